Context: an optimization exercise on an open-source flow, tuned for small area, a short achievable clock period and few clock cycles. The choices shown serve that exercise and are no tape-out recipe. Function was checked by simulation only, so behaviour that the tests miss may differ from the original. Runs are listed by start time; runs that overlapped did not see each other's results, and the first one shown may already differ from the original design. Not every run is shown, and edits may drop behaviour that the tests do not exercise.

===== design/flow/config.mk =====
export PLATFORM = sky130hd
export DESIGN_NAME = gemm_accelerator_top
export DESIGN_NICKNAME = gemm_accelerator_top
export VERILOG_FILES = /design/flow/design.v
export SDC_FILE = /design/flow/constraint.sdc
export NUM_CORES = 4
export LEC_CHECK = 0
export CAP_MARGIN = 20
export CORE_MARGIN = 2
export CORE_UTILIZATION = 40
export SLEW_MARGIN = 20

===== design/flow/constraint.sdc =====
create_clock -name core_clock -period 7.0 [get_ports {clk}]
set_input_delay 1.4000 -clock core_clock [delete_from_list [all_inputs] [get_ports {clk}]]
set_output_delay 1.4000 -clock core_clock [all_outputs]
set_load 0.01 [all_outputs]

===== design/flow/design.v =====
`timescale 1ns / 1ps
module bram_buffer #(
    parameter WIDTH = 64,    
    parameter DEPTH = 256    
)(
    input                        clk,
    input                        we,     
    input  [$clog2(DEPTH)-1:0]   addr,   
    input  [WIDTH-1:0]           din,    
    output reg [WIDTH-1:0]       dout    
);
    reg [WIDTH-1:0] mem [0:DEPTH-1];
    always @(posedge clk) begin
        if (we) begin
            mem[addr] <= din;
        end
        dout <= mem[addr];
    end
endmodule
`timescale 1ns / 1ps
module pe #(
    parameter DW = 16,         
    parameter USE_RELU = 0     
)(
    input               clk,
    input               rst_n,
    input               load_w,     
    input      [DW-1:0] a_in,       
    input      [DW-1:0] sum_in,     
    input      [DW-1:0] w_in,       
    output reg [DW-1:0] a_out,      
    output reg [DW-1:0] sum_out,    
    output reg [DW-1:0] w_out       
);
    reg [DW-1:0] weight_reg;
    wire [DW-1:0] mac_result;
    always @(posedge clk or negedge rst_n) begin
        if (!rst_n) begin
            weight_reg <= 0;
            w_out      <= 0;
            a_out      <= 0;
            sum_out    <= 0;
        end else begin
            if (load_w) begin
                weight_reg <= w_in;
                w_out      <= w_in;        
            end
            a_out <= a_in;
            if (USE_RELU && (mac_result[DW-1] == 1'b1))  
                sum_out <= 0;
            else
                sum_out <= mac_result;
        end
    end
    assign mac_result = sum_in + (a_in * weight_reg);
endmodule
`timescale 1ns / 1ps
module systolic_array #(
    parameter N  = 4,   
    parameter DW = 16   
)(
    input                     clk,
    input                     rst_n,
    input                     load_weights,
    input      [N*DW-1:0]     A_flat,  
    input      [N*DW-1:0]     B_flat,  
    output     [N*DW-1:0]     C_flat   
);
    wire [DW-1:0] A_in [0:N-1];
    wire [DW-1:0] B_in [0:N-1];
    wire [DW-1:0] C_out [0:N-1];
    genvar k;
    generate
        for (k=0; k<N; k=k+1) begin : UNPACK
            assign A_in[k] = A_flat[k*DW +: DW];
            assign B_in[k] = B_flat[k*DW +: DW];
            assign C_flat[k*DW +: DW] = C_out[k];
        end
    endgenerate
    wire [DW-1:0] pe_a   [0:N-1][0:N];    
    wire [DW-1:0] pe_sum [0:N][0:N-1];    
    wire [DW-1:0] pe_w   [0:N][0:N-1];    
    reg [DW-1:0] a_skew_buf [0:N-1][0:N-1];  
    integer i_s, j_s;
    always @(posedge clk or negedge rst_n) begin
        if(!rst_n) begin
            for(i_s=0; i_s<N; i_s=i_s+1)
                for(j_s=0; j_s<N; j_s=j_s+1)
                    a_skew_buf[i_s][j_s] <= 0;
        end else begin
            for(i_s=0; i_s<N; i_s=i_s+1) begin
                a_skew_buf[i_s][0] <= A_in[i_s];
                for(j_s=1; j_s<N; j_s=j_s+1)
                    a_skew_buf[i_s][j_s] <= a_skew_buf[i_s][j_s-1];
            end
        end
    end
    genvar r, c;
    generate
        for (r=0; r<N; r=r+1) begin : ROW
            for (c=0; c<N; c=c+1) begin : COL
                assign pe_a[r][0] = (r==0) ? A_in[0] : a_skew_buf[r][r-1];
                if (r == 0) begin
                    assign pe_sum[0][c] = {DW{1'b0}};
                    assign pe_w[0][c]   = B_in[c];
                end
                pe #(.DW(DW)) pe_core (
                    .clk(clk), .rst_n(rst_n), .load_w(load_weights),
                    .a_in    (pe_a[r][c]),
                    .sum_in  (pe_sum[r][c]),
                    .w_in    (pe_w[r][c]),
                    .a_out   (pe_a[r][c+1]),
                    .sum_out (pe_sum[r+1][c]),
                    .w_out   (pe_w[r+1][c])
                );
            end
        end
    endgenerate
    reg [DW-1:0] c_deskew_buf [0:N-1][0:N-1];
    integer i_d, j_d;
    always @(posedge clk or negedge rst_n) begin
        if(!rst_n) begin
            for(i_d=0; i_d<N; i_d=i_d+1)
                for(j_d=0; j_d<N; j_d=j_d+1)
                    c_deskew_buf[i_d][j_d] <= 0;
        end else begin
            for(i_d=0; i_d<N; i_d=i_d+1) begin
                c_deskew_buf[i_d][0] <= pe_sum[N][i_d];
                for(j_d=1; j_d<N; j_d=j_d+1)
                    c_deskew_buf[i_d][j_d] <= c_deskew_buf[i_d][j_d-1];
            end
        end
    end
    genvar d;
    generate
        for (d=0; d<N; d=d+1) begin : DESKEW
            if (d == N-1) begin
                assign C_out[d] = pe_sum[N][d];
            end else begin
                assign C_out[d] = c_deskew_buf[d][N-2-d];
            end
        end
    endgenerate
endmodule
`timescale 1ns / 1ps
module gemm_controller #(
    parameter N = 4,
    parameter K = 16,
    parameter ADDR_WIDTH = 8
)(
    input                     clk,
    input                     rst_n,
    input                     start,
    output reg                load_weights,
    output reg                done,
    output                    busy,
    output reg [ADDR_WIDTH-1:0] addr_a,
    output reg [ADDR_WIDTH-1:0] addr_b,
    output reg [ADDR_WIDTH-1:0] addr_c,
    output reg                  we_c
);
    localparam IDLE   = 0;
    localparam LOAD_W = 1;
    localparam EXEC   = 2;
    reg [2:0] state;
    reg [15:0] counter;
    assign busy = (state != IDLE);
    always @(posedge clk or negedge rst_n) begin
        if (!rst_n) begin
            state <= IDLE;
            load_weights <= 0;
            done <= 0;
            addr_a <= 0;
            addr_b <= 0;
            addr_c <= 0;
            we_c <= 0;
            counter <= 0;
        end else begin
            we_c <= 0;
            done <= 0;
            case (state)
                IDLE: begin
                    if (start) begin
                        state <= LOAD_W;
                        counter <= 0;
                        addr_b <= N-1;       
                    end
                end
                LOAD_W: begin
                    load_weights <= (counter < N);
                    if (addr_b != 0) addr_b <= addr_b - 1;
                    if (counter == N) begin
                        state <= EXEC;
                        counter <= 0;
                        load_weights <= 0;
                        addr_a <= 0;
                    end else begin
                        counter <= counter + 1;
                    end
                end
                EXEC: begin
                    if (addr_a < K)
                        addr_a <= addr_a + 1;
                    counter <= counter + 1;
                    if (counter >= (2*N - 1) && counter < (2*N - 1 + K)) begin
                        we_c <= 1;
                        addr_c <= (counter - (2*N - 1));
                    end
                    if (counter == (2*N - 1 + K)) begin
                        state <= IDLE;
                        done <= 1;
                    end
                end
                default: state <= IDLE;
            endcase
        end
    end
endmodule
`timescale 1ns / 1ps
module gemm_accelerator_top #(
    parameter N  = 4,    
    parameter DW = 16,   
    parameter DEPTH = 16  
)(
    input         clk,
    input         rst_n,
    input         start_accel,
    output        done_accel,
    input         host_we_a,
    input  [7:0]  host_addr_a,
    input  [N*DW-1:0] host_wdata_a,
    input         host_we_b,
    input  [7:0]  host_addr_b,
    input  [N*DW-1:0] host_wdata_b,
    input  [7:0]  host_addr_c,
    output [N*DW-1:0] host_rdata_c
);
    localparam AW_AC = $clog2(DEPTH);
    localparam AW_B  = $clog2(N);
    wire load_weights;
    wire busy;
    wire [7:0] ctrl_addr_a, ctrl_addr_b, ctrl_addr_c;
    wire       ctrl_we_c;
    wire [N*DW-1:0] ram_a_out, ram_b_out, array_out;
    wire [7:0] mux_addr_a = (busy)      ? ctrl_addr_a : host_addr_a;
    wire [7:0] mux_addr_b = (busy)      ? ctrl_addr_b : host_addr_b;
    wire [7:0] mux_addr_c = (ctrl_we_c) ? ctrl_addr_c : host_addr_c;
    bram_buffer #(.WIDTH(N*DW), .DEPTH(DEPTH)) buff_A (
        .clk(clk), .we(host_we_a), .addr(mux_addr_a[AW_AC-1:0]), 
        .din(host_wdata_a), .dout(ram_a_out)
    );
    bram_buffer #(.WIDTH(N*DW), .DEPTH(N)) buff_B (
        .clk(clk), .we(host_we_b), .addr(mux_addr_b[AW_B-1:0]), 
        .din(host_wdata_b), .dout(ram_b_out)
    );
    bram_buffer #(.WIDTH(N*DW), .DEPTH(DEPTH)) buff_C (
        .clk(clk), .we(ctrl_we_c), .addr(mux_addr_c[AW_AC-1:0]), 
        .din(array_out), .dout(host_rdata_c)
    );
    systolic_array #(.N(N), .DW(DW)) array_core (
        .clk(clk), .rst_n(rst_n),
        .load_weights(load_weights),
        .A_flat(ram_a_out),
        .B_flat(ram_b_out),
        .C_flat(array_out)
    );
    gemm_controller #(.N(N), .K(DEPTH), .ADDR_WIDTH(8)) ctrl_unit (
        .clk(clk), .rst_n(rst_n),
        .start(start_accel),
        .done(done_accel),
        .busy(busy),
        .load_weights(load_weights),
        .addr_a(ctrl_addr_a),
        .addr_b(ctrl_addr_b),
        .addr_c(ctrl_addr_c),
        .we_c(ctrl_we_c)
    );
endmodule

===== design/flow/run.sh =====
#!/bin/bash
# synth_recipe.tcl (not shown) runs the flow's synth.tcl, then flattens the netlist and writes it again
# the make line also repeats each setting of config.mk as NAME=value (left out here)
make -C /OpenROAD-flow-scripts/flow DESIGN_CONFIG=/design/flow/config.mk WORK_HOME=/design/flow/orfs CLKGATE_MAP_FILE= SYNTH_SCRIPT=/design/flow/synth_recipe.tcl finish

==> results of run 1 <==
[worst max-delay path, delay by kind of cell (launching register included)]
family,cells,cell delay (ns)
simple gates,2,0.45
flops,1,0.80
buf+inv,2,0.09
xor+xnor,1,0.15
fa+ha+maj,7,2.94
compound gates,4,1.31
[worst max-delay path by stage]
stage	to	slack, ns
2_1_floorplan	buff_A.mem[10][0]	-0.32
3_3_place_gp	array_core.ROW[0].COL[1].pe_core.sum_out[13]	1.16
3_5_place_dp	array_core.ROW[0].COL[1].pe_core.sum_out[13]	1.14
4_1_cts	array_core.ROW[0].COL[1].pe_core.sum_out[13]	1.13
5_1_grt	array_core.ROW[0].COL[1].pe_core.sum_out[13]	0.93
6_report	array_core.ROW[0].COL[1].pe_core.sum_out[13]	1.16
[cells in the mapped netlist, types with 143 or more instances]
cell type  count  area (um^2)
a211oi_1     143         1070
and2_1      1000         6260
clkbuf_1     413         1550
dfrtp_1      937        23400
dfxtp_1      192         3840
edfxtp_1    2304        69200
fa_1        1448        29000
ha_1         830        10400
inv_1       2302         8640
mux2_2       262         2950
mux4_2       576        13000
nand2_1     1652         6200
xnor2_1      506         4430
[area by class of cell]
cell class / instances / area, um^2
sequential: 3433 / 96500
fill: 41900 / 258000
clock inverter: 184 / 2160
multi-input combinational: 7466 / 80600
timing repair buffer: 345 / 3670
inverter: 2302 / 8640
tap: 6198 / 7750
clock buffer: 495 / 10300
antenna: 12 / 30.0
[through the flow]
step	util	cell area (um^2)	TNS (ns)	std cells
finish	0.448	210000	0	20400
global route	0.448	210000	0	20400
global placement	0.422	197000	0	19700
CTS	0.448	209000	0	20400
detailed placement	0.422	197000	0	19700
floorplan	-	188000	-120.48	13700
[cells by family after synthesis]
| kind of cell | after synthesis | synth area share |
|---|---|---|
| DFF | 3433 | 0.514 |
| and+or+nand+nor | 3066 | 0.0780 |
| buffers and inverters | 2842 | 0.0585 |
| adders and majority gates | 2278 | 0.210 |
| muxes | 858 | 0.0860 |
| xor gates and xnor gates | 643 | 0.0312 |
| AOI/OAI and AO/OA | 621 | 0.0223 |
[layer usage]
metal / vias up / part of all wire / GRT usage
li1: 45800 / - / -
met1: 53900 / 0.44 / 0.249
met2: 2204 / 0.49 / 0.312
met3: 653 / 0.048 / 0.0238
met4: 24 / 0.023 / 0.0418
met5: - / 0.00038 / 0
==> out/results.md, run 1 <==
• no timing/DRC/antenna violations — status
• 0.114 ns — worst clock skew
• 0.283 — tightest slew margin relative to the limit
• fa_1 — Worst path most repeated cell
• 1.14 ns — worst-case setup slack after placement
• 1.07 ns — slew of the pin with the lowest slew margin
• and2_1 > fa_1 > fa_1 > ha_1 > inv_1 > fa_1 > fa_1 > fa_1 > inv_1 > ha_1 > and3_1 > a221o_1 > o41ai_1 > o21ai_0 > a21oi_1 > xnor2_1 — cells traversed along the worst timing path
• 6.70 ns — arrival time of the worst setup path
• flop — element type at the critical path start
• 6606 — violation count after the first detailed-route iteration
• 13.7k — synthesized netlist cell count
• 207 — count of input and output buffers
• 2304 — number of enable flip-flop cells after synthesis
• 103k — via count of the routed design
• 0.113 — share of post-route cells with drive strength above 1
• 1.16 ns — flop2flop setup slack
• 0.467 mm^2 — Floorplan Core Area
• 20.8 um — routed wire length per instance
• 70 — number of different library cells in the post-synthesis netlist
• 17 — largest fanout on the critical path
• array_core.ROW[0].COL[1].pe_core.w_out[1] — worst reg2reg startpoint
• 0.309 ns — worst hold slack
• array_core.ROW[0].COL[1].pe_core.sum_out[13] — Crit Reg-Reg Endpoint
• 16.3k — final net count
• 1.02 ns — clock insertion delay at the later pin of the skew report
• 13.7 um^2 — Mean Syn Cell Area
• 3433 — Synth Register Bits
• 0.188 mm^2 — Synth Cell Area
• array_core.ROW[0].COL[1].pe_core.w_out[1] — Setup crit start
• 16 — Worst Reg2Reg Path Length in Cells
• 110k — via count of the first global-routing pass
• 145 — maximum number of pins on one net before global-route repair
• 0 — # setup viols final
• 6 — 1st-pass router iterations
• 1.16 ns — Setup WS post-layout
• 171 MHz — highest clock rate
• 7.86 ns — Worst Path Required
• no — setup repair after global routing missed its margin
• 0 — final-report max-slew violation count
• 363 — number of buffers added by the clock tree synthesis step
• 0.273 — async set or reset register ratio after synthesis
• 222 — top-level I/O count
• clkbuf_16 — root buffer cell
• 0.514 — portion of the post-synthesis area used by sequential elements
• 251 — number of cell rows
• 0 — final-report hold violation count
• edfxtp_1 — dominant synthesized flop cell
• 42 — initial antenna violation count
• flop — element type at the critical path end
• 5.02 — average vias per placed instance
• 0.835 — share of the cycle needed by the critical path after routing
• 0.06 ns — post-CTS clock slew at the launch and capture registers of the worst setup and hold paths
• 689 um — Die W
• reg -> reg — kind of path behind the tightest hold check
• done — CTS tree
• array_core.a_skew_buf[12][2] — end point of the worst hold path
• 689 um — floorplan die height
• 11.7% — area added between synthesis and finish
• 0 — Antenna Nets Post-Route
• 5.84 ns — Min Clock Period, post-route
• 0.402 — starting utilization of the core area
• 668000 um — first-pass GRT wire length
• 0 — Remaining DRCs
• 0.475 mm^2 — die footprint
• dfrtp_1 — Slowest cell on crit path
• 278000 um — detailed placer's ending HPWL
• 4 — maximum clock insertion buffer count
• buff_A.mem: 1024 flops, buff_C.mem: 1024 flops — biggest registers after layout
• 16.2k — post-synth net total
• 0.829 — routability congestion estimate
• 0 — sum of overflow across all layers after global routing
• edfxtp_1 — most common cell after layout, fill and taps aside
• 0 — postcts setup bufs
• 9 — count of synthesis-stage warnings from yosys
• 0 — max-cap viol count
• 0 — post_cts resized
• 5 — number of H-tree levels
• buff_A.dout[50] — hold path start
• 0.183 — all-layer global routing usage
• reg -> reg — startpoint-to-endpoint class of the critical path
• 426000 um — total wire length
• edfxtp_1, inv_1, nand2_1, fa_1, and2_1 — commonest non-fill, non-tap cells in the layout
• 3433 — Sinks on Clock Net
• 0 — cts-stage hold buffer count
• 0 — depth of the worst hold-timing path
• 0.80 ns — Largest stage delay, worst path
Testbench counts, summed over its fixed seeds: cycles 7,944.
Power of run 1 is left out: the tool's default activity adds up to more than one toggle a clock period on the data nets, which glitch-free logic cannot reach.
==> run 2, diff against run 1 <==
==> design/flow/design.v (replaced) <==
`timescale 1ns / 1ps
module a_ring (
    input              clk,
    input      [63:0]  q,          
    input              we,
    input      [3:0]   waddr,
    input      [63:0]  din,
    output     [63:0]  row0,       
    output     [63:0]  row15       
);
    reg [63:0] mem [0:15];
    integer i;
    always @(posedge clk)
        for (i = 0; i < 16; i = i + 1)
            mem[i] <= (we && waddr == q[4*((i + 1) % 16) +: 4]) ? din : mem[(i + 1) % 16];
    assign row0  = mem[0];
    assign row15 = mem[15];
endmodule
module bram_buffer #(
    parameter WIDTH = 64,
    parameter DEPTH = 4
)(
    input                       clk,
    input                       we,
    input  [$clog2(DEPTH)-1:0]  waddr,
    input  [WIDTH-1:0]          din,
    output [WIDTH*DEPTH-1:0]    all       
);
    reg [WIDTH-1:0] mem [0:DEPTH-1];
    always @(posedge clk)
        if (we) mem[waddr] <= din;
    genvar r;
    generate
        for (r = 0; r < DEPTH; r = r + 1) begin : ALL
            assign all[WIDTH*r +: WIDTH] = mem[r];
        end
    endgenerate
endmodule
module c_ring #(
    parameter OFS = 0
)(
    input              clk,
    input      [63:0]  q,
    input              ins,        
    input      [63:0]  din,
    input      [3:0]   raddr,
    output reg [63:0]  dout
);
    reg [63:0] mem [0:15];
    reg [63:0] rd;
    integer i;
    always @(*) begin
        rd = 64'd0;
        for (i = 0; i < 16; i = i + 1)
            rd = rd | ({64{raddr == q[4*((i + 16 - OFS) % 16) +: 4]}} & mem[i]);
    end
    always @(posedge clk) begin
        for (i = 0; i < 15; i = i + 1)
            mem[i] <= mem[i + 1];
        mem[15] <= ins ? din : mem[0];
        dout <= rd;
    end
endmodule
`timescale 1ns / 1ps
module pe (
    input             clk,
    input      [63:0] a_in,    
    input      [63:0] t_in,    
    input     [103:0] b_in,    
    output     [15:0] c_out
);
    wire [15:0] a0 = a_in[15:0];
    wire [15:0] t0 = t_in[15:0];
    wire [25:0] b0 = b_in[25:0];
    wire [15:0] a1 = a_in[31:16];
    wire [15:0] t1 = t_in[31:16];
    wire [25:0] b1 = b_in[51:26];
    wire [15:0] a2 = a_in[47:32];
    wire [15:0] t2 = t_in[47:32];
    wire [25:0] b2 = b_in[77:52];
    wire [15:0] a3 = a_in[63:48];
    wire [15:0] t3 = t_in[63:48];
    wire [25:0] b3 = b_in[103:78];
    reg  [15:0] p0_x;
    reg  [15:0] p0_y;
    reg  [15:0] p1_x;
    reg  [15:0] p1_y;
    reg  [15:0] p2_x;
    reg  [15:0] p2_y;
    reg  [15:0] p3_x;
    reg  [15:0] p3_y;
    reg  [15:0] n_q;
    reg  [15:0] s_x;
    reg  [15:0] s_y;
    wire pp1;
    wire pp2;
    wire pp3;
    wire pp4;
    wire pp5;
    wire pp6;
    wire pp7;
    wire pp8;
    wire pp9;
    wire pp10;
    wire pp11;
    wire pp12;
    wire pp13;
    wire pp14;
    wire pp15;
    wire pp16;
    wire pp17;
    wire pp18;
    wire pp19;
    wire pp20;
    wire pp21;
    wire pp22;
    wire pp23;
    wire pp24;
    wire pp25;
    wire pp26;
    wire pp27;
    wire pp28;
    wire pp29;
    wire pp30;
    wire pp31;
    wire pp32;
    wire pp33;
    wire pp34;
    wire pp35;
    wire pp36;
    wire pp37;
    wire pp38;
    wire pp39;
    wire pp40;
    wire pp41;
    wire pp42;
    wire pp43;
    wire pp44;
    wire pp45;
    wire pp46;
    wire pp47;
    wire pp48;
    wire pp49;
    wire pp50;
    wire pp51;
    wire s52;
    wire c53;
    wire s54;
    wire c55;
    wire s56;
    wire c57;
    wire s58;
    wire c59;
    wire s60;
    wire c61;
    wire s62;
    wire c63;
    wire s64;
    wire c65;
    wire s66;
    wire c67;
    wire s68;
    wire c69;
    wire s70;
    wire c71;
    wire s72;
    wire c73;
    wire s74;
    wire c75;
    wire s76;
    wire c77;
    wire s78;
    wire c79;
    wire s80;
    wire c81;
    wire s82;
    wire c83;
    wire s84;
    wire c85;
    wire s86;
    wire c87;
    wire s88;
    wire c89;
    wire s90;
    wire c91;
    wire s92;
    wire c93;
    wire s94;
    wire c95;
    wire pp96;
    wire pp97;
    wire pp98;
    wire pp99;
    wire pp100;
    wire pp101;
    wire pp102;
    wire pp103;
    wire pp104;
    wire pp105;
    wire pp106;
    wire pp107;
    wire pp108;
    wire pp109;
    wire pp110;
    wire pp111;
    wire pp112;
    wire pp113;
    wire pp114;
    wire pp115;
    wire pp116;
    wire pp117;
    wire pp118;
    wire pp119;
    wire pp120;
    wire pp121;
    wire pp122;
    wire pp123;
    wire pp124;
    wire pp125;
    wire pp126;
    wire pp127;
    wire pp128;
    wire pp129;
    wire pp130;
    wire pp131;
    wire pp132;
    wire pp133;
    wire pp134;
    wire pp135;
    wire pp136;
    wire pp137;
    wire pp138;
    wire pp139;
    wire pp140;
    wire pp141;
    wire pp142;
    wire pp143;
    wire pp144;
    wire pp145;
    wire pp146;
    wire s147;
    wire c148;
    wire s149;
    wire c150;
    wire s151;
    wire c152;
    wire s153;
    wire c154;
    wire s155;
    wire c156;
    wire s157;
    wire c158;
    wire s159;
    wire c160;
    wire s161;
    wire c162;
    wire s163;
    wire c164;
    wire s165;
    wire c166;
    wire s167;
    wire c168;
    wire s169;
    wire c170;
    wire s171;
    wire c172;
    wire s173;
    wire c174;
    wire s175;
    wire c176;
    wire s177;
    wire c178;
    wire s179;
    wire c180;
    wire s181;
    wire c182;
    wire s183;
    wire c184;
    wire s185;
    wire c186;
    wire s187;
    wire c188;
    wire s189;
    wire c190;
    wire pp191;
    wire pp192;
    wire pp193;
    wire pp194;
    wire pp195;
    wire pp196;
    wire pp197;
    wire pp198;
    wire pp199;
    wire pp200;
    wire pp201;
    wire pp202;
    wire pp203;
    wire pp204;
    wire pp205;
    wire pp206;
    wire pp207;
    wire pp208;
    wire pp209;
    wire pp210;
    wire pp211;
    wire pp212;
    wire pp213;
    wire pp214;
    wire pp215;
    wire pp216;
    wire pp217;
    wire pp218;
    wire pp219;
    wire pp220;
    wire pp221;
    wire pp222;
    wire pp223;
    wire pp224;
    wire pp225;
    wire pp226;
    wire pp227;
    wire pp228;
    wire pp229;
    wire pp230;
    wire pp231;
    wire pp232;
    wire pp233;
    wire pp234;
    wire pp235;
    wire pp236;
    wire pp237;
    wire pp238;
    wire pp239;
    wire pp240;
    wire pp241;
    wire s242;
    wire c243;
    wire s244;
    wire c245;
    wire s246;
    wire c247;
    wire s248;
    wire c249;
    wire s250;
    wire c251;
    wire s252;
    wire c253;
    wire s254;
    wire c255;
    wire s256;
    wire c257;
    wire s258;
    wire c259;
    wire s260;
    wire c261;
    wire s262;
    wire c263;
    wire s264;
    wire c265;
    wire s266;
    wire c267;
    wire s268;
    wire c269;
    wire s270;
    wire c271;
    wire s272;
    wire c273;
    wire s274;
    wire c275;
    wire s276;
    wire c277;
    wire s278;
    wire c279;
    wire s280;
    wire c281;
    wire s282;
    wire c283;
    wire s284;
    wire c285;
    wire pp286;
    wire pp287;
    wire pp288;
    wire pp289;
    wire pp290;
    wire pp291;
    wire pp292;
    wire pp293;
    wire pp294;
    wire pp295;
    wire pp296;
    wire pp297;
    wire pp298;
    wire pp299;
    wire pp300;
    wire pp301;
    wire pp302;
    wire pp303;
    wire pp304;
    wire pp305;
    wire pp306;
    wire pp307;
    wire pp308;
    wire pp309;
    wire pp310;
    wire pp311;
    wire pp312;
    wire pp313;
    wire pp314;
    wire pp315;
    wire pp316;
    wire pp317;
    wire pp318;
    wire pp319;
    wire pp320;
    wire pp321;
    wire pp322;
    wire pp323;
    wire pp324;
    wire pp325;
    wire pp326;
    wire pp327;
    wire pp328;
    wire pp329;
    wire pp330;
    wire pp331;
    wire pp332;
    wire pp333;
    wire pp334;
    wire pp335;
    wire pp336;
    wire s337;
    wire c338;
    wire s339;
    wire c340;
    wire s341;
    wire c342;
    wire s343;
    wire c344;
    wire s345;
    wire c346;
    wire s347;
    wire c348;
    wire s349;
    wire c350;
    wire s351;
    wire c352;
    wire s353;
    wire c354;
    wire s355;
    wire c356;
    wire s357;
    wire c358;
    wire s359;
    wire c360;
    wire s361;
    wire c362;
    wire s363;
    wire c364;
    wire s365;
    wire c366;
    wire s367;
    wire c368;
    wire s369;
    wire c370;
    wire s371;
    wire c372;
    wire s373;
    wire c374;
    wire s375;
    wire c376;
    wire s377;
    wire c378;
    wire s379;
    wire c380;
    wire s381;
    wire c382;
    wire s383;
    wire c384;
    wire s385;
    wire c386;
    wire s387;
    wire c388;
    wire s389;
    wire c390;
    wire s391;
    wire c392;
    wire s393;
    wire c394;
    wire s395;
    wire c396;
    wire s397;
    wire c398;
    wire s399;
    wire c400;
    wire s401;
    wire c402;
    wire s403;
    wire c404;
    wire s405;
    wire c406;
    wire s407;
    wire c408;
    wire s409;
    wire c410;
    wire s411;
    wire c412;
    wire s413;
    wire c414;
    wire s415;
    wire c416;
    wire s417;
    wire c418;
    wire s419;
    wire c420;
    wire s421;
    wire c422;
    wire s423;
    wire c424;
    wire s425;
    wire c426;
    wire s427;
    wire c428;
    wire s429;
    wire c430;
    wire s431;
    wire c432;
    wire s433;
    wire c434;
    wire s435;
    wire c436;
    wire s437;
    wire c438;
    wire s439;
    wire c440;
    wire s441;
    wire c442;
    wire s443;
    wire c444;
    wire s445;
    wire c446;
    wire s447;
    wire c448;
    wire s449;
    wire c450;
    wire s451;
    wire c452;
    wire s453;
    wire c454;
    wire s455;
    wire c456;
    wire s457;
    wire c458;
    wire s459;
    wire c460;
    wire s461;
    wire c462;
    wire s463;
    wire c464;
    wire s465;
    wire c466;
    wire s467;
    wire c468;
    wire s469;
    wire c470;
    wire s471;
    wire c472;
    wire s473;
    wire c474;
    wire s475;
    wire c476;
    wire s477;
    wire c478;
    wire s479;
    wire c480;
    wire s481;
    wire c482;
    wire s483;
    wire c484;
    wire s485;
    wire c486;
    wire s487;
    wire c488;
    wire s489;
    wire c490;
    wire s491;
    wire c492;
    wire s493;
    wire c494;
    wire s495;
    wire c496;
    wire s497;
    wire c498;
    wire s499;
    wire c500;
    wire s501;
    wire c502;
    wire s503;
    wire c504;
    wire s505;
    wire c506;
    wire s507;
    wire c508;
    wire s509;
    wire c510;
    wire s511;
    wire c512;
    wire s513;
    wire c514;
    wire s515;
    wire c516;
    wire s517;
    wire c518;
    wire s519;
    wire c520;
    wire s521;
    wire c522;
    wire s523;
    wire c524;
    wire s525;
    wire c526;
    wire s527;
    wire c528;
    wire s529;
    wire c530;
    wire s531;
    wire c532;
    wire s533;
    wire c534;
    wire s535;
    wire c536;
    wire s537;
    wire c538;
    wire s539;
    wire c540;
    wire s541;
    wire c542;
    wire s543;
    wire c544;
    wire s545;
    wire c546;
    wire s547;
    wire c548;
    wire s549;
    wire c550;
    wire s551;
    wire c552;
    wire s553;
    wire c554;
    wire s555;
    wire c556;
    wire s557;
    wire c558;
    wire s559;
    wire c560;
    wire s561;
    wire c562;
    wire s563;
    wire c564;
    wire s565;
    wire c566;
    wire s567;
    wire c568;
    wire s569;
    wire c570;
    wire s571;
    wire c572;
    wire s573;
    wire c574;
    wire s575;
    wire c576;
    wire s577;
    wire c578;
    wire s579;
    wire c580;
    wire s581;
    wire c582;
    wire s583;
    wire c584;
    wire s585;
    wire c586;
    wire s587;
    wire c588;
    wire s589;
    wire c590;
    wire s591;
    wire c592;
    wire s593;
    wire c594;
    wire s595;
    wire c596;
    wire s597;
    wire c598;
    wire s599;
    wire c600;
    assign pp1 = ((b0[0] & a0[0]) | (b0[2] & t0[0])) ^ b0[4];
    assign pp2 = ((b0[0] & a0[1]) | (b0[2] & t0[1]) | (b0[1] & a0[0])) ^ b0[4];
    assign pp3 = ((b0[0] & a0[2]) | (b0[2] & t0[2]) | (b0[1] & a0[1]) | (b0[3] & a0[0])) ^ b0[4];
    assign pp4 = ((b0[0] & a0[3]) | (b0[2] & t0[3]) | (b0[1] & a0[2]) | (b0[3] & a0[1])) ^ b0[4];
    assign pp5 = ((b0[0] & a0[4]) | (b0[2] & t0[4]) | (b0[1] & a0[3]) | (b0[3] & a0[2])) ^ b0[4];
    assign pp6 = ((b0[0] & a0[5]) | (b0[2] & t0[5]) | (b0[1] & a0[4]) | (b0[3] & a0[3])) ^ b0[4];
    assign pp7 = ((b0[0] & a0[6]) | (b0[2] & t0[6]) | (b0[1] & a0[5]) | (b0[3] & a0[4])) ^ b0[4];
    assign pp8 = ((b0[0] & a0[7]) | (b0[2] & t0[7]) | (b0[1] & a0[6]) | (b0[3] & a0[5])) ^ b0[4];
    assign pp9 = ((b0[0] & a0[8]) | (b0[2] & t0[8]) | (b0[1] & a0[7]) | (b0[3] & a0[6])) ^ b0[4];
    assign pp10 = ((b0[0] & a0[9]) | (b0[2] & t0[9]) | (b0[1] & a0[8]) | (b0[3] & a0[7])) ^ b0[4];
    assign pp11 = ((b0[0] & a0[10]) | (b0[2] & t0[10]) | (b0[1] & a0[9]) | (b0[3] & a0[8])) ^ b0[4];
    assign pp12 = ((b0[0] & a0[11]) | (b0[2] & t0[11]) | (b0[1] & a0[10]) | (b0[3] & a0[9])) ^ b0[4];
    assign pp13 = ((b0[0] & a0[12]) | (b0[2] & t0[12]) | (b0[1] & a0[11]) | (b0[3] & a0[10])) ^ b0[4];
    assign pp14 = ((b0[0] & a0[13]) | (b0[2] & t0[13]) | (b0[1] & a0[12]) | (b0[3] & a0[11])) ^ b0[4];
    assign pp15 = ((b0[0] & a0[14]) | (b0[2] & t0[14]) | (b0[1] & a0[13]) | (b0[3] & a0[12])) ^ b0[4];
    assign pp16 = ((b0[0] & a0[15]) | (b0[2] & t0[15]) | (b0[1] & a0[14]) | (b0[3] & a0[13])) ^ b0[4];
    assign pp17 = ((b0[5] & a0[0]) | (b0[7] & t0[0])) ^ b0[9];
    assign pp18 = ((b0[5] & a0[1]) | (b0[7] & t0[1]) | (b0[6] & a0[0])) ^ b0[9];
    assign pp19 = ((b0[5] & a0[2]) | (b0[7] & t0[2]) | (b0[6] & a0[1]) | (b0[8] & a0[0])) ^ b0[9];
    assign pp20 = ((b0[5] & a0[3]) | (b0[7] & t0[3]) | (b0[6] & a0[2]) | (b0[8] & a0[1])) ^ b0[9];
    assign pp21 = ((b0[5] & a0[4]) | (b0[7] & t0[4]) | (b0[6] & a0[3]) | (b0[8] & a0[2])) ^ b0[9];
    assign pp22 = ((b0[5] & a0[5]) | (b0[7] & t0[5]) | (b0[6] & a0[4]) | (b0[8] & a0[3])) ^ b0[9];
    assign pp23 = ((b0[5] & a0[6]) | (b0[7] & t0[6]) | (b0[6] & a0[5]) | (b0[8] & a0[4])) ^ b0[9];
    assign pp24 = ((b0[5] & a0[7]) | (b0[7] & t0[7]) | (b0[6] & a0[6]) | (b0[8] & a0[5])) ^ b0[9];
    assign pp25 = ((b0[5] & a0[8]) | (b0[7] & t0[8]) | (b0[6] & a0[7]) | (b0[8] & a0[6])) ^ b0[9];
    assign pp26 = ((b0[5] & a0[9]) | (b0[7] & t0[9]) | (b0[6] & a0[8]) | (b0[8] & a0[7])) ^ b0[9];
    assign pp27 = ((b0[5] & a0[10]) | (b0[7] & t0[10]) | (b0[6] & a0[9]) | (b0[8] & a0[8])) ^ b0[9];
    assign pp28 = ((b0[5] & a0[11]) | (b0[7] & t0[11]) | (b0[6] & a0[10]) | (b0[8] & a0[9])) ^ b0[9];
    assign pp29 = ((b0[5] & a0[12]) | (b0[7] & t0[12]) | (b0[6] & a0[11]) | (b0[8] & a0[10])) ^ b0[9];
    assign pp30 = ((b0[10] & a0[0]) | (b0[12] & t0[0])) ^ b0[14];
    assign pp31 = ((b0[10] & a0[1]) | (b0[12] & t0[1]) | (b0[11] & a0[0])) ^ b0[14];
    assign pp32 = ((b0[10] & a0[2]) | (b0[12] & t0[2]) | (b0[11] & a0[1]) | (b0[13] & a0[0])) ^ b0[14];
    assign pp33 = ((b0[10] & a0[3]) | (b0[12] & t0[3]) | (b0[11] & a0[2]) | (b0[13] & a0[1])) ^ b0[14];
    assign pp34 = ((b0[10] & a0[4]) | (b0[12] & t0[4]) | (b0[11] & a0[3]) | (b0[13] & a0[2])) ^ b0[14];
    assign pp35 = ((b0[10] & a0[5]) | (b0[12] & t0[5]) | (b0[11] & a0[4]) | (b0[13] & a0[3])) ^ b0[14];
    assign pp36 = ((b0[10] & a0[6]) | (b0[12] & t0[6]) | (b0[11] & a0[5]) | (b0[13] & a0[4])) ^ b0[14];
    assign pp37 = ((b0[10] & a0[7]) | (b0[12] & t0[7]) | (b0[11] & a0[6]) | (b0[13] & a0[5])) ^ b0[14];
    assign pp38 = ((b0[10] & a0[8]) | (b0[12] & t0[8]) | (b0[11] & a0[7]) | (b0[13] & a0[6])) ^ b0[14];
    assign pp39 = ((b0[10] & a0[9]) | (b0[12] & t0[9]) | (b0[11] & a0[8]) | (b0[13] & a0[7])) ^ b0[14];
    assign pp40 = ((b0[15] & a0[0]) | (b0[17] & t0[0])) ^ b0[19];
    assign pp41 = ((b0[15] & a0[1]) | (b0[17] & t0[1]) | (b0[16] & a0[0])) ^ b0[19];
    assign pp42 = ((b0[15] & a0[2]) | (b0[17] & t0[2]) | (b0[16] & a0[1]) | (b0[18] & a0[0])) ^ b0[19];
    assign pp43 = ((b0[15] & a0[3]) | (b0[17] & t0[3]) | (b0[16] & a0[2]) | (b0[18] & a0[1])) ^ b0[19];
    assign pp44 = ((b0[15] & a0[4]) | (b0[17] & t0[4]) | (b0[16] & a0[3]) | (b0[18] & a0[2])) ^ b0[19];
    assign pp45 = ((b0[15] & a0[5]) | (b0[17] & t0[5]) | (b0[16] & a0[4]) | (b0[18] & a0[3])) ^ b0[19];
    assign pp46 = ((b0[15] & a0[6]) | (b0[17] & t0[6]) | (b0[16] & a0[5]) | (b0[18] & a0[4])) ^ b0[19];
    assign pp47 = ((b0[20] & a0[0]) | (b0[22] & t0[0])) ^ b0[24];
    assign pp48 = ((b0[20] & a0[1]) | (b0[22] & t0[1]) | (b0[21] & a0[0])) ^ b0[24];
    assign pp49 = ((b0[20] & a0[2]) | (b0[22] & t0[2]) | (b0[21] & a0[1]) | (b0[23] & a0[0])) ^ b0[24];
    assign pp50 = ((b0[20] & a0[3]) | (b0[22] & t0[3]) | (b0[21] & a0[2]) | (b0[23] & a0[1])) ^ b0[24];
    assign pp51 = b0[25] & a0[0];
    assign s52 = pp13 ^ pp26;
    assign c53 = pp13 & pp26;
    assign s54 = pp14 ^ pp27 ^ pp37;
    assign c55 = (pp14 & pp27) | (pp14 & pp37) | (pp27 & pp37);
    assign s56 = pp15 ^ pp28 ^ pp38;
    assign c57 = (pp15 & pp28) | (pp15 & pp38) | (pp28 & pp38);
    assign s58 = pp16 ^ pp29 ^ pp39;
    assign c59 = (pp16 & pp29) | (pp16 & pp39) | (pp29 & pp39);
    assign s60 = pp46 ^ pp50;
    assign c61 = pp46 & pp50;
    assign s62 = pp10 ^ pp23;
    assign c63 = pp10 & pp23;
    assign s64 = pp11 ^ pp24 ^ pp34;
    assign c65 = (pp11 & pp24) | (pp11 & pp34) | (pp24 & pp34);
    assign s66 = pp12 ^ pp25 ^ pp35;
    assign c67 = (pp12 & pp25) | (pp12 & pp35) | (pp25 & pp35);
    assign s68 = s52 ^ pp36 ^ pp43;
    assign c69 = (s52 & pp36) | (s52 & pp43) | (pp36 & pp43);
    assign s70 = s54 ^ pp44 ^ pp48;
    assign c71 = (s54 & pp44) | (s54 & pp48) | (pp44 & pp48);
    assign s72 = s56 ^ pp45 ^ pp49;
    assign c73 = (s56 & pp45) | (s56 & pp49) | (pp45 & pp49);
    assign s74 = s58 ^ s60 ^ pp51;
    assign c75 = (s58 & s60) | (s58 & pp51) | (s60 & pp51);
    assign s76 = pp7 ^ pp20;
    assign c77 = pp7 & pp20;
    assign s78 = pp8 ^ pp21 ^ pp31;
    assign c79 = (pp8 & pp21) | (pp8 & pp31) | (pp21 & pp31);
    assign s80 = pp9 ^ pp22 ^ pp32;
    assign c81 = (pp9 & pp22) | (pp9 & pp32) | (pp22 & pp32);
    assign s82 = s62 ^ pp33 ^ pp40;
    assign c83 = (s62 & pp33) | (s62 & pp40) | (pp33 & pp40);
    assign s84 = s64 ^ pp41 ^ c63;
    assign c85 = (s64 & pp41) | (s64 & c63) | (pp41 & c63);
    assign s86 = s66 ^ pp42 ^ c65;
    assign c87 = (s66 & pp42) | (s66 & c65) | (pp42 & c65);
    assign s88 = s68 ^ pp47 ^ c67;
    assign c89 = (s68 & pp47) | (s68 & c67) | (pp47 & c67);
    assign s90 = s70 ^ c53 ^ c69;
    assign c91 = (s70 & c53) | (s70 & c69) | (c53 & c69);
    assign s92 = s72 ^ c55 ^ c71;
    assign c93 = (s72 & c55) | (s72 & c71) | (c55 & c71);
    assign s94 = s74 ^ c57 ^ c73;
    assign c95 = (s74 & c57) | (s74 & c73) | (c57 & c73);
    assign pp96 = ((b1[0] & a1[0]) | (b1[2] & t1[0])) ^ b1[4];
    assign pp97 = ((b1[0] & a1[1]) | (b1[2] & t1[1]) | (b1[1] & a1[0])) ^ b1[4];
    assign pp98 = ((b1[0] & a1[2]) | (b1[2] & t1[2]) | (b1[1] & a1[1]) | (b1[3] & a1[0])) ^ b1[4];
    assign pp99 = ((b1[0] & a1[3]) | (b1[2] & t1[3]) | (b1[1] & a1[2]) | (b1[3] & a1[1])) ^ b1[4];
    assign pp100 = ((b1[0] & a1[4]) | (b1[2] & t1[4]) | (b1[1] & a1[3]) | (b1[3] & a1[2])) ^ b1[4];
    assign pp101 = ((b1[0] & a1[5]) | (b1[2] & t1[5]) | (b1[1] & a1[4]) | (b1[3] & a1[3])) ^ b1[4];
    assign pp102 = ((b1[0] & a1[6]) | (b1[2] & t1[6]) | (b1[1] & a1[5]) | (b1[3] & a1[4])) ^ b1[4];
    assign pp103 = ((b1[0] & a1[7]) | (b1[2] & t1[7]) | (b1[1] & a1[6]) | (b1[3] & a1[5])) ^ b1[4];
    assign pp104 = ((b1[0] & a1[8]) | (b1[2] & t1[8]) | (b1[1] & a1[7]) | (b1[3] & a1[6])) ^ b1[4];
    assign pp105 = ((b1[0] & a1[9]) | (b1[2] & t1[9]) | (b1[1] & a1[8]) | (b1[3] & a1[7])) ^ b1[4];
    assign pp106 = ((b1[0] & a1[10]) | (b1[2] & t1[10]) | (b1[1] & a1[9]) | (b1[3] & a1[8])) ^ b1[4];
    assign pp107 = ((b1[0] & a1[11]) | (b1[2] & t1[11]) | (b1[1] & a1[10]) | (b1[3] & a1[9])) ^ b1[4];
    assign pp108 = ((b1[0] & a1[12]) | (b1[2] & t1[12]) | (b1[1] & a1[11]) | (b1[3] & a1[10])) ^ b1[4];
    assign pp109 = ((b1[0] & a1[13]) | (b1[2] & t1[13]) | (b1[1] & a1[12]) | (b1[3] & a1[11])) ^ b1[4];
    assign pp110 = ((b1[0] & a1[14]) | (b1[2] & t1[14]) | (b1[1] & a1[13]) | (b1[3] & a1[12])) ^ b1[4];
    assign pp111 = ((b1[0] & a1[15]) | (b1[2] & t1[15]) | (b1[1] & a1[14]) | (b1[3] & a1[13])) ^ b1[4];
    assign pp112 = ((b1[5] & a1[0]) | (b1[7] & t1[0])) ^ b1[9];
    assign pp113 = ((b1[5] & a1[1]) | (b1[7] & t1[1]) | (b1[6] & a1[0])) ^ b1[9];
    assign pp114 = ((b1[5] & a1[2]) | (b1[7] & t1[2]) | (b1[6] & a1[1]) | (b1[8] & a1[0])) ^ b1[9];
    assign pp115 = ((b1[5] & a1[3]) | (b1[7] & t1[3]) | (b1[6] & a1[2]) | (b1[8] & a1[1])) ^ b1[9];
    assign pp116 = ((b1[5] & a1[4]) | (b1[7] & t1[4]) | (b1[6] & a1[3]) | (b1[8] & a1[2])) ^ b1[9];
    assign pp117 = ((b1[5] & a1[5]) | (b1[7] & t1[5]) | (b1[6] & a1[4]) | (b1[8] & a1[3])) ^ b1[9];
    assign pp118 = ((b1[5] & a1[6]) | (b1[7] & t1[6]) | (b1[6] & a1[5]) | (b1[8] & a1[4])) ^ b1[9];
    assign pp119 = ((b1[5] & a1[7]) | (b1[7] & t1[7]) | (b1[6] & a1[6]) | (b1[8] & a1[5])) ^ b1[9];
    assign pp120 = ((b1[5] & a1[8]) | (b1[7] & t1[8]) | (b1[6] & a1[7]) | (b1[8] & a1[6])) ^ b1[9];
    assign pp121 = ((b1[5] & a1[9]) | (b1[7] & t1[9]) | (b1[6] & a1[8]) | (b1[8] & a1[7])) ^ b1[9];
    assign pp122 = ((b1[5] & a1[10]) | (b1[7] & t1[10]) | (b1[6] & a1[9]) | (b1[8] & a1[8])) ^ b1[9];
    assign pp123 = ((b1[5] & a1[11]) | (b1[7] & t1[11]) | (b1[6] & a1[10]) | (b1[8] & a1[9])) ^ b1[9];
    assign pp124 = ((b1[5] & a1[12]) | (b1[7] & t1[12]) | (b1[6] & a1[11]) | (b1[8] & a1[10])) ^ b1[9];
    assign pp125 = ((b1[10] & a1[0]) | (b1[12] & t1[0])) ^ b1[14];
    assign pp126 = ((b1[10] & a1[1]) | (b1[12] & t1[1]) | (b1[11] & a1[0])) ^ b1[14];
    assign pp127 = ((b1[10] & a1[2]) | (b1[12] & t1[2]) | (b1[11] & a1[1]) | (b1[13] & a1[0])) ^ b1[14];
    assign pp128 = ((b1[10] & a1[3]) | (b1[12] & t1[3]) | (b1[11] & a1[2]) | (b1[13] & a1[1])) ^ b1[14];
    assign pp129 = ((b1[10] & a1[4]) | (b1[12] & t1[4]) | (b1[11] & a1[3]) | (b1[13] & a1[2])) ^ b1[14];
    assign pp130 = ((b1[10] & a1[5]) | (b1[12] & t1[5]) | (b1[11] & a1[4]) | (b1[13] & a1[3])) ^ b1[14];
    assign pp131 = ((b1[10] & a1[6]) | (b1[12] & t1[6]) | (b1[11] & a1[5]) | (b1[13] & a1[4])) ^ b1[14];
    assign pp132 = ((b1[10] & a1[7]) | (b1[12] & t1[7]) | (b1[11] & a1[6]) | (b1[13] & a1[5])) ^ b1[14];
    assign pp133 = ((b1[10] & a1[8]) | (b1[12] & t1[8]) | (b1[11] & a1[7]) | (b1[13] & a1[6])) ^ b1[14];
    assign pp134 = ((b1[10] & a1[9]) | (b1[12] & t1[9]) | (b1[11] & a1[8]) | (b1[13] & a1[7])) ^ b1[14];
    assign pp135 = ((b1[15] & a1[0]) | (b1[17] & t1[0])) ^ b1[19];
    assign pp136 = ((b1[15] & a1[1]) | (b1[17] & t1[1]) | (b1[16] & a1[0])) ^ b1[19];
    assign pp137 = ((b1[15] & a1[2]) | (b1[17] & t1[2]) | (b1[16] & a1[1]) | (b1[18] & a1[0])) ^ b1[19];
    assign pp138 = ((b1[15] & a1[3]) | (b1[17] & t1[3]) | (b1[16] & a1[2]) | (b1[18] & a1[1])) ^ b1[19];
    assign pp139 = ((b1[15] & a1[4]) | (b1[17] & t1[4]) | (b1[16] & a1[3]) | (b1[18] & a1[2])) ^ b1[19];
    assign pp140 = ((b1[15] & a1[5]) | (b1[17] & t1[5]) | (b1[16] & a1[4]) | (b1[18] & a1[3])) ^ b1[19];
    assign pp141 = ((b1[15] & a1[6]) | (b1[17] & t1[6]) | (b1[16] & a1[5]) | (b1[18] & a1[4])) ^ b1[19];
    assign pp142 = ((b1[20] & a1[0]) | (b1[22] & t1[0])) ^ b1[24];
    assign pp143 = ((b1[20] & a1[1]) | (b1[22] & t1[1]) | (b1[21] & a1[0])) ^ b1[24];
    assign pp144 = ((b1[20] & a1[2]) | (b1[22] & t1[2]) | (b1[21] & a1[1]) | (b1[23] & a1[0])) ^ b1[24];
    assign pp145 = ((b1[20] & a1[3]) | (b1[22] & t1[3]) | (b1[21] & a1[2]) | (b1[23] & a1[1])) ^ b1[24];
    assign pp146 = b1[25] & a1[0];
    assign s147 = pp108 ^ pp121;
    assign c148 = pp108 & pp121;
    assign s149 = pp109 ^ pp122 ^ pp132;
    assign c150 = (pp109 & pp122) | (pp109 & pp132) | (pp122 & pp132);
    assign s151 = pp110 ^ pp123 ^ pp133;
    assign c152 = (pp110 & pp123) | (pp110 & pp133) | (pp123 & pp133);
    assign s153 = pp111 ^ pp124 ^ pp134;
    assign c154 = (pp111 & pp124) | (pp111 & pp134) | (pp124 & pp134);
    assign s155 = pp141 ^ pp145;
    assign c156 = pp141 & pp145;
    assign s157 = pp105 ^ pp118;
    assign c158 = pp105 & pp118;
    assign s159 = pp106 ^ pp119 ^ pp129;
    assign c160 = (pp106 & pp119) | (pp106 & pp129) | (pp119 & pp129);
    assign s161 = pp107 ^ pp120 ^ pp130;
    assign c162 = (pp107 & pp120) | (pp107 & pp130) | (pp120 & pp130);
    assign s163 = s147 ^ pp131 ^ pp138;
    assign c164 = (s147 & pp131) | (s147 & pp138) | (pp131 & pp138);
    assign s165 = s149 ^ pp139 ^ pp143;
    assign c166 = (s149 & pp139) | (s149 & pp143) | (pp139 & pp143);
    assign s167 = s151 ^ pp140 ^ pp144;
    assign c168 = (s151 & pp140) | (s151 & pp144) | (pp140 & pp144);
    assign s169 = s153 ^ s155 ^ pp146;
    assign c170 = (s153 & s155) | (s153 & pp146) | (s155 & pp146);
    assign s171 = pp102 ^ pp115;
    assign c172 = pp102 & pp115;
    assign s173 = pp103 ^ pp116 ^ pp126;
    assign c174 = (pp103 & pp116) | (pp103 & pp126) | (pp116 & pp126);
    assign s175 = pp104 ^ pp117 ^ pp127;
    assign c176 = (pp104 & pp117) | (pp104 & pp127) | (pp117 & pp127);
    assign s177 = s157 ^ pp128 ^ pp135;
    assign c178 = (s157 & pp128) | (s157 & pp135) | (pp128 & pp135);
    assign s179 = s159 ^ pp136 ^ c158;
    assign c180 = (s159 & pp136) | (s159 & c158) | (pp136 & c158);
    assign s181 = s161 ^ pp137 ^ c160;
    assign c182 = (s161 & pp137) | (s161 & c160) | (pp137 & c160);
    assign s183 = s163 ^ pp142 ^ c162;
    assign c184 = (s163 & pp142) | (s163 & c162) | (pp142 & c162);
    assign s185 = s165 ^ c148 ^ c164;
    assign c186 = (s165 & c148) | (s165 & c164) | (c148 & c164);
    assign s187 = s167 ^ c150 ^ c166;
    assign c188 = (s167 & c150) | (s167 & c166) | (c150 & c166);
    assign s189 = s169 ^ c152 ^ c168;
    assign c190 = (s169 & c152) | (s169 & c168) | (c152 & c168);
    assign pp191 = ((b2[0] & a2[0]) | (b2[2] & t2[0])) ^ b2[4];
    assign pp192 = ((b2[0] & a2[1]) | (b2[2] & t2[1]) | (b2[1] & a2[0])) ^ b2[4];
    assign pp193 = ((b2[0] & a2[2]) | (b2[2] & t2[2]) | (b2[1] & a2[1]) | (b2[3] & a2[0])) ^ b2[4];
    assign pp194 = ((b2[0] & a2[3]) | (b2[2] & t2[3]) | (b2[1] & a2[2]) | (b2[3] & a2[1])) ^ b2[4];
    assign pp195 = ((b2[0] & a2[4]) | (b2[2] & t2[4]) | (b2[1] & a2[3]) | (b2[3] & a2[2])) ^ b2[4];
    assign pp196 = ((b2[0] & a2[5]) | (b2[2] & t2[5]) | (b2[1] & a2[4]) | (b2[3] & a2[3])) ^ b2[4];
    assign pp197 = ((b2[0] & a2[6]) | (b2[2] & t2[6]) | (b2[1] & a2[5]) | (b2[3] & a2[4])) ^ b2[4];
    assign pp198 = ((b2[0] & a2[7]) | (b2[2] & t2[7]) | (b2[1] & a2[6]) | (b2[3] & a2[5])) ^ b2[4];
    assign pp199 = ((b2[0] & a2[8]) | (b2[2] & t2[8]) | (b2[1] & a2[7]) | (b2[3] & a2[6])) ^ b2[4];
    assign pp200 = ((b2[0] & a2[9]) | (b2[2] & t2[9]) | (b2[1] & a2[8]) | (b2[3] & a2[7])) ^ b2[4];
    assign pp201 = ((b2[0] & a2[10]) | (b2[2] & t2[10]) | (b2[1] & a2[9]) | (b2[3] & a2[8])) ^ b2[4];
    assign pp202 = ((b2[0] & a2[11]) | (b2[2] & t2[11]) | (b2[1] & a2[10]) | (b2[3] & a2[9])) ^ b2[4];
    assign pp203 = ((b2[0] & a2[12]) | (b2[2] & t2[12]) | (b2[1] & a2[11]) | (b2[3] & a2[10])) ^ b2[4];
    assign pp204 = ((b2[0] & a2[13]) | (b2[2] & t2[13]) | (b2[1] & a2[12]) | (b2[3] & a2[11])) ^ b2[4];
    assign pp205 = ((b2[0] & a2[14]) | (b2[2] & t2[14]) | (b2[1] & a2[13]) | (b2[3] & a2[12])) ^ b2[4];
    assign pp206 = ((b2[0] & a2[15]) | (b2[2] & t2[15]) | (b2[1] & a2[14]) | (b2[3] & a2[13])) ^ b2[4];
    assign pp207 = ((b2[5] & a2[0]) | (b2[7] & t2[0])) ^ b2[9];
    assign pp208 = ((b2[5] & a2[1]) | (b2[7] & t2[1]) | (b2[6] & a2[0])) ^ b2[9];
    assign pp209 = ((b2[5] & a2[2]) | (b2[7] & t2[2]) | (b2[6] & a2[1]) | (b2[8] & a2[0])) ^ b2[9];
    assign pp210 = ((b2[5] & a2[3]) | (b2[7] & t2[3]) | (b2[6] & a2[2]) | (b2[8] & a2[1])) ^ b2[9];
    assign pp211 = ((b2[5] & a2[4]) | (b2[7] & t2[4]) | (b2[6] & a2[3]) | (b2[8] & a2[2])) ^ b2[9];
    assign pp212 = ((b2[5] & a2[5]) | (b2[7] & t2[5]) | (b2[6] & a2[4]) | (b2[8] & a2[3])) ^ b2[9];
    assign pp213 = ((b2[5] & a2[6]) | (b2[7] & t2[6]) | (b2[6] & a2[5]) | (b2[8] & a2[4])) ^ b2[9];
    assign pp214 = ((b2[5] & a2[7]) | (b2[7] & t2[7]) | (b2[6] & a2[6]) | (b2[8] & a2[5])) ^ b2[9];
    assign pp215 = ((b2[5] & a2[8]) | (b2[7] & t2[8]) | (b2[6] & a2[7]) | (b2[8] & a2[6])) ^ b2[9];
    assign pp216 = ((b2[5] & a2[9]) | (b2[7] & t2[9]) | (b2[6] & a2[8]) | (b2[8] & a2[7])) ^ b2[9];
    assign pp217 = ((b2[5] & a2[10]) | (b2[7] & t2[10]) | (b2[6] & a2[9]) | (b2[8] & a2[8])) ^ b2[9];
    assign pp218 = ((b2[5] & a2[11]) | (b2[7] & t2[11]) | (b2[6] & a2[10]) | (b2[8] & a2[9])) ^ b2[9];
    assign pp219 = ((b2[5] & a2[12]) | (b2[7] & t2[12]) | (b2[6] & a2[11]) | (b2[8] & a2[10])) ^ b2[9];
    assign pp220 = ((b2[10] & a2[0]) | (b2[12] & t2[0])) ^ b2[14];
    assign pp221 = ((b2[10] & a2[1]) | (b2[12] & t2[1]) | (b2[11] & a2[0])) ^ b2[14];
    assign pp222 = ((b2[10] & a2[2]) | (b2[12] & t2[2]) | (b2[11] & a2[1]) | (b2[13] & a2[0])) ^ b2[14];
    assign pp223 = ((b2[10] & a2[3]) | (b2[12] & t2[3]) | (b2[11] & a2[2]) | (b2[13] & a2[1])) ^ b2[14];
    assign pp224 = ((b2[10] & a2[4]) | (b2[12] & t2[4]) | (b2[11] & a2[3]) | (b2[13] & a2[2])) ^ b2[14];
    assign pp225 = ((b2[10] & a2[5]) | (b2[12] & t2[5]) | (b2[11] & a2[4]) | (b2[13] & a2[3])) ^ b2[14];
    assign pp226 = ((b2[10] & a2[6]) | (b2[12] & t2[6]) | (b2[11] & a2[5]) | (b2[13] & a2[4])) ^ b2[14];
    assign pp227 = ((b2[10] & a2[7]) | (b2[12] & t2[7]) | (b2[11] & a2[6]) | (b2[13] & a2[5])) ^ b2[14];
    assign pp228 = ((b2[10] & a2[8]) | (b2[12] & t2[8]) | (b2[11] & a2[7]) | (b2[13] & a2[6])) ^ b2[14];
    assign pp229 = ((b2[10] & a2[9]) | (b2[12] & t2[9]) | (b2[11] & a2[8]) | (b2[13] & a2[7])) ^ b2[14];
    assign pp230 = ((b2[15] & a2[0]) | (b2[17] & t2[0])) ^ b2[19];
    assign pp231 = ((b2[15] & a2[1]) | (b2[17] & t2[1]) | (b2[16] & a2[0])) ^ b2[19];
    assign pp232 = ((b2[15] & a2[2]) | (b2[17] & t2[2]) | (b2[16] & a2[1]) | (b2[18] & a2[0])) ^ b2[19];
    assign pp233 = ((b2[15] & a2[3]) | (b2[17] & t2[3]) | (b2[16] & a2[2]) | (b2[18] & a2[1])) ^ b2[19];
    assign pp234 = ((b2[15] & a2[4]) | (b2[17] & t2[4]) | (b2[16] & a2[3]) | (b2[18] & a2[2])) ^ b2[19];
    assign pp235 = ((b2[15] & a2[5]) | (b2[17] & t2[5]) | (b2[16] & a2[4]) | (b2[18] & a2[3])) ^ b2[19];
    assign pp236 = ((b2[15] & a2[6]) | (b2[17] & t2[6]) | (b2[16] & a2[5]) | (b2[18] & a2[4])) ^ b2[19];
    assign pp237 = ((b2[20] & a2[0]) | (b2[22] & t2[0])) ^ b2[24];
    assign pp238 = ((b2[20] & a2[1]) | (b2[22] & t2[1]) | (b2[21] & a2[0])) ^ b2[24];
    assign pp239 = ((b2[20] & a2[2]) | (b2[22] & t2[2]) | (b2[21] & a2[1]) | (b2[23] & a2[0])) ^ b2[24];
    assign pp240 = ((b2[20] & a2[3]) | (b2[22] & t2[3]) | (b2[21] & a2[2]) | (b2[23] & a2[1])) ^ b2[24];
    assign pp241 = b2[25] & a2[0];
    assign s242 = pp203 ^ pp216;
    assign c243 = pp203 & pp216;
    assign s244 = pp204 ^ pp217 ^ pp227;
    assign c245 = (pp204 & pp217) | (pp204 & pp227) | (pp217 & pp227);
    assign s246 = pp205 ^ pp218 ^ pp228;
    assign c247 = (pp205 & pp218) | (pp205 & pp228) | (pp218 & pp228);
    assign s248 = pp206 ^ pp219 ^ pp229;
    assign c249 = (pp206 & pp219) | (pp206 & pp229) | (pp219 & pp229);
    assign s250 = pp236 ^ pp240;
    assign c251 = pp236 & pp240;
    assign s252 = pp200 ^ pp213;
    assign c253 = pp200 & pp213;
    assign s254 = pp201 ^ pp214 ^ pp224;
    assign c255 = (pp201 & pp214) | (pp201 & pp224) | (pp214 & pp224);
    assign s256 = pp202 ^ pp215 ^ pp225;
    assign c257 = (pp202 & pp215) | (pp202 & pp225) | (pp215 & pp225);
    assign s258 = s242 ^ pp226 ^ pp233;
    assign c259 = (s242 & pp226) | (s242 & pp233) | (pp226 & pp233);
    assign s260 = s244 ^ pp234 ^ pp238;
    assign c261 = (s244 & pp234) | (s244 & pp238) | (pp234 & pp238);
    assign s262 = s246 ^ pp235 ^ pp239;
    assign c263 = (s246 & pp235) | (s246 & pp239) | (pp235 & pp239);
    assign s264 = s248 ^ s250 ^ pp241;
    assign c265 = (s248 & s250) | (s248 & pp241) | (s250 & pp241);
    assign s266 = pp197 ^ pp210;
    assign c267 = pp197 & pp210;
    assign s268 = pp198 ^ pp211 ^ pp221;
    assign c269 = (pp198 & pp211) | (pp198 & pp221) | (pp211 & pp221);
    assign s270 = pp199 ^ pp212 ^ pp222;
    assign c271 = (pp199 & pp212) | (pp199 & pp222) | (pp212 & pp222);
    assign s272 = s252 ^ pp223 ^ pp230;
    assign c273 = (s252 & pp223) | (s252 & pp230) | (pp223 & pp230);
    assign s274 = s254 ^ pp231 ^ c253;
    assign c275 = (s254 & pp231) | (s254 & c253) | (pp231 & c253);
    assign s276 = s256 ^ pp232 ^ c255;
    assign c277 = (s256 & pp232) | (s256 & c255) | (pp232 & c255);
    assign s278 = s258 ^ pp237 ^ c257;
    assign c279 = (s258 & pp237) | (s258 & c257) | (pp237 & c257);
    assign s280 = s260 ^ c243 ^ c259;
    assign c281 = (s260 & c243) | (s260 & c259) | (c243 & c259);
    assign s282 = s262 ^ c245 ^ c261;
    assign c283 = (s262 & c245) | (s262 & c261) | (c245 & c261);
    assign s284 = s264 ^ c247 ^ c263;
    assign c285 = (s264 & c247) | (s264 & c263) | (c247 & c263);
    assign pp286 = ((b3[0] & a3[0]) | (b3[2] & t3[0])) ^ b3[4];
    assign pp287 = ((b3[0] & a3[1]) | (b3[2] & t3[1]) | (b3[1] & a3[0])) ^ b3[4];
    assign pp288 = ((b3[0] & a3[2]) | (b3[2] & t3[2]) | (b3[1] & a3[1]) | (b3[3] & a3[0])) ^ b3[4];
    assign pp289 = ((b3[0] & a3[3]) | (b3[2] & t3[3]) | (b3[1] & a3[2]) | (b3[3] & a3[1])) ^ b3[4];
    assign pp290 = ((b3[0] & a3[4]) | (b3[2] & t3[4]) | (b3[1] & a3[3]) | (b3[3] & a3[2])) ^ b3[4];
    assign pp291 = ((b3[0] & a3[5]) | (b3[2] & t3[5]) | (b3[1] & a3[4]) | (b3[3] & a3[3])) ^ b3[4];
    assign pp292 = ((b3[0] & a3[6]) | (b3[2] & t3[6]) | (b3[1] & a3[5]) | (b3[3] & a3[4])) ^ b3[4];
    assign pp293 = ((b3[0] & a3[7]) | (b3[2] & t3[7]) | (b3[1] & a3[6]) | (b3[3] & a3[5])) ^ b3[4];
    assign pp294 = ((b3[0] & a3[8]) | (b3[2] & t3[8]) | (b3[1] & a3[7]) | (b3[3] & a3[6])) ^ b3[4];
    assign pp295 = ((b3[0] & a3[9]) | (b3[2] & t3[9]) | (b3[1] & a3[8]) | (b3[3] & a3[7])) ^ b3[4];
    assign pp296 = ((b3[0] & a3[10]) | (b3[2] & t3[10]) | (b3[1] & a3[9]) | (b3[3] & a3[8])) ^ b3[4];
    assign pp297 = ((b3[0] & a3[11]) | (b3[2] & t3[11]) | (b3[1] & a3[10]) | (b3[3] & a3[9])) ^ b3[4];
    assign pp298 = ((b3[0] & a3[12]) | (b3[2] & t3[12]) | (b3[1] & a3[11]) | (b3[3] & a3[10])) ^ b3[4];
    assign pp299 = ((b3[0] & a3[13]) | (b3[2] & t3[13]) | (b3[1] & a3[12]) | (b3[3] & a3[11])) ^ b3[4];
    assign pp300 = ((b3[0] & a3[14]) | (b3[2] & t3[14]) | (b3[1] & a3[13]) | (b3[3] & a3[12])) ^ b3[4];
    assign pp301 = ((b3[0] & a3[15]) | (b3[2] & t3[15]) | (b3[1] & a3[14]) | (b3[3] & a3[13])) ^ b3[4];
    assign pp302 = ((b3[5] & a3[0]) | (b3[7] & t3[0])) ^ b3[9];
    assign pp303 = ((b3[5] & a3[1]) | (b3[7] & t3[1]) | (b3[6] & a3[0])) ^ b3[9];
    assign pp304 = ((b3[5] & a3[2]) | (b3[7] & t3[2]) | (b3[6] & a3[1]) | (b3[8] & a3[0])) ^ b3[9];
    assign pp305 = ((b3[5] & a3[3]) | (b3[7] & t3[3]) | (b3[6] & a3[2]) | (b3[8] & a3[1])) ^ b3[9];
    assign pp306 = ((b3[5] & a3[4]) | (b3[7] & t3[4]) | (b3[6] & a3[3]) | (b3[8] & a3[2])) ^ b3[9];
    assign pp307 = ((b3[5] & a3[5]) | (b3[7] & t3[5]) | (b3[6] & a3[4]) | (b3[8] & a3[3])) ^ b3[9];
    assign pp308 = ((b3[5] & a3[6]) | (b3[7] & t3[6]) | (b3[6] & a3[5]) | (b3[8] & a3[4])) ^ b3[9];
    assign pp309 = ((b3[5] & a3[7]) | (b3[7] & t3[7]) | (b3[6] & a3[6]) | (b3[8] & a3[5])) ^ b3[9];
    assign pp310 = ((b3[5] & a3[8]) | (b3[7] & t3[8]) | (b3[6] & a3[7]) | (b3[8] & a3[6])) ^ b3[9];
    assign pp311 = ((b3[5] & a3[9]) | (b3[7] & t3[9]) | (b3[6] & a3[8]) | (b3[8] & a3[7])) ^ b3[9];
    assign pp312 = ((b3[5] & a3[10]) | (b3[7] & t3[10]) | (b3[6] & a3[9]) | (b3[8] & a3[8])) ^ b3[9];
    assign pp313 = ((b3[5] & a3[11]) | (b3[7] & t3[11]) | (b3[6] & a3[10]) | (b3[8] & a3[9])) ^ b3[9];
    assign pp314 = ((b3[5] & a3[12]) | (b3[7] & t3[12]) | (b3[6] & a3[11]) | (b3[8] & a3[10])) ^ b3[9];
    assign pp315 = ((b3[10] & a3[0]) | (b3[12] & t3[0])) ^ b3[14];
    assign pp316 = ((b3[10] & a3[1]) | (b3[12] & t3[1]) | (b3[11] & a3[0])) ^ b3[14];
    assign pp317 = ((b3[10] & a3[2]) | (b3[12] & t3[2]) | (b3[11] & a3[1]) | (b3[13] & a3[0])) ^ b3[14];
    assign pp318 = ((b3[10] & a3[3]) | (b3[12] & t3[3]) | (b3[11] & a3[2]) | (b3[13] & a3[1])) ^ b3[14];
    assign pp319 = ((b3[10] & a3[4]) | (b3[12] & t3[4]) | (b3[11] & a3[3]) | (b3[13] & a3[2])) ^ b3[14];
    assign pp320 = ((b3[10] & a3[5]) | (b3[12] & t3[5]) | (b3[11] & a3[4]) | (b3[13] & a3[3])) ^ b3[14];
    assign pp321 = ((b3[10] & a3[6]) | (b3[12] & t3[6]) | (b3[11] & a3[5]) | (b3[13] & a3[4])) ^ b3[14];
    assign pp322 = ((b3[10] & a3[7]) | (b3[12] & t3[7]) | (b3[11] & a3[6]) | (b3[13] & a3[5])) ^ b3[14];
    assign pp323 = ((b3[10] & a3[8]) | (b3[12] & t3[8]) | (b3[11] & a3[7]) | (b3[13] & a3[6])) ^ b3[14];
    assign pp324 = ((b3[10] & a3[9]) | (b3[12] & t3[9]) | (b3[11] & a3[8]) | (b3[13] & a3[7])) ^ b3[14];
    assign pp325 = ((b3[15] & a3[0]) | (b3[17] & t3[0])) ^ b3[19];
    assign pp326 = ((b3[15] & a3[1]) | (b3[17] & t3[1]) | (b3[16] & a3[0])) ^ b3[19];
    assign pp327 = ((b3[15] & a3[2]) | (b3[17] & t3[2]) | (b3[16] & a3[1]) | (b3[18] & a3[0])) ^ b3[19];
    assign pp328 = ((b3[15] & a3[3]) | (b3[17] & t3[3]) | (b3[16] & a3[2]) | (b3[18] & a3[1])) ^ b3[19];
    assign pp329 = ((b3[15] & a3[4]) | (b3[17] & t3[4]) | (b3[16] & a3[3]) | (b3[18] & a3[2])) ^ b3[19];
    assign pp330 = ((b3[15] & a3[5]) | (b3[17] & t3[5]) | (b3[16] & a3[4]) | (b3[18] & a3[3])) ^ b3[19];
    assign pp331 = ((b3[15] & a3[6]) | (b3[17] & t3[6]) | (b3[16] & a3[5]) | (b3[18] & a3[4])) ^ b3[19];
    assign pp332 = ((b3[20] & a3[0]) | (b3[22] & t3[0])) ^ b3[24];
    assign pp333 = ((b3[20] & a3[1]) | (b3[22] & t3[1]) | (b3[21] & a3[0])) ^ b3[24];
    assign pp334 = ((b3[20] & a3[2]) | (b3[22] & t3[2]) | (b3[21] & a3[1]) | (b3[23] & a3[0])) ^ b3[24];
    assign pp335 = ((b3[20] & a3[3]) | (b3[22] & t3[3]) | (b3[21] & a3[2]) | (b3[23] & a3[1])) ^ b3[24];
    assign pp336 = b3[25] & a3[0];
    assign s337 = pp298 ^ pp311;
    assign c338 = pp298 & pp311;
    assign s339 = pp299 ^ pp312 ^ pp322;
    assign c340 = (pp299 & pp312) | (pp299 & pp322) | (pp312 & pp322);
    assign s341 = pp300 ^ pp313 ^ pp323;
    assign c342 = (pp300 & pp313) | (pp300 & pp323) | (pp313 & pp323);
    assign s343 = pp301 ^ pp314 ^ pp324;
    assign c344 = (pp301 & pp314) | (pp301 & pp324) | (pp314 & pp324);
    assign s345 = pp331 ^ pp335;
    assign c346 = pp331 & pp335;
    assign s347 = pp295 ^ pp308;
    assign c348 = pp295 & pp308;
    assign s349 = pp296 ^ pp309 ^ pp319;
    assign c350 = (pp296 & pp309) | (pp296 & pp319) | (pp309 & pp319);
    assign s351 = pp297 ^ pp310 ^ pp320;
    assign c352 = (pp297 & pp310) | (pp297 & pp320) | (pp310 & pp320);
    assign s353 = s337 ^ pp321 ^ pp328;
    assign c354 = (s337 & pp321) | (s337 & pp328) | (pp321 & pp328);
    assign s355 = s339 ^ pp329 ^ pp333;
    assign c356 = (s339 & pp329) | (s339 & pp333) | (pp329 & pp333);
    assign s357 = s341 ^ pp330 ^ pp334;
    assign c358 = (s341 & pp330) | (s341 & pp334) | (pp330 & pp334);
    assign s359 = s343 ^ s345 ^ pp336;
    assign c360 = (s343 & s345) | (s343 & pp336) | (s345 & pp336);
    assign s361 = pp292 ^ pp305;
    assign c362 = pp292 & pp305;
    assign s363 = pp293 ^ pp306 ^ pp316;
    assign c364 = (pp293 & pp306) | (pp293 & pp316) | (pp306 & pp316);
    assign s365 = pp294 ^ pp307 ^ pp317;
    assign c366 = (pp294 & pp307) | (pp294 & pp317) | (pp307 & pp317);
    assign s367 = s347 ^ pp318 ^ pp325;
    assign c368 = (s347 & pp318) | (s347 & pp325) | (pp318 & pp325);
    assign s369 = s349 ^ pp326 ^ c348;
    assign c370 = (s349 & pp326) | (s349 & c348) | (pp326 & c348);
    assign s371 = s351 ^ pp327 ^ c350;
    assign c372 = (s351 & pp327) | (s351 & c350) | (pp327 & c350);
    assign s373 = s353 ^ pp332 ^ c352;
    assign c374 = (s353 & pp332) | (s353 & c352) | (pp332 & c352);
    assign s375 = s355 ^ c338 ^ c354;
    assign c376 = (s355 & c338) | (s355 & c354) | (c338 & c354);
    assign s377 = s357 ^ c340 ^ c356;
    assign c378 = (s357 & c340) | (s357 & c356) | (c340 & c356);
    assign s379 = s359 ^ c342 ^ c358;
    assign c380 = (s359 & c342) | (s359 & c358) | (c342 & c358);
    assign s381 = p0_x[0] ^ p0_y[0] ^ p1_x[0];
    assign c382 = (p0_x[0] & p0_y[0]) | (p0_x[0] & p1_x[0]) | (p0_y[0] & p1_x[0]);
    assign s383 = p1_y[0] ^ p2_x[0];
    assign c384 = p1_y[0] & p2_x[0];
    assign s385 = p0_x[1] ^ p0_y[1] ^ p1_x[1];
    assign c386 = (p0_x[1] & p0_y[1]) | (p0_x[1] & p1_x[1]) | (p0_y[1] & p1_x[1]);
    assign s387 = p1_y[1] ^ p2_x[1] ^ p2_y[1];
    assign c388 = (p1_y[1] & p2_x[1]) | (p1_y[1] & p2_y[1]) | (p2_x[1] & p2_y[1]);
    assign s389 = p3_x[1] ^ p3_y[1];
    assign c390 = p3_x[1] & p3_y[1];
    assign s391 = p0_x[2] ^ p0_y[2] ^ p1_x[2];
    assign c392 = (p0_x[2] & p0_y[2]) | (p0_x[2] & p1_x[2]) | (p0_y[2] & p1_x[2]);
    assign s393 = p1_y[2] ^ p2_x[2] ^ p2_y[2];
    assign c394 = (p1_y[2] & p2_x[2]) | (p1_y[2] & p2_y[2]) | (p2_x[2] & p2_y[2]);
    assign s395 = p3_x[2] ^ p3_y[2] ^ n_q[2];
    assign c396 = (p3_x[2] & p3_y[2]) | (p3_x[2] & n_q[2]) | (p3_y[2] & n_q[2]);
    assign s397 = p0_x[3] ^ p0_y[3] ^ p1_x[3];
    assign c398 = (p0_x[3] & p0_y[3]) | (p0_x[3] & p1_x[3]) | (p0_y[3] & p1_x[3]);
    assign s399 = p1_y[3] ^ p2_x[3] ^ p2_y[3];
    assign c400 = (p1_y[3] & p2_x[3]) | (p1_y[3] & p2_y[3]) | (p2_x[3] & p2_y[3]);
    assign s401 = p3_x[3] ^ p3_y[3] ^ n_q[3];
    assign c402 = (p3_x[3] & p3_y[3]) | (p3_x[3] & n_q[3]) | (p3_y[3] & n_q[3]);
    assign s403 = p0_x[4] ^ p0_y[4] ^ p1_x[4];
    assign c404 = (p0_x[4] & p0_y[4]) | (p0_x[4] & p1_x[4]) | (p0_y[4] & p1_x[4]);
    assign s405 = p1_y[4] ^ p2_x[4] ^ p2_y[4];
    assign c406 = (p1_y[4] & p2_x[4]) | (p1_y[4] & p2_y[4]) | (p2_x[4] & p2_y[4]);
    assign s407 = p3_x[4] ^ p3_y[4] ^ n_q[4];
    assign c408 = (p3_x[4] & p3_y[4]) | (p3_x[4] & n_q[4]) | (p3_y[4] & n_q[4]);
    assign s409 = p0_x[5] ^ p0_y[5] ^ p1_x[5];
    assign c410 = (p0_x[5] & p0_y[5]) | (p0_x[5] & p1_x[5]) | (p0_y[5] & p1_x[5]);
    assign s411 = p1_y[5] ^ p2_x[5] ^ p2_y[5];
    assign c412 = (p1_y[5] & p2_x[5]) | (p1_y[5] & p2_y[5]) | (p2_x[5] & p2_y[5]);
    assign s413 = p3_x[5] ^ p3_y[5] ^ n_q[5];
    assign c414 = (p3_x[5] & p3_y[5]) | (p3_x[5] & n_q[5]) | (p3_y[5] & n_q[5]);
    assign s415 = p0_x[6] ^ p0_y[6] ^ p1_x[6];
    assign c416 = (p0_x[6] & p0_y[6]) | (p0_x[6] & p1_x[6]) | (p0_y[6] & p1_x[6]);
    assign s417 = p1_y[6] ^ p2_x[6] ^ p2_y[6];
    assign c418 = (p1_y[6] & p2_x[6]) | (p1_y[6] & p2_y[6]) | (p2_x[6] & p2_y[6]);
    assign s419 = p3_x[6] ^ p3_y[6] ^ n_q[6];
    assign c420 = (p3_x[6] & p3_y[6]) | (p3_x[6] & n_q[6]) | (p3_y[6] & n_q[6]);
    assign s421 = p0_x[7] ^ p0_y[7] ^ p1_x[7];
    assign c422 = (p0_x[7] & p0_y[7]) | (p0_x[7] & p1_x[7]) | (p0_y[7] & p1_x[7]);
    assign s423 = p1_y[7] ^ p2_x[7] ^ p2_y[7];
    assign c424 = (p1_y[7] & p2_x[7]) | (p1_y[7] & p2_y[7]) | (p2_x[7] & p2_y[7]);
    assign s425 = p3_x[7] ^ p3_y[7] ^ n_q[7];
    assign c426 = (p3_x[7] & p3_y[7]) | (p3_x[7] & n_q[7]) | (p3_y[7] & n_q[7]);
    assign s427 = p0_x[8] ^ p0_y[8] ^ p1_x[8];
    assign c428 = (p0_x[8] & p0_y[8]) | (p0_x[8] & p1_x[8]) | (p0_y[8] & p1_x[8]);
    assign s429 = p1_y[8] ^ p2_x[8] ^ p2_y[8];
    assign c430 = (p1_y[8] & p2_x[8]) | (p1_y[8] & p2_y[8]) | (p2_x[8] & p2_y[8]);
    assign s431 = p3_x[8] ^ p3_y[8] ^ n_q[8];
    assign c432 = (p3_x[8] & p3_y[8]) | (p3_x[8] & n_q[8]) | (p3_y[8] & n_q[8]);
    assign s433 = p0_x[9] ^ p0_y[9] ^ p1_x[9];
    assign c434 = (p0_x[9] & p0_y[9]) | (p0_x[9] & p1_x[9]) | (p0_y[9] & p1_x[9]);
    assign s435 = p1_y[9] ^ p2_x[9] ^ p2_y[9];
    assign c436 = (p1_y[9] & p2_x[9]) | (p1_y[9] & p2_y[9]) | (p2_x[9] & p2_y[9]);
    assign s437 = p3_x[9] ^ p3_y[9] ^ n_q[9];
    assign c438 = (p3_x[9] & p3_y[9]) | (p3_x[9] & n_q[9]) | (p3_y[9] & n_q[9]);
    assign s439 = p0_x[10] ^ p0_y[10] ^ p1_x[10];
    assign c440 = (p0_x[10] & p0_y[10]) | (p0_x[10] & p1_x[10]) | (p0_y[10] & p1_x[10]);
    assign s441 = p1_y[10] ^ p2_x[10] ^ p2_y[10];
    assign c442 = (p1_y[10] & p2_x[10]) | (p1_y[10] & p2_y[10]) | (p2_x[10] & p2_y[10]);
    assign s443 = p3_x[10] ^ p3_y[10] ^ n_q[10];
    assign c444 = (p3_x[10] & p3_y[10]) | (p3_x[10] & n_q[10]) | (p3_y[10] & n_q[10]);
    assign s445 = p0_x[11] ^ p0_y[11] ^ p1_x[11];
    assign c446 = (p0_x[11] & p0_y[11]) | (p0_x[11] & p1_x[11]) | (p0_y[11] & p1_x[11]);
    assign s447 = p1_y[11] ^ p2_x[11] ^ p2_y[11];
    assign c448 = (p1_y[11] & p2_x[11]) | (p1_y[11] & p2_y[11]) | (p2_x[11] & p2_y[11]);
    assign s449 = p3_x[11] ^ p3_y[11] ^ n_q[11];
    assign c450 = (p3_x[11] & p3_y[11]) | (p3_x[11] & n_q[11]) | (p3_y[11] & n_q[11]);
    assign s451 = p0_x[12] ^ p0_y[12] ^ p1_x[12];
    assign c452 = (p0_x[12] & p0_y[12]) | (p0_x[12] & p1_x[12]) | (p0_y[12] & p1_x[12]);
    assign s453 = p1_y[12] ^ p2_x[12] ^ p2_y[12];
    assign c454 = (p1_y[12] & p2_x[12]) | (p1_y[12] & p2_y[12]) | (p2_x[12] & p2_y[12]);
    assign s455 = p3_x[12] ^ p3_y[12] ^ n_q[12];
    assign c456 = (p3_x[12] & p3_y[12]) | (p3_x[12] & n_q[12]) | (p3_y[12] & n_q[12]);
    assign s457 = p0_x[13] ^ p0_y[13] ^ p1_x[13];
    assign c458 = (p0_x[13] & p0_y[13]) | (p0_x[13] & p1_x[13]) | (p0_y[13] & p1_x[13]);
    assign s459 = p1_y[13] ^ p2_x[13] ^ p2_y[13];
    assign c460 = (p1_y[13] & p2_x[13]) | (p1_y[13] & p2_y[13]) | (p2_x[13] & p2_y[13]);
    assign s461 = p3_x[13] ^ p3_y[13] ^ n_q[13];
    assign c462 = (p3_x[13] & p3_y[13]) | (p3_x[13] & n_q[13]) | (p3_y[13] & n_q[13]);
    assign s463 = p0_x[14] ^ p0_y[14] ^ p1_x[14];
    assign c464 = (p0_x[14] & p0_y[14]) | (p0_x[14] & p1_x[14]) | (p0_y[14] & p1_x[14]);
    assign s465 = p1_y[14] ^ p2_x[14] ^ p2_y[14];
    assign c466 = (p1_y[14] & p2_x[14]) | (p1_y[14] & p2_y[14]) | (p2_x[14] & p2_y[14]);
    assign s467 = p3_x[14] ^ p3_y[14] ^ n_q[14];
    assign c468 = (p3_x[14] & p3_y[14]) | (p3_x[14] & n_q[14]) | (p3_y[14] & n_q[14]);
    assign s469 = p0_x[15] ^ p0_y[15] ^ p1_x[15];
    assign c470 = (p0_x[15] & p0_y[15]) | (p0_x[15] & p1_x[15]) | (p0_y[15] & p1_x[15]);
    assign s471 = p1_y[15] ^ p2_x[15] ^ p2_y[15];
    assign c472 = (p1_y[15] & p2_x[15]) | (p1_y[15] & p2_y[15]) | (p2_x[15] & p2_y[15]);
    assign s473 = p3_x[15] ^ p3_y[15] ^ n_q[15];
    assign c474 = (p3_x[15] & p3_y[15]) | (p3_x[15] & n_q[15]) | (p3_y[15] & n_q[15]);
    assign s475 = s381 ^ s383 ^ p2_y[0];
    assign c476 = (s381 & s383) | (s381 & p2_y[0]) | (s383 & p2_y[0]);
    assign s477 = s385 ^ s387 ^ s389;
    assign c478 = (s385 & s387) | (s385 & s389) | (s387 & s389);
    assign s479 = n_q[1] ^ c382;
    assign c480 = n_q[1] & c382;
    assign s481 = s391 ^ s393 ^ s395;
    assign c482 = (s391 & s393) | (s391 & s395) | (s393 & s395);
    assign s483 = c386 ^ c388 ^ c390;
    assign c484 = (c386 & c388) | (c386 & c390) | (c388 & c390);
    assign s485 = s397 ^ s399 ^ s401;
    assign c486 = (s397 & s399) | (s397 & s401) | (s399 & s401);
    assign s487 = c392 ^ c394 ^ c396;
    assign c488 = (c392 & c394) | (c392 & c396) | (c394 & c396);
    assign s489 = s403 ^ s405 ^ s407;
    assign c490 = (s403 & s405) | (s403 & s407) | (s405 & s407);
    assign s491 = c398 ^ c400 ^ c402;
    assign c492 = (c398 & c400) | (c398 & c402) | (c400 & c402);
    assign s493 = s409 ^ s411 ^ s413;
    assign c494 = (s409 & s411) | (s409 & s413) | (s411 & s413);
    assign s495 = c404 ^ c406 ^ c408;
    assign c496 = (c404 & c406) | (c404 & c408) | (c406 & c408);
    assign s497 = s415 ^ s417 ^ s419;
    assign c498 = (s415 & s417) | (s415 & s419) | (s417 & s419);
    assign s499 = c410 ^ c412 ^ c414;
    assign c500 = (c410 & c412) | (c410 & c414) | (c412 & c414);
    assign s501 = s421 ^ s423 ^ s425;
    assign c502 = (s421 & s423) | (s421 & s425) | (s423 & s425);
    assign s503 = c416 ^ c418 ^ c420;
    assign c504 = (c416 & c418) | (c416 & c420) | (c418 & c420);
    assign s505 = s427 ^ s429 ^ s431;
    assign c506 = (s427 & s429) | (s427 & s431) | (s429 & s431);
    assign s507 = c422 ^ c424 ^ c426;
    assign c508 = (c422 & c424) | (c422 & c426) | (c424 & c426);
    assign s509 = s433 ^ s435 ^ s437;
    assign c510 = (s433 & s435) | (s433 & s437) | (s435 & s437);
    assign s511 = c428 ^ c430 ^ c432;
    assign c512 = (c428 & c430) | (c428 & c432) | (c430 & c432);
    assign s513 = s439 ^ s441 ^ s443;
    assign c514 = (s439 & s441) | (s439 & s443) | (s441 & s443);
    assign s515 = c434 ^ c436 ^ c438;
    assign c516 = (c434 & c436) | (c434 & c438) | (c436 & c438);
    assign s517 = s445 ^ s447 ^ s449;
    assign c518 = (s445 & s447) | (s445 & s449) | (s447 & s449);
    assign s519 = c440 ^ c442 ^ c444;
    assign c520 = (c440 & c442) | (c440 & c444) | (c442 & c444);
    assign s521 = s451 ^ s453 ^ s455;
    assign c522 = (s451 & s453) | (s451 & s455) | (s453 & s455);
    assign s523 = c446 ^ c448 ^ c450;
    assign c524 = (c446 & c448) | (c446 & c450) | (c448 & c450);
    assign s525 = s457 ^ s459 ^ s461;
    assign c526 = (s457 & s459) | (s457 & s461) | (s459 & s461);
    assign s527 = c452 ^ c454 ^ c456;
    assign c528 = (c452 & c454) | (c452 & c456) | (c454 & c456);
    assign s529 = s463 ^ s465 ^ s467;
    assign c530 = (s463 & s465) | (s463 & s467) | (s465 & s467);
    assign s531 = c458 ^ c460 ^ c462;
    assign c532 = (c458 & c460) | (c458 & c462) | (c460 & c462);
    assign s533 = s469 ^ s471 ^ s473;
    assign c534 = (s469 & s471) | (s469 & s473) | (s471 & s473);
    assign s535 = c464 ^ c466 ^ c468;
    assign c536 = (c464 & c466) | (c464 & c468) | (c466 & c468);
    assign s537 = s475 ^ p3_x[0];
    assign c538 = s475 & p3_x[0];
    assign s539 = s477 ^ s479 ^ c384;
    assign c540 = (s477 & s479) | (s477 & c384) | (s479 & c384);
    assign s541 = s481 ^ s483 ^ c478;
    assign c542 = (s481 & s483) | (s481 & c478) | (s483 & c478);
    assign s543 = s485 ^ s487 ^ c482;
    assign c544 = (s485 & s487) | (s485 & c482) | (s487 & c482);
    assign s545 = s489 ^ s491 ^ c486;
    assign c546 = (s489 & s491) | (s489 & c486) | (s491 & c486);
    assign s547 = s493 ^ s495 ^ c490;
    assign c548 = (s493 & s495) | (s493 & c490) | (s495 & c490);
    assign s549 = s497 ^ s499 ^ c494;
    assign c550 = (s497 & s499) | (s497 & c494) | (s499 & c494);
    assign s551 = s501 ^ s503 ^ c498;
    assign c552 = (s501 & s503) | (s501 & c498) | (s503 & c498);
    assign s553 = s505 ^ s507 ^ c502;
    assign c554 = (s505 & s507) | (s505 & c502) | (s507 & c502);
    assign s555 = s509 ^ s511 ^ c506;
    assign c556 = (s509 & s511) | (s509 & c506) | (s511 & c506);
    assign s557 = s513 ^ s515 ^ c510;
    assign c558 = (s513 & s515) | (s513 & c510) | (s515 & c510);
    assign s559 = s517 ^ s519 ^ c514;
    assign c560 = (s517 & s519) | (s517 & c514) | (s519 & c514);
    assign s561 = s521 ^ s523 ^ c518;
    assign c562 = (s521 & s523) | (s521 & c518) | (s523 & c518);
    assign s563 = s525 ^ s527 ^ c522;
    assign c564 = (s525 & s527) | (s525 & c522) | (s527 & c522);
    assign s565 = s529 ^ s531 ^ c526;
    assign c566 = (s529 & s531) | (s529 & c526) | (s531 & c526);
    assign s567 = s533 ^ s535 ^ c530;
    assign c568 = (s533 & s535) | (s533 & c530) | (s535 & c530);
    assign s569 = s537 ^ p3_y[0];
    assign c570 = s537 & p3_y[0];
    assign s571 = s539 ^ c476 ^ c538;
    assign c572 = (s539 & c476) | (s539 & c538) | (c476 & c538);
    assign s573 = s541 ^ c480 ^ c540;
    assign c574 = (s541 & c480) | (s541 & c540) | (c480 & c540);
    assign s575 = s543 ^ c484 ^ c542;
    assign c576 = (s543 & c484) | (s543 & c542) | (c484 & c542);
    assign s577 = s545 ^ c488 ^ c544;
    assign c578 = (s545 & c488) | (s545 & c544) | (c488 & c544);
    assign s579 = s547 ^ c492 ^ c546;
    assign c580 = (s547 & c492) | (s547 & c546) | (c492 & c546);
    assign s581 = s549 ^ c496 ^ c548;
    assign c582 = (s549 & c496) | (s549 & c548) | (c496 & c548);
    assign s583 = s551 ^ c500 ^ c550;
    assign c584 = (s551 & c500) | (s551 & c550) | (c500 & c550);
    assign s585 = s553 ^ c504 ^ c552;
    assign c586 = (s553 & c504) | (s553 & c552) | (c504 & c552);
    assign s587 = s555 ^ c508 ^ c554;
    assign c588 = (s555 & c508) | (s555 & c554) | (c508 & c554);
    assign s589 = s557 ^ c512 ^ c556;
    assign c590 = (s557 & c512) | (s557 & c556) | (c512 & c556);
    assign s591 = s559 ^ c516 ^ c558;
    assign c592 = (s559 & c516) | (s559 & c558) | (c516 & c558);
    assign s593 = s561 ^ c520 ^ c560;
    assign c594 = (s561 & c520) | (s561 & c560) | (c520 & c560);
    assign s595 = s563 ^ c524 ^ c562;
    assign c596 = (s563 & c524) | (s563 & c562) | (c524 & c562);
    assign s597 = s565 ^ c528 ^ c564;
    assign c598 = (s565 & c528) | (s565 & c564) | (c528 & c564);
    assign s599 = s567 ^ c532 ^ c566;
    assign c600 = (s567 & c532) | (s567 & c566) | (c532 & c566);
    assign c_out = s_x + s_y;
    always @(posedge clk) begin
        p0_x <= {s94, s92, s90, s88, s86, s84, s82, s80, s78, s76, pp6, pp5, pp4, pp3, pp2, pp1};
        p0_y <= {c93, c91, c89, c87, c85, c83, c81, c79, c77, pp30, pp19, pp18, pp17, 1'b0, 1'b0, 1'b0};
        p1_x <= {s189, s187, s185, s183, s181, s179, s177, s175, s173, s171, pp101, pp100, pp99, pp98, pp97, pp96};
        p1_y <= {c188, c186, c184, c182, c180, c178, c176, c174, c172, pp125, pp114, pp113, pp112, 1'b0, 1'b0, 1'b0};
        p2_x <= {s284, s282, s280, s278, s276, s274, s272, s270, s268, s266, pp196, pp195, pp194, pp193, pp192, pp191};
        p2_y <= {c283, c281, c279, c277, c275, c273, c271, c269, c267, pp220, pp209, pp208, pp207, 1'b0, 1'b0, 1'b0};
        p3_x <= {s379, s377, s375, s373, s371, s369, s367, s365, s363, s361, pp291, pp290, pp289, pp288, pp287, pp286};
        p3_y <= {c378, c376, c374, c372, c370, c368, c366, c364, c362, pp315, pp304, pp303, pp302, 1'b0, 1'b0, 1'b0};
        n_q <= (16'd1 & {16{b0[4]}}) + (16'd8 & {16{b0[9]}}) + (16'd64 & {16{b0[14]}}) + (16'd512 & {16{b0[19]}}) + (16'd4096 & {16{b0[24]}}) + (16'd1 & {16{b1[4]}}) + (16'd8 & {16{b1[9]}}) + (16'd64 & {16{b1[14]}}) + (16'd512 & {16{b1[19]}}) + (16'd4096 & {16{b1[24]}}) + (16'd1 & {16{b2[4]}}) + (16'd8 & {16{b2[9]}}) + (16'd64 & {16{b2[14]}}) + (16'd512 & {16{b2[19]}}) + (16'd4096 & {16{b2[24]}}) + (16'd1 & {16{b3[4]}}) + (16'd8 & {16{b3[9]}}) + (16'd64 & {16{b3[14]}}) + (16'd512 & {16{b3[19]}}) + (16'd4096 & {16{b3[24]}});
        s_x <= {s599, s597, s595, s593, s591, s589, s587, s585, s583, s581, s579, s577, s575, s573, s571, s569};
        s_y <= {c598, c596, c594, c592, c590, c588, c586, c584, c582, c580, c578, c576, c574, c572, c570, n_q[0]};
    end
endmodule
module booth8_enc (
    input  [15:0] b,
    output [25:0] r
);
    wire [16:0] be = {b, 1'b0};           
    genvar m;
    generate
        for (m = 0; m < 5; m = m + 1) begin : D
            wire neg = be[3*m + 3];
            wire x1  = be[3*m + 2] ^ neg;
            wire x0  = be[3*m + 1] ^ neg;
            wire xm  = be[3*m]     ^ neg;
            assign r[5*m +: 5] = {neg,
                                  x1 & x0 & xm,
                                  x1 & (x0 ^ xm),
                                  (x1 & ~x0 & ~xm) | (~x1 & x0 & xm),
                                  ~x1 & (x0 ^ xm)};
        end
    endgenerate
    assign r[25] = b[15] ^ b[14];
endmodule
`timescale 1ns / 1ps
module systolic_array (
    input          clk,
    input  [63:0]  a_now,         
    input  [63:0]  a_prev,        
    input  [415:0] b_all,         
    output [63:0]  c_row
);
    reg [63:0] t_q;
    integer k;
    always @(posedge clk)
        for (k = 0; k < 4; k = k + 1)
            t_q[16*k +: 16] <= a_now[16*k +: 16] + {a_now[16*k +: 15], 1'b0};
    genvar j;
    generate
        for (j = 0; j < 4; j = j + 1) begin : COL
            pe col (
                .clk  (clk),
                .a_in (a_prev),
                .t_in (t_q),
                .b_in ({b_all[312 + 26*j +: 26], b_all[208 + 26*j +: 26],
                        b_all[104 + 26*j +: 26], b_all[      26*j +: 26]}),
                .c_out(c_row[16*j +: 16])
            );
        end
    endgenerate
endmodule
`timescale 1ns / 1ps
module gemm_controller #(
    parameter LAT = 3               
)(
    input            clk,
    input            rst_n,
    input            start,
    output reg       done,
    output    [63:0] q,
    output           c_ins          
);
    reg           busy;
    reg [3:0]     cnt;              
    reg [LAT-1:0] vld;              
    reg [LAT-1:0] lst;              
    reg [3:0]     tag [0:15];
    integer       p;
    wire go    = !busy && start;
    wire issue = go || (busy && cnt != 4'd0);
    wire last  = busy && cnt == 4'd15;
    assign c_ins = vld[LAT-1];
    genvar g;
    generate
        for (g = 0; g < 16; g = g + 1) begin : Q
            assign q[4*g +: 4] = tag[g];
        end
    endgenerate
    always @(posedge clk or negedge rst_n) begin
        if (!rst_n) begin
            for (p = 0; p < 16; p = p + 1)
                tag[p] <= p[3:0];
        end else begin
            for (p = 0; p < 16; p = p + 1)
                tag[p] <= tag[(p + 1) % 16];
        end
    end
    always @(posedge clk or negedge rst_n) begin
        if (!rst_n) begin
            busy <= 1'b0;
            done <= 1'b0;
            cnt  <= 4'd0;
            vld  <= {LAT{1'b0}};
            lst  <= {LAT{1'b0}};
        end else begin
            if (go)
                cnt <= 4'd1;
            else if (busy && cnt != 4'd0)
                cnt <= cnt + 4'd1;         
            if (go)
                busy <= 1'b1;
            else if (lst[LAT-1])
                busy <= 1'b0;
            done <= lst[LAT-1];
            vld  <= {vld[LAT-2:0], issue};
            lst  <= {lst[LAT-2:0], last};
        end
    end
endmodule
`timescale 1ns / 1ps
module gemm_accelerator_top #(
    parameter N  = 4,
    parameter DW = 16,
    parameter DEPTH = 16,
    parameter LAT = 3      
)(
    input         clk,
    input         rst_n,
    input         start_accel,
    output        done_accel,
    input         host_we_a,
    input  [7:0]  host_addr_a,
    input  [N*DW-1:0] host_wdata_a,
    input         host_we_b,
    input  [7:0]  host_addr_b,
    input  [N*DW-1:0] host_wdata_b,
    input  [7:0]  host_addr_c,
    output [N*DW-1:0] host_rdata_c
);
    wire [63:0]  q;
    wire         c_ins;
    wire [63:0]  a_now, a_prev, c_row;
    wire [415:0] b_all;         
    wire [103:0] b_enc;
    a_ring buff_A (
        .clk(clk), .q(q), .we(host_we_a), .waddr(host_addr_a[3:0]),
        .din(host_wdata_a), .row0(a_now), .row15(a_prev)
    );
    genvar e;
    generate
        for (e = 0; e < 4; e = e + 1) begin : BENC
            booth8_enc enc (.b(host_wdata_b[16*e +: 16]), .r(b_enc[26*e +: 26]));
        end
    endgenerate
    bram_buffer #(.WIDTH(104), .DEPTH(4)) buff_B (
        .clk(clk), .we(host_we_b), .waddr(host_addr_b[1:0]), .din(b_enc),
        .all(b_all)
    );
    c_ring #(.OFS(LAT)) buff_C (
        .clk(clk), .q(q), .ins(c_ins), .din(c_row),
        .raddr(host_addr_c[3:0]), .dout(host_rdata_c)
    );
    systolic_array array_core (
        .clk(clk), .a_now(a_now), .a_prev(a_prev), .b_all(b_all), .c_row(c_row)
    );
    gemm_controller #(.LAT(LAT)) ctrl_unit (
        .clk(clk), .rst_n(rst_n), .start(start_accel),
        .done(done_accel), .q(q), .c_ins(c_ins)
    );
endmodule
--- a/design/flow/config.mk
+++ b/design/flow/config.mk
@@ -7,2 +7,3 @@
 export LEC_CHECK = 0
+export ABC_CLOCK_PERIOD_IN_PS = 2000
 export CAP_MARGIN = 20
@@ -10,2 +11,3 @@
 export CORE_UTILIZATION = 40
+export SETUP_SLACK_MARGIN = 4.3
 export SLEW_MARGIN = 20
==> out/results.md, run 2 <==
• 13 — largest fanout on the critical path, -4
• 0.515 — portion of the post-synthesis area used by sequential elements, +0.000925
• 0.06 ns — post-CTS clock slew at the launch and capture registers of the worst setup and hold paths, about the same
• dfxtp_1 — cell taking the most area after synthesis
• clkbuf_16 — root buffer cell
• 0 — final-report hold violation count, unchanged
• 0.276 — all-layer global routing usage, +0.0932
• 0.140 — tightest slew margin relative to the limit, -0.143
• edfxtp_1 — Slowest cell on crit path
• buff_A.mem: 1024 flops, buff_C.mem: 1024 flops, buff_B.mem: 416 flops — biggest registers after layout
• 0.461 — share of the cycle needed by the critical path after routing, -0.374
• 504000 um — total wire length, +18%
• 12.8 um^2 — Mean Syn Cell Area, -6.6%
• 9 — count of synthesis-stage warnings from yosys, unchanged
• 0 — max-cap viol count, unchanged
• 3.23 ns — Min Clock Period, post-route, -2.62 ns
• 5 — number of H-tree levels, unchanged
• 0.410 — fraction of post-synthesis cell area in the top cell type by area, +0.0416
• 12.2k — final net count, -25%
• 5.85 — average vias per placed instance, +17%
• 591 um — floorplan die height, -14%
• reg -> reg — kind of path behind the tightest hold check
• 348 — number of buffers added by the clock tree synthesis step, -4.1%
• 0 ns — Fin Setup TNS, unchanged
• 0.343 mm^2 — Floorplan Core Area, -27%
• 10.8k — synthesized netlist cell count, -21%
• 0.97 ns — clock insertion delay at the later pin of the skew report, -0.05 ns
• 1.00 — routability congestion estimate, +21%
• 310 MHz — highest clock rate, +81%
• 10 — 1st-pass router iterations, +4
• a221oi_2 > xor2_1 > fa_1 > inv_2 > fa_2 > xnor2_2 > xnor2_2 > xnor2_1 > xnor2_1 > xnor2_2 — cells traversed along the worst timing path
• no timing/DRC/antenna violations — status
• 77 — maximum number of pins on one net before global-route repair, -47%
• 0 — Antenna Nets Post-Route, unchanged
• 29.9k — fill cell instance count of the final layout, -29%
• 7.82 ns — Worst Path Required, -0.04 ns
• 222 — top-level I/O count, unchanged
• flop — element type at the critical path start
• 67 — number of different library cells in the post-synthesis netlist, -4.3%
• 65 — initial antenna violation count, +55%
• 11.8k — post-synth net total, -27%
• 94.1k — via count of the routed design, -8.2%
• 20.6% — area added between synthesis and finish
• 93.1k — via count of the first global-routing pass, -16%
• dfxtp_1 — most common cell after layout, fill and taps aside
• 416 — number of enable flip-flop cells after synthesis, -82%
• done — CTS tree
• 0.402 — starting utilization of the core area, about the same
• 0.0229 — async set or reset register ratio after synthesis, -0.250
• 0.0545 ns — worst clock skew, -0.0596 ns
• 693000 um — first-pass GRT wire length, +3.7%
• 4.05 ns — arrival time of the worst setup path, -2.65 ns
• 0.273 — share of post-route cells with drive strength above 1, +0.160
• dfxtp_1, edfxtp_1, fa_1, mux2_2, xnor2_1 — Area contributors post-synth
• 0 — Remaining DRCs, unchanged
• 0.138 mm^2 — Synth Cell Area, -27%
• dfxtp_1, xnor2_1, a22o_1, a221oi_1, mux2_2 — commonest non-fill, non-tap cells in the layout
• 11.3k — violation count after the first detailed-route iteration, +71%
• 215 — number of cell rows, -14%
• 3316 — Synth Register Bits, -3.4%
• reg -> reg — startpoint-to-endpoint class of the critical path
• dfxtp_1 — most instantiated library cell after synthesis
• 0.67 ns — Largest stage delay, worst path, -0.13 ns
• xnor2_2 — Worst path most repeated cell
• 0 — final-report max-slew violation count, unchanged
• dfxtp_1, xnor2_1, mux2_2 — most used standard cells in the synthesized netlist
• 0 — sum of overflow across all layers after global routing, unchanged
• 3316 — Sinks on Clock Net, -3.4%
• 4 — maximum clock insertion buffer count, unchanged
• flop — element type at the critical path end
• 31.4 um — routed wire length per instance, +51%
• 591 um — Die W, -14%
• 0.349 mm^2 — die footprint, -26%
• 1.28 ns — slew of the pin with the lowest slew margin, +0.208 ns
• yes — setup repair after global routing missed its margin
• 0 — # setup viols final, unchanged
• dfxtp_1 — dominant synthesized flop cell
• 316000 um — detailed placer's ending HPWL, +14%
• 207 — count of input and output buffers, unchanged
==> run 2: cell count changes after synthesis, sizes merged, moves of 995 or more <==
cell / before / now
dfxtp: 192 / 2824
edfxtp: 2304 / 416
inv: 2302 / 616
nand2: 1652 / 118
and2: 1003 / 8
==> run 2: per-stage QoR <==
step                       util  setup WS [ns]  hold slack [ns]  cells  instance area (um^2)
after floorplan               -           2.50            0.310  10800                139000
after global placement    0.424          0.889            0.317  14900                145000
after detailed placement  0.424           2.00            0.325  14900                145000
after CTS                 0.477           3.82            0.326  15900                164000
after global routing      0.484           3.70            0.331  16100                166000
final                     0.484           3.77            0.318  16100                166000
==> run 2: logic make-up after synthesis <==
kind of cell / Yosys count / synth area share
XOR/XNOR: 1219 / 0.0775
flip-flops: 3316 / 0.515
adder cells (fa/ha/maj): 858 / 0.111
multiplexers: 1065 / 0.0870
buffers and inverters: 1546 / 0.0464
AND/OR/NAND/NOR: 535 / 0.0245
AO/OA/AOI/OAI: 2260 / 0.138
==> run 2: final timing paths <==
path | startpoint | to | slack, ns | cells past startpoint
worst max register to register | buff_B.mem[0][57] | array_core.COL[2].col.p0_x[15] | 3.77 | 10
worst max-delay path | buff_B.mem[0][57] | array_core.COL[2].col.p0_x[15] | 3.77 | 10
worst min register to register | array_core.COL[2].col.n_q[0] | array_core.COL[2].col.s_y[0] | 0.32 | 0
max in group asynchronous | rst_n | ctrl_unit.vld[2] | 5.92 | 1
min in group asynchronous | rst_n | ctrl_unit.tag[4][0] | 0.48 | 1
worst min-delay path | array_core.COL[2].col.n_q[0] | array_core.COL[2].col.s_y[0] | 0.32 | 0
==> run 2: area by class of cell <==
type | count | area (um^2) | area share
clock inverter | 124 | 1560 | 0.00938
clock buffer | 505 | 10200 | 0.0612
antenna | 15 | 37.5 | 0.000226
tap | 4557 | 5700 | 0.0343
timing repair buffer | 1004 | 10900 | 0.0657
sequential | 3316 | 71400 | 0.430
multi-input combinational | 5941 | 64100 | 0.386
inverter | 616 | 2320 | 0.0140
==> run 2: repair_timing <==
item | CTS | global route
gates resized for setup | 1068 | 276
pin swaps | 419 | 250
setup endpoints to repair | 1599 | 632
hold endpoints to repair | 0 | 0
hold buffers | 0 | 0
buffers inserted | 384 | 106
gates cloned | 29 | 18
==> run 2: worst max-delay path: cells and delay by family, from the launching register on <==
family                   cells  cell delay (ns)
adder cells (fa/ha/maj)      2             0.89
XOR/XNOR                     6             1.12
buffers and inverters        1             0.04
AO/OA/AOI/OAI                1             0.39
flip-flops                   1             0.67
==> run 2: metal layers <==
layer / part of all wire / global-route usage / vias to the layer above
met4: 0.067 / 0.145 / 52
met2: 0.42 / 0.404 / 5454
met1: 0.40 / 0.367 / 47400
met5: 0.00066 / 0 / -
li1: - / - / 39900
met3: 0.11 / 0.0824 / 1347
Testbench counts for the RTL of run 2, summed over its fixed seeds: cycles 6,536.
Power of run 2 is not shown: the default activity estimate is doubtful for this run.
==> run 3, diff against run 2 <==
--- a/design/flow/design.v
+++ b/design/flow/design.v
@@ -8,11 +8,17 @@
     output     [63:0]  row0,       
-    output     [63:0]  row15       
+    output     [63:0]  row1,       
+    output             wr0         
 );
     reg [63:0] mem [0:15];
+    reg [63:0] nxt [0:15];
     integer i;
+    always @(*)
+        for (i = 0; i < 16; i = i + 1)
+            nxt[i] = (we && waddr == q[4*((i + 1) % 16) +: 4]) ? din : mem[(i + 1) % 16];
     always @(posedge clk)
         for (i = 0; i < 16; i = i + 1)
-            mem[i] <= (we && waddr == q[4*((i + 1) % 16) +: 4]) ? din : mem[(i + 1) % 16];
-    assign row0  = mem[0];
-    assign row15 = mem[15];
+            mem[i] <= nxt[i];
+    assign row0 = mem[0];
+    assign row1 = mem[1];
+    assign wr0  = we && waddr == q[7:4];
 endmodule
@@ -49,2 +55,3 @@
     reg [63:0] mem [0:15];
+    wire [63:0] top_next = ins ? din : mem[0];
     reg [63:0] rd;
@@ -53,4 +60,5 @@
         rd = 64'd0;
-        for (i = 0; i < 16; i = i + 1)
+        for (i = 1; i < 16; i = i + 1)
             rd = rd | ({64{raddr == q[4*((i + 16 - OFS) % 16) +: 4]}} & mem[i]);
+        rd = rd | ({64{raddr == q[4*((16 - OFS) % 16) +: 4]}} & top_next);
     end
@@ -59,3 +67,3 @@
             mem[i] <= mem[i + 1];
-        mem[15] <= ins ? din : mem[0];
+        mem[15] <= top_next;
         dout <= rd;
@@ -84,9 +92,13 @@
     reg  [15:0] p0_x;
-    reg  [15:0] p0_y;
+    reg  [15:3] p0_y;
+    reg  [15:12] p0_z;
     reg  [15:0] p1_x;
-    reg  [15:0] p1_y;
+    reg  [15:3] p1_y;
+    reg  [15:12] p1_z;
     reg  [15:0] p2_x;
-    reg  [15:0] p2_y;
+    reg  [15:3] p2_y;
+    reg  [15:12] p2_z;
     reg  [15:0] p3_x;
-    reg  [15:0] p3_y;
+    reg  [15:3] p3_y;
+    reg  [15:12] p3_z;
     reg  [15:0] n_q;
@@ -94,2 +106,3 @@
     reg  [15:0] s_y;
+    reg  [15:12] s_z;
     wire pp1;
@@ -694,2 +707,14 @@
     wire c600;
+    wire s601;
+    wire c602;
+    wire s603;
+    wire c604;
+    wire s605;
+    wire c606;
+    wire s607;
+    wire c608;
+    wire s609;
+    wire c610;
+    wire s611;
+    wire c612;
     assign pp1 = ((b0[0] & a0[0]) | (b0[2] & t0[0])) ^ b0[4];
@@ -781,10 +806,10 @@
     assign c87 = (s66 & pp42) | (s66 & c65) | (pp42 & c65);
-    assign s88 = s68 ^ pp47 ^ c67;
-    assign c89 = (s68 & pp47) | (s68 & c67) | (pp47 & c67);
-    assign s90 = s70 ^ c53 ^ c69;
-    assign c91 = (s70 & c53) | (s70 & c69) | (c53 & c69);
-    assign s92 = s72 ^ c55 ^ c71;
-    assign c93 = (s72 & c55) | (s72 & c71) | (c55 & c71);
-    assign s94 = s74 ^ c57 ^ c73;
-    assign c95 = (s74 & c57) | (s74 & c73) | (c57 & c73);
+    assign s88 = s68 ^ pp47;
+    assign c89 = s68 & pp47;
+    assign s90 = s70 ^ c53;
+    assign c91 = s70 & c53;
+    assign s92 = s72 ^ c55;
+    assign c93 = s72 & c55;
+    assign s94 = s74 ^ c57;
+    assign c95 = s74 & c57;
     assign pp96 = ((b1[0] & a1[0]) | (b1[2] & t1[0])) ^ b1[4];
@@ -876,10 +901,10 @@
     assign c182 = (s161 & pp137) | (s161 & c160) | (pp137 & c160);
-    assign s183 = s163 ^ pp142 ^ c162;
-    assign c184 = (s163 & pp142) | (s163 & c162) | (pp142 & c162);
-    assign s185 = s165 ^ c148 ^ c164;
-    assign c186 = (s165 & c148) | (s165 & c164) | (c148 & c164);
-    assign s187 = s167 ^ c150 ^ c166;
-    assign c188 = (s167 & c150) | (s167 & c166) | (c150 & c166);
-    assign s189 = s169 ^ c152 ^ c168;
-    assign c190 = (s169 & c152) | (s169 & c168) | (c152 & c168);
+    assign s183 = s163 ^ pp142;
+    assign c184 = s163 & pp142;
+    assign s185 = s165 ^ c148;
+    assign c186 = s165 & c148;
+    assign s187 = s167 ^ c150;
+    assign c188 = s167 & c150;
+    assign s189 = s169 ^ c152;
+    assign c190 = s169 & c152;
     assign pp191 = ((b2[0] & a2[0]) | (b2[2] & t2[0])) ^ b2[4];
@@ -971,10 +996,10 @@
     assign c277 = (s256 & pp232) | (s256 & c255) | (pp232 & c255);
-    assign s278 = s258 ^ pp237 ^ c257;
-    assign c279 = (s258 & pp237) | (s258 & c257) | (pp237 & c257);
-    assign s280 = s260 ^ c243 ^ c259;
-    assign c281 = (s260 & c243) | (s260 & c259) | (c243 & c259);
-    assign s282 = s262 ^ c245 ^ c261;
-    assign c283 = (s262 & c245) | (s262 & c261) | (c245 & c261);
-    assign s284 = s264 ^ c247 ^ c263;
-    assign c285 = (s264 & c247) | (s264 & c263) | (c247 & c263);
+    assign s278 = s258 ^ pp237;
+    assign c279 = s258 & pp237;
+    assign s280 = s260 ^ c243;
+    assign c281 = s260 & c243;
+    assign s282 = s262 ^ c245;
+    assign c283 = s262 & c245;
+    assign s284 = s264 ^ c247;
+    assign c285 = s264 & c247;
     assign pp286 = ((b3[0] & a3[0]) | (b3[2] & t3[0])) ^ b3[4];
@@ -1066,243 +1091,260 @@
     assign c372 = (s351 & pp327) | (s351 & c350) | (pp327 & c350);
-    assign s373 = s353 ^ pp332 ^ c352;
-    assign c374 = (s353 & pp332) | (s353 & c352) | (pp332 & c352);
-    assign s375 = s355 ^ c338 ^ c354;
-    assign c376 = (s355 & c338) | (s355 & c354) | (c338 & c354);
-    assign s377 = s357 ^ c340 ^ c356;
-    assign c378 = (s357 & c340) | (s357 & c356) | (c340 & c356);
-    assign s379 = s359 ^ c342 ^ c358;
-    assign c380 = (s359 & c342) | (s359 & c358) | (c342 & c358);
-    assign s381 = p0_x[0] ^ p0_y[0] ^ p1_x[0];
-    assign c382 = (p0_x[0] & p0_y[0]) | (p0_x[0] & p1_x[0]) | (p0_y[0] & p1_x[0]);
-    assign s383 = p1_y[0] ^ p2_x[0];
-    assign c384 = p1_y[0] & p2_x[0];
-    assign s385 = p0_x[1] ^ p0_y[1] ^ p1_x[1];
-    assign c386 = (p0_x[1] & p0_y[1]) | (p0_x[1] & p1_x[1]) | (p0_y[1] & p1_x[1]);
-    assign s387 = p1_y[1] ^ p2_x[1] ^ p2_y[1];
-    assign c388 = (p1_y[1] & p2_x[1]) | (p1_y[1] & p2_y[1]) | (p2_x[1] & p2_y[1]);
-    assign s389 = p3_x[1] ^ p3_y[1];
-    assign c390 = p3_x[1] & p3_y[1];
-    assign s391 = p0_x[2] ^ p0_y[2] ^ p1_x[2];
-    assign c392 = (p0_x[2] & p0_y[2]) | (p0_x[2] & p1_x[2]) | (p0_y[2] & p1_x[2]);
-    assign s393 = p1_y[2] ^ p2_x[2] ^ p2_y[2];
-    assign c394 = (p1_y[2] & p2_x[2]) | (p1_y[2] & p2_y[2]) | (p2_x[2] & p2_y[2]);
-    assign s395 = p3_x[2] ^ p3_y[2] ^ n_q[2];
-    assign c396 = (p3_x[2] & p3_y[2]) | (p3_x[2] & n_q[2]) | (p3_y[2] & n_q[2]);
-    assign s397 = p0_x[3] ^ p0_y[3] ^ p1_x[3];
-    assign c398 = (p0_x[3] & p0_y[3]) | (p0_x[3] & p1_x[3]) | (p0_y[3] & p1_x[3]);
-    assign s399 = p1_y[3] ^ p2_x[3] ^ p2_y[3];
-    assign c400 = (p1_y[3] & p2_x[3]) | (p1_y[3] & p2_y[3]) | (p2_x[3] & p2_y[3]);
-    assign s401 = p3_x[3] ^ p3_y[3] ^ n_q[3];
-    assign c402 = (p3_x[3] & p3_y[3]) | (p3_x[3] & n_q[3]) | (p3_y[3] & n_q[3]);
-    assign s403 = p0_x[4] ^ p0_y[4] ^ p1_x[4];
-    assign c404 = (p0_x[4] & p0_y[4]) | (p0_x[4] & p1_x[4]) | (p0_y[4] & p1_x[4]);
-    assign s405 = p1_y[4] ^ p2_x[4] ^ p2_y[4];
-    assign c406 = (p1_y[4] & p2_x[4]) | (p1_y[4] & p2_y[4]) | (p2_x[4] & p2_y[4]);
-    assign s407 = p3_x[4] ^ p3_y[4] ^ n_q[4];
-    assign c408 = (p3_x[4] & p3_y[4]) | (p3_x[4] & n_q[4]) | (p3_y[4] & n_q[4]);
-    assign s409 = p0_x[5] ^ p0_y[5] ^ p1_x[5];
-    assign c410 = (p0_x[5] & p0_y[5]) | (p0_x[5] & p1_x[5]) | (p0_y[5] & p1_x[5]);
-    assign s411 = p1_y[5] ^ p2_x[5] ^ p2_y[5];
-    assign c412 = (p1_y[5] & p2_x[5]) | (p1_y[5] & p2_y[5]) | (p2_x[5] & p2_y[5]);
-    assign s413 = p3_x[5] ^ p3_y[5] ^ n_q[5];
-    assign c414 = (p3_x[5] & p3_y[5]) | (p3_x[5] & n_q[5]) | (p3_y[5] & n_q[5]);
-    assign s415 = p0_x[6] ^ p0_y[6] ^ p1_x[6];
-    assign c416 = (p0_x[6] & p0_y[6]) | (p0_x[6] & p1_x[6]) | (p0_y[6] & p1_x[6]);
-    assign s417 = p1_y[6] ^ p2_x[6] ^ p2_y[6];
-    assign c418 = (p1_y[6] & p2_x[6]) | (p1_y[6] & p2_y[6]) | (p2_x[6] & p2_y[6]);
-    assign s419 = p3_x[6] ^ p3_y[6] ^ n_q[6];
-    assign c420 = (p3_x[6] & p3_y[6]) | (p3_x[6] & n_q[6]) | (p3_y[6] & n_q[6]);
-    assign s421 = p0_x[7] ^ p0_y[7] ^ p1_x[7];
-    assign c422 = (p0_x[7] & p0_y[7]) | (p0_x[7] & p1_x[7]) | (p0_y[7] & p1_x[7]);
-    assign s423 = p1_y[7] ^ p2_x[7] ^ p2_y[7];
-    assign c424 = (p1_y[7] & p2_x[7]) | (p1_y[7] & p2_y[7]) | (p2_x[7] & p2_y[7]);
-    assign s425 = p3_x[7] ^ p3_y[7] ^ n_q[7];
-    assign c426 = (p3_x[7] & p3_y[7]) | (p3_x[7] & n_q[7]) | (p3_y[7] & n_q[7]);
-    assign s427 = p0_x[8] ^ p0_y[8] ^ p1_x[8];
-    assign c428 = (p0_x[8] & p0_y[8]) | (p0_x[8] & p1_x[8]) | (p0_y[8] & p1_x[8]);
-    assign s429 = p1_y[8] ^ p2_x[8] ^ p2_y[8];
-    assign c430 = (p1_y[8] & p2_x[8]) | (p1_y[8] & p2_y[8]) | (p2_x[8] & p2_y[8]);
-    assign s431 = p3_x[8] ^ p3_y[8] ^ n_q[8];
-    assign c432 = (p3_x[8] & p3_y[8]) | (p3_x[8] & n_q[8]) | (p3_y[8] & n_q[8]);
-    assign s433 = p0_x[9] ^ p0_y[9] ^ p1_x[9];
-    assign c434 = (p0_x[9] & p0_y[9]) | (p0_x[9] & p1_x[9]) | (p0_y[9] & p1_x[9]);
-    assign s435 = p1_y[9] ^ p2_x[9] ^ p2_y[9];
-    assign c436 = (p1_y[9] & p2_x[9]) | (p1_y[9] & p2_y[9]) | (p2_x[9] & p2_y[9]);
-    assign s437 = p3_x[9] ^ p3_y[9] ^ n_q[9];
-    assign c438 = (p3_x[9] & p3_y[9]) | (p3_x[9] & n_q[9]) | (p3_y[9] & n_q[9]);
-    assign s439 = p0_x[10] ^ p0_y[10] ^ p1_x[10];
-    assign c440 = (p0_x[10] & p0_y[10]) | (p0_x[10] & p1_x[10]) | (p0_y[10] & p1_x[10]);
-    assign s441 = p1_y[10] ^ p2_x[10] ^ p2_y[10];
-    assign c442 = (p1_y[10] & p2_x[10]) | (p1_y[10] & p2_y[10]) | (p2_x[10] & p2_y[10]);
-    assign s443 = p3_x[10] ^ p3_y[10] ^ n_q[10];
-    assign c444 = (p3_x[10] & p3_y[10]) | (p3_x[10] & n_q[10]) | (p3_y[10] & n_q[10]);
-    assign s445 = p0_x[11] ^ p0_y[11] ^ p1_x[11];
-    assign c446 = (p0_x[11] & p0_y[11]) | (p0_x[11] & p1_x[11]) | (p0_y[11] & p1_x[11]);
-    assign s447 = p1_y[11] ^ p2_x[11] ^ p2_y[11];
-    assign c448 = (p1_y[11] & p2_x[11]) | (p1_y[11] & p2_y[11]) | (p2_x[11] & p2_y[11]);
-    assign s449 = p3_x[11] ^ p3_y[11] ^ n_q[11];
-    assign c450 = (p3_x[11] & p3_y[11]) | (p3_x[11] & n_q[11]) | (p3_y[11] & n_q[11]);
-    assign s451 = p0_x[12] ^ p0_y[12] ^ p1_x[12];
-    assign c452 = (p0_x[12] & p0_y[12]) | (p0_x[12] & p1_x[12]) | (p0_y[12] & p1_x[12]);
-    assign s453 = p1_y[12] ^ p2_x[12] ^ p2_y[12];
-    assign c454 = (p1_y[12] & p2_x[12]) | (p1_y[12] & p2_y[12]) | (p2_x[12] & p2_y[12]);
-    assign s455 = p3_x[12] ^ p3_y[12] ^ n_q[12];
-    assign c456 = (p3_x[12] & p3_y[12]) | (p3_x[12] & n_q[12]) | (p3_y[12] & n_q[12]);
-    assign s457 = p0_x[13] ^ p0_y[13] ^ p1_x[13];
-    assign c458 = (p0_x[13] & p0_y[13]) | (p0_x[13] & p1_x[13]) | (p0_y[13] & p1_x[13]);
-    assign s459 = p1_y[13] ^ p2_x[13] ^ p2_y[13];
-    assign c460 = (p1_y[13] & p2_x[13]) | (p1_y[13] & p2_y[13]) | (p2_x[13] & p2_y[13]);
-    assign s461 = p3_x[13] ^ p3_y[13] ^ n_q[13];
-    assign c462 = (p3_x[13] & p3_y[13]) | (p3_x[13] & n_q[13]) | (p3_y[13] & n_q[13]);
-    assign s463 = p0_x[14] ^ p0_y[14] ^ p1_x[14];
-    assign c464 = (p0_x[14] & p0_y[14]) | (p0_x[14] & p1_x[14]) | (p0_y[14] & p1_x[14]);
-    assign s465 = p1_y[14] ^ p2_x[14] ^ p2_y[14];
-    assign c466 = (p1_y[14] & p2_x[14]) | (p1_y[14] & p2_y[14]) | (p2_x[14] & p2_y[14]);
-    assign s467 = p3_x[14] ^ p3_y[14] ^ n_q[14];
-    assign c468 = (p3_x[14] & p3_y[14]) | (p3_x[14] & n_q[14]) | (p3_y[14] & n_q[14]);
-    assign s469 = p0_x[15] ^ p0_y[15] ^ p1_x[15];
-    assign c470 = (p0_x[15] & p0_y[15]) | (p0_x[15] & p1_x[15]) | (p0_y[15] & p1_x[15]);
-    assign s471 = p1_y[15] ^ p2_x[15] ^ p2_y[15];
-    assign c472 = (p1_y[15] & p2_x[15]) | (p1_y[15] & p2_y[15]) | (p2_x[15] & p2_y[15]);
-    assign s473 = p3_x[15] ^ p3_y[15] ^ n_q[15];
-    assign c474 = (p3_x[15] & p3_y[15]) | (p3_x[15] & n_q[15]) | (p3_y[15] & n_q[15]);
-    assign s475 = s381 ^ s383 ^ p2_y[0];
-    assign c476 = (s381 & s383) | (s381 & p2_y[0]) | (s383 & p2_y[0]);
-    assign s477 = s385 ^ s387 ^ s389;
-    assign c478 = (s385 & s387) | (s385 & s389) | (s387 & s389);
-    assign s479 = n_q[1] ^ c382;
-    assign c480 = n_q[1] & c382;
-    assign s481 = s391 ^ s393 ^ s395;
-    assign c482 = (s391 & s393) | (s391 & s395) | (s393 & s395);
-    assign s483 = c386 ^ c388 ^ c390;
-    assign c484 = (c386 & c388) | (c386 & c390) | (c388 & c390);
-    assign s485 = s397 ^ s399 ^ s401;
-    assign c486 = (s397 & s399) | (s397 & s401) | (s399 & s401);
-    assign s487 = c392 ^ c394 ^ c396;
-    assign c488 = (c392 & c394) | (c392 & c396) | (c394 & c396);
-    assign s489 = s403 ^ s405 ^ s407;
-    assign c490 = (s403 & s405) | (s403 & s407) | (s405 & s407);
-    assign s491 = c398 ^ c400 ^ c402;
-    assign c492 = (c398 & c400) | (c398 & c402) | (c400 & c402);
-    assign s493 = s409 ^ s411 ^ s413;
-    assign c494 = (s409 & s411) | (s409 & s413) | (s411 & s413);
-    assign s495 = c404 ^ c406 ^ c408;
-    assign c496 = (c404 & c406) | (c404 & c408) | (c406 & c408);
-    assign s497 = s415 ^ s417 ^ s419;
-    assign c498 = (s415 & s417) | (s415 & s419) | (s417 & s419);
-    assign s499 = c410 ^ c412 ^ c414;
-    assign c500 = (c410 & c412) | (c410 & c414) | (c412 & c414);
-    assign s501 = s421 ^ s423 ^ s425;
-    assign c502 = (s421 & s423) | (s421 & s425) | (s423 & s425);
-    assign s503 = c416 ^ c418 ^ c420;
-    assign c504 = (c416 & c418) | (c416 & c420) | (c418 & c420);
-    assign s505 = s427 ^ s429 ^ s431;
-    assign c506 = (s427 & s429) | (s427 & s431) | (s429 & s431);
-    assign s507 = c422 ^ c424 ^ c426;
-    assign c508 = (c422 & c424) | (c422 & c426) | (c424 & c426);
-    assign s509 = s433 ^ s435 ^ s437;
-    assign c510 = (s433 & s435) | (s433 & s437) | (s435 & s437);
-    assign s511 = c428 ^ c430 ^ c432;
-    assign c512 = (c428 & c430) | (c428 & c432) | (c430 & c432);
-    assign s513 = s439 ^ s441 ^ s443;
-    assign c514 = (s439 & s441) | (s439 & s443) | (s441 & s443);
-    assign s515 = c434 ^ c436 ^ c438;
-    assign c516 = (c434 & c436) | (c434 & c438) | (c436 & c438);
-    assign s517 = s445 ^ s447 ^ s449;
-    assign c518 = (s445 & s447) | (s445 & s449) | (s447 & s449);
-    assign s519 = c440 ^ c442 ^ c444;
-    assign c520 = (c440 & c442) | (c440 & c444) | (c442 & c444);
-    assign s521 = s451 ^ s453 ^ s455;
-    assign c522 = (s451 & s453) | (s451 & s455) | (s453 & s455);
-    assign s523 = c446 ^ c448 ^ c450;
-    assign c524 = (c446 & c448) | (c446 & c450) | (c448 & c450);
-    assign s525 = s457 ^ s459 ^ s461;
-    assign c526 = (s457 & s459) | (s457 & s461) | (s459 & s461);
-    assign s527 = c452 ^ c454 ^ c456;
-    assign c528 = (c452 & c454) | (c452 & c456) | (c454 & c456);
-    assign s529 = s463 ^ s465 ^ s467;
-    assign c530 = (s463 & s465) | (s463 & s467) | (s465 & s467);
-    assign s531 = c458 ^ c460 ^ c462;
-    assign c532 = (c458 & c460) | (c458 & c462) | (c460 & c462);
-    assign s533 = s469 ^ s471 ^ s473;
-    assign c534 = (s469 & s471) | (s469 & s473) | (s471 & s473);
-    assign s535 = c464 ^ c466 ^ c468;
-    assign c536 = (c464 & c466) | (c464 & c468) | (c466 & c468);
-    assign s537 = s475 ^ p3_x[0];
-    assign c538 = s475 & p3_x[0];
-    assign s539 = s477 ^ s479 ^ c384;
-    assign c540 = (s477 & s479) | (s477 & c384) | (s479 & c384);
-    assign s541 = s481 ^ s483 ^ c478;
-    assign c542 = (s481 & s483) | (s481 & c478) | (s483 & c478);
-    assign s543 = s485 ^ s487 ^ c482;
-    assign c544 = (s485 & s487) | (s485 & c482) | (s487 & c482);
-    assign s545 = s489 ^ s491 ^ c486;
-    assign c546 = (s489 & s491) | (s489 & c486) | (s491 & c486);
-    assign s547 = s493 ^ s495 ^ c490;
-    assign c548 = (s493 & s495) | (s493 & c490) | (s495 & c490);
-    assign s549 = s497 ^ s499 ^ c494;
-    assign c550 = (s497 & s499) | (s497 & c494) | (s499 & c494);
-    assign s551 = s501 ^ s503 ^ c498;
-    assign c552 = (s501 & s503) | (s501 & c498) | (s503 & c498);
-    assign s553 = s505 ^ s507 ^ c502;
-    assign c554 = (s505 & s507) | (s505 & c502) | (s507 & c502);
-    assign s555 = s509 ^ s511 ^ c506;
-    assign c556 = (s509 & s511) | (s509 & c506) | (s511 & c506);
-    assign s557 = s513 ^ s515 ^ c510;
-    assign c558 = (s513 & s515) | (s513 & c510) | (s515 & c510);
-    assign s559 = s517 ^ s519 ^ c514;
-    assign c560 = (s517 & s519) | (s517 & c514) | (s519 & c514);
-    assign s561 = s521 ^ s523 ^ c518;
-    assign c562 = (s521 & s523) | (s521 & c518) | (s523 & c518);
-    assign s563 = s525 ^ s527 ^ c522;
-    assign c564 = (s525 & s527) | (s525 & c522) | (s527 & c522);
-    assign s565 = s529 ^ s531 ^ c526;
-    assign c566 = (s529 & s531) | (s529 & c526) | (s531 & c526);
-    assign s567 = s533 ^ s535 ^ c530;
-    assign c568 = (s533 & s535) | (s533 & c530) | (s535 & c530);
-    assign s569 = s537 ^ p3_y[0];
-    assign c570 = s537 & p3_y[0];
-    assign s571 = s539 ^ c476 ^ c538;
-    assign c572 = (s539 & c476) | (s539 & c538) | (c476 & c538);
-    assign s573 = s541 ^ c480 ^ c540;
-    assign c574 = (s541 & c480) | (s541 & c540) | (c480 & c540);
+    assign s373 = s353 ^ pp332;
+    assign c374 = s353 & pp332;
+    assign s375 = s355 ^ c338;
+    assign c376 = s355 & c338;
+    assign s377 = s357 ^ c340;
+    assign c378 = s357 & c340;
+    assign s379 = s359 ^ c342;
+    assign c380 = s359 & c342;
+    assign s381 = p0_x[12] ^ p0_y[12] ^ p0_z[12];
+    assign c382 = (p0_x[12] & p0_y[12]) | (p0_x[12] & p0_z[12]) | (p0_y[12] & p0_z[12]);
+    assign s383 = p1_x[12] ^ p1_y[12] ^ p1_z[12];
+    assign c384 = (p1_x[12] & p1_y[12]) | (p1_x[12] & p1_z[12]) | (p1_y[12] & p1_z[12]);
+    assign s385 = p0_x[13] ^ p0_y[13] ^ p0_z[13];
+    assign c386 = (p0_x[13] & p0_y[13]) | (p0_x[13] & p0_z[13]) | (p0_y[13] & p0_z[13]);
+    assign s387 = p1_x[13] ^ p1_y[13] ^ p1_z[13];
+    assign c388 = (p1_x[13] & p1_y[13]) | (p1_x[13] & p1_z[13]) | (p1_y[13] & p1_z[13]);
+    assign s389 = p2_x[13] ^ p2_y[13] ^ p2_z[13];
+    assign c390 = (p2_x[13] & p2_y[13]) | (p2_x[13] & p2_z[13]) | (p2_y[13] & p2_z[13]);
+    assign s391 = p0_x[14] ^ p0_y[14] ^ p0_z[14];
+    assign c392 = (p0_x[14] & p0_y[14]) | (p0_x[14] & p0_z[14]) | (p0_y[14] & p0_z[14]);
+    assign s393 = p1_x[14] ^ p1_y[14] ^ p1_z[14];
+    assign c394 = (p1_x[14] & p1_y[14]) | (p1_x[14] & p1_z[14]) | (p1_y[14] & p1_z[14]);
+    assign s395 = p2_x[14] ^ p2_y[14] ^ p2_z[14];
+    assign c396 = (p2_x[14] & p2_y[14]) | (p2_x[14] & p2_z[14]) | (p2_y[14] & p2_z[14]);
+    assign s397 = p3_x[14] ^ p3_y[14];
+    assign c398 = p3_x[14] & p3_y[14];
+    assign s399 = p0_x[15] ^ p0_y[15] ^ p0_z[15];
+    assign c400 = (p0_x[15] & p0_y[15]) | (p0_x[15] & p0_z[15]) | (p0_y[15] & p0_z[15]);
+    assign s401 = p1_x[15] ^ p1_y[15] ^ p1_z[15];
+    assign c402 = (p1_x[15] & p1_y[15]) | (p1_x[15] & p1_z[15]) | (p1_y[15] & p1_z[15]);
+    assign s403 = p2_x[15] ^ p2_y[15] ^ p2_z[15];
+    assign c404 = (p2_x[15] & p2_y[15]) | (p2_x[15] & p2_z[15]) | (p2_y[15] & p2_z[15]);
+    assign s405 = p3_x[15] ^ p3_y[15] ^ p3_z[15];
+    assign c406 = (p3_x[15] & p3_y[15]) | (p3_x[15] & p3_z[15]) | (p3_y[15] & p3_z[15]);
+    assign s407 = p0_x[3] ^ p0_y[3] ^ p1_x[3];
+    assign c408 = (p0_x[3] & p0_y[3]) | (p0_x[3] & p1_x[3]) | (p0_y[3] & p1_x[3]);
+    assign s409 = p1_y[3] ^ p2_x[3];
+    assign c410 = p1_y[3] & p2_x[3];
+    assign s411 = p0_x[4] ^ p0_y[4] ^ p1_x[4];
+    assign c412 = (p0_x[4] & p0_y[4]) | (p0_x[4] & p1_x[4]) | (p0_y[4] & p1_x[4]);
+    assign s413 = p1_y[4] ^ p2_x[4] ^ p2_y[4];
+    assign c414 = (p1_y[4] & p2_x[4]) | (p1_y[4] & p2_y[4]) | (p2_x[4] & p2_y[4]);
+    assign s415 = p3_x[4] ^ p3_y[4];
+    assign c416 = p3_x[4] & p3_y[4];
+    assign s417 = p0_x[5] ^ p0_y[5] ^ p1_x[5];
+    assign c418 = (p0_x[5] & p0_y[5]) | (p0_x[5] & p1_x[5]) | (p0_y[5] & p1_x[5]);
+    assign s419 = p1_y[5] ^ p2_x[5] ^ p2_y[5];
+    assign c420 = (p1_y[5] & p2_x[5]) | (p1_y[5] & p2_y[5]) | (p2_x[5] & p2_y[5]);
+    assign s421 = p3_x[5] ^ p3_y[5] ^ n_q[5];
+    assign c422 = (p3_x[5] & p3_y[5]) | (p3_x[5] & n_q[5]) | (p3_y[5] & n_q[5]);
+    assign s423 = p0_x[6] ^ p0_y[6] ^ p1_x[6];
+    assign c424 = (p0_x[6] & p0_y[6]) | (p0_x[6] & p1_x[6]) | (p0_y[6] & p1_x[6]);
+    assign s425 = p1_y[6] ^ p2_x[6] ^ p2_y[6];
+    assign c426 = (p1_y[6] & p2_x[6]) | (p1_y[6] & p2_y[6]) | (p2_x[6] & p2_y[6]);
+    assign s427 = p3_x[6] ^ p3_y[6] ^ n_q[6];
+    assign c428 = (p3_x[6] & p3_y[6]) | (p3_x[6] & n_q[6]) | (p3_y[6] & n_q[6]);
+    assign s429 = p0_x[7] ^ p0_y[7] ^ p1_x[7];
+    assign c430 = (p0_x[7] & p0_y[7]) | (p0_x[7] & p1_x[7]) | (p0_y[7] & p1_x[7]);
+    assign s431 = p1_y[7] ^ p2_x[7] ^ p2_y[7];
+    assign c432 = (p1_y[7] & p2_x[7]) | (p1_y[7] & p2_y[7]) | (p2_x[7] & p2_y[7]);
+    assign s433 = p3_x[7] ^ p3_y[7] ^ n_q[7];
+    assign c434 = (p3_x[7] & p3_y[7]) | (p3_x[7] & n_q[7]) | (p3_y[7] & n_q[7]);
+    assign s435 = p0_x[8] ^ p0_y[8] ^ p1_x[8];
+    assign c436 = (p0_x[8] & p0_y[8]) | (p0_x[8] & p1_x[8]) | (p0_y[8] & p1_x[8]);
+    assign s437 = p1_y[8] ^ p2_x[8] ^ p2_y[8];
+    assign c438 = (p1_y[8] & p2_x[8]) | (p1_y[8] & p2_y[8]) | (p2_x[8] & p2_y[8]);
+    assign s439 = p3_x[8] ^ p3_y[8] ^ n_q[8];
+    assign c440 = (p3_x[8] & p3_y[8]) | (p3_x[8] & n_q[8]) | (p3_y[8] & n_q[8]);
+    assign s441 = p0_x[9] ^ p0_y[9] ^ p1_x[9];
+    assign c442 = (p0_x[9] & p0_y[9]) | (p0_x[9] & p1_x[9]) | (p0_y[9] & p1_x[9]);
+    assign s443 = p1_y[9] ^ p2_x[9] ^ p2_y[9];
+    assign c444 = (p1_y[9] & p2_x[9]) | (p1_y[9] & p2_y[9]) | (p2_x[9] & p2_y[9]);
+    assign s445 = p3_x[9] ^ p3_y[9] ^ n_q[9];
+    assign c446 = (p3_x[9] & p3_y[9]) | (p3_x[9] & n_q[9]) | (p3_y[9] & n_q[9]);
+    assign s447 = p0_x[10] ^ p0_y[10] ^ p1_x[10];
+    assign c448 = (p0_x[10] & p0_y[10]) | (p0_x[10] & p1_x[10]) | (p0_y[10] & p1_x[10]);
+    assign s449 = p1_y[10] ^ p2_x[10] ^ p2_y[10];
+    assign c450 = (p1_y[10] & p2_x[10]) | (p1_y[10] & p2_y[10]) | (p2_x[10] & p2_y[10]);
+    assign s451 = p3_x[10] ^ p3_y[10] ^ n_q[10];
+    assign c452 = (p3_x[10] & p3_y[10]) | (p3_x[10] & n_q[10]) | (p3_y[10] & n_q[10]);
+    assign s453 = p0_x[11] ^ p0_y[11] ^ p1_x[11];
+    assign c454 = (p0_x[11] & p0_y[11]) | (p0_x[11] & p1_x[11]) | (p0_y[11] & p1_x[11]);
+    assign s455 = p1_y[11] ^ p2_x[11] ^ p2_y[11];
+    assign c456 = (p1_y[11] & p2_x[11]) | (p1_y[11] & p2_y[11]) | (p2_x[11] & p2_y[11]);
+    assign s457 = p3_x[11] ^ p3_y[11] ^ n_q[11];
+    assign c458 = (p3_x[11] & p3_y[11]) | (p3_x[11] & n_q[11]) | (p3_y[11] & n_q[11]);
+    assign s459 = s381 ^ s383 ^ p2_x[12];
+    assign c460 = (s381 & s383) | (s381 & p2_x[12]) | (s383 & p2_x[12]);
+    assign s461 = p2_y[12] ^ p2_z[12] ^ p3_x[12];
+    assign c462 = (p2_y[12] & p2_z[12]) | (p2_y[12] & p3_x[12]) | (p2_z[12] & p3_x[12]);
+    assign s463 = p3_y[12] ^ p3_z[12] ^ n_q[12];
+    assign c464 = (p3_y[12] & p3_z[12]) | (p3_y[12] & n_q[12]) | (p3_z[12] & n_q[12]);
+    assign s465 = s385 ^ s387 ^ s389;
+    assign c466 = (s385 & s387) | (s385 & s389) | (s387 & s389);
+    assign s467 = p3_x[13] ^ p3_y[13] ^ p3_z[13];
+    assign c468 = (p3_x[13] & p3_y[13]) | (p3_x[13] & p3_z[13]) | (p3_y[13] & p3_z[13]);
+    assign s469 = n_q[13] ^ c382 ^ c384;
+    assign c470 = (n_q[13] & c382) | (n_q[13] & c384) | (c382 & c384);
+    assign s471 = s391 ^ s393 ^ s395;
+    assign c472 = (s391 & s393) | (s391 & s395) | (s393 & s395);
+    assign s473 = s397 ^ p3_z[14] ^ n_q[14];
+    assign c474 = (s397 & p3_z[14]) | (s397 & n_q[14]) | (p3_z[14] & n_q[14]);
+    assign s475 = c386 ^ c388 ^ c390;
+    assign c476 = (c386 & c388) | (c386 & c390) | (c388 & c390);
+    assign s477 = s399 ^ s401 ^ s403;
+    assign c478 = (s399 & s401) | (s399 & s403) | (s401 & s403);
+    assign s479 = s405 ^ n_q[15] ^ c392;
+    assign c480 = (s405 & n_q[15]) | (s405 & c392) | (n_q[15] & c392);
+    assign s481 = c394 ^ c396 ^ c398;
+    assign c482 = (c394 & c396) | (c394 & c398) | (c396 & c398);
+    assign s483 = p0_x[0] ^ p1_x[0];
+    assign c484 = p0_x[0] & p1_x[0];
+    assign s485 = p0_x[1] ^ p1_x[1] ^ p2_x[1];
+    assign c486 = (p0_x[1] & p1_x[1]) | (p0_x[1] & p2_x[1]) | (p1_x[1] & p2_x[1]);
+    assign s487 = p0_x[2] ^ p1_x[2] ^ p2_x[2];
+    assign c488 = (p0_x[2] & p1_x[2]) | (p0_x[2] & p2_x[2]) | (p1_x[2] & p2_x[2]);
+    assign s489 = s407 ^ s409 ^ p2_y[3];
+    assign c490 = (s407 & s409) | (s407 & p2_y[3]) | (s409 & p2_y[3]);
+    assign s491 = p3_x[3] ^ p3_y[3];
+    assign c492 = p3_x[3] & p3_y[3];
+    assign s493 = s411 ^ s413 ^ s415;
+    assign c494 = (s411 & s413) | (s411 & s415) | (s413 & s415);
+    assign s495 = n_q[4] ^ c408 ^ c410;
+    assign c496 = (n_q[4] & c408) | (n_q[4] & c410) | (c408 & c410);
+    assign s497 = s417 ^ s419 ^ s421;
+    assign c498 = (s417 & s419) | (s417 & s421) | (s419 & s421);
+    assign s499 = c412 ^ c414 ^ c416;
+    assign c500 = (c412 & c414) | (c412 & c416) | (c414 & c416);
+    assign s501 = s423 ^ s425 ^ s427;
+    assign c502 = (s423 & s425) | (s423 & s427) | (s425 & s427);
+    assign s503 = c418 ^ c420 ^ c422;
+    assign c504 = (c418 & c420) | (c418 & c422) | (c420 & c422);
+    assign s505 = s429 ^ s431 ^ s433;
+    assign c506 = (s429 & s431) | (s429 & s433) | (s431 & s433);
+    assign s507 = c424 ^ c426 ^ c428;
+    assign c508 = (c424 & c426) | (c424 & c428) | (c426 & c428);
+    assign s509 = s435 ^ s437 ^ s439;
+    assign c510 = (s435 & s437) | (s435 & s439) | (s437 & s439);
+    assign s511 = c430 ^ c432 ^ c434;
+    assign c512 = (c430 & c432) | (c430 & c434) | (c432 & c434);
+    assign s513 = s441 ^ s443 ^ s445;
+    assign c514 = (s441 & s443) | (s441 & s445) | (s443 & s445);
+    assign s515 = c436 ^ c438 ^ c440;
+    assign c516 = (c436 & c438) | (c436 & c440) | (c438 & c440);
+    assign s517 = s447 ^ s449 ^ s451;
+    assign c518 = (s447 & s449) | (s447 & s451) | (s449 & s451);
+    assign s519 = c442 ^ c444 ^ c446;
+    assign c520 = (c442 & c444) | (c442 & c446) | (c444 & c446);
+    assign s521 = s453 ^ s455 ^ s457;
+    assign c522 = (s453 & s455) | (s453 & s457) | (s455 & s457);
+    assign s523 = c448 ^ c450 ^ c452;
+    assign c524 = (c448 & c450) | (c448 & c452) | (c450 & c452);
+    assign s525 = s459 ^ s461 ^ s463;
+    assign c526 = (s459 & s461) | (s459 & s463) | (s461 & s463);
+    assign s527 = c454 ^ c456 ^ c458;
+    assign c528 = (c454 & c456) | (c454 & c458) | (c456 & c458);
+    assign s529 = s465 ^ s467 ^ s469;
+    assign c530 = (s465 & s467) | (s465 & s469) | (s467 & s469);
+    assign s531 = c460 ^ c462 ^ c464;
+    assign c532 = (c460 & c462) | (c460 & c464) | (c462 & c464);
+    assign s533 = s471 ^ s473 ^ s475;
+    assign c534 = (s471 & s473) | (s471 & s475) | (s473 & s475);
+    assign s535 = c466 ^ c468 ^ c470;
+    assign c536 = (c466 & c468) | (c466 & c470) | (c468 & c470);
+    assign s537 = s477 ^ s479 ^ s481;
+    assign c538 = (s477 & s479) | (s477 & s481) | (s479 & s481);
+    assign s539 = c472 ^ c474 ^ c476;
+    assign c540 = (c472 & c474) | (c472 & c476) | (c474 & c476);
+    assign s541 = s483 ^ p2_x[0];
+    assign c542 = s483 & p2_x[0];
+    assign s543 = s485 ^ p3_x[1] ^ n_q[1];
+    assign c544 = (s485 & p3_x[1]) | (s485 & n_q[1]) | (p3_x[1] & n_q[1]);
+    assign s545 = s487 ^ p3_x[2] ^ n_q[2];
+    assign c546 = (s487 & p3_x[2]) | (s487 & n_q[2]) | (p3_x[2] & n_q[2]);
+    assign s547 = s489 ^ s491 ^ n_q[3];
+    assign c548 = (s489 & s491) | (s489 & n_q[3]) | (s491 & n_q[3]);
+    assign s549 = s493 ^ s495 ^ c490;
+    assign c550 = (s493 & s495) | (s493 & c490) | (s495 & c490);
+    assign s551 = s497 ^ s499 ^ c494;
+    assign c552 = (s497 & s499) | (s497 & c494) | (s499 & c494);
+    assign s553 = s501 ^ s503 ^ c498;
+    assign c554 = (s501 & s503) | (s501 & c498) | (s503 & c498);
+    assign s555 = s505 ^ s507 ^ c502;
+    assign c556 = (s505 & s507) | (s505 & c502) | (s507 & c502);
+    assign s557 = s509 ^ s511 ^ c506;
+    assign c558 = (s509 & s511) | (s509 & c506) | (s511 & c506);
+    assign s559 = s513 ^ s515 ^ c510;
+    assign c560 = (s513 & s515) | (s513 & c510) | (s515 & c510);
+    assign s561 = s517 ^ s519 ^ c514;
+    assign c562 = (s517 & s519) | (s517 & c514) | (s519 & c514);
+    assign s563 = s521 ^ s523 ^ c518;
+    assign c564 = (s521 & s523) | (s521 & c518) | (s523 & c518);
+    assign s565 = s525 ^ s527 ^ c522;
+    assign c566 = (s525 & s527) | (s525 & c522) | (s527 & c522);
+    assign s567 = s529 ^ s531 ^ c526;
+    assign c568 = (s529 & s531) | (s529 & c526) | (s531 & c526);
+    assign s569 = s533 ^ s535 ^ c530;
+    assign c570 = (s533 & s535) | (s533 & c530) | (s535 & c530);
+    assign s571 = s537 ^ s539 ^ c534;
+    assign c572 = (s537 & s539) | (s537 & c534) | (s539 & c534);
+    assign s573 = s541 ^ p3_x[0];
+    assign c574 = s541 & p3_x[0];
     assign s575 = s543 ^ c484 ^ c542;
     assign c576 = (s543 & c484) | (s543 & c542) | (c484 & c542);
-    assign s577 = s545 ^ c488 ^ c544;
-    assign c578 = (s545 & c488) | (s545 & c544) | (c488 & c544);
-    assign s579 = s547 ^ c492 ^ c546;
-    assign c580 = (s547 & c492) | (s547 & c546) | (c492 & c546);
-    assign s581 = s549 ^ c496 ^ c548;
-    assign c582 = (s549 & c496) | (s549 & c548) | (c496 & c548);
-    assign s583 = s551 ^ c500 ^ c550;
-    assign c584 = (s551 & c500) | (s551 & c550) | (c500 & c550);
-    assign s585 = s553 ^ c504 ^ c552;
-    assign c586 = (s553 & c504) | (s553 & c552) | (c504 & c552);
-    assign s587 = s555 ^ c508 ^ c554;
-    assign c588 = (s555 & c508) | (s555 & c554) | (c508 & c554);
-    assign s589 = s557 ^ c512 ^ c556;
-    assign c590 = (s557 & c512) | (s557 & c556) | (c512 & c556);
-    assign s591 = s559 ^ c516 ^ c558;
-    assign c592 = (s559 & c516) | (s559 & c558) | (c516 & c558);
-    assign s593 = s561 ^ c520 ^ c560;
-    assign c594 = (s561 & c520) | (s561 & c560) | (c520 & c560);
-    assign s595 = s563 ^ c524 ^ c562;
-    assign c596 = (s563 & c524) | (s563 & c562) | (c524 & c562);
-    assign s597 = s565 ^ c528 ^ c564;
-    assign c598 = (s565 & c528) | (s565 & c564) | (c528 & c564);
-    assign s599 = s567 ^ c532 ^ c566;
-    assign c600 = (s567 & c532) | (s567 & c566) | (c532 & c566);
-    assign c_out = s_x + s_y;
+    assign s577 = s545 ^ c486 ^ c544;
+    assign c578 = (s545 & c486) | (s545 & c544) | (c486 & c544);
+    assign s579 = s547 ^ c488 ^ c546;
+    assign c580 = (s547 & c488) | (s547 & c546) | (c488 & c546);
+    assign s581 = s549 ^ c492 ^ c548;
+    assign c582 = (s549 & c492) | (s549 & c548) | (c492 & c548);
+    assign s583 = s551 ^ c496 ^ c550;
+    assign c584 = (s551 & c496) | (s551 & c550) | (c496 & c550);
+    assign s585 = s553 ^ c500 ^ c552;
+    assign c586 = (s553 & c500) | (s553 & c552) | (c500 & c552);
+    assign s587 = s555 ^ c504 ^ c554;
+    assign c588 = (s555 & c504) | (s555 & c554) | (c504 & c554);
+    assign s589 = s557 ^ c508 ^ c556;
+    assign c590 = (s557 & c508) | (s557 & c556) | (c508 & c556);
+    assign s591 = s559 ^ c512 ^ c558;
+    assign c592 = (s559 & c512) | (s559 & c558) | (c512 & c558);
+    assign s593 = s561 ^ c516 ^ c560;
+    assign c594 = (s561 & c516) | (s561 & c560) | (c516 & c560);
+    assign s595 = s563 ^ c520 ^ c562;
+    assign c596 = (s563 & c520) | (s563 & c562) | (c520 & c562);
+    assign s597 = s565 ^ c524;
+    assign c598 = s565 & c524;
+    assign s599 = s567 ^ c528;
+    assign c600 = s567 & c528;
+    assign s601 = s569 ^ c532;
+    assign c602 = s569 & c532;
+    assign s603 = s571 ^ c536;
+    assign c604 = s571 & c536;
+    assign s605 = s_x[12] ^ s_y[12];
+    assign c606 = s_x[12] & s_y[12];
+    assign s607 = s_x[13] ^ s_y[13] ^ s_z[13];
+    assign c608 = (s_x[13] & s_y[13]) | (s_x[13] & s_z[13]) | (s_y[13] & s_z[13]);
+    assign s609 = s_x[14] ^ s_y[14] ^ s_z[14];
+    assign c610 = (s_x[14] & s_y[14]) | (s_x[14] & s_z[14]) | (s_y[14] & s_z[14]);
+    assign s611 = s_x[15] ^ s_y[15] ^ s_z[15];
+    assign c612 = (s_x[15] & s_y[15]) | (s_x[15] & s_z[15]) | (s_y[15] & s_z[15]);
+    assign c_out = {s611, s609, s607, s605, s_x[11], s_x[10], s_x[9], s_x[8], s_x[7], s_x[6], s_x[5], s_x[4], s_x[3], s_x[2], s_x[1], s_x[0]} + {c610, c608, c606, s_z[12], s_y[11], s_y[10], s_y[9], s_y[8], s_y[7], s_y[6], s_y[5], s_y[4], s_y[3], s_y[2], s_y[1], s_y[0]};
     always @(posedge clk) begin
         p0_x <= {s94, s92, s90, s88, s86, s84, s82, s80, s78, s76, pp6, pp5, pp4, pp3, pp2, pp1};
-        p0_y <= {c93, c91, c89, c87, c85, c83, c81, c79, c77, pp30, pp19, pp18, pp17, 1'b0, 1'b0, 1'b0};
+        p0_y <= {c73, c71, c69, c67, c85, c83, c81, c79, c77, pp30, pp19, pp18, pp17};
+        p0_z <= {c93, c91, c89, c87};
         p1_x <= {s189, s187, s185, s183, s181, s179, s177, s175, s173, s171, pp101, pp100, pp99, pp98, pp97, pp96};
-        p1_y <= {c188, c186, c184, c182, c180, c178, c176, c174, c172, pp125, pp114, pp113, pp112, 1'b0, 1'b0, 1'b0};
+        p1_y <= {c168, c166, c164, c162, c180, c178, c176, c174, c172, pp125, pp114, pp113, pp112};
+        p1_z <= {c188, c186, c184, c182};
         p2_x <= {s284, s282, s280, s278, s276, s274, s272, s270, s268, s266, pp196, pp195, pp194, pp193, pp192, pp191};
-        p2_y <= {c283, c281, c279, c277, c275, c273, c271, c269, c267, pp220, pp209, pp208, pp207, 1'b0, 1'b0, 1'b0};
+        p2_y <= {c263, c261, c259, c257, c275, c273, c271, c269, c267, pp220, pp209, pp208, pp207};
+        p2_z <= {c283, c281, c279, c277};
         p3_x <= {s379, s377, s375, s373, s371, s369, s367, s365, s363, s361, pp291, pp290, pp289, pp288, pp287, pp286};
-        p3_y <= {c378, c376, c374, c372, c370, c368, c366, c364, c362, pp315, pp304, pp303, pp302, 1'b0, 1'b0, 1'b0};
+        p3_y <= {c358, c356, c354, c352, c370, c368, c366, c364, c362, pp315, pp304, pp303, pp302};
+        p3_z <= {c378, c376, c374, c372};
         n_q <= (16'd1 & {16{b0[4]}}) + (16'd8 & {16{b0[9]}}) + (16'd64 & {16{b0[14]}}) + (16'd512 & {16{b0[19]}}) + (16'd4096 & {16{b0[24]}}) + (16'd1 & {16{b1[4]}}) + (16'd8 & {16{b1[9]}}) + (16'd64 & {16{b1[14]}}) + (16'd512 & {16{b1[19]}}) + (16'd4096 & {16{b1[24]}}) + (16'd1 & {16{b2[4]}}) + (16'd8 & {16{b2[9]}}) + (16'd64 & {16{b2[14]}}) + (16'd512 & {16{b2[19]}}) + (16'd4096 & {16{b2[24]}}) + (16'd1 & {16{b3[4]}}) + (16'd8 & {16{b3[9]}}) + (16'd64 & {16{b3[14]}}) + (16'd512 & {16{b3[19]}}) + (16'd4096 & {16{b3[24]}});
-        s_x <= {s599, s597, s595, s593, s591, s589, s587, s585, s583, s581, s579, s577, s575, s573, s571, s569};
-        s_y <= {c598, c596, c594, c592, c590, c588, c586, c584, c582, c580, c578, c576, c574, c572, c570, n_q[0]};
+        s_x <= {s603, s601, s599, s597, s595, s593, s591, s589, s587, s585, s583, s581, s579, s577, s575, s573};
+        s_y <= {c570, c568, c566, c564, c594, c592, c590, c588, c586, c584, c582, c580, c578, c576, c574, n_q[0]};
+        s_z <= {c602, c600, c598, c596};
     end
@@ -1333,4 +1375,4 @@
     input          clk,
-    input  [63:0]  a_now,         
-    input  [63:0]  a_prev,        
+    input  [63:0]  a_row,         
+    input  [63:0]  a_row1,        
     input  [415:0] b_all,         
@@ -1342,3 +1384,3 @@
         for (k = 0; k < 4; k = k + 1)
-            t_q[16*k +: 16] <= a_now[16*k +: 16] + {a_now[16*k +: 15], 1'b0};
+            t_q[16*k +: 16] <= a_row1[16*k +: 16] + {a_row1[16*k +: 15], 1'b0};
     genvar j;
@@ -1348,3 +1390,3 @@
                 .clk  (clk),
-                .a_in (a_prev),
+                .a_in (a_row),
                 .t_in (t_q),
@@ -1359,3 +1401,3 @@
 module gemm_controller #(
-    parameter LAT = 3               
+    parameter LAT = 2               
 )(
@@ -1364,2 +1406,3 @@
     input            start,
+    input            a_wr0,         
     output reg       done,
@@ -1369,3 +1412,4 @@
     reg           busy;
-    reg [3:0]     cnt;              
+    reg [4:0]     left;             
+    reg           wr0_q;
     reg [LAT-1:0] vld;              
@@ -1374,5 +1418,7 @@
     integer       p;
-    wire go    = !busy && start;
-    wire issue = go || (busy && cnt != 4'd0);
-    wire last  = busy && cnt == 4'd15;
+    wire go        = !busy && start;
+    wire issue_go  = go && !wr0_q;
+    wire issue_run = busy && left != 5'd0;
+    wire issue     = issue_go || issue_run;
+    wire last      = issue_run && left == 5'd1;
     assign c_ins = vld[LAT-1];
@@ -1397,3 +1443,4 @@
             done <= 1'b0;
-            cnt  <= 4'd0;
+            left <= 5'd0;
+            wr0_q <= 1'b0;
             vld  <= {LAT{1'b0}};
@@ -1401,11 +1448,12 @@
         end else begin
+            wr0_q <= a_wr0;
             if (go)
-                cnt <= 4'd1;
-            else if (busy && cnt != 4'd0)
-                cnt <= cnt + 4'd1;         
+                left <= issue_go ? 5'd15 : 5'd16;
+            else if (issue_run)
+                left <= left - 5'd1;
             if (go)
                 busy <= 1'b1;
-            else if (lst[LAT-1])
+            else if (lst[LAT-2])
                 busy <= 1'b0;
-            done <= lst[LAT-1];
+            done <= lst[LAT-2];
             vld  <= {vld[LAT-2:0], issue};
@@ -1420,3 +1468,3 @@
     parameter DEPTH = 16,
-    parameter LAT = 3      
+    parameter LAT = 2      
 )(
@@ -1437,3 +1485,4 @@
     wire         c_ins;
-    wire [63:0]  a_now, a_prev, c_row;
+    wire [63:0]  a_row, a_row1, c_row;
+    wire         a_wr0;
     wire [415:0] b_all;         
@@ -1442,3 +1491,3 @@
         .clk(clk), .q(q), .we(host_we_a), .waddr(host_addr_a[3:0]),
-        .din(host_wdata_a), .row0(a_now), .row15(a_prev)
+        .din(host_wdata_a), .row0(a_row), .row1(a_row1), .wr0(a_wr0)
     );
@@ -1459,6 +1508,6 @@
     systolic_array array_core (
-        .clk(clk), .a_now(a_now), .a_prev(a_prev), .b_all(b_all), .c_row(c_row)
+        .clk(clk), .a_row(a_row), .a_row1(a_row1), .b_all(b_all), .c_row(c_row)
     );
     gemm_controller #(.LAT(LAT)) ctrl_unit (
-        .clk(clk), .rst_n(rst_n), .start(start_accel),
+        .clk(clk), .rst_n(rst_n), .start(start_accel), .a_wr0(a_wr0),
         .done(done_accel), .q(q), .c_ins(c_ins)
--- a/design/flow/config.mk
+++ b/design/flow/config.mk
@@ -7,7 +7,8 @@
 export LEC_CHECK = 0
-export ABC_CLOCK_PERIOD_IN_PS = 2000
 export CAP_MARGIN = 20
 export CORE_MARGIN = 2
-export CORE_UTILIZATION = 40
-export SETUP_SLACK_MARGIN = 4.3
+export CORE_UTILIZATION = 55
+export CTS_CLUSTER_DIAMETER = 60
+export CTS_CLUSTER_SIZE = 24
+export SETUP_SLACK_MARGIN = 4.15
 export SLEW_MARGIN = 20
==> out/results.md, run 3 <==
• buff_C.mem[12][16] — end point of the worst hold path
• 2.05 ns — worst-case setup slack after placement, +0.0503 ns
• 11.0k — violation count after the first detailed-route iteration, -2.2%
• 0.513 — global routing usage on met2, +0.109
• reg -> reg — kind of path behind the tightest hold check
• 0 — final-report max-slew violation count, unchanged
• 53 — initial antenna violation count, -18%
• 14.0k — placed insts, -6.1%
• met2 — global route hottest layer
• flip-flops — cell class contributing the biggest share of worst-path delay
• buff_A.mem: 1024 flops, buff_C.mem: 1024 flops, buff_B.mem: 416 flops — biggest registers after layout
• 4 — number of H-tree levels, -1
• 214 — number of buffers added by the clock tree synthesis step, -39%
• 10 — count of synthesis-stage warnings from yosys, +1
• 105 — maximum number of pins on one net before global-route repair, +36%
• 7 — Worst Reg2Reg Path Length in Cells, -3
• no timing/DRC/antenna violations — status
• dfxtp_4 — Slowest cell on crit path
• 509 um — Die W, -14%
• 0 — # setup viols final, unchanged
• dfxtp_1 — cell taking the most area after synthesis
• 0.963 — routability congestion estimate, -3.9%
• output port — element type at the critical path end
• 341 MHz — highest clock rate, +9.9%
• 0 — depth of the worst hold-timing path, unchanged
• clkbuf_16 — root buffer cell
• 185 — number of cell rows, -14%
• dfxtp_1 — most instantiated library cell after synthesis
• 1.54 ns — arrival time of the worst setup path, -2.51 ns
• 9 — 1st-pass router iterations, -1
• 3399 — Sinks on Clock Net, +2.5%
• 0.254 mm^2 — Floorplan Core Area, -26%
• 294000 um — detailed placer's ending HPWL, -7.2%
• 0.170 — tightest slew margin relative to the limit, +0.0307
• 11.2k — synthesized netlist cell count, +3.4%
• 0.416 — fraction of post-synthesis cell area in the top cell type by area, +0.00525
• 1 — number of buffers and inverters on the critical path, unchanged
• 0.419 — share of the cycle needed by the critical path after routing, -0.0416
• yes — setup repair after global routing missed its margin
• array_core.COL[1].col.p1_z[14] — worst reg2reg startpoint
• 1 — largest fanout on the critical path, -12
• dfxtp_1, edfxtp_1, fa_1, mux2_2, xnor2_1 — Area contributors post-synth
• 3399 — Synth Register Bits, +2.5%
• 1.24 ns — slew of the pin with the lowest slew margin, -0.0392 ns
• done — CTS tree
• 0.259 mm^2 — die footprint, -26%
• 0 — sum of overflow across all layers after global routing, unchanged
• flop — element type at the critical path start
• 14.7k — final cell count without fillers, -8.6%
• 0.552 — starting utilization of the core area, +0.150
• 0.444 — global routing usage on met1, +0.0775
• 0.140 mm^2 — Synth Cell Area, +1.7%
• 4.07 ns — flop2flop setup slack, +0.30 ns
• 0.0779 ns — worst clock skew, +0.0234 ns
• 12.2k — post-synth net total, +3.4%
• dfxtp_1, xnor2_1, a22o_1, a221oi_1, mux2_2 — commonest non-fill, non-tap cells in the layout
• 0 ns — Fin Setup TNS, unchanged
• 0.518 — portion of the post-synthesis area used by sequential elements, +0.00335
• buff_C.mem[13][16] — hold path start
• 0.106 — fraction of met3 tracks used by global routing, +0.0241
• 416 — number of enable flip-flop cells after synthesis, unchanged
• 3 — maximum clock insertion buffer count, -1
• 509 um — floorplan die height, -14%
• 0.47 ns — Largest stage delay, worst path, -0.20 ns
• 92.2k — via count of the routed design, -2.1%
• 0 — Antenna Nets Post-Route, unchanged
• 0.0221 — async set or reset register ratio after synthesis, -0.000854
• 0.92 ns — clock insertion delay at the later pin of the skew report, -0.05 ns
• reg -> out — startpoint-to-endpoint class of the critical path
• 90.6k — via count of the first global-routing pass, -2.7%
• 0.0729 mm^2 — Sequential cell area, +2.2%
• dfxtp_1 — most common cell after layout, fill and taps aside
• dfxtp_1, xnor2_1, mux2_2 — most used standard cells in the synthesized netlist
• 12.2k — final net count, -0.50%
• 0.09 ns — post-CTS clock slew at the launch and capture registers of the worst setup and hold paths, +0.03 ns
• 5.60 ns — Worst Path Required, -2.22 ns
• 640000 um — first-pass GRT wire length, -7.7%
• 0 — final-report hold violation count, unchanged
• buf_6 — cells traversed along the worst timing path
• 2.94 ns — Min Clock Period, post-route, -0.291 ns
• 458000 um — total wire length, -9.1%
• 0.0634 mm^2 — combined area of the multi-input logic cells, -1.1%
• 4.06 ns — Setup WS post-layout, +0.291 ns
• 20.0k — fill cell instance count of the final layout, -33%
• 79 — number of different library cells in the post-synthesis netlist, +18%
• array_core.COL[1].col.s_x[14] — Crit Reg-Reg Endpoint
• 12.5 um^2 — Mean Syn Cell Area, -1.7%
• 31.2 um — routed wire length per instance, -0.58%
• 207 — count of input and output buffers, unchanged
• 222 — top-level I/O count, unchanged
• dfxtp_1 — dominant synthesized flop cell
• 0 — Remaining DRCs, unchanged
• 0.342 — all-layer global routing usage, +0.0662
• 0.206 — share of post-route cells with drive strength above 1, -0.0673
• 12.4% — area added between synthesis and finish
• 6.27 — average vias per placed instance, +7.1%
• 0 — max-cap viol count, unchanged
[run 3: what timing repair did]
| action | 4_1_cts | 5_1_grt |
|---|---|---|
| hold buffers | 0 | 0 |
| buffers inserted | 125 | 154 |
| gates cloned | 3 | 10 |
| resized for setup | 567 | 191 |
| pin swaps | 94 | 91 |
| endpoints found under the setup margin | 1483 | 743 |
[run 3: metrics by stage]
step,area [um^2],utilization,hold slack [ns]
2_1_floorplan,142000,-,0.310
3_3_place_gp,146000,0.575,0.315
3_5_place_dp,146000,0.575,0.315
4_1_cts,155000,0.611,0.301
5_1_grt,157000,0.620,0.308
6_report,157000,0.620,0.308
[run 3: metal layers]
layer  part of all wire  wire (um)  vias up
li1                   -          -    39800
met1               0.39     180000    46000
met2               0.43     197000     5013
met3               0.11      51900     1308
met4              0.062      28400       42
met5             0.0013        594        -
[run 3: layout make-up]
cell class / count / area share
Antenna cell: 30 / 0.000477
Clock buffer: 244 / 0.0357
Clock inverter: 135 / 0.0118
Inverter: 628 / 0.0150
Multi-Input combinational cell: 6174 / 0.403
Sequential cell: 3399 / 0.463
Tap cell: 3366 / 0.0268
Timing Repair Buffer: 716 / 0.0446
[run 3: worst max-delay path by stage]
stage / slack, ns / endpoint / cells after the start / start
after CTS: 3.92 / buff_B.mem[1][27] / 3 / host_addr_b[1]
after global placement: 2.08 / buff_C.dout[26] / 6 / host_addr_c[1]
after global routing: 4.02 / host_rdata_c[62] / 1 / buff_C.dout[62]
after detailed placement: 2.05 / buff_C.dout[11] / 6 / host_addr_c[1]
final: 4.06 / host_rdata_c[62] / 1 / buff_C.dout[62]
after floorplan: 2.50 / buff_B.mem[0][0] / 1 / host_we_b
[run 3: cells by family after synthesis]
| group | after synthesis | synth area share |
|---|---|---|
| DFF | 3399 | 0.518 |
| AOI/OAI and AO/OA | 2309 | 0.137 |
| buffers and inverters | 1595 | 0.0461 |
| xor gates and xnor gates | 1246 | 0.0779 |
| muxes | 993 | 0.0798 |
| adders and majority gates | 891 | 0.111 |
| and+or+nand+nor | 731 | 0.0297 |
Testbench counts for the RTL of run 3, summed over its fixed seeds: cycles 6,286.
Power of run 3 is not shown: the default activity estimate is doubtful for this run.
==> run 4, diff against run 3 <==
--- a/design/flow/design.v
+++ b/design/flow/design.v
@@ -58,2 +58,3 @@
     integer i;
+    wire hit0 = raddr == q[4*((16 - OFS) % 16) +: 4];
     always @(*) begin
@@ -62,3 +63,3 @@
             rd = rd | ({64{raddr == q[4*((i + 16 - OFS) % 16) +: 4]}} & mem[i]);
-        rd = rd | ({64{raddr == q[4*((16 - OFS) % 16) +: 4]}} & top_next);
+        rd = rd | ({64{hit0 && !ins}} & mem[0]) | ({64{hit0 && ins}} & din);
     end
--- a/design/flow/config.mk
+++ b/design/flow/config.mk
@@ -9,3 +9,3 @@
 export CORE_MARGIN = 2
-export CORE_UTILIZATION = 55
+export CORE_UTILIZATION = 68
 export CTS_CLUSTER_DIAMETER = 60
==> out/results.md, run 4 <==
• 12.1k — final net count, -0.53%
• 9 — 1st-pass router iterations, unchanged
• 0 — # setup viols final, unchanged
• yes — setup repair after global routing missed its margin
• 31.0 um — routed wire length per instance, -0.56%
• 105 — maximum number of pins on one net before global-route repair, unchanged
• fa_2 — Worst path most repeated cell
• 2 — number of buffers and inverters on the critical path, +1
• 0.396 — all-layer global routing usage, +0.0540
• 11.2k — synthesized netlist cell count, +0.32%
• 278000 um — detailed placer's ending HPWL, -5.4%
• 0.685 — starting utilization of the core area, +0.133
• 166 — number of cell rows, -10%
• 12.5 um^2 — Mean Syn Cell Area, about the same
• 0.09 ns — post-CTS clock slew at the launch and capture registers of the worst setup and hold paths, about the same
• 0.65 ns — Largest stage delay, worst path, +0.18 ns
• dfxtp_1 — most common cell after layout, fill and taps aside
• 1 — largest fanout on the critical path, unchanged
• 10 — count of synthesis-stage warnings from yosys, unchanged
• dfxtp_1, xnor2_1, a22o_1, a221oi_1, inv_1 — commonest non-fill, non-tap cells in the layout
• dfxtp_1 — most instantiated library cell after synthesis
• 3 — maximum clock insertion buffer count, unchanged
• dfxtp_1 — dominant synthesized flop cell
• 0 — sum of overflow across all layers after global routing, unchanged
• 0.92 ns — clock insertion delay at the later pin of the skew report, about the same
• 458 um — floorplan die height, -9.9%
• 0.205 mm^2 — Floorplan Core Area, -19%
• 0.0728 mm^2 — Sequential cell area, about the same
• dfxtp_1, xnor2_1, mux2_2 — most used standard cells in the synthesized netlist
• adder cells — cell class contributing the biggest share of worst-path delay
• 13.9k — final cell count without fillers, -5.4%
• 3399 — Sinks on Clock Net, unchanged
• 13.3k — fill cell instance count of the final layout, -33%
• 0.0635 mm^2 — combined area of the multi-input logic cells, +0.27%
• 91.4k — via count of the first global-routing pass, +0.87%
• 0.189 — share of post-route cells with drive strength above 1, -0.0173
• 92.6k — via count of the routed design, +0.51%
• 6.67 — average vias per placed instance, +6.3%
• 42 — initial antenna violation count, -21%
• 0 — max-cap viol count, unchanged
• 4 — number of H-tree levels, unchanged
• 613000 um — first-pass GRT wire length, -4.2%
• 1.26 ns — slew of the pin with the lowest slew margin, +0.0171 ns
• 0.210 mm^2 — die footprint, -19%
• 0 — Antenna Nets Post-Route, unchanged
• no timing/DRC/antenna violations — status
• 0 — Remaining DRCs, unchanged
• dfxtp_1, edfxtp_1, fa_1, mux2_2, xnor2_1 — Area contributors post-synth
• 3.93 ns — flop2flop setup slack, -0.14 ns
• 0.415 — fraction of post-synthesis cell area in the top cell type by area, -0.000926
• flop — element type at the critical path end
• 3.07 ns — Min Clock Period, post-route, +0.135 ns
• 13.3k — placed insts, -4.9%
• 207 — count of input and output buffers, unchanged
• fa_2 > fa_1 > inv_2 > fa_2 > inv_2 > fa_2 > ha_4 — cells traversed along the worst timing path
• 0.0778 ns — worst clock skew, -0.0000748 ns
• reg -> reg — kind of path behind the tightest hold check
• reg -> reg — startpoint-to-endpoint class of the critical path
• done — CTS tree
• 0.993 — routability congestion estimate, +3.1%
• 416 — number of enable flip-flop cells after synthesis, unchanged
• 7.78 ns — Worst Path Required, +2.18 ns
• 431000 um — total wire length, -6.0%
• 222 — top-level I/O count, unchanged
• 0 — final-report hold violation count, unchanged
• 190 — number of buffers added by the clock tree synthesis step, -11%
• 0.154 — tightest slew margin relative to the limit, -0.0163
• 10.0% — area added between synthesis and finish
• 0 — final-report max-slew violation count, unchanged
• 12.2k — post-synth net total, +0.29%
• 3.85 ns — arrival time of the worst setup path, +2.31 ns
• 0.517 — portion of the post-synthesis area used by sequential elements, -0.00116
• 85 — number of different library cells in the post-synthesis netlist, +7.6%
• fa_2 — Slowest cell on crit path
• 0.0221 — async set or reset register ratio after synthesis, unchanged
• 326 MHz — highest clock rate, -4.4%
• 3399 — Synth Register Bits, unchanged
• flop — element type at the critical path start
• 0 ns — Fin Setup TNS, unchanged
• 11.4k — violation count after the first detailed-route iteration, +3.4%
• clkbuf_16 — root buffer cell
• 0.140 mm^2 — Synth Cell Area, +0.22%
• dfxtp_1 — cell taking the most area after synthesis
• 458 um — Die W, -9.9%
• buff_A.mem: 1024 flops, buff_C.mem: 1024 flops, buff_B.mem: 416 flops — biggest registers after layout
• 0.439 — share of the cycle needed by the critical path after routing, +0.0193
-- run 4: changes by cell type in the layout (fill, tap and decap cells not counted), sizes merged, moves of 12 or more --
cell	previous run	this run
nor2	92	104
clkbuf	258	225
a222oi	112	99
nand3	76	53
buf	567	489
inv	695	678
clkinv	58	38
nand4	59	77
-- run 4: kinds of logic (layout without fill, tap and decap cells) --
family                     Yosys count  count (layout)  synth area share
DFF                               3399            3399             0.517
xor gates and xnor gates          1246            1246            0.0777
adders and majority gates          891             891             0.111
and+or+nand+nor                    763             766            0.0311
AOI/OAI and AO/OA                 2312            2312             0.136
buffers and inverters             1599            1583            0.0474
other                                0              19                 0
muxes                              990             990            0.0794
-- run 4: repair_timing --
action / CTS / global route
hold buffers: 0 / 0
setup buffers: 71 / 172
resized for setup: 509 / 179
gates cloned: 6 / 12
pin swaps: 74 / 52
setup endpoints to repair: 1347 / 322
-- run 4: worst paths after layout --
check                                                     from  cells past startpoint                            end
worst min register to register               buff_C.mem[1][13]                      0              buff_C.mem[0][13]
min in group asynchronous                                rst_n                      2              ctrl_unit.left[3]
worst min-delay path                         buff_C.mem[1][13]                      0              buff_C.mem[0][13]
worst max-delay path            array_core.COL[3].col.p0_y[12]                      7  array_core.COL[3].col.s_x[12]
worst max register to register  array_core.COL[3].col.p0_y[12]                      7  array_core.COL[3].col.s_x[12]
max in group asynchronous                                rst_n                      2               ctrl_unit.vld[1]
-- run 4: worst register-to-register path: stages (launching register included) --
cell	delay (ns)
dfxtp_2	0.37
fa_2	0.51
fa_1	0.55
inv_2	0.04
fa_2	0.57
inv_2	0.05
fa_2	0.65
ha_4	0.23
-- run 4: per-stage QoR --
stage | area [um^2] | util | worst slack, ns | hold slack, ns
detailed placement | 145000 | 0.706 | 2.34 | 0.315
CTS | 152000 | 0.742 | 3.99 | 0.290
global route | 154000 | 0.753 | 3.94 | 0.287
floorplan | 142000 | - | 2.50 | 0.310
global placement | 145000 | 0.706 | 2.37 | 0.314
finish | 154000 | 0.753 | 3.93 | 0.295
-- run 4: per-layer routing --
metal  global-route usage  vias up  share of wire
met2                0.605     5760           0.44
li1                     -    39600              -
met5                    0        -        0.00047
met4                0.277       32          0.087
met1                0.497    45700           0.36
met3               0.0967     1567           0.11
-- run 4: layout make-up --
cell class / count / area share
clock buffer: 213 / 0.0319
clock inverter: 98 / 0.00809
tap: 2688 / 0.0218
antenna: 19 / 0.000308
sequential: 3399 / 0.472
inverter: 631 / 0.0154
timing repair buffer: 641 / 0.0394
multi-input combinational: 6205 / 0.411
Testbench counts for the RTL of run 4, summed over its fixed seeds: cycles 6,286.
Power of run 4 is not shown: the default activity estimate is doubtful for this run.
==> run 5, diff against run 4 <==
==> design/flow/design.v (replaced) <==
`timescale 1ns / 1ps
module a_ring (
    input              clk,
    input      [63:0]  q,          
    input              we,
    input      [3:0]   waddr,
    input      [63:0]  din,
    output     [63:0]  row0,       
    output     [63:0]  row1,       
    output             wr0         
);
    reg [63:0] mem [0:15];
    reg [63:0] nxt [0:15];
    integer i;
    always @(*)
        for (i = 0; i < 16; i = i + 1)
            nxt[i] = (we && waddr == q[4*((i + 1) % 16) +: 4]) ? din : mem[(i + 1) % 16];
    always @(posedge clk)
        for (i = 0; i < 16; i = i + 1)
            mem[i] <= nxt[i];
    assign row0 = mem[0];
    assign row1 = mem[1];
    assign wr0  = we && waddr == q[7:4];
endmodule
module bram_buffer #(
    parameter WIDTH = 64,
    parameter DEPTH = 4
)(
    input                       clk,
    input                       we,
    input  [$clog2(DEPTH)-1:0]  waddr,
    input  [WIDTH-1:0]          din,
    output [WIDTH*DEPTH-1:0]    all       
);
    reg [WIDTH-1:0] mem [0:DEPTH-1];
    always @(posedge clk)
        if (we) mem[waddr] <= din;
    genvar r;
    generate
        for (r = 0; r < DEPTH; r = r + 1) begin : ALL
            assign all[WIDTH*r +: WIDTH] = mem[r];
        end
    endgenerate
endmodule
module c_ring #(
    parameter OFS = 0
)(
    input              clk,
    input      [63:0]  q,
    input              ins,        
    input      [63:0]  din,
    input      [3:0]   raddr,
    output reg [63:0]  dout
);
    reg [63:0] mem [0:15];
    wire [63:0] top_next = ins ? din : mem[0];
    reg [63:0] rd;
    integer i;
    wire hit0 = raddr == q[4*((16 - OFS) % 16) +: 4];
    always @(*) begin
        rd = 64'd0;
        for (i = 1; i < 16; i = i + 1)
            rd = rd | ({64{raddr == q[4*((i + 16 - OFS) % 16) +: 4]}} & mem[i]);
        rd = rd | ({64{hit0 && !ins}} & mem[0]) | ({64{hit0 && ins}} & din);
    end
    always @(posedge clk) begin
        for (i = 0; i < 15; i = i + 1)
            mem[i] <= mem[i + 1];
        mem[15] <= top_next;
        dout <= rd;
    end
endmodule
`timescale 1ns / 1ps
module pe (
    input             clk,
    input      [63:0] a_in,    
    input      [63:0] t_in,    
    input     [103:0] b_in,    
    output     [15:0] c_out
);
    wire [15:0] a0 = a_in[15:0];
    wire [15:0] t0 = t_in[15:0];
    wire [25:0] b0 = b_in[25:0];
    wire [15:0] a1 = a_in[31:16];
    wire [15:0] t1 = t_in[31:16];
    wire [25:0] b1 = b_in[51:26];
    wire [15:0] a2 = a_in[47:32];
    wire [15:0] t2 = t_in[47:32];
    wire [25:0] b2 = b_in[77:52];
    wire [15:0] a3 = a_in[63:48];
    wire [15:0] t3 = t_in[63:48];
    wire [25:0] b3 = b_in[103:78];
    reg  [15:0] p0_x;
    reg  [15:3] p0_y;
    reg  [15:12] p0_z;
    reg  [15:0] p1_x;
    reg  [15:3] p1_y;
    reg  [15:12] p1_z;
    reg  [15:0] p2_x;
    reg  [15:3] p2_y;
    reg  [15:12] p2_z;
    reg  [15:0] p3_x;
    reg  [15:3] p3_y;
    reg  [15:12] p3_z;
    reg  [15:0] n_q;
    reg  [15:0] s_x;
    reg  [15:0] s_y;
    reg  [15:12] s_z;
    wire pp1;
    wire pp2;
    wire pp3;
    wire pp4;
    wire pp5;
    wire pp6;
    wire pp7;
    wire pp8;
    wire pp9;
    wire pp10;
    wire pp11;
    wire pp12;
    wire pp13;
    wire pp14;
    wire pp15;
    wire pp16;
    wire pp17;
    wire pp18;
    wire pp19;
    wire pp20;
    wire pp21;
    wire pp22;
    wire pp23;
    wire pp24;
    wire pp25;
    wire pp26;
    wire pp27;
    wire pp28;
    wire pp29;
    wire pp30;
    wire pp31;
    wire pp32;
    wire pp33;
    wire pp34;
    wire pp35;
    wire pp36;
    wire pp37;
    wire pp38;
    wire pp39;
    wire pp40;
    wire pp41;
    wire pp42;
    wire pp43;
    wire pp44;
    wire pp45;
    wire pp46;
    wire pp47;
    wire pp48;
    wire pp49;
    wire pp50;
    wire pp51;
    wire s52;
    wire c53;
    wire s54;
    wire c55;
    wire s56;
    wire c57;
    wire s58;
    wire c59;
    wire s60;
    wire c61;
    wire s62;
    wire c63;
    wire s64;
    wire c65;
    wire s66;
    wire c67;
    wire s68;
    wire c69;
    wire s70;
    wire c71;
    wire s72;
    wire c73;
    wire s74;
    wire c75;
    wire s76;
    wire c77;
    wire s78;
    wire c79;
    wire s80;
    wire c81;
    wire s82;
    wire c83;
    wire s84;
    wire c85;
    wire s86;
    wire c87;
    wire pp88;
    wire pp89;
    wire pp90;
    wire pp91;
    wire pp92;
    wire pp93;
    wire pp94;
    wire pp95;
    wire pp96;
    wire pp97;
    wire pp98;
    wire pp99;
    wire pp100;
    wire pp101;
    wire pp102;
    wire pp103;
    wire pp104;
    wire pp105;
    wire pp106;
    wire pp107;
    wire pp108;
    wire pp109;
    wire pp110;
    wire pp111;
    wire pp112;
    wire pp113;
    wire pp114;
    wire pp115;
    wire pp116;
    wire pp117;
    wire pp118;
    wire pp119;
    wire pp120;
    wire pp121;
    wire pp122;
    wire pp123;
    wire pp124;
    wire pp125;
    wire pp126;
    wire pp127;
    wire pp128;
    wire pp129;
    wire pp130;
    wire pp131;
    wire pp132;
    wire pp133;
    wire pp134;
    wire pp135;
    wire pp136;
    wire pp137;
    wire pp138;
    wire s139;
    wire c140;
    wire s141;
    wire c142;
    wire s143;
    wire c144;
    wire s145;
    wire c146;
    wire s147;
    wire c148;
    wire s149;
    wire c150;
    wire s151;
    wire c152;
    wire s153;
    wire c154;
    wire s155;
    wire c156;
    wire s157;
    wire c158;
    wire s159;
    wire c160;
    wire s161;
    wire c162;
    wire s163;
    wire c164;
    wire s165;
    wire c166;
    wire s167;
    wire c168;
    wire s169;
    wire c170;
    wire s171;
    wire c172;
    wire s173;
    wire c174;
    wire pp175;
    wire pp176;
    wire pp177;
    wire pp178;
    wire pp179;
    wire pp180;
    wire pp181;
    wire pp182;
    wire pp183;
    wire pp184;
    wire pp185;
    wire pp186;
    wire pp187;
    wire pp188;
    wire pp189;
    wire pp190;
    wire pp191;
    wire pp192;
    wire pp193;
    wire pp194;
    wire pp195;
    wire pp196;
    wire pp197;
    wire pp198;
    wire pp199;
    wire pp200;
    wire pp201;
    wire pp202;
    wire pp203;
    wire pp204;
    wire pp205;
    wire pp206;
    wire pp207;
    wire pp208;
    wire pp209;
    wire pp210;
    wire pp211;
    wire pp212;
    wire pp213;
    wire pp214;
    wire pp215;
    wire pp216;
    wire pp217;
    wire pp218;
    wire pp219;
    wire pp220;
    wire pp221;
    wire pp222;
    wire pp223;
    wire pp224;
    wire pp225;
    wire s226;
    wire c227;
    wire s228;
    wire c229;
    wire s230;
    wire c231;
    wire s232;
    wire c233;
    wire s234;
    wire c235;
    wire s236;
    wire c237;
    wire s238;
    wire c239;
    wire s240;
    wire c241;
    wire s242;
    wire c243;
    wire s244;
    wire c245;
    wire s246;
    wire c247;
    wire s248;
    wire c249;
    wire s250;
    wire c251;
    wire s252;
    wire c253;
    wire s254;
    wire c255;
    wire s256;
    wire c257;
    wire s258;
    wire c259;
    wire s260;
    wire c261;
    wire pp262;
    wire pp263;
    wire pp264;
    wire pp265;
    wire pp266;
    wire pp267;
    wire pp268;
    wire pp269;
    wire pp270;
    wire pp271;
    wire pp272;
    wire pp273;
    wire pp274;
    wire pp275;
    wire pp276;
    wire pp277;
    wire pp278;
    wire pp279;
    wire pp280;
    wire pp281;
    wire pp282;
    wire pp283;
    wire pp284;
    wire pp285;
    wire pp286;
    wire pp287;
    wire pp288;
    wire pp289;
    wire pp290;
    wire pp291;
    wire pp292;
    wire pp293;
    wire pp294;
    wire pp295;
    wire pp296;
    wire pp297;
    wire pp298;
    wire pp299;
    wire pp300;
    wire pp301;
    wire pp302;
    wire pp303;
    wire pp304;
    wire pp305;
    wire pp306;
    wire pp307;
    wire pp308;
    wire pp309;
    wire pp310;
    wire pp311;
    wire pp312;
    wire s313;
    wire c314;
    wire s315;
    wire c316;
    wire s317;
    wire c318;
    wire s319;
    wire c320;
    wire s321;
    wire c322;
    wire s323;
    wire c324;
    wire s325;
    wire c326;
    wire s327;
    wire c328;
    wire s329;
    wire c330;
    wire s331;
    wire c332;
    wire s333;
    wire c334;
    wire s335;
    wire c336;
    wire s337;
    wire c338;
    wire s339;
    wire c340;
    wire s341;
    wire c342;
    wire s343;
    wire c344;
    wire s345;
    wire c346;
    wire s347;
    wire c348;
    wire s349;
    wire c350;
    wire s351;
    wire c352;
    wire s353;
    wire c354;
    wire s355;
    wire c356;
    wire s357;
    wire c358;
    wire s359;
    wire c360;
    wire s361;
    wire c362;
    wire s363;
    wire c364;
    wire s365;
    wire c366;
    wire s367;
    wire c368;
    wire s369;
    wire c370;
    wire s371;
    wire c372;
    wire s373;
    wire c374;
    wire s375;
    wire c376;
    wire s377;
    wire c378;
    wire s379;
    wire c380;
    wire s381;
    wire c382;
    wire s383;
    wire c384;
    wire s385;
    wire c386;
    wire s387;
    wire c388;
    wire s389;
    wire c390;
    wire s391;
    wire c392;
    wire s393;
    wire c394;
    wire s395;
    wire c396;
    wire s397;
    wire c398;
    wire s399;
    wire c400;
    wire s401;
    wire c402;
    wire s403;
    wire c404;
    wire s405;
    wire c406;
    wire s407;
    wire c408;
    wire s409;
    wire c410;
    wire s411;
    wire c412;
    wire s413;
    wire c414;
    wire s415;
    wire c416;
    wire s417;
    wire c418;
    wire s419;
    wire c420;
    wire s421;
    wire c422;
    wire s423;
    wire c424;
    wire s425;
    wire c426;
    wire s427;
    wire c428;
    wire s429;
    wire c430;
    wire s431;
    wire c432;
    wire s433;
    wire c434;
    wire s435;
    wire c436;
    wire s437;
    wire c438;
    wire s439;
    wire c440;
    wire s441;
    wire c442;
    wire s443;
    wire c444;
    wire s445;
    wire c446;
    wire s447;
    wire c448;
    wire s449;
    wire c450;
    wire s451;
    wire c452;
    wire s453;
    wire c454;
    wire s455;
    wire c456;
    wire s457;
    wire c458;
    wire s459;
    wire c460;
    wire s461;
    wire c462;
    wire s463;
    wire c464;
    wire s465;
    wire c466;
    wire s467;
    wire c468;
    wire s469;
    wire c470;
    wire s471;
    wire c472;
    wire s473;
    wire c474;
    wire s475;
    wire c476;
    wire s477;
    wire c478;
    wire s479;
    wire c480;
    wire s481;
    wire c482;
    wire s483;
    wire c484;
    wire s485;
    wire c486;
    wire s487;
    wire c488;
    wire s489;
    wire c490;
    wire s491;
    wire c492;
    wire s493;
    wire c494;
    wire s495;
    wire c496;
    wire s497;
    wire c498;
    wire s499;
    wire c500;
    wire s501;
    wire c502;
    wire s503;
    wire c504;
    wire s505;
    wire c506;
    wire s507;
    wire c508;
    wire s509;
    wire c510;
    wire s511;
    wire c512;
    wire s513;
    wire c514;
    wire s515;
    wire c516;
    wire s517;
    wire c518;
    wire s519;
    wire c520;
    wire s521;
    wire c522;
    wire s523;
    wire c524;
    wire s525;
    wire c526;
    wire s527;
    wire c528;
    wire s529;
    wire c530;
    wire s531;
    wire c532;
    wire s533;
    wire c534;
    wire s535;
    wire c536;
    wire s537;
    wire c538;
    wire s539;
    wire c540;
    wire s541;
    wire c542;
    wire s543;
    wire c544;
    wire s545;
    wire c546;
    wire s547;
    wire c548;
    wire s549;
    wire c550;
    wire s551;
    wire c552;
    wire s553;
    wire c554;
    wire s555;
    wire c556;
    wire s557;
    wire c558;
    wire s559;
    wire c560;
    wire s561;
    wire c562;
    wire s563;
    wire c564;
    wire s565;
    wire c566;
    wire s567;
    wire c568;
    wire s569;
    wire c570;
    wire s571;
    wire c572;
    wire s573;
    wire c574;
    wire s575;
    wire c576;
    wire s577;
    wire c578;
    assign pp1 = ((b0[0] & a0[0]) | (b0[2] & t0[0])) ^ b0[4];
    assign pp2 = ((b0[0] & a0[1]) | (b0[2] & t0[1]) | (b0[1] & a0[0])) ^ b0[4];
    assign pp3 = ((b0[0] & a0[2]) | (b0[2] & t0[2]) | (b0[1] & a0[1]) | (b0[3] & a0[0])) ^ b0[4];
    assign pp4 = ((b0[0] & a0[3]) | (b0[2] & t0[3]) | (b0[1] & a0[2]) | (b0[3] & a0[1])) ^ b0[4];
    assign pp5 = ((b0[0] & a0[4]) | (b0[2] & t0[4]) | (b0[1] & a0[3]) | (b0[3] & a0[2])) ^ b0[4];
    assign pp6 = ((b0[0] & a0[5]) | (b0[2] & t0[5]) | (b0[1] & a0[4]) | (b0[3] & a0[3])) ^ b0[4];
    assign pp7 = ((b0[0] & a0[6]) | (b0[2] & t0[6]) | (b0[1] & a0[5]) | (b0[3] & a0[4])) ^ b0[4];
    assign pp8 = ((b0[0] & a0[7]) | (b0[2] & t0[7]) | (b0[1] & a0[6]) | (b0[3] & a0[5])) ^ b0[4];
    assign pp9 = ((b0[0] & a0[8]) | (b0[2] & t0[8]) | (b0[1] & a0[7]) | (b0[3] & a0[6])) ^ b0[4];
    assign pp10 = ((b0[0] & a0[9]) | (b0[2] & t0[9]) | (b0[1] & a0[8]) | (b0[3] & a0[7])) ^ b0[4];
    assign pp11 = ((b0[0] & a0[10]) | (b0[2] & t0[10]) | (b0[1] & a0[9]) | (b0[3] & a0[8])) ^ b0[4];
    assign pp12 = ((b0[0] & a0[11]) | (b0[2] & t0[11]) | (b0[1] & a0[10]) | (b0[3] & a0[9])) ^ b0[4];
    assign pp13 = ((b0[0] & a0[12]) | (b0[2] & t0[12]) | (b0[1] & a0[11]) | (b0[3] & a0[10])) ^ b0[4];
    assign pp14 = ((b0[0] & a0[13]) | (b0[2] & t0[13]) | (b0[1] & a0[12]) | (b0[3] & a0[11])) ^ b0[4];
    assign pp15 = ((b0[0] & a0[14]) | (b0[2] & t0[14]) | (b0[1] & a0[13]) | (b0[3] & a0[12])) ^ b0[4];
    assign pp16 = ((b0[0] & a0[15]) | (b0[2] & t0[15]) | (b0[1] & a0[14]) | (b0[3] & a0[13])) ^ b0[4];
    assign pp17 = ((b0[5] & a0[0]) | (b0[7] & t0[0])) ^ b0[9];
    assign pp18 = ((b0[5] & a0[1]) | (b0[7] & t0[1]) | (b0[6] & a0[0])) ^ b0[9];
    assign pp19 = ((b0[5] & a0[2]) | (b0[7] & t0[2]) | (b0[6] & a0[1]) | (b0[8] & a0[0])) ^ b0[9];
    assign pp20 = ((b0[5] & a0[3]) | (b0[7] & t0[3]) | (b0[6] & a0[2]) | (b0[8] & a0[1])) ^ b0[9];
    assign pp21 = ((b0[5] & a0[4]) | (b0[7] & t0[4]) | (b0[6] & a0[3]) | (b0[8] & a0[2])) ^ b0[9];
    assign pp22 = ((b0[5] & a0[5]) | (b0[7] & t0[5]) | (b0[6] & a0[4]) | (b0[8] & a0[3])) ^ b0[9];
    assign pp23 = ((b0[5] & a0[6]) | (b0[7] & t0[6]) | (b0[6] & a0[5]) | (b0[8] & a0[4])) ^ b0[9];
    assign pp24 = ((b0[5] & a0[7]) | (b0[7] & t0[7]) | (b0[6] & a0[6]) | (b0[8] & a0[5])) ^ b0[9];
    assign pp25 = ((b0[5] & a0[8]) | (b0[7] & t0[8]) | (b0[6] & a0[7]) | (b0[8] & a0[6])) ^ b0[9];
    assign pp26 = ((b0[5] & a0[9]) | (b0[7] & t0[9]) | (b0[6] & a0[8]) | (b0[8] & a0[7])) ^ b0[9];
    assign pp27 = ((b0[5] & a0[10]) | (b0[7] & t0[10]) | (b0[6] & a0[9]) | (b0[8] & a0[8])) ^ b0[9];
    assign pp28 = ((b0[5] & a0[11]) | (b0[7] & t0[11]) | (b0[6] & a0[10]) | (b0[8] & a0[9])) ^ b0[9];
    assign pp29 = ((b0[5] & a0[12]) | (b0[7] & t0[12]) | (b0[6] & a0[11]) | (b0[8] & a0[10])) ^ b0[9];
    assign pp30 = ((b0[10] & a0[0]) | (b0[12] & t0[0])) ^ b0[14];
    assign pp31 = ((b0[10] & a0[1]) | (b0[12] & t0[1]) | (b0[11] & a0[0])) ^ b0[14];
    assign pp32 = ((b0[10] & a0[2]) | (b0[12] & t0[2]) | (b0[11] & a0[1]) | (b0[13] & a0[0])) ^ b0[14];
    assign pp33 = ((b0[10] & a0[3]) | (b0[12] & t0[3]) | (b0[11] & a0[2]) | (b0[13] & a0[1])) ^ b0[14];
    assign pp34 = ((b0[10] & a0[4]) | (b0[12] & t0[4]) | (b0[11] & a0[3]) | (b0[13] & a0[2])) ^ b0[14];
    assign pp35 = ((b0[10] & a0[5]) | (b0[12] & t0[5]) | (b0[11] & a0[4]) | (b0[13] & a0[3])) ^ b0[14];
    assign pp36 = ((b0[10] & a0[6]) | (b0[12] & t0[6]) | (b0[11] & a0[5]) | (b0[13] & a0[4])) ^ b0[14];
    assign pp37 = ((b0[10] & a0[7]) | (b0[12] & t0[7]) | (b0[11] & a0[6]) | (b0[13] & a0[5])) ^ b0[14];
    assign pp38 = ((b0[10] & a0[8]) | (b0[12] & t0[8]) | (b0[11] & a0[7]) | (b0[13] & a0[6])) ^ b0[14];
    assign pp39 = ((b0[10] & a0[9]) | (b0[12] & t0[9]) | (b0[11] & a0[8]) | (b0[13] & a0[7])) ^ b0[14];
    assign pp40 = ((b0[15] & a0[0]) | (b0[17] & t0[0])) ^ b0[19];
    assign pp41 = ((b0[15] & a0[1]) | (b0[17] & t0[1]) | (b0[16] & a0[0])) ^ b0[19];
    assign pp42 = ((b0[15] & a0[2]) | (b0[17] & t0[2]) | (b0[16] & a0[1]) | (b0[18] & a0[0])) ^ b0[19];
    assign pp43 = ((b0[15] & a0[3]) | (b0[17] & t0[3]) | (b0[16] & a0[2]) | (b0[18] & a0[1])) ^ b0[19];
    assign pp44 = ((b0[15] & a0[4]) | (b0[17] & t0[4]) | (b0[16] & a0[3]) | (b0[18] & a0[2])) ^ b0[19];
    assign pp45 = ((b0[15] & a0[5]) | (b0[17] & t0[5]) | (b0[16] & a0[4]) | (b0[18] & a0[3])) ^ b0[19];
    assign pp46 = ((b0[15] & a0[6]) | (b0[17] & t0[6]) | (b0[16] & a0[5]) | (b0[18] & a0[4])) ^ b0[19];
    assign pp47 = ((b0[20] & a0[0]) | (b0[22] & t0[0])) ^ b0[24];
    assign pp48 = ((b0[20] & a0[1]) | (b0[22] & t0[1]) | (b0[21] & a0[0])) ^ b0[24];
    assign pp49 = ((b0[20] & a0[2]) | (b0[22] & t0[2]) | (b0[21] & a0[1]) | (b0[23] & a0[0])) ^ b0[24];
    assign pp50 = ((b0[20] & a0[3]) | (b0[22] & t0[3]) | (b0[21] & a0[2]) | (b0[23] & a0[1])) ^ b0[24];
    assign pp51 = b0[25] & a0[0];
    assign s52 = pp10 ^ pp23;
    assign c53 = pp10 & pp23;
    assign s54 = pp11 ^ pp24 ^ pp34;
    assign c55 = (pp11 & pp24) | (pp11 & pp34) | (pp24 & pp34);
    assign s56 = pp12 ^ pp25 ^ pp35;
    assign c57 = (pp12 & pp25) | (pp12 & pp35) | (pp25 & pp35);
    assign s58 = pp13 ^ pp26 ^ pp36;
    assign c59 = (pp13 & pp26) | (pp13 & pp36) | (pp26 & pp36);
    assign s60 = pp14 ^ pp27 ^ pp37;
    assign c61 = (pp14 & pp27) | (pp14 & pp37) | (pp27 & pp37);
    assign s62 = pp15 ^ pp28 ^ pp38;
    assign c63 = (pp15 & pp28) | (pp15 & pp38) | (pp28 & pp38);
    assign s64 = pp16 ^ pp29 ^ pp39;
    assign c65 = (pp16 & pp29) | (pp16 & pp39) | (pp29 & pp39);
    assign s66 = pp46 ^ pp50;
    assign c67 = pp46 & pp50;
    assign s68 = pp7 ^ pp20;
    assign c69 = pp7 & pp20;
    assign s70 = pp8 ^ pp21 ^ pp31;
    assign c71 = (pp8 & pp21) | (pp8 & pp31) | (pp21 & pp31);
    assign s72 = pp9 ^ pp22 ^ pp32;
    assign c73 = (pp9 & pp22) | (pp9 & pp32) | (pp22 & pp32);
    assign s74 = s52 ^ pp33 ^ pp40;
    assign c75 = (s52 & pp33) | (s52 & pp40) | (pp33 & pp40);
    assign s76 = s54 ^ pp41 ^ c53;
    assign c77 = (s54 & pp41) | (s54 & c53) | (pp41 & c53);
    assign s78 = s56 ^ pp42 ^ c55;
    assign c79 = (s56 & pp42) | (s56 & c55) | (pp42 & c55);
    assign s80 = s58 ^ pp43 ^ pp47;
    assign c81 = (s58 & pp43) | (s58 & pp47) | (pp43 & pp47);
    assign s82 = s60 ^ pp44 ^ pp48;
    assign c83 = (s60 & pp44) | (s60 & pp48) | (pp44 & pp48);
    assign s84 = s62 ^ pp45 ^ pp49;
    assign c85 = (s62 & pp45) | (s62 & pp49) | (pp45 & pp49);
    assign s86 = s64 ^ s66 ^ pp51;
    assign c87 = (s64 & s66) | (s64 & pp51) | (s66 & pp51);
    assign pp88 = ((b1[0] & a1[0]) | (b1[2] & t1[0])) ^ b1[4];
    assign pp89 = ((b1[0] & a1[1]) | (b1[2] & t1[1]) | (b1[1] & a1[0])) ^ b1[4];
    assign pp90 = ((b1[0] & a1[2]) | (b1[2] & t1[2]) | (b1[1] & a1[1]) | (b1[3] & a1[0])) ^ b1[4];
    assign pp91 = ((b1[0] & a1[3]) | (b1[2] & t1[3]) | (b1[1] & a1[2]) | (b1[3] & a1[1])) ^ b1[4];
    assign pp92 = ((b1[0] & a1[4]) | (b1[2] & t1[4]) | (b1[1] & a1[3]) | (b1[3] & a1[2])) ^ b1[4];
    assign pp93 = ((b1[0] & a1[5]) | (b1[2] & t1[5]) | (b1[1] & a1[4]) | (b1[3] & a1[3])) ^ b1[4];
    assign pp94 = ((b1[0] & a1[6]) | (b1[2] & t1[6]) | (b1[1] & a1[5]) | (b1[3] & a1[4])) ^ b1[4];
    assign pp95 = ((b1[0] & a1[7]) | (b1[2] & t1[7]) | (b1[1] & a1[6]) | (b1[3] & a1[5])) ^ b1[4];
    assign pp96 = ((b1[0] & a1[8]) | (b1[2] & t1[8]) | (b1[1] & a1[7]) | (b1[3] & a1[6])) ^ b1[4];
    assign pp97 = ((b1[0] & a1[9]) | (b1[2] & t1[9]) | (b1[1] & a1[8]) | (b1[3] & a1[7])) ^ b1[4];
    assign pp98 = ((b1[0] & a1[10]) | (b1[2] & t1[10]) | (b1[1] & a1[9]) | (b1[3] & a1[8])) ^ b1[4];
    assign pp99 = ((b1[0] & a1[11]) | (b1[2] & t1[11]) | (b1[1] & a1[10]) | (b1[3] & a1[9])) ^ b1[4];
    assign pp100 = ((b1[0] & a1[12]) | (b1[2] & t1[12]) | (b1[1] & a1[11]) | (b1[3] & a1[10])) ^ b1[4];
    assign pp101 = ((b1[0] & a1[13]) | (b1[2] & t1[13]) | (b1[1] & a1[12]) | (b1[3] & a1[11])) ^ b1[4];
    assign pp102 = ((b1[0] & a1[14]) | (b1[2] & t1[14]) | (b1[1] & a1[13]) | (b1[3] & a1[12])) ^ b1[4];
    assign pp103 = ((b1[0] & a1[15]) | (b1[2] & t1[15]) | (b1[1] & a1[14]) | (b1[3] & a1[13])) ^ b1[4];
    assign pp104 = ((b1[5] & a1[0]) | (b1[7] & t1[0])) ^ b1[9];
    assign pp105 = ((b1[5] & a1[1]) | (b1[7] & t1[1]) | (b1[6] & a1[0])) ^ b1[9];
    assign pp106 = ((b1[5] & a1[2]) | (b1[7] & t1[2]) | (b1[6] & a1[1]) | (b1[8] & a1[0])) ^ b1[9];
    assign pp107 = ((b1[5] & a1[3]) | (b1[7] & t1[3]) | (b1[6] & a1[2]) | (b1[8] & a1[1])) ^ b1[9];
    assign pp108 = ((b1[5] & a1[4]) | (b1[7] & t1[4]) | (b1[6] & a1[3]) | (b1[8] & a1[2])) ^ b1[9];
    assign pp109 = ((b1[5] & a1[5]) | (b1[7] & t1[5]) | (b1[6] & a1[4]) | (b1[8] & a1[3])) ^ b1[9];
    assign pp110 = ((b1[5] & a1[6]) | (b1[7] & t1[6]) | (b1[6] & a1[5]) | (b1[8] & a1[4])) ^ b1[9];
    assign pp111 = ((b1[5] & a1[7]) | (b1[7] & t1[7]) | (b1[6] & a1[6]) | (b1[8] & a1[5])) ^ b1[9];
    assign pp112 = ((b1[5] & a1[8]) | (b1[7] & t1[8]) | (b1[6] & a1[7]) | (b1[8] & a1[6])) ^ b1[9];
    assign pp113 = ((b1[5] & a1[9]) | (b1[7] & t1[9]) | (b1[6] & a1[8]) | (b1[8] & a1[7])) ^ b1[9];
    assign pp114 = ((b1[5] & a1[10]) | (b1[7] & t1[10]) | (b1[6] & a1[9]) | (b1[8] & a1[8])) ^ b1[9];
    assign pp115 = ((b1[5] & a1[11]) | (b1[7] & t1[11]) | (b1[6] & a1[10]) | (b1[8] & a1[9])) ^ b1[9];
    assign pp116 = ((b1[5] & a1[12]) | (b1[7] & t1[12]) | (b1[6] & a1[11]) | (b1[8] & a1[10])) ^ b1[9];
    assign pp117 = ((b1[10] & a1[0]) | (b1[12] & t1[0])) ^ b1[14];
    assign pp118 = ((b1[10] & a1[1]) | (b1[12] & t1[1]) | (b1[11] & a1[0])) ^ b1[14];
    assign pp119 = ((b1[10] & a1[2]) | (b1[12] & t1[2]) | (b1[11] & a1[1]) | (b1[13] & a1[0])) ^ b1[14];
    assign pp120 = ((b1[10] & a1[3]) | (b1[12] & t1[3]) | (b1[11] & a1[2]) | (b1[13] & a1[1])) ^ b1[14];
    assign pp121 = ((b1[10] & a1[4]) | (b1[12] & t1[4]) | (b1[11] & a1[3]) | (b1[13] & a1[2])) ^ b1[14];
    assign pp122 = ((b1[10] & a1[5]) | (b1[12] & t1[5]) | (b1[11] & a1[4]) | (b1[13] & a1[3])) ^ b1[14];
    assign pp123 = ((b1[10] & a1[6]) | (b1[12] & t1[6]) | (b1[11] & a1[5]) | (b1[13] & a1[4])) ^ b1[14];
    assign pp124 = ((b1[10] & a1[7]) | (b1[12] & t1[7]) | (b1[11] & a1[6]) | (b1[13] & a1[5])) ^ b1[14];
    assign pp125 = ((b1[10] & a1[8]) | (b1[12] & t1[8]) | (b1[11] & a1[7]) | (b1[13] & a1[6])) ^ b1[14];
    assign pp126 = ((b1[10] & a1[9]) | (b1[12] & t1[9]) | (b1[11] & a1[8]) | (b1[13] & a1[7])) ^ b1[14];
    assign pp127 = ((b1[15] & a1[0]) | (b1[17] & t1[0])) ^ b1[19];
    assign pp128 = ((b1[15] & a1[1]) | (b1[17] & t1[1]) | (b1[16] & a1[0])) ^ b1[19];
    assign pp129 = ((b1[15] & a1[2]) | (b1[17] & t1[2]) | (b1[16] & a1[1]) | (b1[18] & a1[0])) ^ b1[19];
    assign pp130 = ((b1[15] & a1[3]) | (b1[17] & t1[3]) | (b1[16] & a1[2]) | (b1[18] & a1[1])) ^ b1[19];
    assign pp131 = ((b1[15] & a1[4]) | (b1[17] & t1[4]) | (b1[16] & a1[3]) | (b1[18] & a1[2])) ^ b1[19];
    assign pp132 = ((b1[15] & a1[5]) | (b1[17] & t1[5]) | (b1[16] & a1[4]) | (b1[18] & a1[3])) ^ b1[19];
    assign pp133 = ((b1[15] & a1[6]) | (b1[17] & t1[6]) | (b1[16] & a1[5]) | (b1[18] & a1[4])) ^ b1[19];
    assign pp134 = ((b1[20] & a1[0]) | (b1[22] & t1[0])) ^ b1[24];
    assign pp135 = ((b1[20] & a1[1]) | (b1[22] & t1[1]) | (b1[21] & a1[0])) ^ b1[24];
    assign pp136 = ((b1[20] & a1[2]) | (b1[22] & t1[2]) | (b1[21] & a1[1]) | (b1[23] & a1[0])) ^ b1[24];
    assign pp137 = ((b1[20] & a1[3]) | (b1[22] & t1[3]) | (b1[21] & a1[2]) | (b1[23] & a1[1])) ^ b1[24];
    assign pp138 = b1[25] & a1[0];
    assign s139 = pp97 ^ pp110;
    assign c140 = pp97 & pp110;
    assign s141 = pp98 ^ pp111 ^ pp121;
    assign c142 = (pp98 & pp111) | (pp98 & pp121) | (pp111 & pp121);
    assign s143 = pp99 ^ pp112 ^ pp122;
    assign c144 = (pp99 & pp112) | (pp99 & pp122) | (pp112 & pp122);
    assign s145 = pp100 ^ pp113 ^ pp123;
    assign c146 = (pp100 & pp113) | (pp100 & pp123) | (pp113 & pp123);
    assign s147 = pp101 ^ pp114 ^ pp124;
    assign c148 = (pp101 & pp114) | (pp101 & pp124) | (pp114 & pp124);
    assign s149 = pp102 ^ pp115 ^ pp125;
    assign c150 = (pp102 & pp115) | (pp102 & pp125) | (pp115 & pp125);
    assign s151 = pp103 ^ pp116 ^ pp126;
    assign c152 = (pp103 & pp116) | (pp103 & pp126) | (pp116 & pp126);
    assign s153 = pp133 ^ pp137;
    assign c154 = pp133 & pp137;
    assign s155 = pp94 ^ pp107;
    assign c156 = pp94 & pp107;
    assign s157 = pp95 ^ pp108 ^ pp118;
    assign c158 = (pp95 & pp108) | (pp95 & pp118) | (pp108 & pp118);
    assign s159 = pp96 ^ pp109 ^ pp119;
    assign c160 = (pp96 & pp109) | (pp96 & pp119) | (pp109 & pp119);
    assign s161 = s139 ^ pp120 ^ pp127;
    assign c162 = (s139 & pp120) | (s139 & pp127) | (pp120 & pp127);
    assign s163 = s141 ^ pp128 ^ c140;
    assign c164 = (s141 & pp128) | (s141 & c140) | (pp128 & c140);
    assign s165 = s143 ^ pp129 ^ c142;
    assign c166 = (s143 & pp129) | (s143 & c142) | (pp129 & c142);
    assign s167 = s145 ^ pp130 ^ pp134;
    assign c168 = (s145 & pp130) | (s145 & pp134) | (pp130 & pp134);
    assign s169 = s147 ^ pp131 ^ pp135;
    assign c170 = (s147 & pp131) | (s147 & pp135) | (pp131 & pp135);
    assign s171 = s149 ^ pp132 ^ pp136;
    assign c172 = (s149 & pp132) | (s149 & pp136) | (pp132 & pp136);
    assign s173 = s151 ^ s153 ^ pp138;
    assign c174 = (s151 & s153) | (s151 & pp138) | (s153 & pp138);
    assign pp175 = ((b2[0] & a2[0]) | (b2[2] & t2[0])) ^ b2[4];
    assign pp176 = ((b2[0] & a2[1]) | (b2[2] & t2[1]) | (b2[1] & a2[0])) ^ b2[4];
    assign pp177 = ((b2[0] & a2[2]) | (b2[2] & t2[2]) | (b2[1] & a2[1]) | (b2[3] & a2[0])) ^ b2[4];
    assign pp178 = ((b2[0] & a2[3]) | (b2[2] & t2[3]) | (b2[1] & a2[2]) | (b2[3] & a2[1])) ^ b2[4];
    assign pp179 = ((b2[0] & a2[4]) | (b2[2] & t2[4]) | (b2[1] & a2[3]) | (b2[3] & a2[2])) ^ b2[4];
    assign pp180 = ((b2[0] & a2[5]) | (b2[2] & t2[5]) | (b2[1] & a2[4]) | (b2[3] & a2[3])) ^ b2[4];
    assign pp181 = ((b2[0] & a2[6]) | (b2[2] & t2[6]) | (b2[1] & a2[5]) | (b2[3] & a2[4])) ^ b2[4];
    assign pp182 = ((b2[0] & a2[7]) | (b2[2] & t2[7]) | (b2[1] & a2[6]) | (b2[3] & a2[5])) ^ b2[4];
    assign pp183 = ((b2[0] & a2[8]) | (b2[2] & t2[8]) | (b2[1] & a2[7]) | (b2[3] & a2[6])) ^ b2[4];
    assign pp184 = ((b2[0] & a2[9]) | (b2[2] & t2[9]) | (b2[1] & a2[8]) | (b2[3] & a2[7])) ^ b2[4];
    assign pp185 = ((b2[0] & a2[10]) | (b2[2] & t2[10]) | (b2[1] & a2[9]) | (b2[3] & a2[8])) ^ b2[4];
    assign pp186 = ((b2[0] & a2[11]) | (b2[2] & t2[11]) | (b2[1] & a2[10]) | (b2[3] & a2[9])) ^ b2[4];
    assign pp187 = ((b2[0] & a2[12]) | (b2[2] & t2[12]) | (b2[1] & a2[11]) | (b2[3] & a2[10])) ^ b2[4];
    assign pp188 = ((b2[0] & a2[13]) | (b2[2] & t2[13]) | (b2[1] & a2[12]) | (b2[3] & a2[11])) ^ b2[4];
    assign pp189 = ((b2[0] & a2[14]) | (b2[2] & t2[14]) | (b2[1] & a2[13]) | (b2[3] & a2[12])) ^ b2[4];
    assign pp190 = ((b2[0] & a2[15]) | (b2[2] & t2[15]) | (b2[1] & a2[14]) | (b2[3] & a2[13])) ^ b2[4];
    assign pp191 = ((b2[5] & a2[0]) | (b2[7] & t2[0])) ^ b2[9];
    assign pp192 = ((b2[5] & a2[1]) | (b2[7] & t2[1]) | (b2[6] & a2[0])) ^ b2[9];
    assign pp193 = ((b2[5] & a2[2]) | (b2[7] & t2[2]) | (b2[6] & a2[1]) | (b2[8] & a2[0])) ^ b2[9];
    assign pp194 = ((b2[5] & a2[3]) | (b2[7] & t2[3]) | (b2[6] & a2[2]) | (b2[8] & a2[1])) ^ b2[9];
    assign pp195 = ((b2[5] & a2[4]) | (b2[7] & t2[4]) | (b2[6] & a2[3]) | (b2[8] & a2[2])) ^ b2[9];
    assign pp196 = ((b2[5] & a2[5]) | (b2[7] & t2[5]) | (b2[6] & a2[4]) | (b2[8] & a2[3])) ^ b2[9];
    assign pp197 = ((b2[5] & a2[6]) | (b2[7] & t2[6]) | (b2[6] & a2[5]) | (b2[8] & a2[4])) ^ b2[9];
    assign pp198 = ((b2[5] & a2[7]) | (b2[7] & t2[7]) | (b2[6] & a2[6]) | (b2[8] & a2[5])) ^ b2[9];
    assign pp199 = ((b2[5] & a2[8]) | (b2[7] & t2[8]) | (b2[6] & a2[7]) | (b2[8] & a2[6])) ^ b2[9];
    assign pp200 = ((b2[5] & a2[9]) | (b2[7] & t2[9]) | (b2[6] & a2[8]) | (b2[8] & a2[7])) ^ b2[9];
    assign pp201 = ((b2[5] & a2[10]) | (b2[7] & t2[10]) | (b2[6] & a2[9]) | (b2[8] & a2[8])) ^ b2[9];
    assign pp202 = ((b2[5] & a2[11]) | (b2[7] & t2[11]) | (b2[6] & a2[10]) | (b2[8] & a2[9])) ^ b2[9];
    assign pp203 = ((b2[5] & a2[12]) | (b2[7] & t2[12]) | (b2[6] & a2[11]) | (b2[8] & a2[10])) ^ b2[9];
    assign pp204 = ((b2[10] & a2[0]) | (b2[12] & t2[0])) ^ b2[14];
    assign pp205 = ((b2[10] & a2[1]) | (b2[12] & t2[1]) | (b2[11] & a2[0])) ^ b2[14];
    assign pp206 = ((b2[10] & a2[2]) | (b2[12] & t2[2]) | (b2[11] & a2[1]) | (b2[13] & a2[0])) ^ b2[14];
    assign pp207 = ((b2[10] & a2[3]) | (b2[12] & t2[3]) | (b2[11] & a2[2]) | (b2[13] & a2[1])) ^ b2[14];
    assign pp208 = ((b2[10] & a2[4]) | (b2[12] & t2[4]) | (b2[11] & a2[3]) | (b2[13] & a2[2])) ^ b2[14];
    assign pp209 = ((b2[10] & a2[5]) | (b2[12] & t2[5]) | (b2[11] & a2[4]) | (b2[13] & a2[3])) ^ b2[14];
    assign pp210 = ((b2[10] & a2[6]) | (b2[12] & t2[6]) | (b2[11] & a2[5]) | (b2[13] & a2[4])) ^ b2[14];
    assign pp211 = ((b2[10] & a2[7]) | (b2[12] & t2[7]) | (b2[11] & a2[6]) | (b2[13] & a2[5])) ^ b2[14];
    assign pp212 = ((b2[10] & a2[8]) | (b2[12] & t2[8]) | (b2[11] & a2[7]) | (b2[13] & a2[6])) ^ b2[14];
    assign pp213 = ((b2[10] & a2[9]) | (b2[12] & t2[9]) | (b2[11] & a2[8]) | (b2[13] & a2[7])) ^ b2[14];
    assign pp214 = ((b2[15] & a2[0]) | (b2[17] & t2[0])) ^ b2[19];
    assign pp215 = ((b2[15] & a2[1]) | (b2[17] & t2[1]) | (b2[16] & a2[0])) ^ b2[19];
    assign pp216 = ((b2[15] & a2[2]) | (b2[17] & t2[2]) | (b2[16] & a2[1]) | (b2[18] & a2[0])) ^ b2[19];
    assign pp217 = ((b2[15] & a2[3]) | (b2[17] & t2[3]) | (b2[16] & a2[2]) | (b2[18] & a2[1])) ^ b2[19];
    assign pp218 = ((b2[15] & a2[4]) | (b2[17] & t2[4]) | (b2[16] & a2[3]) | (b2[18] & a2[2])) ^ b2[19];
    assign pp219 = ((b2[15] & a2[5]) | (b2[17] & t2[5]) | (b2[16] & a2[4]) | (b2[18] & a2[3])) ^ b2[19];
    assign pp220 = ((b2[15] & a2[6]) | (b2[17] & t2[6]) | (b2[16] & a2[5]) | (b2[18] & a2[4])) ^ b2[19];
    assign pp221 = ((b2[20] & a2[0]) | (b2[22] & t2[0])) ^ b2[24];
    assign pp222 = ((b2[20] & a2[1]) | (b2[22] & t2[1]) | (b2[21] & a2[0])) ^ b2[24];
    assign pp223 = ((b2[20] & a2[2]) | (b2[22] & t2[2]) | (b2[21] & a2[1]) | (b2[23] & a2[0])) ^ b2[24];
    assign pp224 = ((b2[20] & a2[3]) | (b2[22] & t2[3]) | (b2[21] & a2[2]) | (b2[23] & a2[1])) ^ b2[24];
    assign pp225 = b2[25] & a2[0];
    assign s226 = pp184 ^ pp197;
    assign c227 = pp184 & pp197;
    assign s228 = pp185 ^ pp198 ^ pp208;
    assign c229 = (pp185 & pp198) | (pp185 & pp208) | (pp198 & pp208);
    assign s230 = pp186 ^ pp199 ^ pp209;
    assign c231 = (pp186 & pp199) | (pp186 & pp209) | (pp199 & pp209);
    assign s232 = pp187 ^ pp200 ^ pp210;
    assign c233 = (pp187 & pp200) | (pp187 & pp210) | (pp200 & pp210);
    assign s234 = pp188 ^ pp201 ^ pp211;
    assign c235 = (pp188 & pp201) | (pp188 & pp211) | (pp201 & pp211);
    assign s236 = pp189 ^ pp202 ^ pp212;
    assign c237 = (pp189 & pp202) | (pp189 & pp212) | (pp202 & pp212);
    assign s238 = pp190 ^ pp203 ^ pp213;
    assign c239 = (pp190 & pp203) | (pp190 & pp213) | (pp203 & pp213);
    assign s240 = pp220 ^ pp224;
    assign c241 = pp220 & pp224;
    assign s242 = pp181 ^ pp194;
    assign c243 = pp181 & pp194;
    assign s244 = pp182 ^ pp195 ^ pp205;
    assign c245 = (pp182 & pp195) | (pp182 & pp205) | (pp195 & pp205);
    assign s246 = pp183 ^ pp196 ^ pp206;
    assign c247 = (pp183 & pp196) | (pp183 & pp206) | (pp196 & pp206);
    assign s248 = s226 ^ pp207 ^ pp214;
    assign c249 = (s226 & pp207) | (s226 & pp214) | (pp207 & pp214);
    assign s250 = s228 ^ pp215 ^ c227;
    assign c251 = (s228 & pp215) | (s228 & c227) | (pp215 & c227);
    assign s252 = s230 ^ pp216 ^ c229;
    assign c253 = (s230 & pp216) | (s230 & c229) | (pp216 & c229);
    assign s254 = s232 ^ pp217 ^ pp221;
    assign c255 = (s232 & pp217) | (s232 & pp221) | (pp217 & pp221);
    assign s256 = s234 ^ pp218 ^ pp222;
    assign c257 = (s234 & pp218) | (s234 & pp222) | (pp218 & pp222);
    assign s258 = s236 ^ pp219 ^ pp223;
    assign c259 = (s236 & pp219) | (s236 & pp223) | (pp219 & pp223);
    assign s260 = s238 ^ s240 ^ pp225;
    assign c261 = (s238 & s240) | (s238 & pp225) | (s240 & pp225);
    assign pp262 = ((b3[0] & a3[0]) | (b3[2] & t3[0])) ^ b3[4];
    assign pp263 = ((b3[0] & a3[1]) | (b3[2] & t3[1]) | (b3[1] & a3[0])) ^ b3[4];
    assign pp264 = ((b3[0] & a3[2]) | (b3[2] & t3[2]) | (b3[1] & a3[1]) | (b3[3] & a3[0])) ^ b3[4];
    assign pp265 = ((b3[0] & a3[3]) | (b3[2] & t3[3]) | (b3[1] & a3[2]) | (b3[3] & a3[1])) ^ b3[4];
    assign pp266 = ((b3[0] & a3[4]) | (b3[2] & t3[4]) | (b3[1] & a3[3]) | (b3[3] & a3[2])) ^ b3[4];
    assign pp267 = ((b3[0] & a3[5]) | (b3[2] & t3[5]) | (b3[1] & a3[4]) | (b3[3] & a3[3])) ^ b3[4];
    assign pp268 = ((b3[0] & a3[6]) | (b3[2] & t3[6]) | (b3[1] & a3[5]) | (b3[3] & a3[4])) ^ b3[4];
    assign pp269 = ((b3[0] & a3[7]) | (b3[2] & t3[7]) | (b3[1] & a3[6]) | (b3[3] & a3[5])) ^ b3[4];
    assign pp270 = ((b3[0] & a3[8]) | (b3[2] & t3[8]) | (b3[1] & a3[7]) | (b3[3] & a3[6])) ^ b3[4];
    assign pp271 = ((b3[0] & a3[9]) | (b3[2] & t3[9]) | (b3[1] & a3[8]) | (b3[3] & a3[7])) ^ b3[4];
    assign pp272 = ((b3[0] & a3[10]) | (b3[2] & t3[10]) | (b3[1] & a3[9]) | (b3[3] & a3[8])) ^ b3[4];
    assign pp273 = ((b3[0] & a3[11]) | (b3[2] & t3[11]) | (b3[1] & a3[10]) | (b3[3] & a3[9])) ^ b3[4];
    assign pp274 = ((b3[0] & a3[12]) | (b3[2] & t3[12]) | (b3[1] & a3[11]) | (b3[3] & a3[10])) ^ b3[4];
    assign pp275 = ((b3[0] & a3[13]) | (b3[2] & t3[13]) | (b3[1] & a3[12]) | (b3[3] & a3[11])) ^ b3[4];
    assign pp276 = ((b3[0] & a3[14]) | (b3[2] & t3[14]) | (b3[1] & a3[13]) | (b3[3] & a3[12])) ^ b3[4];
    assign pp277 = ((b3[0] & a3[15]) | (b3[2] & t3[15]) | (b3[1] & a3[14]) | (b3[3] & a3[13])) ^ b3[4];
    assign pp278 = ((b3[5] & a3[0]) | (b3[7] & t3[0])) ^ b3[9];
    assign pp279 = ((b3[5] & a3[1]) | (b3[7] & t3[1]) | (b3[6] & a3[0])) ^ b3[9];
    assign pp280 = ((b3[5] & a3[2]) | (b3[7] & t3[2]) | (b3[6] & a3[1]) | (b3[8] & a3[0])) ^ b3[9];
    assign pp281 = ((b3[5] & a3[3]) | (b3[7] & t3[3]) | (b3[6] & a3[2]) | (b3[8] & a3[1])) ^ b3[9];
    assign pp282 = ((b3[5] & a3[4]) | (b3[7] & t3[4]) | (b3[6] & a3[3]) | (b3[8] & a3[2])) ^ b3[9];
    assign pp283 = ((b3[5] & a3[5]) | (b3[7] & t3[5]) | (b3[6] & a3[4]) | (b3[8] & a3[3])) ^ b3[9];
    assign pp284 = ((b3[5] & a3[6]) | (b3[7] & t3[6]) | (b3[6] & a3[5]) | (b3[8] & a3[4])) ^ b3[9];
    assign pp285 = ((b3[5] & a3[7]) | (b3[7] & t3[7]) | (b3[6] & a3[6]) | (b3[8] & a3[5])) ^ b3[9];
    assign pp286 = ((b3[5] & a3[8]) | (b3[7] & t3[8]) | (b3[6] & a3[7]) | (b3[8] & a3[6])) ^ b3[9];
    assign pp287 = ((b3[5] & a3[9]) | (b3[7] & t3[9]) | (b3[6] & a3[8]) | (b3[8] & a3[7])) ^ b3[9];
    assign pp288 = ((b3[5] & a3[10]) | (b3[7] & t3[10]) | (b3[6] & a3[9]) | (b3[8] & a3[8])) ^ b3[9];
    assign pp289 = ((b3[5] & a3[11]) | (b3[7] & t3[11]) | (b3[6] & a3[10]) | (b3[8] & a3[9])) ^ b3[9];
    assign pp290 = ((b3[5] & a3[12]) | (b3[7] & t3[12]) | (b3[6] & a3[11]) | (b3[8] & a3[10])) ^ b3[9];
    assign pp291 = ((b3[10] & a3[0]) | (b3[12] & t3[0])) ^ b3[14];
    assign pp292 = ((b3[10] & a3[1]) | (b3[12] & t3[1]) | (b3[11] & a3[0])) ^ b3[14];
    assign pp293 = ((b3[10] & a3[2]) | (b3[12] & t3[2]) | (b3[11] & a3[1]) | (b3[13] & a3[0])) ^ b3[14];
    assign pp294 = ((b3[10] & a3[3]) | (b3[12] & t3[3]) | (b3[11] & a3[2]) | (b3[13] & a3[1])) ^ b3[14];
    assign pp295 = ((b3[10] & a3[4]) | (b3[12] & t3[4]) | (b3[11] & a3[3]) | (b3[13] & a3[2])) ^ b3[14];
    assign pp296 = ((b3[10] & a3[5]) | (b3[12] & t3[5]) | (b3[11] & a3[4]) | (b3[13] & a3[3])) ^ b3[14];
    assign pp297 = ((b3[10] & a3[6]) | (b3[12] & t3[6]) | (b3[11] & a3[5]) | (b3[13] & a3[4])) ^ b3[14];
    assign pp298 = ((b3[10] & a3[7]) | (b3[12] & t3[7]) | (b3[11] & a3[6]) | (b3[13] & a3[5])) ^ b3[14];
    assign pp299 = ((b3[10] & a3[8]) | (b3[12] & t3[8]) | (b3[11] & a3[7]) | (b3[13] & a3[6])) ^ b3[14];
    assign pp300 = ((b3[10] & a3[9]) | (b3[12] & t3[9]) | (b3[11] & a3[8]) | (b3[13] & a3[7])) ^ b3[14];
    assign pp301 = ((b3[15] & a3[0]) | (b3[17] & t3[0])) ^ b3[19];
    assign pp302 = ((b3[15] & a3[1]) | (b3[17] & t3[1]) | (b3[16] & a3[0])) ^ b3[19];
    assign pp303 = ((b3[15] & a3[2]) | (b3[17] & t3[2]) | (b3[16] & a3[1]) | (b3[18] & a3[0])) ^ b3[19];
    assign pp304 = ((b3[15] & a3[3]) | (b3[17] & t3[3]) | (b3[16] & a3[2]) | (b3[18] & a3[1])) ^ b3[19];
    assign pp305 = ((b3[15] & a3[4]) | (b3[17] & t3[4]) | (b3[16] & a3[3]) | (b3[18] & a3[2])) ^ b3[19];
    assign pp306 = ((b3[15] & a3[5]) | (b3[17] & t3[5]) | (b3[16] & a3[4]) | (b3[18] & a3[3])) ^ b3[19];
    assign pp307 = ((b3[15] & a3[6]) | (b3[17] & t3[6]) | (b3[16] & a3[5]) | (b3[18] & a3[4])) ^ b3[19];
    assign pp308 = ((b3[20] & a3[0]) | (b3[22] & t3[0])) ^ b3[24];
    assign pp309 = ((b3[20] & a3[1]) | (b3[22] & t3[1]) | (b3[21] & a3[0])) ^ b3[24];
    assign pp310 = ((b3[20] & a3[2]) | (b3[22] & t3[2]) | (b3[21] & a3[1]) | (b3[23] & a3[0])) ^ b3[24];
    assign pp311 = ((b3[20] & a3[3]) | (b3[22] & t3[3]) | (b3[21] & a3[2]) | (b3[23] & a3[1])) ^ b3[24];
    assign pp312 = b3[25] & a3[0];
    assign s313 = pp271 ^ pp284;
    assign c314 = pp271 & pp284;
    assign s315 = pp272 ^ pp285 ^ pp295;
    assign c316 = (pp272 & pp285) | (pp272 & pp295) | (pp285 & pp295);
    assign s317 = pp273 ^ pp286 ^ pp296;
    assign c318 = (pp273 & pp286) | (pp273 & pp296) | (pp286 & pp296);
    assign s319 = pp274 ^ pp287 ^ pp297;
    assign c320 = (pp274 & pp287) | (pp274 & pp297) | (pp287 & pp297);
    assign s321 = pp275 ^ pp288 ^ pp298;
    assign c322 = (pp275 & pp288) | (pp275 & pp298) | (pp288 & pp298);
    assign s323 = pp276 ^ pp289 ^ pp299;
    assign c324 = (pp276 & pp289) | (pp276 & pp299) | (pp289 & pp299);
    assign s325 = pp277 ^ pp290 ^ pp300;
    assign c326 = (pp277 & pp290) | (pp277 & pp300) | (pp290 & pp300);
    assign s327 = pp307 ^ pp311;
    assign c328 = pp307 & pp311;
    assign s329 = pp268 ^ pp281;
    assign c330 = pp268 & pp281;
    assign s331 = pp269 ^ pp282 ^ pp292;
    assign c332 = (pp269 & pp282) | (pp269 & pp292) | (pp282 & pp292);
    assign s333 = pp270 ^ pp283 ^ pp293;
    assign c334 = (pp270 & pp283) | (pp270 & pp293) | (pp283 & pp293);
    assign s335 = s313 ^ pp294 ^ pp301;
    assign c336 = (s313 & pp294) | (s313 & pp301) | (pp294 & pp301);
    assign s337 = s315 ^ pp302 ^ c314;
    assign c338 = (s315 & pp302) | (s315 & c314) | (pp302 & c314);
    assign s339 = s317 ^ pp303 ^ c316;
    assign c340 = (s317 & pp303) | (s317 & c316) | (pp303 & c316);
    assign s341 = s319 ^ pp304 ^ pp308;
    assign c342 = (s319 & pp304) | (s319 & pp308) | (pp304 & pp308);
    assign s343 = s321 ^ pp305 ^ pp309;
    assign c344 = (s321 & pp305) | (s321 & pp309) | (pp305 & pp309);
    assign s345 = s323 ^ pp306 ^ pp310;
    assign c346 = (s323 & pp306) | (s323 & pp310) | (pp306 & pp310);
    assign s347 = s325 ^ s327 ^ pp312;
    assign c348 = (s325 & s327) | (s325 & pp312) | (s327 & pp312);
    assign s349 = p0_x[3] ^ p0_y[3] ^ p1_x[3];
    assign c350 = (p0_x[3] & p0_y[3]) | (p0_x[3] & p1_x[3]) | (p0_y[3] & p1_x[3]);
    assign s351 = p1_y[3] ^ p2_x[3];
    assign c352 = p1_y[3] & p2_x[3];
    assign s353 = p0_x[4] ^ p0_y[4] ^ p1_x[4];
    assign c354 = (p0_x[4] & p0_y[4]) | (p0_x[4] & p1_x[4]) | (p0_y[4] & p1_x[4]);
    assign s355 = p1_y[4] ^ p2_x[4] ^ p2_y[4];
    assign c356 = (p1_y[4] & p2_x[4]) | (p1_y[4] & p2_y[4]) | (p2_x[4] & p2_y[4]);
    assign s357 = p3_x[4] ^ p3_y[4];
    assign c358 = p3_x[4] & p3_y[4];
    assign s359 = p0_x[5] ^ p0_y[5] ^ p1_x[5];
    assign c360 = (p0_x[5] & p0_y[5]) | (p0_x[5] & p1_x[5]) | (p0_y[5] & p1_x[5]);
    assign s361 = p1_y[5] ^ p2_x[5] ^ p2_y[5];
    assign c362 = (p1_y[5] & p2_x[5]) | (p1_y[5] & p2_y[5]) | (p2_x[5] & p2_y[5]);
    assign s363 = p3_x[5] ^ p3_y[5] ^ n_q[5];
    assign c364 = (p3_x[5] & p3_y[5]) | (p3_x[5] & n_q[5]) | (p3_y[5] & n_q[5]);
    assign s365 = p0_x[6] ^ p0_y[6] ^ p1_x[6];
    assign c366 = (p0_x[6] & p0_y[6]) | (p0_x[6] & p1_x[6]) | (p0_y[6] & p1_x[6]);
    assign s367 = p1_y[6] ^ p2_x[6] ^ p2_y[6];
    assign c368 = (p1_y[6] & p2_x[6]) | (p1_y[6] & p2_y[6]) | (p2_x[6] & p2_y[6]);
    assign s369 = p3_x[6] ^ p3_y[6] ^ n_q[6];
    assign c370 = (p3_x[6] & p3_y[6]) | (p3_x[6] & n_q[6]) | (p3_y[6] & n_q[6]);
    assign s371 = p0_x[7] ^ p0_y[7] ^ p1_x[7];
    assign c372 = (p0_x[7] & p0_y[7]) | (p0_x[7] & p1_x[7]) | (p0_y[7] & p1_x[7]);
    assign s373 = p1_y[7] ^ p2_x[7] ^ p2_y[7];
    assign c374 = (p1_y[7] & p2_x[7]) | (p1_y[7] & p2_y[7]) | (p2_x[7] & p2_y[7]);
    assign s375 = p3_x[7] ^ p3_y[7] ^ n_q[7];
    assign c376 = (p3_x[7] & p3_y[7]) | (p3_x[7] & n_q[7]) | (p3_y[7] & n_q[7]);
    assign s377 = p0_x[8] ^ p0_y[8] ^ p1_x[8];
    assign c378 = (p0_x[8] & p0_y[8]) | (p0_x[8] & p1_x[8]) | (p0_y[8] & p1_x[8]);
    assign s379 = p1_y[8] ^ p2_x[8] ^ p2_y[8];
    assign c380 = (p1_y[8] & p2_x[8]) | (p1_y[8] & p2_y[8]) | (p2_x[8] & p2_y[8]);
    assign s381 = p3_x[8] ^ p3_y[8] ^ n_q[8];
    assign c382 = (p3_x[8] & p3_y[8]) | (p3_x[8] & n_q[8]) | (p3_y[8] & n_q[8]);
    assign s383 = p0_x[9] ^ p0_y[9] ^ p1_x[9];
    assign c384 = (p0_x[9] & p0_y[9]) | (p0_x[9] & p1_x[9]) | (p0_y[9] & p1_x[9]);
    assign s385 = p1_y[9] ^ p2_x[9] ^ p2_y[9];
    assign c386 = (p1_y[9] & p2_x[9]) | (p1_y[9] & p2_y[9]) | (p2_x[9] & p2_y[9]);
    assign s387 = p3_x[9] ^ p3_y[9] ^ n_q[9];
    assign c388 = (p3_x[9] & p3_y[9]) | (p3_x[9] & n_q[9]) | (p3_y[9] & n_q[9]);
    assign s389 = p0_x[10] ^ p0_y[10] ^ p1_x[10];
    assign c390 = (p0_x[10] & p0_y[10]) | (p0_x[10] & p1_x[10]) | (p0_y[10] & p1_x[10]);
    assign s391 = p1_y[10] ^ p2_x[10] ^ p2_y[10];
    assign c392 = (p1_y[10] & p2_x[10]) | (p1_y[10] & p2_y[10]) | (p2_x[10] & p2_y[10]);
    assign s393 = p3_x[10] ^ p3_y[10] ^ n_q[10];
    assign c394 = (p3_x[10] & p3_y[10]) | (p3_x[10] & n_q[10]) | (p3_y[10] & n_q[10]);
    assign s395 = p0_x[11] ^ p0_y[11] ^ p1_x[11];
    assign c396 = (p0_x[11] & p0_y[11]) | (p0_x[11] & p1_x[11]) | (p0_y[11] & p1_x[11]);
    assign s397 = p1_y[11] ^ p2_x[11] ^ p2_y[11];
    assign c398 = (p1_y[11] & p2_x[11]) | (p1_y[11] & p2_y[11]) | (p2_x[11] & p2_y[11]);
    assign s399 = p3_x[11] ^ p3_y[11] ^ n_q[11];
    assign c400 = (p3_x[11] & p3_y[11]) | (p3_x[11] & n_q[11]) | (p3_y[11] & n_q[11]);
    assign s401 = p0_x[12] ^ p0_y[12] ^ p0_z[12];
    assign c402 = (p0_x[12] & p0_y[12]) | (p0_x[12] & p0_z[12]) | (p0_y[12] & p0_z[12]);
    assign s403 = p1_x[12] ^ p1_y[12] ^ p1_z[12];
    assign c404 = (p1_x[12] & p1_y[12]) | (p1_x[12] & p1_z[12]) | (p1_y[12] & p1_z[12]);
    assign s405 = p2_x[12] ^ p2_y[12] ^ p2_z[12];
    assign c406 = (p2_x[12] & p2_y[12]) | (p2_x[12] & p2_z[12]) | (p2_y[12] & p2_z[12]);
    assign s407 = p3_x[12] ^ p3_y[12];
    assign c408 = p3_x[12] & p3_y[12];
    assign s409 = p0_x[13] ^ p0_y[13] ^ p0_z[13];
    assign c410 = (p0_x[13] & p0_y[13]) | (p0_x[13] & p0_z[13]) | (p0_y[13] & p0_z[13]);
    assign s411 = p1_x[13] ^ p1_y[13] ^ p1_z[13];
    assign c412 = (p1_x[13] & p1_y[13]) | (p1_x[13] & p1_z[13]) | (p1_y[13] & p1_z[13]);
    assign s413 = p2_x[13] ^ p2_y[13] ^ p2_z[13];
    assign c414 = (p2_x[13] & p2_y[13]) | (p2_x[13] & p2_z[13]) | (p2_y[13] & p2_z[13]);
    assign s415 = p3_x[13] ^ p3_y[13] ^ p3_z[13];
    assign c416 = (p3_x[13] & p3_y[13]) | (p3_x[13] & p3_z[13]) | (p3_y[13] & p3_z[13]);
    assign s417 = p0_x[14] ^ p0_y[14] ^ p0_z[14];
    assign c418 = (p0_x[14] & p0_y[14]) | (p0_x[14] & p0_z[14]) | (p0_y[14] & p0_z[14]);
    assign s419 = p1_x[14] ^ p1_y[14] ^ p1_z[14];
    assign c420 = (p1_x[14] & p1_y[14]) | (p1_x[14] & p1_z[14]) | (p1_y[14] & p1_z[14]);
    assign s421 = p2_x[14] ^ p2_y[14] ^ p2_z[14];
    assign c422 = (p2_x[14] & p2_y[14]) | (p2_x[14] & p2_z[14]) | (p2_y[14] & p2_z[14]);
    assign s423 = p3_x[14] ^ p3_y[14] ^ p3_z[14];
    assign c424 = (p3_x[14] & p3_y[14]) | (p3_x[14] & p3_z[14]) | (p3_y[14] & p3_z[14]);
    assign s425 = p0_x[15] ^ p0_y[15] ^ p0_z[15];
    assign c426 = (p0_x[15] & p0_y[15]) | (p0_x[15] & p0_z[15]) | (p0_y[15] & p0_z[15]);
    assign s427 = p1_x[15] ^ p1_y[15] ^ p1_z[15];
    assign c428 = (p1_x[15] & p1_y[15]) | (p1_x[15] & p1_z[15]) | (p1_y[15] & p1_z[15]);
    assign s429 = p2_x[15] ^ p2_y[15] ^ p2_z[15];
    assign c430 = (p2_x[15] & p2_y[15]) | (p2_x[15] & p2_z[15]) | (p2_y[15] & p2_z[15]);
    assign s431 = p3_x[15] ^ p3_y[15] ^ p3_z[15];
    assign c432 = (p3_x[15] & p3_y[15]) | (p3_x[15] & p3_z[15]) | (p3_y[15] & p3_z[15]);
    assign s433 = p0_x[0] ^ p1_x[0];
    assign c434 = p0_x[0] & p1_x[0];
    assign s435 = p0_x[1] ^ p1_x[1] ^ p2_x[1];
    assign c436 = (p0_x[1] & p1_x[1]) | (p0_x[1] & p2_x[1]) | (p1_x[1] & p2_x[1]);
    assign s437 = p0_x[2] ^ p1_x[2] ^ p2_x[2];
    assign c438 = (p0_x[2] & p1_x[2]) | (p0_x[2] & p2_x[2]) | (p1_x[2] & p2_x[2]);
    assign s439 = s349 ^ s351 ^ p2_y[3];
    assign c440 = (s349 & s351) | (s349 & p2_y[3]) | (s351 & p2_y[3]);
    assign s441 = p3_x[3] ^ p3_y[3];
    assign c442 = p3_x[3] & p3_y[3];
    assign s443 = s353 ^ s355 ^ s357;
    assign c444 = (s353 & s355) | (s353 & s357) | (s355 & s357);
    assign s445 = n_q[4] ^ c350 ^ c352;
    assign c446 = (n_q[4] & c350) | (n_q[4] & c352) | (c350 & c352);
    assign s447 = s359 ^ s361 ^ s363;
    assign c448 = (s359 & s361) | (s359 & s363) | (s361 & s363);
    assign s449 = c354 ^ c356 ^ c358;
    assign c450 = (c354 & c356) | (c354 & c358) | (c356 & c358);
    assign s451 = s365 ^ s367 ^ s369;
    assign c452 = (s365 & s367) | (s365 & s369) | (s367 & s369);
    assign s453 = c360 ^ c362 ^ c364;
    assign c454 = (c360 & c362) | (c360 & c364) | (c362 & c364);
    assign s455 = s371 ^ s373 ^ s375;
    assign c456 = (s371 & s373) | (s371 & s375) | (s373 & s375);
    assign s457 = c366 ^ c368 ^ c370;
    assign c458 = (c366 & c368) | (c366 & c370) | (c368 & c370);
    assign s459 = s377 ^ s379 ^ s381;
    assign c460 = (s377 & s379) | (s377 & s381) | (s379 & s381);
    assign s461 = c372 ^ c374 ^ c376;
    assign c462 = (c372 & c374) | (c372 & c376) | (c374 & c376);
    assign s463 = s383 ^ s385 ^ s387;
    assign c464 = (s383 & s385) | (s383 & s387) | (s385 & s387);
    assign s465 = c378 ^ c380 ^ c382;
    assign c466 = (c378 & c380) | (c378 & c382) | (c380 & c382);
    assign s467 = s389 ^ s391 ^ s393;
    assign c468 = (s389 & s391) | (s389 & s393) | (s391 & s393);
    assign s469 = c384 ^ c386 ^ c388;
    assign c470 = (c384 & c386) | (c384 & c388) | (c386 & c388);
    assign s471 = s395 ^ s397 ^ s399;
    assign c472 = (s395 & s397) | (s395 & s399) | (s397 & s399);
    assign s473 = c390 ^ c392 ^ c394;
    assign c474 = (c390 & c392) | (c390 & c394) | (c392 & c394);
    assign s475 = s401 ^ s403 ^ s405;
    assign c476 = (s401 & s403) | (s401 & s405) | (s403 & s405);
    assign s477 = s407 ^ p3_z[12] ^ n_q[12];
    assign c478 = (s407 & p3_z[12]) | (s407 & n_q[12]) | (p3_z[12] & n_q[12]);
    assign s479 = c396 ^ c398;
    assign c480 = c396 & c398;
    assign s481 = s409 ^ s411 ^ s413;
    assign c482 = (s409 & s411) | (s409 & s413) | (s411 & s413);
    assign s483 = s415 ^ n_q[13] ^ c402;
    assign c484 = (s415 & n_q[13]) | (s415 & c402) | (n_q[13] & c402);
    assign s485 = c404 ^ c406 ^ c408;
    assign c486 = (c404 & c406) | (c404 & c408) | (c406 & c408);
    assign s487 = s417 ^ s419 ^ s421;
    assign c488 = (s417 & s419) | (s417 & s421) | (s419 & s421);
    assign s489 = s423 ^ n_q[14] ^ c410;
    assign c490 = (s423 & n_q[14]) | (s423 & c410) | (n_q[14] & c410);
    assign s491 = c412 ^ c414 ^ c416;
    assign c492 = (c412 & c414) | (c412 & c416) | (c414 & c416);
    assign s493 = s425 ^ s427 ^ s429;
    assign c494 = (s425 & s427) | (s425 & s429) | (s427 & s429);
    assign s495 = s431 ^ n_q[15] ^ c418;
    assign c496 = (s431 & n_q[15]) | (s431 & c418) | (n_q[15] & c418);
    assign s497 = c420 ^ c422 ^ c424;
    assign c498 = (c420 & c422) | (c420 & c424) | (c422 & c424);
    assign s499 = s433 ^ p2_x[0];
    assign c500 = s433 & p2_x[0];
    assign s501 = s435 ^ p3_x[1] ^ n_q[1];
    assign c502 = (s435 & p3_x[1]) | (s435 & n_q[1]) | (p3_x[1] & n_q[1]);
    assign s503 = s437 ^ p3_x[2] ^ n_q[2];
    assign c504 = (s437 & p3_x[2]) | (s437 & n_q[2]) | (p3_x[2] & n_q[2]);
    assign s505 = s439 ^ s441 ^ n_q[3];
    assign c506 = (s439 & s441) | (s439 & n_q[3]) | (s441 & n_q[3]);
    assign s507 = s443 ^ s445 ^ c440;
    assign c508 = (s443 & s445) | (s443 & c440) | (s445 & c440);
    assign s509 = s447 ^ s449 ^ c444;
    assign c510 = (s447 & s449) | (s447 & c444) | (s449 & c444);
    assign s511 = s451 ^ s453 ^ c448;
    assign c512 = (s451 & s453) | (s451 & c448) | (s453 & c448);
    assign s513 = s455 ^ s457 ^ c452;
    assign c514 = (s455 & s457) | (s455 & c452) | (s457 & c452);
    assign s515 = s459 ^ s461 ^ c456;
    assign c516 = (s459 & s461) | (s459 & c456) | (s461 & c456);
    assign s517 = s463 ^ s465 ^ c460;
    assign c518 = (s463 & s465) | (s463 & c460) | (s465 & c460);
    assign s519 = s467 ^ s469 ^ c464;
    assign c520 = (s467 & s469) | (s467 & c464) | (s469 & c464);
    assign s521 = s471 ^ s473 ^ c468;
    assign c522 = (s471 & s473) | (s471 & c468) | (s473 & c468);
    assign s523 = s475 ^ s477 ^ s479;
    assign c524 = (s475 & s477) | (s475 & s479) | (s477 & s479);
    assign s525 = c400 ^ c472;
    assign c526 = c400 & c472;
    assign s527 = s481 ^ s483 ^ s485;
    assign c528 = (s481 & s483) | (s481 & s485) | (s483 & s485);
    assign s529 = c476 ^ c478 ^ c480;
    assign c530 = (c476 & c478) | (c476 & c480) | (c478 & c480);
    assign s531 = s487 ^ s489 ^ s491;
    assign c532 = (s487 & s489) | (s487 & s491) | (s489 & s491);
    assign s533 = c482 ^ c484 ^ c486;
    assign c534 = (c482 & c484) | (c482 & c486) | (c484 & c486);
    assign s535 = s493 ^ s495 ^ s497;
    assign c536 = (s493 & s495) | (s493 & s497) | (s495 & s497);
    assign s537 = c488 ^ c490 ^ c492;
    assign c538 = (c488 & c490) | (c488 & c492) | (c490 & c492);
    assign s539 = s499 ^ p3_x[0];
    assign c540 = s499 & p3_x[0];
    assign s541 = s501 ^ c434 ^ c500;
    assign c542 = (s501 & c434) | (s501 & c500) | (c434 & c500);
    assign s543 = s503 ^ c436 ^ c502;
    assign c544 = (s503 & c436) | (s503 & c502) | (c436 & c502);
    assign s545 = s505 ^ c438 ^ c504;
    assign c546 = (s505 & c438) | (s505 & c504) | (c438 & c504);
    assign s547 = s507 ^ c442 ^ c506;
    assign c548 = (s507 & c442) | (s507 & c506) | (c442 & c506);
    assign s549 = s509 ^ c446 ^ c508;
    assign c550 = (s509 & c446) | (s509 & c508) | (c446 & c508);
    assign s551 = s511 ^ c450 ^ c510;
    assign c552 = (s511 & c450) | (s511 & c510) | (c450 & c510);
    assign s553 = s513 ^ c454 ^ c512;
    assign c554 = (s513 & c454) | (s513 & c512) | (c454 & c512);
    assign s555 = s515 ^ c458 ^ c514;
    assign c556 = (s515 & c458) | (s515 & c514) | (c458 & c514);
    assign s557 = s517 ^ c462 ^ c516;
    assign c558 = (s517 & c462) | (s517 & c516) | (c462 & c516);
    assign s559 = s519 ^ c466 ^ c518;
    assign c560 = (s519 & c466) | (s519 & c518) | (c466 & c518);
    assign s561 = s521 ^ c470 ^ c520;
    assign c562 = (s521 & c470) | (s521 & c520) | (c470 & c520);
    assign s563 = s523 ^ s525 ^ c474;
    assign c564 = (s523 & s525) | (s523 & c474) | (s525 & c474);
    assign s565 = s527 ^ s529 ^ c524;
    assign c566 = (s527 & s529) | (s527 & c524) | (s529 & c524);
    assign s567 = s531 ^ s533 ^ c528;
    assign c568 = (s531 & s533) | (s531 & c528) | (s533 & c528);
    assign s569 = s535 ^ s537 ^ c532;
    assign c570 = (s535 & s537) | (s535 & c532) | (s537 & c532);
    assign s571 = s_x[12] ^ s_y[12];
    assign c572 = s_x[12] & s_y[12];
    assign s573 = s_x[13] ^ s_y[13] ^ s_z[13];
    assign c574 = (s_x[13] & s_y[13]) | (s_x[13] & s_z[13]) | (s_y[13] & s_z[13]);
    assign s575 = s_x[14] ^ s_y[14] ^ s_z[14];
    assign c576 = (s_x[14] & s_y[14]) | (s_x[14] & s_z[14]) | (s_y[14] & s_z[14]);
    assign s577 = s_x[15] ^ s_y[15] ^ s_z[15];
    assign c578 = (s_x[15] & s_y[15]) | (s_x[15] & s_z[15]) | (s_y[15] & s_z[15]);
    assign c_out = {s577, s575, s573, s571, s_x[11], s_x[10], s_x[9], s_x[8], s_x[7], s_x[6], s_x[5], s_x[4], s_x[3], s_x[2], s_x[1], s_x[0]} + {c576, c574, c572, s_z[12], s_y[11], s_y[10], s_y[9], s_y[8], s_y[7], s_y[6], s_y[5], s_y[4], s_y[3], s_y[2], s_y[1], s_y[0]};
    always @(posedge clk) begin
        p0_x <= {s86, s84, s82, s80, s78, s76, s74, s72, s70, s68, pp6, pp5, pp4, pp3, pp2, pp1};
        p0_y <= {c63, c61, c59, c57, c77, c75, c73, c71, c69, pp30, pp19, pp18, pp17};
        p0_z <= {c85, c83, c81, c79};
        p1_x <= {s173, s171, s169, s167, s165, s163, s161, s159, s157, s155, pp93, pp92, pp91, pp90, pp89, pp88};
        p1_y <= {c150, c148, c146, c144, c164, c162, c160, c158, c156, pp117, pp106, pp105, pp104};
        p1_z <= {c172, c170, c168, c166};
        p2_x <= {s260, s258, s256, s254, s252, s250, s248, s246, s244, s242, pp180, pp179, pp178, pp177, pp176, pp175};
        p2_y <= {c237, c235, c233, c231, c251, c249, c247, c245, c243, pp204, pp193, pp192, pp191};
        p2_z <= {c259, c257, c255, c253};
        p3_x <= {s347, s345, s343, s341, s339, s337, s335, s333, s331, s329, pp267, pp266, pp265, pp264, pp263, pp262};
        p3_y <= {c324, c322, c320, c318, c338, c336, c334, c332, c330, pp291, pp280, pp279, pp278};
        p3_z <= {c346, c344, c342, c340};
        n_q <= (16'd1 & {16{b0[4]}}) + (16'd8 & {16{b0[9]}}) + (16'd64 & {16{b0[14]}}) + (16'd512 & {16{b0[19]}}) + (16'd4096 & {16{b0[24]}}) + (16'd1 & {16{b1[4]}}) + (16'd8 & {16{b1[9]}}) + (16'd64 & {16{b1[14]}}) + (16'd512 & {16{b1[19]}}) + (16'd4096 & {16{b1[24]}}) + (16'd1 & {16{b2[4]}}) + (16'd8 & {16{b2[9]}}) + (16'd64 & {16{b2[14]}}) + (16'd512 & {16{b2[19]}}) + (16'd4096 & {16{b2[24]}}) + (16'd1 & {16{b3[4]}}) + (16'd8 & {16{b3[9]}}) + (16'd64 & {16{b3[14]}}) + (16'd512 & {16{b3[19]}}) + (16'd4096 & {16{b3[24]}});
        s_x <= {s569, s567, s565, s563, s561, s559, s557, s555, s553, s551, s549, s547, s545, s543, s541, s539};
        s_y <= {c534, c530, c526, c522, c560, c558, c556, c554, c552, c550, c548, c546, c544, c542, c540, n_q[0]};
        s_z <= {c568, c566, c564, c562};
    end
endmodule
module booth8_enc (
    input  [15:0] b,
    output [25:0] r
);
    wire [16:0] be = {b, 1'b0};           
    genvar m;
    generate
        for (m = 0; m < 5; m = m + 1) begin : D
            wire neg = be[3*m + 3];
            wire x1  = be[3*m + 2] ^ neg;
            wire x0  = be[3*m + 1] ^ neg;
            wire xm  = be[3*m]     ^ neg;
            assign r[5*m +: 5] = {neg,
                                  x1 & x0 & xm,
                                  x1 & (x0 ^ xm),
                                  (x1 & ~x0 & ~xm) | (~x1 & x0 & xm),
                                  ~x1 & (x0 ^ xm)};
        end
    endgenerate
    assign r[25] = b[15] ^ b[14];
endmodule
`timescale 1ns / 1ps
module systolic_array (
    input          clk,
    input  [63:0]  a_row,         
    input  [63:0]  a_row1,        
    input  [415:0] b_all,         
    output [63:0]  c_row
);
    reg [63:0] t_q;
    integer k;
    always @(posedge clk)
        for (k = 0; k < 4; k = k + 1)
            t_q[16*k +: 16] <= a_row1[16*k +: 16] + {a_row1[16*k +: 15], 1'b0};
    genvar j;
    generate
        for (j = 0; j < 4; j = j + 1) begin : COL
            pe col (
                .clk  (clk),
                .a_in (a_row),
                .t_in (t_q),
                .b_in ({b_all[312 + 26*j +: 26], b_all[208 + 26*j +: 26],
                        b_all[104 + 26*j +: 26], b_all[      26*j +: 26]}),
                .c_out(c_row[16*j +: 16])
            );
        end
    endgenerate
endmodule
`timescale 1ns / 1ps
module gemm_controller #(
    parameter LAT = 2               
)(
    input            clk,
    input            rst_n,
    input            start,
    input            a_wr0,         
    output reg       done,
    output    [63:0] q,
    output           c_ins          
);
    reg           busy;
    reg [4:0]     left;             
    reg           wr0_q;
    reg [LAT-1:0] vld;              
    reg [LAT-1:0] lst;              
    reg [3:0]     tag [0:15];
    integer       p;
    wire go        = !busy && start;
    wire issue_go  = go && !wr0_q;
    wire issue_run = busy && left != 5'd0;
    wire issue     = issue_go || issue_run;
    wire last      = issue_run && left == 5'd1;
    assign c_ins = vld[LAT-1];
    genvar g;
    generate
        for (g = 0; g < 16; g = g + 1) begin : Q
            assign q[4*g +: 4] = tag[g];
        end
    endgenerate
    always @(posedge clk or negedge rst_n) begin
        if (!rst_n) begin
            for (p = 0; p < 16; p = p + 1)
                tag[p] <= p[3:0];
        end else begin
            for (p = 0; p < 16; p = p + 1)
                tag[p] <= tag[(p + 1) % 16];
        end
    end
    always @(posedge clk or negedge rst_n) begin
        if (!rst_n) begin
            busy <= 1'b0;
            done <= 1'b0;
            left <= 5'd0;
            wr0_q <= 1'b0;
            vld  <= {LAT{1'b0}};
            lst  <= {LAT{1'b0}};
        end else begin
            wr0_q <= a_wr0;
            if (go)
                left <= issue_go ? 5'd15 : 5'd16;
            else if (issue_run)
                left <= left - 5'd1;
            if (go)
                busy <= 1'b1;
            else if (lst[LAT-2])
                busy <= 1'b0;
            done <= lst[LAT-2];
            vld  <= {vld[LAT-2:0], issue};
            lst  <= {lst[LAT-2:0], last};
        end
    end
endmodule
`timescale 1ns / 1ps
module gemm_accelerator_top #(
    parameter N  = 4,
    parameter DW = 16,
    parameter DEPTH = 16,
    parameter LAT = 2      
)(
    input         clk,
    input         rst_n,
    input         start_accel,
    output        done_accel,
    input         host_we_a,
    input  [7:0]  host_addr_a,
    input  [N*DW-1:0] host_wdata_a,
    input         host_we_b,
    input  [7:0]  host_addr_b,
    input  [N*DW-1:0] host_wdata_b,
    input  [7:0]  host_addr_c,
    output [N*DW-1:0] host_rdata_c
);
    wire [63:0]  q;
    wire         c_ins;
    wire [63:0]  a_row, a_row1, c_row;
    wire         a_wr0;
    wire [415:0] b_all;         
    wire [103:0] b_enc;
    a_ring buff_A (
        .clk(clk), .q(q), .we(host_we_a), .waddr(host_addr_a[3:0]),
        .din(host_wdata_a), .row0(a_row), .row1(a_row1), .wr0(a_wr0)
    );
    genvar e;
    generate
        for (e = 0; e < 4; e = e + 1) begin : BENC
            booth8_enc enc (.b(host_wdata_b[16*e +: 16]), .r(b_enc[26*e +: 26]));
        end
    endgenerate
    bram_buffer #(.WIDTH(104), .DEPTH(4)) buff_B (
        .clk(clk), .we(host_we_b), .waddr(host_addr_b[1:0]), .din(b_enc),
        .all(b_all)
    );
    c_ring #(.OFS(LAT)) buff_C (
        .clk(clk), .q(q), .ins(c_ins), .din(c_row),
        .raddr(host_addr_c[3:0]), .dout(host_rdata_c)
    );
    systolic_array array_core (
        .clk(clk), .a_row(a_row), .a_row1(a_row1), .b_all(b_all), .c_row(c_row)
    );
    gemm_controller #(.LAT(LAT)) ctrl_unit (
        .clk(clk), .rst_n(rst_n), .start(start_accel), .a_wr0(a_wr0),
        .done(done_accel), .q(q), .c_ins(c_ins)
    );
endmodule
==> out/results.md, run 5 <==
• no timing/DRC/antenna violations — status
• array_core.COL[1].col.p1_x[14] — worst reg2reg startpoint
• dfxtp_1 — most common cell after layout, fill and taps aside
• 0.520 — portion of the post-synthesis area used by sequential elements, +0.00286
• 7.84 ns — Worst Path Required, +0.06 ns
• xnor2_1 — Worst path most repeated cell
• 11.8k — final net count, -2.6%
• 0.0945 ns — worst clock skew, +0.0167 ns
• 166 — number of cell rows, unchanged
• 0.09 ns — post-CTS clock slew at the launch and capture registers of the worst setup and hold paths, about the same
• 207 — count of input and output buffers, unchanged
• 0.204 mm^2 — Floorplan Core Area, -0.30%
• 0 — final-report max-slew violation count, unchanged
• 3.83 ns — arrival time of the worst setup path, -0.02 ns
• 105 — maximum number of pins on one net before global-route repair, unchanged
• 0.427 — share of the cycle needed by the critical path after routing, -0.0121
• 0.66 ns — Largest stage delay, worst path, about the same
• dfxtp_1, edfxtp_1, fa_1, mux2_2, xnor2_1 — Area contributors post-synth
• array_core.COL[2].col.n_q[0] — hold path start
• 457 um — floorplan die height, -0.27%
• array_core.COL[1].col.s_x[15] — Crit Reg-Reg Endpoint
• 0.417 — fraction of post-synthesis cell area in the top cell type by area, +0.00229
• flop — element type at the critical path end
• 91.7k — via count of the first global-routing pass, +0.39%
• 0 — final-report hold violation count, unchanged
• 0.140 mm^2 — Synth Cell Area, -0.55%
• 0 ns — Fin Setup TNS, unchanged
• 12.1k — post-synth net total, -0.95%
• 3399 — Sinks on Clock Net, unchanged
• 416 — number of enable flip-flop cells after synthesis, unchanged
• 11.1k — synthesized netlist cell count, -0.61%
• 0 — Antenna Nets Post-Route, unchanged
• dfxtp_1 — most instantiated library cell after synthesis
• 0.209 mm^2 — die footprint, -0.54%
• dfxtp_1 — dominant synthesized flop cell
• flop — element type at the critical path start
• 6.77 — average vias per placed instance, +1.6%
• 2.99 ns — Min Clock Period, post-route, -0.0846 ns
• 20 — 1st-pass router iterations, +11
• 31.5 um — routed wire length per instance, +1.8%
• 430000 um — total wire length, -0.21%
• reg -> reg — startpoint-to-endpoint class of the critical path
• fa_2 > inv_2 > fa_1 > inv_1 > fa_2 > xnor2_2 > xnor2_1 > xnor2_1 > xnor2_1 > xnor2_1 — cells traversed along the worst timing path
• done — CTS tree
• 0 — sum of overflow across all layers after global routing, unchanged
• 10 — count of synthesis-stage warnings from yosys, unchanged
• 1.01 — routability congestion estimate, +1.7%
• 0 — # setup viols final, unchanged
• 0 — max-cap viol count, unchanged
• 335 MHz — highest clock rate, +2.8%
• 0.402 — all-layer global routing usage, +0.00577
• 4.01 ns — flop2flop setup slack, +0.08 ns
• 0.160 — share of post-route cells with drive strength above 1, -0.0286
• 36 — initial antenna violation count, -14%
• 0 — cts-stage hold buffer count, unchanged
• 0 — Remaining DRCs, unchanged
• reg -> reg — kind of path behind the tightest hold check
• dfxtp_1, xnor2_1, a22o_1, a221oi_1, inv_1 — commonest non-fill, non-tap cells in the layout
• 12.1k — violation count after the first detailed-route iteration, +6.2%
• 0 — depth of the worst hold-timing path, unchanged
• dfxtp_1, xnor2_1, mux2_2 — most used standard cells in the synthesized netlist
• 280000 um — detailed placer's ending HPWL, +0.87%
• 1 — largest fanout on the critical path, unchanged
• 12.5 um^2 — Mean Syn Cell Area, about the same
• 0.96 ns — clock insertion delay at the later pin of the skew report, +0.04 ns
• 8.88% — area added between synthesis and finish
• 92.2k — via count of the routed design, -0.41%
• 0.683 — starting utilization of the core area, -0.00168
• 10 — Worst Reg2Reg Path Length in Cells, +3
• yes — setup repair after global routing missed its margin
• 618000 um — first-pass GRT wire length, +0.78%
• 222 — top-level I/O count, unchanged
• 192 — number of buffers added by the clock tree synthesis step, +1.1%
• buff_A.mem: 1024 flops, buff_C.mem: 1024 flops, buff_B.mem: 416 flops — biggest registers after layout
• 3 — maximum clock insertion buffer count, unchanged
• 4 — number of H-tree levels, unchanged
• 13.5k — fill cell instance count of the final layout, +1.7%
• 457 um — Die W, -0.27%
• 89 — number of different library cells in the post-synthesis netlist, +4.7%
• dfxtp_1 — cell taking the most area after synthesis
• 0.0943 — tightest slew margin relative to the limit, -0.0596
• clkbuf_16 — root buffer cell
• 3399 — Synth Register Bits, unchanged
• array_core.COL[2].col.s_y[0] — end point of the worst hold path
• 1.36 ns — slew of the pin with the lowest slew margin, +0.0967 ns
• fa_2 — Slowest cell on crit path
• 0.0221 — async set or reset register ratio after synthesis, unchanged
-- run 5: cell types whose count changed after synthesis, moves of 15 or more --
cell / change
mux2_1: +68
fa_1: +20
buf_6: -50
o21ai_0: -24
xor2_1: -17
inv_1: -24
mux2_2: -62
a22oi_1: -33
buf_2: +35
a221oi_1: +15
ha_1: -68
-- run 5: worst max path at each step --
stage	cells after the start	from	slack [ns]	to
finish	10	array_core.COL[1].col.p1_x[14]	4.01	array_core.COL[1].col.s_x[15]
global route	10	array_core.COL[0].col.p0_y[14]	3.93	array_core.COL[0].col.s_x[15]
CTS	10	array_core.COL[0].col.p0_y[14]	4.04	array_core.COL[0].col.s_x[15]
detailed placement	9	host_addr_c[0]	2.15	buff_C.dout[20]
global placement	9	host_addr_c[0]	2.17	buff_C.dout[6]
floorplan	1	host_we_b	2.50	buff_B.mem[0][0]
-- run 5: final cells by class --
| cell class | count | area, um^2 | area share |
|---|---|---|---|
| clock inverter | 94 | 1160 | 0.00761 |
| tap | 2688 | 3360 | 0.0221 |
| sequential | 3399 | 72800 | 0.479 |
| timing repair buffer | 440 | 4550 | 0.0299 |
| inverter | 607 | 2280 | 0.0150 |
| antenna | 25 | 62.6 | 0.000412 |
| multi-input combinational | 6157 | 62700 | 0.413 |
| clock buffer | 215 | 5050 | 0.0332 |
-- run 5: worst max-delay path, delay by kind of cell (launching register included) --
kind	cells	cell delay, ns
xor+xnor	5	0.91
fa+ha+maj	3	1.55
flops	1	0.32
buf+inv	2	0.12
-- run 5: metrics by stage --
stage	hold WS [ns]	setup slack [ns]	instance area (um^2)	std cells	util
floorplan	0.310	2.50	141000	11100	-
global placement	0.315	2.17	144000	13200	0.705
detailed placement	0.312	2.15	144000	13200	0.705
CTS	0.325	4.04	151000	13600	0.741
global route	0.341	3.93	152000	13600	0.744
finish	0.329	4.01	152000	13600	0.744
-- run 5: routing by layer --
metal	up-vias	global-route usage	wire [um]
li1	39100	-	-
met1	45600	0.498	155000
met2	5854	0.607	189000
met3	1644	0.118	49800
met4	44	0.277	35900
met5	-	0.00666	506
-- run 5: repair_timing --
| action | CTS | global route |
|---|---|---|
| setup endpoints to repair | 1270 | 568 |
| cloned | 11 | 4 |
| gates resized for setup | 488 | 93 |
| pin swaps | 41 | 35 |
| setup buffers | 36 | 10 |
-- run 5: cell families after synthesis --
group,after synthesis,share of synthesized area
flops,3399,0.520
compound gates,2326,0.138
buf+inv,1578,0.0447
xor+xnor,1219,0.0765
mux,996,0.0803
fa+ha+maj,843,0.108
simple gates,771,0.0316
Testbench counts for the RTL of run 5, summed over its fixed seeds: cycles 6,286.
Power of run 5 is not shown: the default activity estimate is doubtful for this run.
==> run 6, diff against run 5 <==
--- a/design/flow/config.mk
+++ b/design/flow/config.mk
@@ -9,3 +9,3 @@
 export CORE_MARGIN = 2
-export CORE_UTILIZATION = 68
+export CORE_UTILIZATION = 55
 export CTS_CLUSTER_DIAMETER = 60
==> out/results.md, run 6 <==
• done — CTS tree
• 0.174 — share of post-route cells with drive strength above 1, +0.0138
• 0.343 — all-layer global routing usage, -0.0584
• 11.1k — synthesized netlist cell count, unchanged
• 0.554 — starting utilization of the core area, -0.129
• 459000 um — total wire length, +6.7%
• 91.3k — via count of the routed design, -0.98%
• 0 — cts-stage hold buffer count, unchanged
• dfxtp_1, xnor2_1, a22o_1, a221oi_1, inv_1 — commonest non-fill, non-tap cells in the layout
• 12.5 um^2 — Mean Syn Cell Area, unchanged
• 0.0221 — async set or reset register ratio after synthesis, unchanged
• 1.22 ns — slew of the pin with the lowest slew margin, -0.140 ns
• 11.4% — area added between synthesis and finish
• 0.94 ns — clock insertion delay at the later pin of the skew report, -0.02 ns
• 0.140 mm^2 — Synth Cell Area, unchanged
• dfxtp_1 — dominant synthesized flop cell
• 105 — maximum number of pins on one net before global-route repair, unchanged
• 222 — top-level I/O count, unchanged
• yes — setup repair after global routing missed its margin
• 644000 um — first-pass GRT wire length, +4.2%
• 184 — number of cell rows, +11%
• 0.426 — share of the cycle needed by the critical path after routing, about the same
• 7.76 ns — Worst Path Required, -0.08 ns
• 298000 um — detailed placer's ending HPWL, +6.3%
• 3399 — Synth Register Bits, unchanged
• 4 — number of H-tree levels, unchanged
• reg -> reg — kind of path behind the tightest hold check
• 31.8 um — routed wire length per instance, +0.73%
• 90.5k — via count of the first global-routing pass, -1.3%
• 0.145 mm^2 — placed inst area, +0.84%
• 209 — number of buffers added by the clock tree synthesis step, +8.9%
• 416 — number of enable flip-flop cells after synthesis, unchanged
• 0.954 — routability congestion estimate, -5.5%
• dfxtp_1, xnor2_1, mux2_2 — most used standard cells in the synthesized netlist
• 0.258 mm^2 — die footprint, +23%
• 10 — count of synthesis-stage warnings from yosys, unchanged
• 0 — # setup viols final, unchanged
• 45 — initial antenna violation count, +25%
• 508 um — Die W, +11%
• 0 — final-report hold violation count, unchanged
• 6.33 — average vias per placed instance, -6.5%
• dfxtp_1, edfxtp_1, fa_1, mux2_2, xnor2_1 — Area contributors post-synth
• 8 — 1st-pass router iterations, -60%
• 0.417 — fraction of post-synthesis cell area in the top cell type by area, unchanged
• 11.9k — final net count, +0.86%
• 3.74 ns — arrival time of the worst setup path, -0.09 ns
• 0 — final-report max-slew violation count, unchanged
• 0 — Antenna Nets Post-Route, unchanged
• 12.1k — post-synth net total, unchanged
• dfxtp_1 — most common cell after layout, fill and taps aside
• 89 — number of different library cells in the post-synthesis netlist, unchanged
• no timing/DRC/antenna violations — status
• dfxtp_1 — most instantiated library cell after synthesis
• 335 MHz — highest clock rate, about the same
• 0.185 — tightest slew margin relative to the limit, +0.0911
• clkbuf_16 — root buffer cell
• buff_A.mem: 1024 flops, buff_C.mem: 1024 flops, buff_B.mem: 416 flops — biggest registers after layout
• 0.0869 ns — worst clock skew, -0.00759 ns
• 207 — count of input and output buffers, unchanged
• 0 — Remaining DRCs, unchanged
• flop — element type at the critical path start
• 2.28 ns — worst-case setup slack after placement, +0.135 ns
• 0 — max-cap viol count, unchanged
• 10.8k — violation count after the first detailed-route iteration, -11%
• dfxtp_1 — cell taking the most area after synthesis
• 1 — largest fanout on the critical path, unchanged
• 2.98 ns — Min Clock Period, post-route, -0.00180 ns
• 3 — maximum clock insertion buffer count, unchanged
• 14.4k — final cell count without fillers, +5.9%
• 0.520 — portion of the post-synthesis area used by sequential elements, unchanged
• 508 um — floorplan die height, +11%
• 13.9k — placed insts, +5.2%
• 3399 — Sinks on Clock Net, unchanged
• 0.09 ns — post-CTS clock slew at the launch and capture registers of the worst setup and hold paths, about the same
• 0 ns — Fin Setup TNS, unchanged
• 0 — sum of overflow across all layers after global routing, unchanged
• reg -> reg — startpoint-to-endpoint class of the critical path
• flop — element type at the critical path end
• 0.155 mm^2 — final cell area excluding filler cells, +2.3%
• 0.252 mm^2 — Floorplan Core Area, +23%
• 4.02 ns — Setup WS post-layout, +0.00180 ns
-- run 6: cell count changes in the layout (fill, tap and decap cells not counted), sizes merged, moves of 2 or more --
cell | previous run | this run
buf | 287 | 366
clkinv | 32 | 55
clkinvlp | 5 | 10
inv | 659 | 661
dlymetal6s2s | 2 | 0
clkbuf | 226 | 256
and3 | 8 | 6
bufbuf | 9 | 13
bufinv | 5 | 8
clkdlybuf4s50 | 128 | 132
dlygate4sd2 | 3 | 5
-- run 6: worst max-delay path, cell delays in order (launching register included) --
cell and delay, ns:
dfxtp_2 0.33, fa_2 0.58, inv_2 0.08, fa_1 0.51, inv_1 0.06, fa_2 0.35
xnor2_2 0.15, xnor2_1 0.14, xnor2_1 0.18, xnor2_2 0.32, xnor2_1 0.12
-- run 6: cells by family after synthesis --
group | synth area share
DFF | 0.520
AOI/OAI and AO/OA | 0.138
buffers and inverters | 0.0447
xor gates and xnor gates | 0.0765
muxes | 0.0803
adders and majority gates | 0.108
and+or+nand+nor | 0.0316
-- run 6: worst paths after layout --
path	from	endpoint	slack [ns]	depth (start not counted)
setup / recovery	array_core.COL[0].col.p1_z[14]	array_core.COL[0].col.s_x[15]	4.02	10
hold / removal	buff_C.mem[2][47]	buff_C.mem[1][47]	0.31	0
setup reg to reg	array_core.COL[0].col.p1_z[14]	array_core.COL[0].col.s_x[15]	4.02	10
hold reg to reg	buff_C.mem[2][47]	buff_C.mem[1][47]	0.31	0
max in group asynchronous	rst_n	ctrl_unit.vld[1]	5.63	1
min in group asynchronous	rst_n	ctrl_unit.left[4]	0.61	1
-- run 6: area by class of cell --
cell class / count / area, um^2
Clock inverter: 127 / 1850
Fill cell: 19800 / 96400
Tap cell: 3348 / 4190
Multi-Input combinational cell: 6155 / 62800
Sequential cell: 3399 / 72800
Inverter: 607 / 2300
Antenna cell: 25 / 62.6
Timing Repair Buffer: 527 / 5890
Clock buffer: 246 / 5540
-- run 6: layer usage --
metal | share of wire | global-route usage | up-vias
li1 | - | - | 39300
met1 | 0.39 | 0.445 | 46200
met2 | 0.45 | 0.531 | 4647
met3 | 0.091 | 0.0708 | 1190
met4 | 0.069 | 0.206 | 36
met5 | 0.00057 | 0 | -
-- run 6: per-stage QoR --
stage          utilization  hold slack (ns)
6_report             0.617            0.308
5_1_grt              0.617            0.299
4_1_cts              0.613            0.297
3_5_place_dp         0.577            0.314
3_3_place_gp         0.577            0.316
2_1_floorplan            -            0.310
-- run 6: timing repair --
action / 4_1_cts / 5_1_grt
cloned: 16 / 15
endpoints found under the setup margin: 1315 / 474
buffers inserted: 53 / 32
pin swaps: 69 / 41
resized for setup: 532 / 95
hold endpoints to repair: 0 / 0
Power of run 6 is not shown: the default activity estimate is doubtful for this run.
==> run 7, diff against run 6 <==
--- a/design/flow/config.mk
+++ b/design/flow/config.mk
@@ -12,3 +12,3 @@
 export CTS_CLUSTER_SIZE = 24
-export SETUP_SLACK_MARGIN = 4.15
+export SETUP_SLACK_MARGIN = 4.3
 export SLEW_MARGIN = 20
==> out/results.md, run 7 <==
• no timing/DRC/antenna violations — status
• 0 — max-cap viol count, unchanged
• 12.0k — final net count, +0.78%
• 54 — initial antenna violation count, +20%
• reg -> reg — kind of path behind the tightest hold check
• 0 — sum of overflow across all layers after global routing, unchanged
• 7.77 ns — Worst Path Required, about the same
• 13.1% — area added between synthesis and finish
• 105 — maximum number of pins on one net before global-route repair, unchanged
• 0.0895 ns — worst clock skew, +0.00254 ns
• dfxtp_1 — most common cell after layout, fill and taps aside
• 0 — # setup viols final, unchanged
• 91.1k — via count of the first global-routing pass, +0.70%
• 0.140 mm^2 — Synth Cell Area, unchanged
• 89 — number of different library cells in the post-synthesis netlist, unchanged
• 91.9k — via count of the routed design, +0.64%
• fa_1 > inv_2 > fa_1 > inv_2 > fa_2 > xnor2_2 > xnor2_1 > xnor2_1 > xnor2_2 > xnor2_1 — cells traversed along the worst timing path
• 0.427 — share of the cycle needed by the critical path after routing, +0.00111
• done — CTS tree
• 1 — largest fanout on the critical path, unchanged
• 0.554 — starting utilization of the core area, unchanged
• 0.94 ns — clock insertion delay at the later pin of the skew report, about the same
• 0.417 — fraction of post-synthesis cell area in the top cell type by area, unchanged
• 0.954 — routability congestion estimate, unchanged
• 11.1k — synthesized netlist cell count, unchanged
• 10.9k — violation count after the first detailed-route iteration, +1.2%
• array_core.COL[0].col.p2_z[14] — Setup crit start
• reg -> reg — startpoint-to-endpoint class of the critical path
• flop — element type at the critical path end
• flop — element type at the critical path start
• 0.62 ns — Largest stage delay, worst path, +0.04 ns
• dfxtp_1 — most instantiated library cell after synthesis
• dfxtp_1, xnor2_1, mux2_2 — most used standard cells in the synthesized netlist
• buff_A.mem: 1024 flops, buff_C.mem: 1024 flops, buff_B.mem: 416 flops — biggest registers after layout
• yes — setup repair after global routing missed its margin
• 12.5 um^2 — Mean Syn Cell Area, unchanged
• 0 — final-report max-slew violation count, unchanged
• 0 — final-report hold violation count, unchanged
• 10 — 1st-pass router iterations, +2
• 0 — cts-stage hold buffer count, unchanged
• 19.5k — fill cell instance count of the final layout, -1.4%
• dfxtp_1, xnor2_1, a22o_1, a221oi_1, inv_1 — commonest non-fill, non-tap cells in the layout
• 2.99 ns — Min Clock Period, post-route, +0.00776 ns
• 468000 um — total wire length, +2.0%
• 12.1k — post-synth net total, unchanged
• 0.252 mm^2 — Floorplan Core Area, unchanged
• dfxtp_1, edfxtp_1, fa_1, mux2_2, xnor2_1 — Area contributors post-synth
• 222 — top-level I/O count, unchanged
• 3399 — Synth Register Bits, unchanged
• 4.01 ns — flop2flop setup slack, about the same
• buff_C.mem[12][28] — hold path start
• 0.355 — all-layer global routing usage, +0.0111
• xnor2_1 — Worst path most repeated cell
• fa_1 — Slowest cell on crit path
• 184 — number of cell rows, unchanged
• 3399 — Sinks on Clock Net, unchanged
• 209 — number of buffers added by the clock tree synthesis step, unchanged
• 334 MHz — highest clock rate, -0.26%
• 0.0221 — async set or reset register ratio after synthesis, unchanged
• 0.196 — share of post-route cells with drive strength above 1, +0.0220
• 508 um — floorplan die height, unchanged
• 0 — Remaining DRCs, unchanged
• 0 — Antenna Nets Post-Route, unchanged
• 0.09 ns — post-CTS clock slew at the launch and capture registers of the worst setup and hold paths, about the same
• 32.2 um — routed wire length per instance, +1.4%
• 207 — count of input and output buffers, unchanged
• dfxtp_1 — dominant synthesized flop cell
• 3 — maximum clock insertion buffer count, unchanged
• array_core.COL[0].col.p2_z[14] — worst reg2reg startpoint
• 6.33 — average vias per placed instance, about the same
• 416 — number of enable flip-flop cells after synthesis, unchanged
• 660000 um — first-pass GRT wire length, +2.6%
• 298000 um — detailed placer's ending HPWL, unchanged
• 10 — count of synthesis-stage warnings from yosys, unchanged
• 3.76 ns — arrival time of the worst setup path, +0.02 ns
• 0.204 — tightest slew margin relative to the limit, +0.0188
• clkbuf_16 — root buffer cell
• 0.520 — portion of the post-synthesis area used by sequential elements, unchanged
• 0.258 mm^2 — die footprint, unchanged
• dfxtp_1 — cell taking the most area after synthesis
• 0 ns — Fin Setup TNS, unchanged
• 4 — number of H-tree levels, unchanged
• 508 um — Die W, unchanged
• 1.19 ns — slew of the pin with the lowest slew margin, -0.0281 ns
## run 7: cell counts after synthesis
No cell type changed its count.
## run 7: repair_timing
item,CTS,global route
pin swaps,182,91
gates resized for setup,792,175
endpoints found under the setup margin,1483,863
cloned,43,6
buffers inserted,112,48
## run 7: kinds of logic after synthesis
group / share of synthesized area
compound gates: 0.138
xor+xnor: 0.0765
buf+inv: 0.0447
mux: 0.0803
flops: 0.520
fa+ha+maj: 0.108
simple gates: 0.0316
## run 7: per-stage QoR
stage          hold slack, ns  area [um^2]  instances  setup slack (ns)  utilization
6_report                0.303       158000      14500              4.01        0.627
3_5_place_dp            0.314       145000      13900              2.28        0.577
3_3_place_gp            0.316       145000      13900              2.30        0.577
5_1_grt                 0.307       158000      14500              3.99        0.627
4_1_cts                 0.301       157000      14400              4.03        0.622
2_1_floorplan           0.310       141000      11100              2.50            -
## run 7: layout make-up
class | count | area (um^2) | share of cell area
flip-flops and latches | 3399 | 73000 | 0.462
clock buffers | 246 | 5540 | 0.0351
repair buffers | 618 | 7660 | 0.0485
repair inverters | 1 | 8.76 | 0.0000555
well taps | 3348 | 4190 | 0.0265
multi-input cells | 6156 | 63300 | 0.401
diodes | 23 | 57.6 | 0.000364
clock inverters | 127 | 1850 | 0.0117
inverters | 607 | 2290 | 0.0145
## run 7: worst paths after layout
check	cells past startpoint	end
max in group asynchronous	1	ctrl_unit.vld[1]
min in group asynchronous	1	ctrl_unit.done
min reg2reg	0	buff_C.mem[11][28]
max	10	array_core.COL[0].col.s_x[15]
min	0	buff_C.mem[11][28]
max reg2reg	10	array_core.COL[0].col.s_x[15]
## run 7: layer usage
layer	global-route usage	vias to the layer above	share of wire
li1	-	39500	-
met1	0.457	46400	0.39
met2	0.551	4699	0.45
met3	0.0748	1246	0.091
met4	0.210	54	0.070
met5	0	-	0.00084
## run 7: critical path: cells and delay by family (launching register included)
| kind | cells | cell delay [ns] |
|---|---|---|
| xor+xnor | 5 | 0.93 |
| fa+ha+maj | 3 | 1.46 |
| buf+inv | 2 | 0.10 |
| flops | 1 | 0.33 |
Power of run 7 is not shown: the default activity estimate is doubtful for this run.
==> run 8, diff against run 7 <==
--- a/design/flow/config.mk
+++ b/design/flow/config.mk
@@ -9,6 +9,6 @@
 export CORE_MARGIN = 2
-export CORE_UTILIZATION = 55
+export CORE_UTILIZATION = 62
 export CTS_CLUSTER_DIAMETER = 60
 export CTS_CLUSTER_SIZE = 24
-export SETUP_SLACK_MARGIN = 4.3
+export SETUP_SLACK_MARGIN = 4.15
 export SLEW_MARGIN = 20
==> out/results.md, run 8 <==
• no timing/DRC/antenna violations — status
• 435000 um — total wire length, -7.0%
• 222 — top-level I/O count, unchanged
• 4.03 ns — flop2flop setup slack, +0.02 ns
• 0 ns — Fin Setup TNS, unchanged
• 3 — maximum clock insertion buffer count, unchanged
• 2 — number of buffers and inverters on the critical path, unchanged
• 0.989 — routability congestion estimate, +3.6%
• array_core.COL[2].col.s_y[0] — end point of the worst hold path
• 11.8k — final net count, -1.3%
• 10 — Worst Reg2Reg Path Length in Cells, unchanged
• 0 — Remaining DRCs, unchanged
• 6.52 — average vias per placed instance, +3.0%
• 174 — number of cell rows, -5.4%
• 0.229 mm^2 — die footprint, -11%
• 336 MHz — highest clock rate, +0.63%
• array_core.COL[0].col.p0_z[14] — worst reg2reg startpoint
• 13 — 1st-pass router iterations, +3
• 91.2k — via count of the routed design, -0.81%
• 0.0221 — async set or reset register ratio after synthesis, unchanged
• dfxtp_1, edfxtp_1, fa_1, mux2_2, xnor2_1 — Area contributors post-synth
• 0.09 ns — post-CTS clock slew at the launch and capture registers of the worst setup and hold paths, about the same
• 0 — final-report max-slew violation count, unchanged
• 89 — number of different library cells in the post-synthesis netlist, unchanged
• 0.520 — portion of the post-synthesis area used by sequential elements, unchanged
• 49 — initial antenna violation count, -9.3%
• 4 — number of H-tree levels, unchanged
• 10 — count of synthesis-stage warnings from yosys, unchanged
• 283000 um — detailed placer's ending HPWL, -4.9%
• fa_2 > inv_2 > fa_1 > inv_1 > fa_2 > xnor2_2 > xnor2_2 > xnor2_2 > xnor2_2 > xnor2_1 — cells traversed along the worst timing path
• 0.145 mm^2 — placed inst area, -0.43%
• 0 — depth of the worst hold-timing path, unchanged
• 90.5k — via count of the first global-routing pass, -0.66%
• 0.142 — tightest slew margin relative to the limit, -0.0627
• 1 — largest fanout on the critical path, unchanged
• 201 — number of buffers added by the clock tree synthesis step, -3.8%
• clkbuf_16 — root buffer cell
• fa_2 — Slowest cell on crit path
• 0.0727 ns — worst clock skew, -0.0167 ns
• xnor2_2 — Worst path most repeated cell
• array_core.COL[2].col.n_q[0] — hold path start
• 0 — # setup viols final, unchanged
• 105 — maximum number of pins on one net before global-route repair, unchanged
• 0 — cts-stage hold buffer count, unchanged
• dfxtp_1, xnor2_1, a221oi_1, a22o_1, inv_1 — commonest non-fill, non-tap cells in the layout
• 11.1k — synthesized netlist cell count, unchanged
• 11.0k — violation count after the first detailed-route iteration, +1.1%
• yes — setup repair after global routing missed its margin
• 0.371 — all-layer global routing usage, +0.0165
• 0.685 — final core occ, +0.0578
• 4.03 ns — Setup WS post-layout, +0.0186 ns
• dfxtp_1 — most common cell after layout, fill and taps aside
• 0.224 mm^2 — Floorplan Core Area, -11%
• 31.1 um — routed wire length per instance, -3.5%
• 0.623 — starting utilization of the core area, +0.0683
• 0.92 ns — clock insertion delay at the later pin of the skew report, -0.02 ns
• dfxtp_1 — dominant synthesized flop cell
• flop — element type at the critical path end
• dfxtp_1 — most instantiated library cell after synthesis
• reg -> reg — startpoint-to-endpoint class of the critical path
• buff_A.mem: 1024 flops, buff_C.mem: 1024 flops, buff_B.mem: 416 flops — biggest registers after layout
• 0 — sum of overflow across all layers after global routing, unchanged
• 0.140 mm^2 — Synth Cell Area, unchanged
• adder cells — cell class contributing the biggest share of worst-path delay
• 0 — max-cap viol count, unchanged
• 0.417 — fraction of post-synthesis cell area in the top cell type by area, unchanged
• 7.79 ns — Worst Path Required, +0.02 ns
• 0 — final-report hold violation count, unchanged
• 416 — number of enable flip-flop cells after synthesis, unchanged
• 0.425 — share of the cycle needed by the critical path after routing, -0.00266
• done — CTS tree
• 2.97 ns — Min Clock Period, post-route, -0.0186 ns
• dfxtp_1, xnor2_1, mux2_2 — most used standard cells in the synthesized netlist
• 12.5 um^2 — Mean Syn Cell Area, unchanged
• 3399 — Sinks on Clock Net, unchanged
• 479 um — Die W, -5.8%
• flop — element type at the critical path start
• reg -> reg — kind of path behind the tightest hold check
• 0.154 mm^2 — final cell area excluding filler cells, -2.8%
• 207 — count of input and output buffers, unchanged
• 12.1k — post-synth net total, unchanged
• 0.62 ns — Largest stage delay, worst path, about the same
• 1.29 ns — slew of the pin with the lowest slew margin, +0.0975 ns
• dfxtp_1 — cell taking the most area after synthesis
• 0.165 — share of post-route cells with drive strength above 1, -0.0309
• 3.76 ns — arrival time of the worst setup path, about the same
• array_core.COL[0].col.s_x[15] — Crit Reg-Reg Endpoint
• 479 um — floorplan die height, -5.8%
• 624000 um — first-pass GRT wire length, -5.6%
• 9.97% — area added between synthesis and finish
• 2.04 ns — worst-case setup slack after placement, -0.245 ns
• 0 — Antenna Nets Post-Route, unchanged
• 3399 — Synth Register Bits, unchanged
-- run 8: worst max-delay path by stage --
stage	startpoint	endpoint	slack (ns)	cells past startpoint
detailed placement	host_addr_c[1]	buff_C.dout[14]	2.04	10
CTS	array_core.COL[0].col.p0_z[14]	array_core.COL[0].col.s_x[15]	4.05	10
finish	array_core.COL[0].col.p0_z[14]	array_core.COL[0].col.s_x[15]	4.03	10
global route	array_core.COL[1].col.p0_z[14]	array_core.COL[1].col.s_x[15]	3.98	10
floorplan	host_we_b	buff_B.mem[0][0]	2.50	1
global placement	host_addr_c[1]	buff_C.dout[14]	2.05	10
-- run 8: final cells by class --
cell class / count / area (um^2)
Timing Repair Buffer: 474 / 5090
Antenna cell: 25 / 62.6
Inverter: 607 / 2280
Tap cell: 2992 / 3740
Multi-Input combinational cell: 6157 / 62600
Clock buffer: 220 / 5190
Clock inverter: 119 / 1750
Sequential cell: 3399 / 72800
Fill cell: 16100 / 70700
-- run 8: kinds of logic (layout without fill, tap and decap cells) --
group	count (synthesis)	count (layout)	share of synthesized area
AOI/OAI and AO/OA	2326	2326	0.138
other	0	25	0
buffers and inverters	1578	1420	0.0447
and+or+nand+nor	771	773	0.0316
adders and majority gates	843	843	0.108
DFF	3399	3399	0.520
muxes	996	996	0.0803
xor gates and xnor gates	1219	1219	0.0765
-- run 8: metrics by stage --
stage | instances | hold slack [ns]
global placement | 13500 | 0.312
finish | 14000 | 0.305
CTS | 14000 | 0.312
detailed placement | 13500 | 0.314
global route | 14000 | 0.322
floorplan | 11100 | 0.310
-- run 8: layer usage --
metal  share of wire  wire [um]  global-route usage  up-vias
met2            0.45     194000               0.568     5088
met3           0.096      41700              0.0850     1419
met4           0.081      35100               0.246       44
met1            0.38     164000               0.473    45400
met5         0.00063        276                   0        -
li1                -          -                   -    39200
-- run 8: what timing repair did --
item                       4_1_cts  5_1_grt
cloned                          21        5
pin swaps                       69       23
setup buffers                   47        8
setup endpoints to repair     1238      438
resized for setup              490       76
Power of run 8 is not shown: the default activity estimate is doubtful for this run.

## static timing again, ports no longer ideal
How much do the figures lean on ideal ports? The routed layouts below were timed once more, with nothing changed but the port constraints.
Step 1, drivers: a clkbuf_16 drives clk and a buf_2 each remaining input, both assumed.
Step 2 moves the port delays by t, midway between the first and last clock arrival at a register: inputs arrive t later, outputs are due t later. That takes back most of the time a late clock gives input paths.
Three values: ideal ports, drivers, drivers and shift; two values: the first two.
| run | t (ns) | setup slack, ns | worst hold slack (ns) |
|---|---|---|---|
| run 1 | 1.062 | 1.158 / 1.158 / 1.158 | 0.309 / 0.309 / 0.309 |
| run 2 | 1.061 | 3.774 / 3.774 / 3.155 | 0.318 / 0.318 / 0.318 |
| run 3 | 1.003 | 4.065 / 3.951 / 3.159 | 0.308 / 0.279 / 0.308 |
| run 4 | 0.969 | 3.930 / 3.930 / 3.129 | 0.295 / 0.295 / 0.295 |
| run 5 | 1.006 | 4.014 / 4.014 / 3.121 | 0.329 / 0.329 / 0.329 |
| run 6 | 0.996 | 4.016 / 4.016 / 3.132 | 0.308 / 0.308 / 0.308 |
| run 7 | 0.997 | 4.008 / 4.008 / 3.292 | 0.303 / 0.303 / 0.303 |
| run 8 | 0.989 | 4.027 / 4.027 / 3.179 | 0.305 / 0.305 / 0.305 |
After both steps setup and hold are still met in every run listed. The setup slack of run 3, which loses most, moves by -0.114 ns with the drivers and by -0.906 ns with both steps.
